Context: an optimization exercise on an open-source flow, tuned for small area. The choices shown serve that exercise and are no tape-out recipe. Where RTL was checked, it was by simulation tests only, not by an equivalence proof against the original. Order is by start time. A run may have started before the one above it ended, and the first run may already hold edits. The series may have gaps, and a smaller design here may also do less where the tests do not look. Function not checked in runs 11 and 12: the RTL went through the layout flow alone. No driver is modelled on the clock port, so clocking that relies on it looks cheaper here than on a real chip.

File: design/flow/config.mk
export PLATFORM = sky130hd
export DESIGN_NAME = uart_top
export DESIGN_NICKNAME = uart_top
export VERILOG_FILES = /design/flow/design.v
export SDC_FILE = /design/flow/constraint.sdc
export NUM_CORES = 4
export LEC_CHECK = 0
export CAP_MARGIN = 20
export CORE_MARGIN = 2
export CORE_UTILIZATION = 40
export SLEW_MARGIN = 20
File: design/flow/constraint.sdc
create_clock -name core_clock -period 5.0 [get_ports {clk_i}]
set_input_delay 1.0000 -clock core_clock [delete_from_list [all_inputs] [get_ports {clk_i}]]
set_output_delay 1.0000 -clock core_clock [all_outputs]
set_load 0.01 [all_outputs]
File: design/flow/design.v
package uart_reg_pkg;
    typedef struct packed {
        reg        TX_EN;  
        reg        TX_CLR_OVRN;  
        reg        RX_EN;  
        reg        RX_CLR_OVRN;  
        reg [7:0]  TX_DATA;  
        reg [15:0]  BAUDDIV;  
    } config_reg_t;
    typedef struct packed {
        reg        RX_VALID;  
        reg        RX_OVRN;  
        reg [4:0]  RX_LVL;  
        reg        RX_BUSY;  
        reg        TX_OVRN;  
        reg [4:0]  TX_LVL;  
        reg        TX_BUSY;  
        reg [7:0]  RX_DATA;  
    } status_reg_t;
endpackage
module baud_gen #(
    parameter int DIV_W = 16
) (
    input wire             clk_i,
    input wire             reset_i,
    input wire             en_i,
    input wire [DIV_W-1:0] div_i,
    output reg             osr_tick_o
);
    reg [DIV_W-1:0] div_r;
    reg [DIV_W-1:0] div_cntr_r;
    reg             baud_clear_r;
    always_ff @(posedge clk_i) begin
        if (reset_i) begin
            div_r        <= 'd0;
            baud_clear_r <= 1'b0;
        end else if (div_i != div_r) begin
            div_r        <= div_i;
            baud_clear_r <= 1'b1;
        end else begin
            baud_clear_r <= 1'b0;
        end
    end
    always_ff @(posedge clk_i) begin
        if (reset_i) begin
            div_cntr_r <= 'd0;
            osr_tick_o <= 1'b0;
        end else if (baud_clear_r) begin
            div_cntr_r <= 'd0;
            osr_tick_o <= 1'b0;
        end else if (en_i) begin
             if (div_cntr_r == div_r-1) begin
                div_cntr_r <= 'd0;
                osr_tick_o <= 1'b1;
            end else begin
                div_cntr_r <= div_cntr_r + 1;
                osr_tick_o <= 1'b0;
            end
        end else begin
            div_cntr_r <= 'd0;
            osr_tick_o <= 1'b0;
        end
    end
endmodule
module baud_from_osr #(
    parameter int OSR = 16
) (
    input wire clk_i,
    input wire reset_i,
    input wire enable_i,
    input wire osr_tick_i,
    output reg baud_tick_o,
    output reg [$clog2(OSR)-1:0] osr_cntr_o
);
    always_ff @(posedge clk_i) begin : baud_cntr
        if (reset_i) begin
            baud_tick_o <= 1'b0;
            osr_cntr_o  <= 0;
        end else if (enable_i) begin
            if (osr_cntr_o == OSR-1 && osr_tick_i) begin
                baud_tick_o <= 1'b1;
                osr_cntr_o <= 0;
            end else if (osr_tick_i) begin
                baud_tick_o <= 1'b0;
                osr_cntr_o <= osr_cntr_o + 1;
            end else begin
                baud_tick_o <= 1'b0;
            end
        end else begin
            baud_tick_o <= 1'b0;
            osr_cntr_o <= 0;
        end
    end
endmodule
`timescale 1ns/1ps
module uart_fifo #(
    parameter int WIDTH = 8,
    parameter int DEPTH = 16
) (
    input  wire             clk_i,
    input  wire             reset_i,
    input  wire [WIDTH-1:0] wdata_i,
    input  wire             wen_i,
    input  wire             ren_i,
    output wire [WIDTH-1:0] rdata_o,
    input wire              clr_ovrn_i,
    output reg              ovrn_o,
    output reg [$clog2(DEPTH):0]   lvl_o,  
    output wire             valid_o,
    output wire             almost_empty_o,
    output wire             empty_o,
    output wire             almost_full_o,
    output wire             full_o
);
    localparam int ADDR_W = $clog2(DEPTH);
    reg [ADDR_W-1:0] write_ptr_r;
    reg [ADDR_W-1:0] read_ptr_r;
    reg [WIDTH-1:0] fifo_data_r [DEPTH-1:0];
    always_ff @(posedge clk_i) begin
        if (reset_i) begin
            write_ptr_r <= 0;
            read_ptr_r  <= 0;
            ovrn_o      <= 0;
            lvl_o       <= 0;
            for (int i=0; i < DEPTH; i++) begin
                fifo_data_r[i] <= 0;
            end
        end else begin
            if (wen_i && ~full_o) begin : write_logic
                fifo_data_r[write_ptr_r] <= wdata_i;
                if (write_ptr_r == DEPTH-1) write_ptr_r <= 0;
                else                        write_ptr_r <= write_ptr_r + 1;
            end
            if (ren_i && ~empty_o) begin : read_logic
                if (read_ptr_r == DEPTH-1) read_ptr_r <= 0;
                else                       read_ptr_r <= read_ptr_r + 1;
            end
            if (wen_i && full_o) ovrn_o <= 1'b1;
            else if (clr_ovrn_i) ovrn_o <= 1'b0;
            casez ({wen_i && ~full_o, ren_i && ~empty_o})
                2'b10: lvl_o <= lvl_o + 1;
                2'b01: lvl_o <= lvl_o - 1;
                default:;
            endcase
        end
    end
    assign valid_o        = ~empty_o;
    assign almost_empty_o = (lvl_o == 1);
    assign empty_o        = (lvl_o == 0);
    assign almost_full_o = (lvl_o == DEPTH-1);
    assign full_o        = (lvl_o == DEPTH);
    assign rdata_o = fifo_data_r[read_ptr_r];
endmodule
`timescale 1ns/1ps
module tx_engine #(
    parameter int OSR = 16  
) (
    input wire       clk_i,
    input wire       reset_i,
    input wire       osr_tick_i,
    input wire       tx_fifo_valid_i,
    input wire [7:0] tx_fifo_data_i,
    output reg       tx_fifo_ren_o,
    input wire       tx_en_i,
    output reg       tx_busy_o,
    output reg       transmit_bit_o
);
    typedef enum logic [3:0] {
        IDLE    = 4'b0001,
        FETCH   = 4'b0010,
        SEND    = 4'b0100,
        STOP    = 4'b1000
    } tx_state_t;
    tx_state_t tx_state_r;
    reg [7:0] transmit_byte_r;
    reg       transmit_en_r;
    reg       start_bit_sent_r;
    reg       stop_bit_sent_r;
    reg [3:0] transmit_cntr_r;
    reg       baud_tick_r;
    always_ff @(posedge clk_i) begin : tx_fsm
        if (reset_i) begin
            tx_state_r       <= IDLE;
            transmit_byte_r  <= 0;
            transmit_en_r    <= 1'b0;
            start_bit_sent_r <= 1'b0;
            stop_bit_sent_r  <= 1'b0;
            transmit_cntr_r  <= 0;
            tx_fifo_ren_o    <= 1'b0;
            tx_busy_o        <= 1'b0;
            transmit_bit_o   <= 1'b1;
        end else begin
            case (tx_state_r)
                IDLE:
                begin
                    if (tx_en_i && tx_fifo_valid_i) begin
                        tx_state_r    <= FETCH;
                        tx_busy_o     <= 1'b1;
                        tx_fifo_ren_o <= 1'b1;
                    end
                end
                FETCH:
                begin
                    tx_fifo_ren_o <= 1'b0;
                    transmit_byte_r <= tx_fifo_data_i;
                    tx_state_r      <= SEND;
                    transmit_en_r   <= 1'b1;
                end
                SEND:
                begin
                    if (baud_tick_r) begin
                        if (~start_bit_sent_r) begin
                            transmit_bit_o   <= 1'b0;
                            start_bit_sent_r <= 1'b1;
                        end else begin
                            if (transmit_cntr_r == 7) begin
                                tx_state_r       <= STOP;
                                transmit_bit_o   <= transmit_byte_r[0];
                            end else begin
                                transmit_bit_o  <= transmit_byte_r[0];
                                transmit_cntr_r <= transmit_cntr_r + 1;
                            end
                            transmit_byte_r <= transmit_byte_r >> 1;
                        end
                    end
                end
                STOP:
                begin
                    if (baud_tick_r) begin
                        if (stop_bit_sent_r) begin
                            tx_state_r       <= IDLE;
                            transmit_cntr_r  <= 0;
                            transmit_en_r    <= 1'b0;
                            stop_bit_sent_r  <= 1'b0;
                            start_bit_sent_r <= 1'b0;
                            tx_busy_o        <= 1'b0;
                        end else begin
                            stop_bit_sent_r <= 1'b1;
                            transmit_bit_o  <= 1'b1;
                        end
                    end
                end
            endcase
        end
    end
    baud_from_osr #(
        .OSR            (OSR)
    ) u_baud_from_osr (
        .clk_i          (clk_i),
        .reset_i        (reset_i),
        .enable_i       (transmit_en_r),
        .osr_tick_i     (osr_tick_i),
        .baud_tick_o    (baud_tick_r)
    );
endmodule
`timescale 1ns/1ps
module rx_engine #(
    parameter int OSR=16
) (
    input wire        clk_i,
    input wire        reset_i,
    input wire        osr_tick_i,
    output reg  [7:0] rx_fifo_data_o,
    output reg        rx_fifo_wen_o,
    input wire        recieve_bit_i,
    input wire        rx_en_i,
    output reg        rx_busy_o
);
    typedef enum logic [3:0] {
        MONITOR       = 4'b0001,
        START_VERIFY  = 4'b0010,
        RECIEVE       = 4'b0100,
        STOP          = 4'b1000
    } rx_state_t;
    rx_state_t            rx_state_r;
    reg                   recieve_en_r;
    reg [$clog2(OSR)-1:0] osr_cntr_r;
    reg [2:0]             recieve_cntr_r;
    wire                  majority;
    reg                   sample_valid;
    reg                   sample_en_r;
    reg                   sample_0;
    reg                   sample_1;
    reg                   sample_2;
    reg                   recieve_bit_s1r;
    reg                   recieve_bit_s2r;
    always_ff @(posedge clk_i) begin : recive_bit_sync
        if (reset_i) begin
            recieve_bit_s1r <= 1'b1;
            recieve_bit_s2r <= 1'b1;
        end else begin
            recieve_bit_s1r <= recieve_bit_i;
            recieve_bit_s2r <= recieve_bit_s1r;
        end
    end
    always_ff @(posedge clk_i) begin : rx_fsm
        if (reset_i) begin
            rx_state_r     <= MONITOR;
            recieve_en_r   <= 1'b0;
            recieve_cntr_r <= 0;
            rx_fifo_data_o <= 0;
            rx_fifo_wen_o  <= 1'b0;
            rx_busy_o      <= 1'b0;
        end else begin
            case (rx_state_r)
                MONITOR:
                begin
                    rx_fifo_wen_o <= 1'b0;
                    if (~recieve_bit_s2r && rx_en_i) begin
                        rx_state_r   <= START_VERIFY;
                        recieve_en_r <= 1'b1;
                        rx_busy_o    <= 1'b1;
                        sample_en_r  <= 1'b1;
                    end else begin
                        recieve_en_r <= 1'b0;
                        rx_busy_o    <= 1'b0;
                        sample_en_r  <= 1'b0;
                    end
                end
                START_VERIFY:
                begin
                    if (sample_valid) begin
                        if (~majority) rx_state_r <= RECIEVE;
                        else           rx_state_r <= MONITOR;
                    end
                end
                RECIEVE:
                begin
                    if (sample_valid) begin
                        if (recieve_cntr_r == 7) begin
                            rx_state_r     <= STOP;
                            recieve_cntr_r <= 0;
                        end else begin
                            recieve_cntr_r <= recieve_cntr_r + 1;
                        end
                        rx_fifo_data_o[recieve_cntr_r] <= majority;
                    end
                end
                STOP:
                begin
                    if (sample_valid) begin
                        rx_state_r   <= MONITOR;
                        recieve_en_r <= 1'b0;
                        rx_busy_o    <= 1'b0;
                        sample_en_r  <= 1'b0;
                        if (majority) rx_fifo_wen_o <= 1'b1;
                    end
                end
            endcase
        end
    end
    always_ff @(posedge clk_i) begin : sample_logic
        if (reset_i) begin
            sample_0     <= 1'b0;
            sample_1     <= 1'b0;
            sample_2     <= 1'b0;
            sample_valid <= 1'b0;
        end else if (osr_tick_i && sample_en_r) begin
            if (osr_cntr_r == (OSR/2 - 2)) begin
                sample_0 <= recieve_bit_s2r;
            end else if (osr_cntr_r == (OSR/2 - 1)) begin
                sample_1 <= recieve_bit_s2r;
            end else if (osr_cntr_r == (OSR/2)) begin
                sample_2     <= recieve_bit_s2r;
                sample_valid <= 1'b1;
            end
        end else begin
            sample_valid <= 1'b0;
        end
    end
    assign majority = (sample_0 && sample_1) ||
                      (sample_0 && sample_2) ||
                      (sample_1 && sample_2);
    baud_from_osr #(
        .OSR            (OSR)
    ) u_baud_from_osr (
        .clk_i          (clk_i),
        .reset_i        (reset_i),
        .enable_i       (recieve_en_r),
        .osr_tick_i     (osr_tick_i),
        .baud_tick_o    (),
        .osr_cntr_o     (osr_cntr_r)
    );
endmodule
`timescale 1ns/1ps
module uart_tx (
    input wire        clk_i,
    input wire        reset_i,
    input wire        osr_tick_i,
    input wire        tx_en_i,
    input wire        tx_clr_ovrn_i,
    input wire        tx_fifo_wen_i,
    input wire [7:0]  tx_fifo_wdata_i,
    output wire       tx_busy_o,
    output wire       tx_ovrn_o,
    output wire [4:0] tx_lvl_o,
    output wire       tx_data_o
);
    wire       tx_fifo_ren;
    wire [7:0] tx_fifo_rdata;
    wire       tx_fifo_valid;
    tx_engine u_tx_engine (
        .clk_i           (clk_i),
        .reset_i         (reset_i),
        .osr_tick_i      (osr_tick_i),
        .tx_fifo_valid_i (tx_fifo_valid),
        .tx_fifo_data_i  (tx_fifo_rdata),
        .tx_fifo_ren_o   (tx_fifo_ren),
        .tx_en_i         (tx_en_i),
        .tx_busy_o       (tx_busy_o),
        .transmit_bit_o  (tx_data_o)
    );
    uart_fifo #(
        .WIDTH  (8),
        .DEPTH  (16)
    ) u_tx_fifo (
        .clk_i           (clk_i),
        .reset_i         (reset_i),
        .wdata_i         (tx_fifo_wdata_i),
        .wen_i           (tx_fifo_wen_i),
        .ren_i           (tx_fifo_ren),
        .rdata_o         (tx_fifo_rdata),
        .clr_ovrn_i      (tx_clr_ovrn_i),
        .ovrn_o          (tx_ovrn_o),
        .lvl_o           (tx_lvl_o),
        .valid_o         (tx_fifo_valid),
        .almost_empty_o  (),
        .empty_o         (),
        .almost_full_o   (),
        .full_o          ()
    );
endmodule
`timescale 1ns/1ps
module uart_rx (
    input wire        clk_i,
    input wire        reset_i,
    input wire        osr_tick_i,
    input wire        rx_data_i,
    input wire        rx_en_i,
    input wire        rx_clr_ovrn_i,
    input wire        rx_fifo_ren_i,
    output wire       rx_busy_o,
    output wire       rx_ovrn_o,
    output wire [4:0] rx_lvl_o,
    output wire       rx_valid_o,
    output wire [7:0] rx_data_o
);
    wire [7:0] rx_fifo_wdata;
    wire       rx_fifo_wen;
    rx_engine u_rx_engine (
        .clk_i          (clk_i),
        .reset_i        (reset_i),
        .osr_tick_i     (osr_tick_i),
        .rx_fifo_data_o (rx_fifo_wdata),
        .rx_fifo_wen_o  (rx_fifo_wen),
        .recieve_bit_i  (rx_data_i),
        .rx_en_i        (rx_en_i),
        .rx_busy_o      (rx_busy_o)
    );
    uart_fifo #(
        .WIDTH  (8),
        .DEPTH  (16)
    ) u_rx_fifo (
        .clk_i           (clk_i),
        .reset_i         (reset_i),
        .wdata_i         (rx_fifo_wdata),
        .wen_i           (rx_fifo_wen),
        .ren_i           (rx_fifo_ren_i),
        .rdata_o         (rx_data_o),
        .clr_ovrn_i      (rx_clr_ovrn_i),
        .ovrn_o          (rx_ovrn_o),
        .lvl_o           (rx_lvl_o),
        .valid_o         (rx_valid_o),
        .almost_empty_o  (),
        .empty_o         (),
        .almost_full_o   (),
        .full_o          ()
    );
endmodule
`timescale 1ns / 1ps
import uart_reg_pkg::*;
module uart_regfile (
    input logic         clk_i,
    input logic         reset_i,
    output uart_reg_pkg::config_reg_t config_grp,
    input uart_reg_pkg::status_reg_t status_grp,
    input logic         reg_we_i,
    input logic [4:0]  reg_waddr_i,
    input logic [31:0]  reg_wdata_i,
    input  logic [4:0] reg_raddr_i,
    output logic [31:0] reg_rdata_o
);
    always_ff @(posedge clk_i) begin : reg_write_ff
        if (reset_i) begin
            config_grp.TX_EN        <= 1'h0;
            config_grp.TX_CLR_OVRN  <= 1'h0;
            config_grp.RX_EN        <= 1'h0;
            config_grp.RX_CLR_OVRN  <= 1'h0;
            config_grp.TX_DATA      <= 8'h00;
            config_grp.BAUDDIV      <= 16'h0029;
        end else if (reg_we_i) begin
            case (reg_waddr_i)
                5'h0:
                begin
                    config_grp.TX_EN        <= reg_wdata_i[0];
                    config_grp.TX_CLR_OVRN  <= reg_wdata_i[1];
                    config_grp.RX_EN        <= reg_wdata_i[2];
                    config_grp.RX_CLR_OVRN  <= reg_wdata_i[3];
                end
                5'h8:
                begin
                    config_grp.TX_DATA      <= reg_wdata_i[7:0];
                end
                5'h10:
                begin
                    config_grp.BAUDDIV      <= reg_wdata_i[15:0];
                end
                endcase
        end
    end
    always_comb begin : reg_read_comb
        reg_rdata_o = 32'h0;
        case (reg_raddr_i)
            5'h0:
            begin
                reg_rdata_o[0]     = config_grp.TX_EN;
                reg_rdata_o[1]     = config_grp.TX_CLR_OVRN;
                reg_rdata_o[2]     = config_grp.RX_EN;
                reg_rdata_o[3]     = config_grp.RX_CLR_OVRN;
            end
            5'h8:
            begin
                reg_rdata_o[7:0]   = config_grp.TX_DATA;
            end
            5'h10:
            begin
                reg_rdata_o[15:0]  = config_grp.BAUDDIV;
            end
            5'h4:
            begin
                reg_rdata_o[0]     = status_grp.RX_VALID;
                reg_rdata_o[1]     = status_grp.RX_OVRN;
                reg_rdata_o[6:2]   = status_grp.RX_LVL;
                reg_rdata_o[7]     = status_grp.RX_BUSY;
                reg_rdata_o[8]     = status_grp.TX_OVRN;
                reg_rdata_o[13:9]  = status_grp.TX_LVL;
                reg_rdata_o[14]    = status_grp.TX_BUSY;
            end
            5'hC:
            begin
                reg_rdata_o[7:0]   = status_grp.RX_DATA;
            end
        endcase
    end
endmodule
`timescale 1ns/1ps
import uart_reg_pkg::*;
module uart_reg_interface (
    input wire pclk_i,
    input wire reset_i,
    input wire        psel_i,
    input wire        penable_i,
    input wire        pwrite_i,
    input wire [4:0] paddr_i,
    input wire [31:0] pwdata_i,
    output wire [31:0] prdata_o,
    output wire       pready_o,
    output wire       pslverr_o,
    output wire       rx_fifo_ren_o,
    output wire       tx_fifo_wen_o,
    output wire [7:0] tx_fifo_wdata_o,
    output uart_reg_pkg::config_reg_t config_grp,
    input uart_reg_pkg::status_reg_t status_grp
);
    wire        reg_we;
    wire [31:0] reg_rdata;
    assign reg_we    = psel_i && penable_i && pwrite_i;
    assign rx_fifo_ren_o = psel_i && penable_i && !pwrite_i &&
                           (paddr_i == 5'hC);
    assign tx_fifo_wen_o   = reg_we && (paddr_i == 5'h8);
    assign tx_fifo_wdata_o = pwdata_i[7:0];
    assign pready_o  = 1'b1;
    assign pslverr_o = psel_i && (paddr_i > 5'h10);
    assign prdata_o  = reg_rdata;
    uart_regfile u_uart_regfile (
        .clk_i       (pclk_i),
        .reset_i     (reset_i),
        .config_grp  (config_grp),
        .status_grp  (status_grp),
        .reg_we_i    (reg_we),
        .reg_waddr_i (paddr_i),
        .reg_wdata_i (pwdata_i),
        .reg_raddr_i (paddr_i),
        .reg_rdata_o (reg_rdata)
    );
endmodule
`timescale 1ns/1ps
import uart_reg_pkg::*;
module uart_top (
    input wire         clk_i,
    input wire         reset_i,
    input wire         rx_data_i,
    output wire        tx_data_o,
    input wire         psel_i,
    input wire         penable_i,
    input wire         pwrite_i,
    input wire  [4:0]  paddr_i,
    input wire  [31:0] pwdata_i,
    output wire [31:0] prdata_o,
    output wire        pready_o,
    output wire        pslverr_o
);
    uart_reg_pkg::config_reg_t config_grp;
    uart_reg_pkg::status_reg_t status_grp;
    wire        rx_fifo_ren;
    wire        tx_fifo_wen;
    wire [7:0]  tx_fifo_wdata;
    wire         osr_tick;
    uart_reg_interface u_uart_reg_interface (
        .pclk_i      (clk_i),
        .reset_i     (reset_i),
        .psel_i      (psel_i),
        .penable_i   (penable_i),
        .pwrite_i    (pwrite_i),
        .paddr_i     (paddr_i),
        .pwdata_i    (pwdata_i),
        .prdata_o    (prdata_o),
        .pready_o    (pready_o),
        .pslverr_o   (pslverr_o),
        .rx_fifo_ren_o(rx_fifo_ren),
        .tx_fifo_wen_o(tx_fifo_wen),
        .tx_fifo_wdata_o(tx_fifo_wdata),
        .config_grp  (config_grp),
        .status_grp  (status_grp)
    );
    baud_gen u_baud_gen (
        .clk_i      (clk_i),
        .reset_i    (reset_i),
        .en_i       (config_grp.TX_EN || config_grp.RX_EN),
        .div_i      (config_grp.BAUDDIV),
        .osr_tick_o (osr_tick)
    );
    uart_rx u_uart_rx (
        .clk_i       (clk_i),
        .reset_i     (reset_i),
        .osr_tick_i  (osr_tick),
        .rx_data_i   (rx_data_i),
        .rx_en_i     (config_grp.RX_EN),
        .rx_clr_ovrn_i(config_grp.RX_CLR_OVRN),
        .rx_fifo_ren_i(rx_fifo_ren),
        .rx_busy_o   (status_grp.RX_BUSY),
        .rx_ovrn_o   (status_grp.RX_OVRN),
        .rx_lvl_o    (status_grp.RX_LVL),
        .rx_valid_o  (status_grp.RX_VALID),
        .rx_data_o   (status_grp.RX_DATA)
    );
    uart_tx u_uart_tx (
        .clk_i       (clk_i),
        .reset_i     (reset_i),
        .osr_tick_i  (osr_tick),
        .tx_en_i     (config_grp.TX_EN),
        .tx_clr_ovrn_i(config_grp.TX_CLR_OVRN),
        .tx_fifo_wen_i(tx_fifo_wen),
        .tx_fifo_wdata_i(tx_fifo_wdata),
        .tx_busy_o   (status_grp.TX_BUSY),
        .tx_ovrn_o   (status_grp.TX_OVRN),
        .tx_lvl_o    (status_grp.TX_LVL),
        .tx_data_o   (tx_data_o)
    );
endmodule
File: design/flow/run.sh
#!/bin/bash
# synth_recipe.tcl (not shown) runs the flow's synth.tcl, then flattens the netlist and writes it again
# the make line also repeats each setting of config.mk as NAME=value (left out here)
make -C /OpenROAD-flow-scripts/flow DESIGN_CONFIG=/design/flow/config.mk WORK_HOME=/design/flow/orfs CLKGATE_MAP_FILE= SYNTH_SCRIPT=/design/flow/synth_recipe.tcl finish
==> reports/results.tsv, run 1 <==
metric	value	unit
initial antenna violation count	0	
worst setup path class	input pin to output port	
drt pass-1 iters	5	
CP Launch Type	input pin	
overall routed net length	44400	um
total track usage	18.0	%
grt total ovfl	0	
Rows	80	
Final setup violation count	0	
reg2reg setup slack	1.68	ns
clock latency (worst-skew pair)	0.56	ns
largest net degree at the start of global routing	118	
hold slack	0.407	ns
clock-pin transition on the worst setup and hold timing paths	0.06	ns
max_slew headroom	30.5	%
post-synth top area share	39.7	%
Post-synth EDFFs	257	
Routability Congestion	0.813	
CTS tree	done	
number of nets still failing antenna checks after routing	0	
RSZ-0062 raised after global routing	no	
Avg Synthesized Cell Area	12.0	um2
clock period minus worst slack	4.70	ns
Max Fclk	213	MHz
worst r2r src	u_uart_rx.u_rx_fifo.lvl_o[0]$_SDFFE_PP0P_	
top cells by area, synth	edfxtp_1 40%, dfxtp_1 16%, mux4_2 8.9%	
DR iter-0 viols	849	
Port Buf Inserts	44	
worst hold endpoint	u_uart_rx.u_rx_engine.recieve_bit_s2r$_SDFF_PP1_	
worst reg2reg path endpoint	u_uart_rx.u_rx_fifo.lvl_o[4]$_SDFFE_PP0P_	
setup repair bufs after CTS	0	
initial core utilization	40.6	%
vias post-DR	12100	
DR vias/cell	5.28	
H-tree Lvls	2	
depth of the worst hold-timing path	1	
die area	50400	um2
Die Width	224	um
CP top delay family	buffers and inverters	
io pins	78	
crit path DAT	3.70	ns
post-synthesis sequential area ratio	55.3	%
worst clock skew	0.00972	ns
crit-path most repeated cell	clkdlybuf4s50_1	
Seq cells post-synth	409	
max-slew violation count	0	
Longest Clk Path Bufs	3	
Util after Layout	45.5	%
routed len/inst	19.4	um
Crit. End Element	output port	
status	finished clean	
ys flop type	edfxtp_1	
commonest non-fill, non-tap cells in the layout	261 x and2_1, 257 x edfxtp_1, 153 x nor2_1	
n_diodes	0	
fraction of final layout cells with drive strength greater than 1	12.7	%
area growth from synthesis to layout	12.1	%
worst path buffer plus inverter count	2	
first-pass GRT wire length	69600	um
fin crit share	94.0	%
HP Class	flop to flop	
CP max FO	7	
total of max-cap violations	0	
Worst Tran Pin Value	1.04	ns
Synth Cell Area	19400	um2
CP cell instances	clkdlybuf4s50_1, or4_1, nor2_1, a222oi_1, o21ai_0, clkdlybuf4s50_1	
Crit-path slowest cell	or4_1	
core area	47800	um2
Hold Path Origin	u_uart_rx.u_rx_engine.recieve_bit_s1r$_SDFF_PP1_	
Async S/R FF share, synth	0	%
Critical Path Stages	6	
Post-CTS Hold Buffers	0	
post-CTS sizing	0	
setup total negative slack	0	ns
final hold violation count	0	
CP max stage delay	0.75	ns
Residual DRC	0	
post-DP HPWL	29800	um
final net count	1719	
root buffer cell	clkbuf_16	
commonest non-fill, non-tap cell in the layout	and2_1	
synth warn	6	
CTS buffer count	44	
Register-to-Register Path Depth	12	
Die Ht	224	um
clk sinks	409	
CP required	4.00	ns
number of global-route vias before repair	12100	
Synth cell types	78	
synthesized instance count	1626	
Yosys top cell by area	edfxtp_1	
==> synthesized netlist by cell type (30+ instances only) <==
cell and n:
mux2i_1 33, nand2_1 111, mux4_2 77, a21oi_1 55, xnor2_1 48, clkbuf_1 61
inv_1 37, ha_1 30, nor2_1 153, edfxtp_1 257, dfxtp_1 152, and2_1 261
==> kinds of logic after synthesis <==
group / synth area share [%]
flops: 55.3
xor+xnor: 3.42
compound gates: 4.82
simple gates: 20.1
fa+ha+maj: 2.19
mux: 10.8
buf+inv: 3.29
other cells: 0.0386
==> worst max-delay path by stage <==
stage	slack, ns	endpoint	start
finish	0.30	prdata_o[4]	paddr_i[2]
global route	0.22	prdata_o[4]	paddr_i[2]
CTS	0.25	prdata_o[5]	paddr_i[2]
detailed placement	0.26	prdata_o[5]	paddr_i[2]
global placement	0.27	prdata_o[5]	paddr_i[2]
floorplan	1.43	u_uart_rx.u_rx_fifo.lvl_o[4]$_SDFFE_PP0P_	paddr_i[4]
==> state kept, by name, summed over array words and instances (netlist names), 3 cells and up, named ones only <==
name                                              cells
u_uart_rx.u_rx_fifo.fifo_data_r                     128
u_uart_tx.u_tx_fifo.fifo_data_r                     128
u_uart_reg_interface.u_uart_regfile.config_grp       28
u_baud_gen.div_cntr_r                                16
u_baud_gen.div_r                                     16
u_uart_rx.u_rx_engine.rx_fifo_data_o                  8
u_uart_tx.u_tx_engine.transmit_byte_r                 8
u_uart_rx.u_rx_fifo.lvl_o                             5
u_uart_tx.u_tx_fifo.lvl_o                             5
u_uart_rx.u_rx_engine.rx_state_r                      4
u_uart_rx.u_rx_engine.u_baud_from_osr.osr_cntr_o      4
u_uart_rx.u_rx_fifo.read_ptr_r                        4
u_uart_rx.u_rx_fifo.write_ptr_r                       4
u_uart_tx.u_tx_engine.transmit_cntr_r                 4
u_uart_tx.u_tx_engine.tx_state_r                      4
u_uart_tx.u_tx_engine.u_baud_from_osr.osr_cntr_o      4
u_uart_tx.u_tx_fifo.read_ptr_r                        4
u_uart_tx.u_tx_fifo.write_ptr_r                       4
u_uart_rx.u_rx_engine.recieve_cntr_r                  3
==> per-layer routing <==
metal / vias up / wire length [um] / part of all wire (%) / GRT usage, %
met1: 6021 / 19800 / 45 / 24.1
met3: 76 / 1740 / 3.9 / 2.87
met2: 227 / 21500 / 48 / 29.8
met5: - / 0 / 0 / 0
met4: 0 / 1380 / 3.1 / 6.07
li1: 5773 / - / - / -
==> final cells by class <==
class	count	area, um2
Clock inverter	16	174
Sequential cell	409	10800
Timing Repair Buffer	60	583
Inverter	38	143
Tap cell	615	769
Clock buffer	63	1260
Fill cell	4371	26100
Multi-Input combinational cell	1091	8100
==> through the flow <==
stage	instances	worst slack (ns)	instance area, um2
CTS	2292	0.251	21800
detailed placement	2213	0.260	20400
floorplan	1641	1.43	19500
global placement	2213	0.273	20400
finish	2292	0.299	21800
global route	2292	0.220	21800
==> worst register-to-register path: stages, from the launching register on <==
cell and delay (ns):
dfxtp_1 0.37, nor4_1 0.67, a21boi_1 0.36, inv_1 0.23
ha_1 0.25, inv_1 0.10, fa_1 0.38, nor2b_1 0.16
o21ai_0 0.12, and3_1 0.19, nor3_1 0.17, xnor2_1 0.14
nor2_1 0.05
Power of run 1 is not shown: the default activity estimate is doubtful for this run.
==> run 2, diff against run 1 <==
==> design/flow/design.v (replaced) <==
package uart_reg_pkg;
    typedef struct packed {
        reg        TX_EN;  
        reg        TX_CLR_OVRN;  
        reg        RX_EN;  
        reg        RX_CLR_OVRN;  
        reg [7:0]  TX_DATA;  
        reg [15:0]  BAUDDIV;  
    } config_reg_t;
    typedef struct packed {
        reg        RX_VALID;  
        reg        RX_OVRN;  
        reg [4:0]  RX_LVL;  
        reg        RX_BUSY;  
        reg        TX_OVRN;  
        reg [4:0]  TX_LVL;  
        reg        TX_BUSY;  
        reg [7:0]  RX_DATA;  
    } status_reg_t;
endpackage
`timescale 1ns/1ps
module uart_top (
    input wire         clk_i,
    input wire         reset_i,
    input wire         rx_data_i,
    output wire        tx_data_o,
    input wire         psel_i,
    input wire         penable_i,
    input wire         pwrite_i,
    input wire  [4:0]  paddr_i,
    input wire  [31:0] pwdata_i,
    output reg  [31:0] prdata_o,
    output wire        pready_o,
    output wire        pslverr_o
);
    wire acc    = psel_i & penable_i;
    wire wr     = acc & pwrite_i;
    wire rd     = acc & ~pwrite_i;
    wire a_cfg  = (paddr_i == 5'h00);
    wire a_txd  = (paddr_i == 5'h08);
    wire a_rxd  = (paddr_i == 5'h0C);
    wire a_baud = (paddr_i == 5'h10);
    assign pready_o  = 1'b1;
    assign pslverr_o = psel_i & paddr_i[4] & (|paddr_i[3:0]);
    reg        tx_en, tx_clr, rx_en, rx_clr;
    reg [7:0]  tx_data_r;
    reg [15:0] baud_div;
    always @(posedge clk_i) begin
        if (reset_i) begin
            tx_en     <= 1'b0;
            tx_clr    <= 1'b0;
            rx_en     <= 1'b0;
            rx_clr    <= 1'b0;
            tx_data_r <= 8'h00;
            baud_div  <= 16'h0029;
        end else begin
            if (wr & a_cfg) begin
                tx_en  <= pwdata_i[0];
                tx_clr <= pwdata_i[1];
                rx_en  <= pwdata_i[2];
                rx_clr <= pwdata_i[3];
            end
            if (wr & a_txd)  tx_data_r <= pwdata_i[7:0];
            if (wr & a_baud) baud_div  <= pwdata_i[15:0];
        end
    end
    reg [15:0] bcnt;
    reg        tick;
    reg        bpend, bclr;
    wire       ben   = tx_en | rx_en;
    wire       bfire = (bcnt == 16'd1);
    always @(posedge clk_i) begin
        bpend <= ~reset_i & wr & a_baud & (pwdata_i[15:0] != baud_div);
        bclr  <= ~reset_i & bpend;
        tick  <= ~reset_i & ben & ~bclr & bfire;
        if (reset_i | ~ben | bclr | bfire) bcnt <= baud_div;
        else                               bcnt <= bcnt - 16'd1;
    end
    reg [7:0] txf [0:15];
    reg [4:0] tx_lvl;
    reg       tx_ovrn;
    wire      tx_full  = tx_lvl[4];
    wire      tx_wr    = wr & a_txd;
    wire      tx_push  = tx_wr & ~tx_full;
    wire      tx_pop;
    wire [7:0] tx_head;
    integer i;
    always @(posedge clk_i) begin
        if (tx_push) begin
            txf[0] <= pwdata_i[7:0];
            for (i = 1; i < 16; i = i + 1) txf[i] <= txf[i-1];
        end
    end
    wire [7:0] txm [0:15];
    genvar g;
    generate
        for (g = 0; g < 16; g = g + 1) begin : g_txm
            assign txm[g] = txf[(g + 15) % 16];
        end
    endgenerate
    assign tx_head = txm[tx_lvl[3:0]];
    always @(posedge clk_i) begin
        if (reset_i) begin
            tx_lvl  <= 5'd0;
            tx_ovrn <= 1'b0;
        end else begin
            if (tx_push & ~tx_pop)      tx_lvl <= tx_lvl + 5'd1;
            else if (~tx_push & tx_pop) tx_lvl <= tx_lvl - 5'd1;
            if (tx_wr & tx_full) tx_ovrn <= 1'b1;
            else if (tx_clr)     tx_ovrn <= 1'b0;
        end
    end
    localparam [3:0] T_IDLE = 4'd0, T_FETCH = 4'd1, T_STOP = 4'd12;
    reg [3:0] tst;
    reg [7:0] tbyte;
    reg [3:0] tcnt;
    reg       tbt;
    wire      tact = (tst != T_IDLE) & (tst != T_FETCH);
    assign    tx_pop = (tst == T_FETCH);
    always @(posedge clk_i) begin
        if (reset_i) begin
            tst <= T_IDLE;
        end else begin
            case (tst)
                T_IDLE:  if (tx_en & (tx_lvl != 5'd0)) tst <= T_FETCH;
                T_FETCH: tst <= 4'd2;
                default: if (tbt) tst <= (tst == T_STOP) ? T_IDLE : tst + 4'd1;
            endcase
        end
        if (tst == T_FETCH) tbyte <= tx_head;
        if (reset_i | ~tact) tcnt <= 4'd0;
        else if (tick)       tcnt <= tcnt + 4'd1;
        tbt <= ~reset_i & tact & tick & (tcnt == 4'd15);
    end
    wire tdata_ph = (tst >= 4'd4) & (tst <= 4'd11);
    wire [2:0] tbit = {tst[3], tst[1:0]};
    assign tx_data_o = (tst == 4'd3) ? 1'b0 : (tdata_ph ? tbyte[tbit] : 1'b1);
    wire tx_busy = (tst != T_IDLE);
    localparam [3:0] R_MON = 4'd0, R_PUSH = 4'd1, R_FS = 4'd2, R_SV = 4'd3, R_STOP = 4'd12;
    reg       s1, s2;
    reg [3:0] rst_q;
    reg [7:0] rbyte;
    reg [3:0] rcnt;
    reg       sp, sq, svalid;
    wire      rbusy = (rst_q != R_MON) & (rst_q != R_PUSH);
    wire      rmon  = (rst_q == R_MON) | (rst_q == R_PUSH) | (rst_q == R_FS);
    wire      rdata_ph = (rst_q >= 4'd4) & (rst_q <= 4'd11);
    always @(posedge clk_i) begin
        if (reset_i) begin
            s1 <= 1'b1;
            s2 <= 1'b1;
        end else begin
            s1 <= rx_data_i;
            s2 <= s1;
        end
    end
    always @(posedge clk_i) begin
        if (reset_i) begin
            rst_q <= R_MON;
        end else if (rmon) begin
            rst_q <= (~s2 & rx_en) ? R_SV : R_MON;
        end else if (svalid) begin
            if (rst_q == R_SV)        rst_q <= sp ? R_FS : 4'd4;
            else if (rst_q == R_STOP) rst_q <= sp ? R_PUSH : R_MON;
            else                      rst_q <= rst_q + 4'd1;
        end
        if (svalid & rdata_ph) rbyte <= {sp, rbyte[7:1]};
        if (reset_i | ~rbusy) rcnt <= 4'd0;
        else if (tick)        rcnt <= rcnt + 4'd1;
        if (tick & rbusy) begin
            if (rcnt == 4'd6) begin
                sp <= s2;
                sq <= s2;
            end else if (rcnt == 4'd7) begin
                sp <= sp & s2;
                sq <= sq | s2;
            end else if (rcnt == 4'd8) begin
                sp <= sp | (sq & s2);
            end
        end
        svalid <= ~reset_i & tick & rbusy & (rcnt == 4'd8);
    end
    reg [7:0] rxf [0:15];
    reg [4:0] rx_lvl;
    reg       rx_ovrn;
    wire      rx_full  = rx_lvl[4];
    wire      rx_wen   = (rst_q == R_PUSH);
    wire      rx_push  = rx_wen & ~rx_full;
    wire      rx_valid = (rx_lvl != 5'd0);
    wire      rx_pop   = rd & a_rxd & rx_valid;
    always @(posedge clk_i) begin
        if (rx_push) begin
            rxf[0] <= rbyte;
            for (i = 1; i < 16; i = i + 1) rxf[i] <= rxf[i-1];
        end
    end
    wire [7:0] rxm [0:15];
    generate
        for (g = 0; g < 16; g = g + 1) begin : g_rxm
            assign rxm[g] = rxf[(g + 15) % 16];
        end
    endgenerate
    wire [7:0] rx_head = rxm[rx_lvl[3:0]];
    always @(posedge clk_i) begin
        if (reset_i) begin
            rx_lvl  <= 5'd0;
            rx_ovrn <= 1'b0;
        end else begin
            if (rx_push & ~rx_pop)      rx_lvl <= rx_lvl + 5'd1;
            else if (~rx_push & rx_pop) rx_lvl <= rx_lvl - 5'd1;
            if (rx_wen & rx_full) rx_ovrn <= 1'b1;
            else if (rx_clr)      rx_ovrn <= 1'b0;
        end
    end
    always @(*) begin
        prdata_o = 32'h0;
        case (paddr_i)
            5'h00: prdata_o[3:0]  = {rx_clr, rx_en, tx_clr, tx_en};
            5'h04: prdata_o[14:0] = {tx_busy, tx_lvl, tx_ovrn, rbusy, rx_lvl, rx_ovrn, rx_valid};
            5'h08: prdata_o[7:0]  = tx_data_r;
            5'h0C: prdata_o[7:0]  = rx_head;
            5'h10: prdata_o[15:0] = baud_div;
            default: ;
        endcase
    end
endmodule
==> reports/results.tsv, run 2 <==
metric	value	unit	change
status	finished clean		
Async S/R FF share, synth	0	%	unchanged
core area	37500	um2	-22%
Final setup violation count	0		unchanged
Critical Path Stages	9		+3
CP Launch Type	input pin		
Longest Clk Path Bufs	3		unchanged
Routability Congestion	0.805		-1.1%
worst setup path class	input pin to output port		
CP max FO	12		+5
CP required	4.00	ns	about the same
crit path DAT	3.61	ns	-0.09 ns
worst r2r src	rx_lvl[1]$_SDFFE_PP0P_		
Seq cells post-synth	353		-14%
DR iter-0 viols	887		+4.5%
CP top delay family	buffers and inverters		
fraction of final layout cells with drive strength greater than 1	11.5	%	-1.2 points
RSZ-0062 raised after global routing	no		
DR vias/cell	5.48		+3.8%
total track usage	18.2	%	+0.27 points
top cells by area, synth	edfxtp_1 54%, dfxtp_1 10%, nand2_1 2.5%		
number of global-route vias before repair	9406		-22%
final net count	1298		-24%
ys flop type	edfxtp_1		
clock latency (worst-skew pair)	0.54	ns	-0.02 ns
routed len/inst	20.3	um	+4.7%
final non-filler cell total	1768		-23%
Hold Path Origin	s1$_SDFF_PP1_		
post-synth top area share	54.2	%	+14 points
Residual DRC	0		unchanged
largest net degree at the start of global routing	79		-33%
Synth cell types	78		unchanged
placed cells	1698		-23%
fin crit share	92.3	%	-1.7 points
Die Width	199	um	-11%
Crit-path slowest cell	clkdlybuf4s50_1		
clock period minus worst slack	4.61	ns	-0.0875 ns
root buffer cell	clkbuf_16		
depth of the worst hold-timing path	1		unchanged
post-DP HPWL	23500	um	-21%
Worst Tran Pin Value	1.07	ns	+0.0327 ns
grt total ovfl	0		unchanged
fill count	3441		-21%
first-pass GRT wire length	55500	um	-20%
Rows	71		-11%
CP max stage delay	0.69	ns	-0.06 ns
reg2reg setup slack	1.52	ns	-0.16 ns
n_diodes	0		unchanged
initial antenna violation count	0		unchanged
synth warn	3		-3
post-CTS sizing	0		unchanged
synthesized instance count	1180		-27%
Largest regs	rxf (128), txf (128)		
Die Ht	199	um	-11%
worst clock skew	0.0157	ns	+0.00597 ns
Yosys top cell by area	edfxtp_1		
CP cell instances	clkdlybuf4s50_1, nor4_1, buf_4, and2_1, buf_4, a22o_1, a21oi_1, o21ai_0, clkdlybuf4s50_1		
Post-CTS Hold Buffers	0		unchanged
Crit. End Element	output port		
number of nets still failing antenna checks after routing	0		unchanged
Post-synth EDFFs	274		+6.6%
die area	39500	um2	-22%
setup repair bufs after CTS	0		unchanged
worst hold endpoint	s2$_SDFF_PP1_		
CTS tree	done		
Avg Synthesized Cell Area	12.9	um2	+7.6%
io pins	78		unchanged
area growth from synthesis to layout	14.5	%	
max_slew headroom	28.4	%	-2.1 points
Port Buf Inserts	44		unchanged
commonest non-fill, non-tap cell in the layout	edfxtp_1		
clk sinks	353		-14%
Register-to-Register Path Depth	11		-1
most common cell in the netlist	edfxtp_1		
HP Class	flop to flop		
worst path buffer plus inverter count	4		+2
initial core utilization	40.5	%	-0.13 points
overall routed net length	35800	um	-19%
clock-pin transition on the worst setup and hold timing paths	0.06	ns	about the same
Post-synth top cells	274 x edfxtp_1, 101 x nand2_1, 79 x dfxtp_1, 72 x nor2_1, 56 x o21ai_0		
Max Fclk	217	MHz	+1.9%
commonest non-fill, non-tap cells in the layout	274 x edfxtp_1, 100 x nand2_1, 78 x dfxtp_1		
worst reg2reg path endpoint	rx_lvl[4]$_SDFFE_PP0P_		
max-slew violation count	0		unchanged
final hold violation count	0		unchanged
H-tree Lvls	2		unchanged
vias post-DR	9685		-20%
setup total negative slack	0	ns	unchanged
CTS buffer count	39		-11%
drt pass-1 iters	5		unchanged
total of max-cap violations	0		unchanged
post-synthesis sequential area ratio	64.6	%	+9.3 points
Synth Cell Area	15200	um2	-22%
-- run 2: worst max-delay path by stage --
stage,startpoint,end,slack (ns)
finish,paddr_i[3],prdata_o[5],0.39
global placement,paddr_i[1],prdata_o[3],0.42
global route,rx_lvl[3]$_SDFFE_PP0P_,prdata_o[0],0.22
detailed placement,paddr_i[1],prdata_o[3],0.42
CTS,rx_lvl[3]$_SDFFE_PP0P_,prdata_o[0],0.40
floorplan,paddr_i[4],tx_lvl[4]$_SDFFE_PP0P_,-1.29
-- run 2: cell type report --
class / count / area [um2] / area share, %
repair buffers: 71 / 638 / 3.67
multi-input cells: 731 / 4950 / 28.5
clock inverters: 23 / 203 / 1.17
flip-flops and latches: 353 / 9810 / 56.4
inverters: 32 / 120 / 0.691
well taps: 511 / 639 / 3.68
clock buffers: 47 / 1030 / 5.90
-- run 2: cell families (layout without fill, tap and decap cells) --
logic type	count (synthesis)	in the layout	synth area share, %
DFF	353	353	64.6
and+or+nand+nor	318	318	10.4
AOI/OAI and AO/OA	268	268	12.2
buffers and inverters	111	173	3.51
muxes	58	58	4.46
xor gates and xnor gates	43	43	2.48
adders and majority gates	27	27	2.32
other	2	17	0.0495
-- run 2: worst register-to-register path, stage by stage (launching register included) --
cell and delay [ns]:
dfxtp_2 0.55, nor2_1 0.53, nand2_1 0.40, o211ai_1 0.30
ha_1 0.22, inv_1 0.11, fa_1 0.41, a21o_1 0.17
a21oi_1 0.19, xnor2_1 0.10, or3_1 0.30, a21oi_1 0.14
-- run 2: metal layers --
| metal | part of all wire [%] | global-route usage [%] | wire, um | vias to the layer above |
|---|---|---|---|---|
| li1 | - | - | - | 4524 |
| met3 | 5.7 | 3.09 | 2040 | 53 |
| met1 | 46 | 26.6 | 16600 | 4797 |
| met2 | 46 | 27.8 | 16400 | 311 |
| met4 | 2.4 | 5.61 | 848 | 0 |
| met5 | 0 | 0 | 0 | - |
-- run 2: through the flow --
step / util, % / setup slack [ns] / area (um2) / hold slack [ns]
floorplan: - / -1.29 / 15300 / 0.389
global placement: 43.1 / 0.421 / 16200 / 0.398
detailed placement: 43.1 / 0.422 / 16200 / 0.396
CTS: 46.4 / 0.402 / 17400 / 0.410
global route: 46.4 / 0.221 / 17400 / 0.423
finish: 46.4 / 0.387 / 17400 / 0.407
Power of run 2 is not shown: the default activity estimate is doubtful for this run.
==> run 3, diff against run 2 <==
--- a/design/flow/config.mk
+++ b/design/flow/config.mk
@@ -5,7 +5,10 @@
 export SDC_FILE = /design/flow/constraint.sdc
 export NUM_CORES = 4
 export LEC_CHECK = 0
+export ABC_AREA = 1
 export CAP_MARGIN = 20
 export CORE_MARGIN = 2
-export CORE_UTILIZATION = 40
+export CORE_UTILIZATION = 60
+export CTS_BUF_LIST = sky130_fd_sc_hd__clkbuf_4
+export CTS_CLUSTER_SIZE = 20
 export SLEW_MARGIN = 20
==> reports/results.tsv, run 3 <==
metric	value	unit	change
CTS buffer count	90		+130%
Post-Synth XOR/XNOR Area	2.10	%	-0.38 points
Setup crit end	prdata_o[3]		
depth of the worst hold-timing path	2		+1
post-synth top area share	54.8	%	+0.65 points
Worst Tran Pin Value	1.05	ns	-0.0246 ns
final net count	1624		+25%
Yosys top cell by area	edfxtp_1		
core area	24500	um2	-35%
total track usage	25.2	%	+6.9 points
synth warn	3		unchanged
crit path DAT	3.47	ns	-0.14 ns
Register-to-Register Path Depth	13		+2
Seq cells post-synth	353		unchanged
DR iter-0 viols	872		-1.7%
DR vias/cell	5.40		-1.4%
Max Fclk	224	MHz	+3.2%
HP Class	flop to flop		
fill count	1893		-45%
top cells by area, synth	edfxtp_1 55%, dfxtp_1 11%, nand2_1 9.7%		
worst clock skew	0.0503	ns	+0.0346 ns
worst r2r src	rst_q[2]$_SDFFE_PP0P_		
worst setup margin	0.529	ns	+0.142 ns
commonest non-fill, non-tap cells in the layout	386 x nand2_1, 274 x edfxtp_1, 148 x nor2_1		
Port Buf Inserts	44		unchanged
final non-filler cell total	1946		+10%
Crit-path slowest cell	nor2_2		
synthesized instance count	1443		+22%
initial antenna violation count	1		+1
Synth Area in Simple Gates	20.6	%	+10 points
first-pass GRT wire length	51900	um	-6.5%
Avg Synthesized Cell Area	10.4	um2	-19%
Routability Congestion	0.847		+5.3%
RSZ-0062 raised after global routing	no		
Rows	57		-20%
Async S/R FF share, synth	0	%	unchanged
clk sinks	353		unchanged
largest net degree at the start of global routing	129		+63%
Crit. End Element	output port		
placed cells	1786		+5.2%
routed len/inst	16.7	um	-17%
compound-gate portion of the synthesized area	5.05	%	-7.2 points
hold slack	0.395	ns	-0.0119 ns
Synth Cell Area	15000	um2	-1.2%
fin crit share	89.4	%	-2.8 points
crit-path most repeated cell	nand2_1		
post-DP HPWL	21400	um	-8.8%
CP required	4.00	ns	about the same
Final setup violation count	0		unchanged
initial core utilization	61.3	%	+21 points
CP top delay family	simple AND/OR/NAND/NOR gates		
commonest non-fill, non-tap cell in the layout	nand2_1		
Synth Area in Adders	2.35	%	+0.028 points
Residual DRC	0		unchanged
status	finished clean		
setup repair bufs after CTS	0		unchanged
clock latency (worst-skew pair)	0.71	ns	+0.17 ns
fraction of final layout cells with drive strength greater than 1	10.7	%	-0.86 points
Post-CTS Hold Buffers	0		unchanged
Critical Path Stages	10		+1
post-synthesis sequential area ratio	65.4	%	+0.77 points
clock-pin transition on the worst setup and hold timing paths	0.07	ns	about the same
overall routed net length	32600	um	-9.2%
CP Launch Type	flop		
Post-synth EDFFs	274		unchanged
CP max FO	15		+3
Hold Path Origin	bpend$_DFF_P_		
largest family of logic cells by synthesized area	simple AND/OR/NAND/NOR gates		
die area	26300	um2	-34%
vias post-DR	10500		+8.5%
area growth from synthesis to layout	12.3	%	
mux cell area share after synthesis	0	%	-4.5 points
crit path from	rx_lvl[1]$_SDFFE_PP0P_		
CP cell instances	inv_1, nor2_2, buf_4, nand3_1, nand2_1, nor2_1, nand2_1, o21ai_1, nand2_1, clkdlybuf4s50_1		
number of nets still failing antenna checks after routing	0		unchanged
max_slew headroom	30.1	%	+1.7 points
Die Width	162	um	-18%
worst path buffer plus inverter count	3		-1
Synth cell types	39		-50%
most common cell in the netlist	nand2_1		
grt total ovfl	0		unchanged
number of global-route vias before repair	10100		+7.9%
max-slew violation count	0		unchanged
ys flop type	edfxtp_1		
io pins	78		unchanged
worst setup path class	flop to output port		
total of max-cap violations	0		unchanged
dpl ws	0.634	ns	+0.212 ns
Largest regs	rxf (128), txf (128)		
final hold violation count	0		unchanged
post-CTS sizing	0		unchanged
clock period minus worst slack	4.47	ns	-0.142 ns
CTS tree	done		
H-tree Lvls	3		+1
CP max stage delay	0.68	ns	about the same
Longest Clk Path Bufs	3		unchanged
reg2reg setup slack	2.14	ns	+0.62 ns
Die Ht	162	um	-18%
Post-synth top cells	386 x nand2_1, 274 x edfxtp_1, 151 x nor2_1, 132 x nand3_1, 95 x inv_1		
root buffer cell	clkbuf_4		
worst reg2reg path endpoint	rx_lvl[3]$_SDFFE_PP0P_		
drt pass-1 iters	5		unchanged
==> run 3: changes by cell type in the layout (fill, tap and decap cells not counted), moves of 19 or more <==
cell	previous run	this run
nand2_1	100	386
clkbuf_16	39	0
nand3_1	31	132
inv_1	30	93
mux2i_1	35	0
clkbuf_4	0	133
buf_4	27	8
nor2b_1	19	0
nor2_1	70	148
a22oi_1	30	0
==> run 3: worst min-delay path by stage <==
stage | endpoint | slack, ns
floorplan | bclr$_DFF_P_ | 0.39
global placement | s2$_SDFF_PP1_ | 0.39
detailed placement | bclr$_DFF_P_ | 0.39
CTS | bclr$_DFF_P_ | 0.39
global route | txf[10][1]$_DFFE_PP_ | 0.41
finish | bclr$_DFF_P_ | 0.39
==> run 3: layout make-up <==
| class | instances | area [um2] | share of cell area, % |
|---|---|---|---|
| diodes | 1 | 2.50 | 0.0148 |
| multi-input cells | 956 | 4600 | 27.3 |
| well taps | 324 | 405 | 2.40 |
| inverters | 100 | 379 | 2.25 |
| clock inverters | 26 | 138 | 0.817 |
| clock buffers | 133 | 998 | 5.92 |
| repair buffers | 53 | 520 | 3.09 |
| flip-flops and latches | 353 | 9810 | 58.2 |
==> run 3: per-stage QoR <==
| step | util (%) | cell area [um2] | setup TNS, ns |
|---|---|---|---|
| floorplan | - | 15100 | -0.138 |
| global placement | 64.3 | 15700 | 0 |
| CTS | 68.9 | 16900 | 0 |
| finish | 68.9 | 16900 | 0 |
| global route | 68.9 | 16900 | 0 |
| detailed placement | 64.3 | 15700 | 0 |
==> run 3: kinds of logic (layout without fill, tap and decap cells) <==
logic type | Yosys count | count (layout)
xor+xnor | 36 | 36
compound gates | 144 | 144
buf+inv | 149 | 312
fa+ha+maj | 27 | 27
flops | 353 | 353
other cells | 2 | 18
simple gates | 732 | 732
==> run 3: tightest hold or removal path: stages (launching register included) <==
cell and delay [ns]:
dfxtp_1 0.30, inv_1 0.04, nor2_1 0.03
==> run 3: layer usage <==
layer / GRT usage, % / vias to the layer above / share of wire, % / wire, um
met5: 0 / - / 0 / 0
met4: 10.7 / 0 / 3.0 / 971
met3: 4.26 / 74 / 4.7 / 1520
met2: 39.8 / 309 / 47 / 15400
met1: 34.9 / 4939 / 45 / 14700
li1: - / 5186 / - / -
Power of run 3 is not shown: the default activity estimate is doubtful for this run.
==> run 4, diff against run 3 <==
--- a/design/flow/config.mk
+++ b/design/flow/config.mk
@@ -9,6 +9,6 @@
 export CAP_MARGIN = 20
 export CORE_MARGIN = 2
 export CORE_UTILIZATION = 60
-export CTS_BUF_LIST = sky130_fd_sc_hd__clkbuf_4
-export CTS_CLUSTER_SIZE = 20
+export CTS_BUF_LIST = sky130_fd_sc_hd__clkbuf_8
+export CTS_CLUSTER_SIZE = 40
 export SLEW_MARGIN = 20
==> reports/results.tsv, run 4 <==
metric	value	unit	change
Post-CTS Hold Buffers	0		unchanged
Seq cells post-synth	353		unchanged
H-tree Lvls	2		-1
status	finished clean		
Die Width	162	um	unchanged
Hold Path Origin	s1$_SDFF_PP1_		
CTS buffer count	54		-40%
Synth Area in Simple Gates	20.6	%	unchanged
clk sinks	353		unchanged
area growth from synthesis to layout	11.4	%	
number of global-route vias before repair	9791		-3.5%
Avg Synthesized Cell Area	10.4	um2	unchanged
Post-synth EDFFs	274		unchanged
most common cell in the netlist	nand2_1		
placed cells	1786		unchanged
overall routed net length	32400	um	-0.58%
n_diodes	0		-1
largest net degree at the start of global routing	129		unchanged
Final setup violation count	0		unchanged
largest family of logic cells by synthesized area	simple AND/OR/NAND/NOR gates		
CTS tree	done		
clock period minus worst slack	4.44	ns	-0.0357 ns
DR iter-0 viols	897		+2.9%
worst setup path class	flop to output port		
worst setup margin	0.565	ns	+0.0357 ns
CP required	4.00	ns	about the same
max_slew headroom	28.5	%	-1.6 points
depth of the worst hold-timing path	1		-1
final non-filler cell total	1886		-3.1%
final net count	1588		-2.2%
crit path DAT	3.44	ns	-0.03 ns
Die Ht	162	um	unchanged
Synth cell types	39		unchanged
clock-pin transition on the worst setup and hold timing paths	0.06	ns	about the same
grt total ovfl	0		unchanged
Async S/R FF share, synth	0	%	unchanged
setup repair bufs after CTS	0		unchanged
number of nets still failing antenna checks after routing	0		unchanged
Post-Synth XOR/XNOR Area	2.10	%	unchanged
commonest non-fill, non-tap cell in the layout	nand2_1		
worst r2r src	rx_lvl[0]$_SDFFE_PP0P_		
Synth Area in Adders	2.35	%	unchanged
HP Class	flop to flop		
Synth Cell Area	15000	um2	unchanged
initial antenna violation count	0		-1
synth warn	3		unchanged
top cells by area, synth	edfxtp_1 55%, dfxtp_1 11%, nand2_1 9.7%		
total track usage	24.8	%	-0.35 points
routed len/inst	17.2	um	+2.6%
io pins	78		unchanged
CP Launch Type	flop		
DP Area	15700	um2	unchanged
final hold violation count	0		unchanged
fraction of final layout cells with drive strength greater than 1	6.53	%	-4.1 points
commonest non-fill, non-tap cells in the layout	386 x nand2_1, 274 x edfxtp_1, 148 x nor2_1		
RSZ-0062 raised after global routing	no		
worst clock skew	0.0352	ns	-0.0150 ns
Rows	57		unchanged
first-pass GRT wire length	51100	um	-1.5%
post-synth top area share	54.8	%	unchanged
compound-gate portion of the synthesized area	5.05	%	unchanged
clock latency (worst-skew pair)	0.59	ns	-0.12 ns
die area	26300	um2	unchanged
mux cell area share after synthesis	0	%	unchanged
Residual DRC	0		unchanged
CP max FO	15		unchanged
max-slew violation count	0		unchanged
vias post-DR	10300		-2.3%
Crit. End Element	output port		
DR vias/cell	5.45		+0.85%
Worst Tran Pin Value	1.07	ns	+0.0233 ns
core area	24500	um2	unchanged
drt pass-1 iters	5		unchanged
Post-synth top cells	386 x nand2_1, 274 x edfxtp_1, 151 x nor2_1, 132 x nand3_1, 95 x inv_1		
fill count	1872		-1.1%
post-route cell area	16700	um2	-0.86%
post-CTS sizing	0		unchanged
worst reg2reg path endpoint	rx_lvl[3]$_SDFFE_PP0P_		
root buffer cell	clkbuf_8		
reg2reg setup slack	2.18	ns	+0.04 ns
Register-to-Register Path Depth	12		-1
total of max-cap violations	0		unchanged
fin crit share	88.7	%	-0.71 points
post-DP HPWL	21400	um	unchanged
initial core utilization	61.3	%	unchanged
Port Buf Inserts	44		unchanged
Routability Congestion	0.847		unchanged
post-synthesis sequential area ratio	65.4	%	unchanged
Max Fclk	225	MHz	+0.80%
crit path from	rx_lvl[1]$_SDFFE_PP0P_		
synthesized instance count	1443		unchanged
Longest Clk Path Bufs	3		unchanged
dpl ws	0.634	ns	unchanged
worst hold endpoint	s2$_SDFF_PP1_		
Yosys top cell by area	edfxtp_1		
ys flop type	edfxtp_1		
Largest regs	rxf (128), txf (128)		
## run 4: area by class of cell
class,count,area (um2),share of cell area (%)
well taps,324,405,2.43
multi-input cells,956,4600,27.5
repair buffers,53,520,3.11
clock buffers,60,826,4.94
flip-flops and latches,353,9810,58.7
inverters,100,379,2.27
clock inverters,40,168,1.00
## run 4: cell families after synthesis
logic type	Yosys count
buffers and inverters	149
DFF	353
AOI/OAI and AO/OA	144
other	2
adders and majority gates	27
and+or+nand+nor	732
xor gates and xnor gates	36
## run 4: how the worst max path moves through the flow
stage / end / slack (ns) / depth (start not counted)
after floorplan: tx_lvl[3]$_SDFFE_PP0P_ / -0.1 / 14
after global placement: prdata_o[3] / 0.66 / 9
after detailed placement: prdata_o[3] / 0.63 / 7
after CTS: prdata_o[3] / 0.53 / 10
after global routing: prdata_o[3] / 0.41 / 10
final: prdata_o[3] / 0.56 / 10
## run 4: worst max-delay path, cell delays in order, from the launching register on
cell	delay (ns)
dfxtp_1	0.55
inv_1	0.18
nor2_2	0.70
buf_4	0.26
nand3_1	0.08
nand2_1	0.11
nor2_1	0.05
nand2_1	0.07
o21ai_1	0.13
nand2_1	0.15
clkdlybuf4s50_1	0.56
## run 4: routing by layer
metal	part of all wire, %	track usage, %	vias up
li1	-	-	5059
met1	45	35.2	4843
met2	46	39.2	295
met3	5.1	3.52	74
met4	3.2	9.69	0
met5	0	0	-
## run 4: stage by stage
stage / hold WS, ns / utilization (%) / TNS [ns]
2_1_floorplan: 0.388 / - / -0.138
3_3_place_gp: 0.391 / 64.3 / 0
3_5_place_dp: 0.395 / 64.3 / 0
4_1_cts: 0.415 / 68.3 / 0
5_1_grt: 0.424 / 68.3 / 0
6_report: 0.411 / 68.3 / 0
Power of run 4 is not shown: the default activity estimate is doubtful for this run.
==> run 5, diff against run 4 <==
==> design/flow/flow/run.sh (new file) <==
#!/bin/bash
set -euo pipefail
export BUFFER_PORTS_ARGS="-buffer_cell sky130_fd_sc_hd__buf_1"
export CTS_ARGS="-sink_clustering_enable -repair_clock_nets -dont_use_dummy_load -buf_list sky130_fd_sc_hd__clkbuf_16 -sink_clustering_size 30 -sink_clustering_max_diameter 60"
bash standard.sh > flow_make.log 2>&1
==> design/flow/standard.sh (new file) <==
#!/bin/bash
# synth_recipe.tcl (not shown) runs the flow's synth.tcl, then flattens the netlist and writes it again
# the make line also repeats each setting of config.mk as NAME=value (left out here)
make -C /OpenROAD-flow-scripts/flow DESIGN_CONFIG=/design/flow/config.mk WORK_HOME=/design/flow/orfs CLKGATE_MAP_FILE= SYNTH_SCRIPT=/design/flow/synth_recipe.tcl "${@:-finish}"
--- a/design/flow/config.mk
+++ b/design/flow/config.mk
@@ -9,6 +9,4 @@
 export CAP_MARGIN = 20
 export CORE_MARGIN = 2
 export CORE_UTILIZATION = 60
-export CTS_BUF_LIST = sky130_fd_sc_hd__clkbuf_8
-export CTS_CLUSTER_SIZE = 40
 export SLEW_MARGIN = 20
removed: design/flow/run.sh
==> reports/results.tsv, run 5 <==
metric	value	unit	change
status	finished clean		
grt total ovfl	0		unchanged
n_diodes	0		unchanged
synthesized instance count	1443		unchanged
Largest regs	rxf (128), txf (128)		
first-pass GRT wire length	50000	um	-2.2%
Routability Congestion	0.841		-0.76%
Util after Layout	65.9	%	-2.4 points
DR iter-0 viols	831		-7.4%
Max Fclk	249	MHz	+10%
Post-synth top cells	386 x nand2_1, 274 x edfxtp_1, 151 x nor2_1, 132 x nand3_1, 95 x inv_1		
Avg Synthesized Cell Area	10.4	um2	unchanged
clk sinks	353		unchanged
synth warn	3		unchanged
Synth cell types	39		unchanged
clock-pin transition on the worst setup and hold timing paths	0.08	ns	+0.02 ns
Async S/R FF share, synth	0	%	unchanged
drt pass-1 iters	5		unchanged
number of global-route vias before repair	9402		-4.0%
clock latency (worst-skew pair)	0.56	ns	-0.03 ns
CTS buffer count	28		-48%
worst path buffer plus inverter count	3		unchanged
initial core utilization	61.3	%	unchanged
post-DP HPWL	21200	um	-1.2%
fraction of final layout cells with drive strength greater than 1	4.10	%	-2.4 points
Residual DRC	0		unchanged
max-slew violation count	0		unchanged
CP top delay family	simple AND/OR/NAND/NOR gates		
crit-path most repeated cell	nand2_1		
met2 routed WL	15000	um	-0.51%
RSZ-0062 raised after global routing	no		
Port Buf Inserts	44		unchanged
reg2reg setup slack	2.12	ns	-0.06 ns
die area	26300	um2	unchanged
io pins	78		unchanged
max layer used	met4		
Final setup violation count	0		unchanged
max_slew headroom	30.6	%	+2.1 points
Die Width	162	um	unchanged
Worst Tran Pin Value	1.04	ns	-0.0314 ns
Rows	57		unchanged
Seq cells post-synth	353		unchanged
M1 WL	14000	um	-4.3%
overall routed net length	31500	um	-2.5%
wire length on met3	1450	um	-11%
Crit. End Element	output port		
Synth Cell Area	15000	um2	unchanged
total track usage	24.1	%	-0.66 points
routed len/inst	17.4	um	+1.4%
worst clock skew	0.0270	ns	-0.00826 ns
CTS tree	done		
initial antenna violation count	0		unchanged
CP max stage delay	0.80	ns	+0.10 ns
Post-CTS Hold Buffers	0		unchanged
Post-synth EDFFs	274		unchanged
commonest non-fill, non-tap cells in the layout	386 x nand2_1, 274 x edfxtp_1, 148 x nor2_1		
DR vias/cell	5.56		+2.0%
total of max-cap violations	0		unchanged
CP cell instances	inv_1, nor2_2, buf_4, nand3_1, nand2_1, nor2_1, nand2_1, o21ai_1, nand2_1, buf_1		
core area	24500	um2	unchanged
setup repair bufs after CTS	0		unchanged
top cells by area, synth	edfxtp_1 55%, dfxtp_1 11%, nand2_1 9.7%		
ys flop type	edfxtp_1		
post-synth top area share	54.8	%	unchanged
clock period minus worst slack	4.02	ns	-0.414 ns
commonest non-fill, non-tap cell in the layout	nand2_1		
root buffer cell	clkbuf_16		
final hold violation count	0		unchanged
H-tree Lvls	1		-1
most common cell in the netlist	nand2_1		
CP required	4.00	ns	about the same
CP Launch Type	flop		
fin crit share	80.4	%	-8.3 points
area growth from synthesis to layout	7.51	%	
Longest Clk Path Bufs	3		unchanged
vias post-DR	10100		-2.0%
final net count	1560		-1.8%
Crit-path slowest cell	nor2_2		
crit path DAT	3.02	ns	-0.42 ns
Die Ht	162	um	unchanged
post-synthesis sequential area ratio	65.4	%	unchanged
number of nets still failing antenna checks after routing	0		unchanged
HP Class	flop to flop		
worst setup path class	flop to output port		
Yosys top cell by area	edfxtp_1		
CP max FO	18		+3
post-CTS sizing	0		unchanged
largest net degree at the start of global routing	129		unchanged
-- run 5: cell counts after synthesis --
No cell type changed its count.
-- run 5: through the flow --
step	hold WS, ns	TNS (ns)	worst slack (ns)	std cells	instance area (um2)
3_5_place_dp	0.397	0	1.36	1784	15400
3_3_place_gp	0.390	0	1.36	1784	15400
4_1_cts	0.409	0	0.986	1812	16100
6_report	0.406	0	0.979	1812	16100
5_1_grt	0.413	0	0.817	1812	16100
2_1_floorplan	0.388	-0.138	-0.0963	1458	15100
-- run 5: cell families (layout without fill, tap and decap cells) --
family                     count (synthesis)  after routing  share of synthesized area [%]
other                                      2             17                         0.0501
buffers and inverters                    149            179                           4.44
AOI/OAI and AO/OA                        144            144                           5.04
xor gates and xnor gates                  36             36                           2.10
DFF                                      353            353                           65.4
and+or+nand+nor                          732            732                           20.6
adders and majority gates                 27             27                           2.35
-- run 5: path summary, 6_finish.rpt --
check                           end  cells after the start              startpoint
max                     prdata_o[4]                     10  rx_lvl[1]$_SDFFE_PP0P_
min                    bclr$_DFF_P_                      2           bpend$_DFF_P_
max reg2reg  rx_lvl[3]$_SDFFE_PP0P_                     12  rx_lvl[0]$_SDFFE_PP0P_
min reg2reg            bclr$_DFF_P_                      2           bpend$_DFF_P_
-- run 5: final cells by class --
| type | count | area [um2] |
|---|---|---|
| flip-flops and latches | 353 | 9810 |
| fillers | 1975 | 8330 |
| multi-input cells | 956 | 4600 |
| clock buffers | 28 | 701 |
| well taps | 324 | 405 |
| inverters | 100 | 379 |
| repair buffers | 51 | 234 |
-- run 5: per-layer routing --
layer  vias to the layer above  track usage (%)
li1                       4951                -
met4                         0             8.29
met3                        62             2.53
met1                      4796             33.5
met2                       260             40.3
met5                         -                0
-- run 5: worst reg2reg max path, cell delays in order (launching register included) --
cell	delay, ns
dfxtp_1	0.41
nor2_2	0.14
buf_4	0.33
nand2_2	0.38
o21ai_0	0.30
ha_1	0.21
inv_1	0.10
ha_1	0.34
a21oi_1	0.15
nand2_1	0.08
xor2_1	0.14
o21ai_0	0.14
inv_1	0.05
Power of run 5 is not shown: the default activity estimate is doubtful for this run.
==> run 6, diff against run 5 <==
==> design/flow/flow/run.sh (replaced) <==
#!/bin/bash
set -euo pipefail
export BUFFER_PORTS_ARGS="-buffer_cell sky130_fd_sc_hd__buf_1"
export CTS_ARGS="-sink_clustering_enable -repair_clock_nets -dont_use_dummy_load -buf_list sky130_fd_sc_hd__clkbuf_8 -sink_clustering_size 16 -sink_clustering_max_diameter 50"
bash standard.sh > flow_make.log 2>&1
==> reports/results.tsv, run 6 <==
metric	value	unit	change
synth warn	3		unchanged
drt pass-1 iters	6		+1
clock latency (worst-skew pair)	0.56	ns	about the same
Synth Cell Area	15000	um2	unchanged
initial antenna violation count	0		unchanged
final net count	1569		+0.58%
io pins	78		unchanged
commonest non-fill, non-tap cells in the layout	386 x nand2_1, 274 x edfxtp_1, 148 x nor2_1		
CTS buffer count	37		+32%
Die Ht	162	um	unchanged
Seq cells post-synth	353		unchanged
area growth from synthesis to layout	6.24	%	
max_slew headroom	31.8	%	+1.2 points
Avg Synthesized Cell Area	10.4	um2	unchanged
Post-synth top cells	386 x nand2_1, 274 x edfxtp_1, 151 x nor2_1, 132 x nand3_1, 95 x inv_1		
Final setup violation count	0		unchanged
Yosys top cell by area	edfxtp_1		
crit-path most repeated cell	nand2_1		
final non-filler cell total	1821		+0.50%
Routability Congestion	0.841		unchanged
Async S/R FF share, synth	0	%	unchanged
clock period minus worst slack	3.98	ns	-0.0421 ns
CP Launch Type	flop		
root buffer cell	clkbuf_8		
first-pass GRT wire length	49900	um	-0.18%
CP max stage delay	0.78	ns	-0.02 ns
clk sinks	353		unchanged
clock-pin transition on the worst setup and hold timing paths	0.09	ns	about the same
grt total ovfl	0		unchanged
top cells by area, synth	edfxtp_1 55%, dfxtp_1 11%, nand2_1 9.7%		
status	finished clean		
ys flop type	edfxtp_1		
core area	24500	um2	unchanged
final hold violation count	0		unchanged
initial core utilization	61.3	%	unchanged
number of nets still failing antenna checks after routing	0		unchanged
number of global-route vias before repair	9454		+0.55%
H-tree Lvls	2		+1
CP cell instances	inv_1, nor2_2, buf_4, nand3_1, nand2_1, nor2_1, nand2_1, o21ai_1, nand2_1, buf_1		
setup repair bufs after CTS	0		unchanged
placed cells	1784		unchanged
worst setup path class	flop to output port		
most common cell in the netlist	nand2_1		
worst clock skew	0.0470	ns	+0.0200 ns
Crit. End Element	output port		
fin crit share	79.6	%	-0.84 points
CTS tree	done		
fraction of final layout cells with drive strength greater than 1	4.68	%	+0.58 points
Residual DRC	0		unchanged
total track usage	24.2	%	+0.080 points
total of max-cap violations	0		unchanged
overall routed net length	31400	um	-0.34%
Synth cell types	39		unchanged
commonest non-fill, non-tap cell in the layout	nand2_1		
vias post-DR	10100		+0.79%
CP max FO	18		unchanged
post-DP HPWL	21200	um	unchanged
Max Fclk	251	MHz	+1.1%
Post-synth EDFFs	274		unchanged
post-synthesis sequential area ratio	65.4	%	unchanged
DR vias/cell	5.57		+0.30%
Longest Clk Path Bufs	3		unchanged
RSZ-0062 raised after global routing	no		
Rows	57		unchanged
post-CTS sizing	0		unchanged
Worst Tran Pin Value	1.02	ns	-0.0183 ns
Die Width	162	um	unchanged
HP Class	flop to flop		
DR iter-0 viols	831		unchanged
crit path DAT	2.98	ns	-0.04 ns
n_diodes	0		unchanged
synthesized instance count	1443		unchanged
max-slew violation count	0		unchanged
Largest regs	rxf (128), txf (128)		
largest net degree at the start of global routing	129		unchanged
Crit-path slowest cell	nor2_2		
post-synth top area share	54.8	%	unchanged
CP required	4.00	ns	about the same
Post-CTS Hold Buffers	0		unchanged
die area	26300	um2	unchanged
Port Buf Inserts	44		unchanged
routed len/inst	17.3	um	-0.83%
==> run 6: worst paths after layout <==
path / end / from / slack (ns) / cells after the start
min reg2reg: rxf[0][0]$_DFFE_PP_ / rbyte[0]$_DFFE_PP_ / 0.39 / 0
min: rxf[0][0]$_DFFE_PP_ / rbyte[0]$_DFFE_PP_ / 0.39 / 0
max reg2reg: rx_lvl[3]$_SDFFE_PP0P_ / rx_lvl[0]$_SDFFE_PP0P_ / 2.13 / 12
max: prdata_o[4] / rx_lvl[1]$_SDFFE_PP0P_ / 1.02 / 10
==> run 6: critical path, delay by kind of cell, from the launching register on <==
kind / cells / cell delay, ns
AOI/OAI and AO/OA: 1 / 0.11
and+or+nand+nor: 6 / 1.19
buffers and inverters: 3 / 0.59
DFF: 1 / 0.54
==> run 6: metrics by stage <==
step / TNS [ns] / area, um2 / utilization (%) / hold WS (ns) / setup WS [ns]
5_1_grt: 0 / 15900 / 65.2 / 0.404 / 0.834
2_1_floorplan: -0.138 / 15100 / - / 0.388 / -0.0963
4_1_cts: 0 / 15900 / 65.1 / 0.395 / 0.995
6_report: 0 / 15900 / 65.2 / 0.395 / 1.02
3_3_place_gp: 0 / 15400 / 63.1 / 0.390 / 1.36
3_5_place_dp: 0 / 15400 / 63.1 / 0.397 / 1.36
==> run 6: cells by family (layout without fill, tap and decap cells) <==
| logic type | count (synthesis) | after routing | share of synthesized area, % |
|---|---|---|---|
| and+or+nand+nor | 732 | 732 | 20.6 |
| xor gates and xnor gates | 36 | 36 | 2.10 |
| adders and majority gates | 27 | 27 | 2.35 |
| AOI/OAI and AO/OA | 144 | 144 | 5.04 |
| DFF | 353 | 353 | 65.4 |
| other | 2 | 17 | 0.0501 |
| buffers and inverters | 149 | 188 | 4.44 |
==> run 6: cell type report <==
cell class,count,area [um2]
clock buffers,37,509
fillers,2012,8520
inverters,100,379
multi-input cells,956,4600
flip-flops and latches,353,9810
well taps,324,405
repair buffers,51,234
==> run 6: per-layer routing <==
layer | global-route usage [%] | up-vias | part of all wire, %
met3 | 3.22 | 66 | 5.4
met4 | 8.85 | 0 | 3.5
met2 | 39.9 | 281 | 48
met5 | 0 | - | 0
met1 | 33.4 | 4837 | 44
li1 | - | 4965 | -
Power of run 6 is not shown: the default activity estimate is doubtful for this run.
==> run 7, diff against run 6 <==
==> design/flow/design.v (replaced) <==
package uart_reg_pkg;
    typedef struct packed {
        reg        TX_EN;  
        reg        TX_CLR_OVRN;  
        reg        RX_EN;  
        reg        RX_CLR_OVRN;  
        reg [7:0]  TX_DATA;  
        reg [15:0]  BAUDDIV;  
    } config_reg_t;
    typedef struct packed {
        reg        RX_VALID;  
        reg        RX_OVRN;  
        reg [4:0]  RX_LVL;  
        reg        RX_BUSY;  
        reg        TX_OVRN;  
        reg [4:0]  TX_LVL;  
        reg        TX_BUSY;  
        reg [7:0]  RX_DATA;  
    } status_reg_t;
endpackage
`timescale 1ns/1ps
module uart_top (
    input wire         clk_i,
    input wire         reset_i,
    input wire         rx_data_i,
    output wire        tx_data_o,
    input wire         psel_i,
    input wire         penable_i,
    input wire         pwrite_i,
    input wire  [4:0]  paddr_i,
    input wire  [31:0] pwdata_i,
    output reg  [31:0] prdata_o,
    output wire        pready_o,
    output wire        pslverr_o
);
    wire acc    = psel_i & penable_i;
    wire wr     = acc & pwrite_i;
    wire rd     = acc & ~pwrite_i;
    wire a_cfg  = (paddr_i == 5'h00);
    wire a_txd  = (paddr_i == 5'h08);
    wire a_rxd  = (paddr_i == 5'h0C);
    wire a_baud = (paddr_i == 5'h10);
    assign pready_o  = 1'b1;
    assign pslverr_o = psel_i & paddr_i[4] & (|paddr_i[3:0]);
    reg        tx_en, tx_clr, rx_en, rx_clr;
    reg [7:0]  tx_data_r;
    reg [15:0] baud_div;
    always @(posedge clk_i) begin
        if (reset_i) begin
            tx_en     <= 1'b0;
            tx_clr    <= 1'b0;
            rx_en     <= 1'b0;
            rx_clr    <= 1'b0;
            tx_data_r <= 8'h00;
            baud_div  <= 16'h0029;
        end else begin
            if (wr & a_cfg) begin
                tx_en  <= pwdata_i[0];
                tx_clr <= pwdata_i[1];
                rx_en  <= pwdata_i[2];
                rx_clr <= pwdata_i[3];
            end
            if (wr & a_txd)  tx_data_r <= pwdata_i[7:0];
            if (wr & a_baud) baud_div  <= pwdata_i[15:0];
        end
    end
    wire       tick;
    wire       tx_busy, tx_ovrn, rx_busy, rx_ovrn;
    wire [4:0] tx_lvl, rx_lvl;
    wire [7:0] rx_head;
    wire       rx_valid = (rx_lvl != 5'd0);
    uart_baud u_baud (
        .clk_i(clk_i), .reset_i(reset_i),
        .en_i(tx_en | rx_en), .div_i(baud_div),
        .wr_i(wr & a_baud), .wdata_i(pwdata_i[15:0]),
        .tick_o(tick)
    );
    uart_txp u_tx (
        .clk_i(clk_i), .reset_i(reset_i), .tick_i(tick),
        .en_i(tx_en), .clr_i(tx_clr),
        .wr_i(wr & a_txd), .wdata_i(pwdata_i[7:0]),
        .lvl_o(tx_lvl), .ovrn_o(tx_ovrn), .busy_o(tx_busy),
        .tx_o(tx_data_o)
    );
    uart_rxp u_rx (
        .clk_i(clk_i), .reset_i(reset_i), .tick_i(tick),
        .en_i(rx_en), .clr_i(rx_clr), .rx_i(rx_data_i),
        .pop_i(rd & a_rxd & rx_valid),
        .lvl_o(rx_lvl), .ovrn_o(rx_ovrn), .busy_o(rx_busy),
        .head_o(rx_head)
    );
    always @(*) begin
        prdata_o = 32'h0;
        case (paddr_i)
            5'h00: prdata_o[3:0]  = {rx_clr, rx_en, tx_clr, tx_en};
            5'h04: prdata_o[14:0] = {tx_busy, tx_lvl, tx_ovrn, rx_busy, rx_lvl, rx_ovrn, rx_valid};
            5'h08: prdata_o[7:0]  = tx_data_r;
            5'h0C: prdata_o[7:0]  = rx_head;
            5'h10: prdata_o[15:0] = baud_div;
            default: ;
        endcase
    end
endmodule
module uart_baud (
    input  wire        clk_i,
    input  wire        reset_i,
    input  wire        en_i,
    input  wire [15:0] div_i,
    input  wire        wr_i,
    input  wire [15:0] wdata_i,
    output reg         tick_o
);
    reg [15:0] bcnt;
    reg        bpend, bclr;
    wire       bfire = (bcnt == 16'd1);
    always @(posedge clk_i) begin
        bpend  <= wr_i & (wdata_i != div_i);
        bclr   <= bpend;
        tick_o <= en_i & ~bclr & bfire;
        if (~en_i | bclr | bfire) bcnt <= div_i;
        else                      bcnt <= bcnt - 16'd1;
    end
endmodule
module uart_txp (
    input  wire       clk_i,
    input  wire       reset_i,
    input  wire       tick_i,
    input  wire       en_i,
    input  wire       clr_i,
    input  wire       wr_i,
    input  wire [7:0] wdata_i,
    output reg  [4:0] lvl_o,
    output reg        ovrn_o,
    output wire       busy_o,
    output wire       tx_o
);
    localparam [3:0] T_IDLE = 4'd0, T_FETCH = 4'd1, T_STOP = 4'd12;
    reg [7:0] fifo [0:15];
    reg [3:0] st;
    reg [7:0] tbyte;
    reg [3:0] cnt;
    reg       btick;
    wire full = lvl_o[4];
    wire push = wr_i & ~full;
    wire pop  = (st == T_FETCH);
    wire act  = (st != T_IDLE) & (st != T_FETCH);
    integer i;
    always @(posedge clk_i) begin
        if (push) begin
            fifo[0] <= wdata_i;
            for (i = 1; i < 16; i = i + 1) fifo[i] <= fifo[i-1];
        end
    end
    wire [7:0] rot [0:15];
    genvar g;
    generate
        for (g = 0; g < 16; g = g + 1) begin : g_rot
            assign rot[g] = fifo[(g + 15) % 16];
        end
    endgenerate
    wire [7:0] head = rot[lvl_o[3:0]];
    always @(posedge clk_i) begin
        if (reset_i) begin
            lvl_o  <= 5'd0;
            ovrn_o <= 1'b0;
            st     <= T_IDLE;
        end else begin
            if (push & ~pop)      lvl_o <= lvl_o + 5'd1;
            else if (~push & pop) lvl_o <= lvl_o - 5'd1;
            if (wr_i & full) ovrn_o <= 1'b1;
            else if (clr_i)  ovrn_o <= 1'b0;
            case (st)
                T_IDLE:  if (en_i & (lvl_o != 5'd0)) st <= T_FETCH;
                T_FETCH: st <= 4'd2;
                default: if (btick) st <= (st == T_STOP) ? T_IDLE : st + 4'd1;
            endcase
        end
        if (pop) tbyte <= head;
        if (~act)        cnt <= 4'd0;
        else if (tick_i) cnt <= cnt + 4'd1;
        btick <= act & tick_i & (cnt == 4'd15);
    end
    wire dph = (st >= 4'd4) & (st <= 4'd11);
    assign tx_o   = (st == 4'd3) ? 1'b0 : (dph ? tbyte[{st[3], st[1:0]}] : 1'b1);
    assign busy_o = (st != T_IDLE);
endmodule
module uart_rxp (
    input  wire       clk_i,
    input  wire       reset_i,
    input  wire       tick_i,
    input  wire       en_i,
    input  wire       clr_i,
    input  wire       rx_i,
    input  wire       pop_i,
    output reg  [4:0] lvl_o,
    output reg        ovrn_o,
    output wire       busy_o,
    output wire [7:0] head_o
);
    localparam [3:0] R_MON = 4'd0, R_PUSH = 4'd1, R_FS = 4'd2, R_SV = 4'd3, R_STOP = 4'd12;
    reg       s1, s2;
    reg [3:0] st;
    reg [7:0] rbyte;
    reg [3:0] cnt;
    reg       sp, sq, svalid;
    reg [7:0] fifo [0:15];
    wire mon  = (st == R_MON) | (st == R_PUSH) | (st == R_FS);
    wire dph  = (st >= 4'd4) & (st <= 4'd11);
    wire full = lvl_o[4];
    wire wen  = (st == R_PUSH);
    wire push = wen & ~full;
    assign busy_o = (st != R_MON) & (st != R_PUSH);
    always @(posedge clk_i) begin
        s1 <= rx_i;
        s2 <= s1;
    end
    always @(posedge clk_i) begin
        if (reset_i) begin
            st     <= R_MON;
            lvl_o  <= 5'd0;
            ovrn_o <= 1'b0;
        end else begin
            if (mon) begin
                st <= (~s2 & en_i) ? R_SV : R_MON;
            end else if (svalid) begin
                if (st == R_SV)        st <= sp ? R_FS : 4'd4;
                else if (st == R_STOP) st <= sp ? R_PUSH : R_MON;
                else                   st <= st + 4'd1;
            end
            if (push & ~pop_i)      lvl_o <= lvl_o + 5'd1;
            else if (~push & pop_i) lvl_o <= lvl_o - 5'd1;
            if (wen & full)  ovrn_o <= 1'b1;
            else if (clr_i)  ovrn_o <= 1'b0;
        end
        if (svalid & dph) rbyte <= {sp, rbyte[7:1]};
        if (~busy_o)     cnt <= 4'd0;
        else if (tick_i) cnt <= cnt + 4'd1;
        if (tick_i & busy_o) begin
            if (cnt == 4'd6) begin
                sp <= s2;
                sq <= s2;
            end else if (cnt == 4'd7) begin
                sp <= sp & s2;
                sq <= sq | s2;
            end else if (cnt == 4'd8) begin
                sp <= sp | (sq & s2);
            end
        end
        svalid <= tick_i & busy_o & (cnt == 4'd8);
    end
    integer i;
    always @(posedge clk_i) begin
        if (push) begin
            fifo[0] <= rbyte;
            for (i = 1; i < 16; i = i + 1) fifo[i] <= fifo[i-1];
        end
    end
    wire [7:0] rot [0:15];
    genvar g;
    generate
        for (g = 0; g < 16; g = g + 1) begin : g_rot
            assign rot[g] = fifo[(g + 15) % 16];
        end
    endgenerate
    assign head_o = rot[lvl_o[3:0]];
endmodule
==> reports/results.tsv, run 7 <==
metric	value	unit	change
RSZ-0062 raised after global routing	no		
Post-synth top cells	403 x nand2_1, 274 x edfxtp_1, 165 x nor2_1, 153 x nand3_1, 113 x inv_1		
max-slew violation count	0		unchanged
routed len/inst	16.9	um	-2.2%
worst clock skew	0.0560	ns	+0.00903 ns
commonest non-fill, non-tap cells in the layout	403 x nand2_1, 274 x edfxtp_1, 163 x nor2_1		
CP max stage delay	0.70	ns	-0.08 ns
Die Ht	163	um	+0.28%
Avg Synthesized Cell Area	10.2	um2	-2.3%
clk sinks	353		unchanged
status	finished clean		
total track usage	24.1	%	-0.17 points
io pins	78		unchanged
final hold violation count	0		unchanged
Seq cells post-synth	353		unchanged
first-pass GRT wire length	49800	um	-0.17%
crit path DAT	2.90	ns	-0.08 ns
area growth from synthesis to layout	6.19	%	about the same
DR vias/cell	5.46		-2.1%
reg2reg setup slack	1.91	ns	-0.22 ns
number of global-route vias before repair	9488		+0.36%
root buffer cell	clkbuf_8		
Residual DRC	0		unchanged
post-synthesis sequential area ratio	65.0	%	-0.37 points
H-tree Lvls	2		unchanged
setup total negative slack	0	ns	unchanged
post-DP HPWL	21000	um	-0.61%
clock-pin transition on the worst setup and hold timing paths	0.08	ns	about the same
CTS tree	done		
max_slew headroom	26.1	%	-5.8 points
initial core utilization	60.4	%	-0.89 points
most common cell in the netlist	nand2_1		
synthesized instance count	1485		+2.9%
CP cell instances	inv_1, nor2_4, nand3_1, nand2_1, inv_1, nand2_1, nor2_1, nand2_1, nand2_1, nand2_1, buf_1		
post-CTS sizing	0		unchanged
Port Buf Inserts	44		unchanged
core area	25000	um2	+2.1%
final non-filler cell total	1867		+2.5%
CTS buffer count	36		-2.7%
largest net degree at the start of global routing	129		unchanged
fraction of final layout cells with drive strength greater than 1	4.23	%	-0.45 points
Yosys top cell by area	edfxtp_1		
clock latency (worst-skew pair)	0.54	ns	-0.02 ns
worst setup path class	flop to output port		
ys flop type	edfxtp_1		
Rows	58		+1.8%
Longest Clk Path Bufs	3		unchanged
placed cells	1831		+2.6%
Worst Tran Pin Value	1.11	ns	+0.0878 ns
vias post-DR	10200		+0.41%
Routability Congestion	0.822		-2.3%
grt total ovfl	0		unchanged
CP required	4.00	ns	about the same
Post-synth EDFFs	274		unchanged
post-synth top area share	54.5	%	-0.31 points
n_diodes	0		unchanged
Synth cell types	33		-15%
fin crit share	78.0	%	-1.6 points
Crit. End Element	output port		
final net count	1609		+2.5%
Synth Cell Area	15100	um2	+0.57%
top cells by area, synth	edfxtp_1 55%, dfxtp_1 10%, nand2_1 10%		
HP Class	flop to flop		
initial antenna violation count	0		unchanged
crit-path most repeated cell	nand2_1		
Crit-path slowest cell	nor2_4		
Util after Layout	64.2	%	-0.98 points
number of nets still failing antenna checks after routing	0		unchanged
overall routed net length	31500	um	+0.30%
Final setup violation count	0		unchanged
setup repair bufs after CTS	0		unchanged
Die Width	163	um	+0.28%
die area	26400	um2	+0.56%
total of max-cap violations	0		unchanged
Async S/R FF share, synth	0	%	unchanged
CP Launch Type	flop		
DR iter-0 viols	885		+6.5%
Largest regs	u_rx.fifo (128), u_tx.fifo (128)		
commonest non-fill, non-tap cell in the layout	nand2_1		
CP max FO	32		+14
Max Fclk	256	MHz	+2.0%
clock period minus worst slack	3.90	ns	-0.0797 ns
synth warn	6		+3
drt pass-1 iters	6		unchanged
Post-CTS Hold Buffers	0		unchanged
run 7: cell count changes after synthesis, sizes merged, moves of 11 or more:
| cell | delta |
|---|---|
| a21oi | -11 |
| inv | +22 |
| nand2 | +14 |
| nand3 | +20 |
| nor2 | +14 |
| o22ai | -13 |
run 7: worst max-delay path, delay by kind of cell (launching register included):
| kind | cells | cell delay, ns |
|---|---|---|
| AND/OR/NAND/NOR | 8 | 1.46 |
| flip-flops | 1 | 0.49 |
| buffers and inverters | 3 | 0.41 |
run 7: per-stage QoR:
stage          hold slack (ns)  instance area (um2)  setup WS [ns]
2_1_floorplan            0.310                15200        -0.0972
6_report                 0.318                16000           1.10
3_5_place_dp             0.315                15500           1.34
5_1_grt                  0.339                16000          0.965
4_1_cts                  0.317                16000           1.10
3_3_place_gp             0.313                15500           1.36
run 7: final cells by class:
type / instances / area, um2
Timing Repair Buffer: 51 / 230
Clock buffer: 36 / 495
Sequential cell: 353 / 9810
Fill cell: 2101 / 8940
Inverter: 120 / 450
Tap cell: 330 / 413
Multi-Input combinational cell: 977 / 4620
run 7: cells by family (layout without fill, tap and decap cells):
family                   Yosys count  count (layout)  synth area share, %
buffers and inverters            170             207                 4.85
AO/OA/AOI/OAI                    127             127                 4.49
adder cells (fa/ha/maj)           27              27                 2.34
other                              2              17               0.0498
AND/OR/NAND/NOR                  775             775                 21.5
flip-flops                       353             353                 65.0
XOR/XNOR                          31              31                 1.80
run 7: path summary, 6_finish.rpt:
check,start,endpoint,depth (start not counted)
worst max-delay path,u_rx.lvl_o[0]$_SDFFE_PP0P_,prdata_o[1],11
worst min-delay path,u_baud.bpend$_DFF_P_,u_baud.bclr$_DFF_P_,0
worst max register to register,u_rx.lvl_o[0]$_SDFFE_PP0P_,u_rx.lvl_o[4]$_SDFFE_PP0P_,14
worst min register to register,u_baud.bpend$_DFF_P_,u_baud.bclr$_DFF_P_,0
run 7: metal layers:
metal	GRT usage (%)	up-vias	routed length [um]	share of wire, %
met2	39.7	240	15000	48
met4	7.84	0	894	2.8
met1	33.5	4848	14300	46
met3	3.16	53	1310	4.1
li1	-	5050	-	-
met5	0	-	0	0
Power of run 7 is not shown: the default activity estimate is doubtful for this run.
==> run 8, diff against run 7 <==
==> design/flow/flow/run.sh (replaced) <==
#!/bin/bash
set -euo pipefail
export BUFFER_PORTS_ARGS="-buffer_cell sky130_fd_sc_hd__buf_1"
export CTS_ARGS="-sink_clustering_enable -repair_clock_nets -dont_use_dummy_load -buf_list sky130_fd_sc_hd__clkbuf_8 -sink_clustering_size 20 -sink_clustering_max_diameter 50"
bash standard.sh > flow_make.log 2>&1
--- a/design/flow/config.mk
+++ b/design/flow/config.mk
@@ -8,5 +8,5 @@
 export ABC_AREA = 1
 export CAP_MARGIN = 20
 export CORE_MARGIN = 2
-export CORE_UTILIZATION = 60
+export CORE_UTILIZATION = 70
 export SLEW_MARGIN = 20
==> reports/results.tsv, run 8 <==
metric	value	unit	change
CP Launch Type	flop		
n_diodes	0		unchanged
CTS buffer count	35		-2.8%
total of max-cap violations	0		unchanged
clock latency (worst-skew pair)	0.57	ns	+0.03 ns
area growth from synthesis to layout	5.70	%	
max_slew headroom	31.1	%	+5.1 points
drt pass-1 iters	5		-1
max-slew violation count	0		unchanged
most common cell in the netlist	nand2_1		
Residual DRC	0		unchanged
core area	21100	um2	-16%
initial core utilization	71.6	%	+11 points
DR iter-0 viols	862		-2.6%
number of global-route vias before repair	9919		+4.5%
Die Ht	151	um	-7.2%
worst clock skew	0.0813	ns	+0.0253 ns
Crit. End Element	output port		
worst setup margin	1.33	ns	+0.235 ns
worst setup path class	flop to output port		
initial antenna violation count	0		unchanged
Async S/R FF share, synth	0	%	unchanged
first-pass GRT wire length	49300	um	-1.1%
Routability Congestion	0.912		+11%
Final setup violation count	0		unchanged
crit-path most repeated cell	nand2_1		
Worst Tran Pin Value	1.03	ns	-0.0762 ns
Synth Cell Area	15100	um2	unchanged
post-DP HPWL	21200	um	+0.96%
post-CTS sizing	0		unchanged
clk sinks	353		unchanged
depth of the worst hold-timing path	0		unchanged
Crit-path slowest cell	nor2_4		
Largest regs	u_rx.fifo (128), u_tx.fifo (128)		
H-tree Lvls	2		unchanged
Longest Clk Path Bufs	3		unchanged
total track usage	28.0	%	+3.9 points
fraction of final layout cells with drive strength greater than 1	4.29	%	+0.062 points
HP Class	flop to flop		
CP max FO	27		-16%
commonest non-fill, non-tap cell in the layout	nand2_1		
Rows	53		-8.6%
CP cell instances	inv_2, nor2_4, nand3_1, nand2_1, nor2_1, nand2_1, inv_1, nand2_1, nand2_1, nand2_1, buf_1		
io pins	78		unchanged
Max Fclk	273	MHz	+6.4%
die area	22700	um2	-14%
top cells by area, synth	edfxtp_1 55%, dfxtp_1 10%, nand2_1 10%		
Avg Synthesized Cell Area	10.2	um2	unchanged
dpl ws	1.46	ns	+0.121 ns
Synth cell types	33		unchanged
setup total negative slack	0	ns	unchanged
routed len/inst	17.4	um	+2.9%
status	finished clean		
root buffer cell	clkbuf_8		
crit path DAT	2.67	ns	-0.23 ns
Yosys top cell by area	edfxtp_1		
largest net degree at the start of global routing	129		unchanged
clock-pin transition on the worst setup and hold timing paths	0.07	ns	about the same
CTS tree	done		
Port Buf Inserts	44		unchanged
vias post-DR	10400		+1.7%
final hold violation count	0		unchanged
CP required	4.00	ns	about the same
fill count	1438		-32%
commonest non-fill, non-tap cells in the layout	403 x nand2_1, 274 x edfxtp_1, 163 x nor2_1		
fin crit share	73.3	%	-4.7 points
clock period minus worst slack	3.67	ns	-0.235 ns
ys flop type	edfxtp_1		
post-synthesis sequential area ratio	65.0	%	unchanged
DR vias/cell	5.72		+4.8%
synthesized instance count	1485		unchanged
Post-synth EDFFs	274		unchanged
RSZ-0062 raised after global routing	no		
Seq cells post-synth	353		unchanged
post-synth top area share	54.5	%	unchanged
grt total ovfl	0		unchanged
final net count	1610		+0.062%
Post-synth top cells	403 x nand2_1, 274 x edfxtp_1, 165 x nor2_1, 153 x nand3_1, 113 x inv_1		
Register-to-Register Path Depth	14		unchanged
overall routed net length	31500	um	about the same
Post-CTS Hold Buffers	0		unchanged
CP max stage delay	0.60	ns	-0.10 ns
Die Width	151	um	-7.2%
setup repair bufs after CTS	0		unchanged
synth warn	6		unchanged
number of nets still failing antenna checks after routing	0		unchanged
## run 8: cell counts after synthesis
Identical to the previous run, type by type.
## run 8: area by class of cell
type                    instances  area [um2]  share of cell area (%)
inverters                     120         450                    2.82
repair buffers                 53         245                    1.54
well taps                     275         344                    2.16
flip-flops and latches        353        9810                    61.5
clock buffers                  35         482                    3.02
multi-input cells             977        4620                    29.0
## run 8: metrics by stage
| step | hold slack (ns) | utilization, % | instance area [um2] | std cells |
|---|---|---|---|---|
| 3_3_place_gp | 0.312 | 73.4 | 15500 | 1778 |
| 6_report | 0.331 | 75.6 | 16000 | 1813 |
| 3_5_place_dp | 0.315 | 73.4 | 15500 | 1778 |
| 4_1_cts | 0.332 | 75.6 | 16000 | 1813 |
| 2_1_floorplan | 0.310 | - | 15200 | 1500 |
| 5_1_grt | 0.345 | 75.6 | 16000 | 1813 |
## run 8: worst paths after layout
check	from	to	slack (ns)
max reg2reg	u_rx.lvl_o[0]$_SDFFE_PP0P_	u_rx.lvl_o[4]$_SDFFE_PP0P_	1.97
min reg2reg	u_baud.bpend$_DFF_P_	u_baud.bclr$_DFF_P_	0.33
min	u_baud.bpend$_DFF_P_	u_baud.bclr$_DFF_P_	0.33
max	u_rx.lvl_o[1]$_SDFFE_PP0P_	prdata_o[7]	1.33
## run 8: kinds of logic after synthesis
family / share of synthesized area, %
flops: 65.0
xor+xnor: 1.80
compound gates: 4.49
fa+ha+maj: 2.34
buf+inv: 4.85
other cells: 0.0498
simple gates: 21.5
## run 8: critical path, delay by kind of cell (launching register included)
kind	cells	cell delay, ns
simple gates	8	1.31
flops	1	0.48
buf+inv	3	0.32
## run 8: layer usage
layer	share of wire, %	up-vias	GRT usage (%)
li1	-	5053	-
met1	42	4892	36.8
met2	48	344	46.4
met3	5.8	80	4.04
met4	4.0	0	13.3
met5	0	-	0
Power of run 8 is not shown: the default activity estimate is doubtful for this run.
==> run 9, diff against run 8 <==
==> design/flow/flow/run.sh (replaced) <==
#!/bin/bash
set -euo pipefail
export BUFFER_PORTS_ARGS="-buffer_cell sky130_fd_sc_hd__buf_1"
export CTS_ARGS="-sink_clustering_enable -repair_clock_nets -dont_use_dummy_load -buf_list sky130_fd_sc_hd__clkbuf_16 -sink_clustering_size 40 -sink_clustering_max_diameter 50"
bash standard.sh > flow_make.log 2>&1
--- a/design/flow/config.mk
+++ b/design/flow/config.mk
@@ -8,5 +8,5 @@
 export ABC_AREA = 1
 export CAP_MARGIN = 20
 export CORE_MARGIN = 2
-export CORE_UTILIZATION = 70
+export CORE_UTILIZATION = 60
 export SLEW_MARGIN = 20
==> reports/results.tsv, run 9 <==
metric	value	unit	change
Max Fclk	261	MHz	-4.2%
total of max-cap violations	0		unchanged
Worst Tran Pin Value	1.10	ns	+0.0634 ns
Final setup violation count	0		unchanged
HP Class	flop to flop		
commonest non-fill, non-tap cell in the layout	nand2_1		
io pins	78		unchanged
Async S/R FF share, synth	0	%	unchanged
Post-synth EDFFs	274		unchanged
CTS buffer count	36		+2.9%
post-synthesis sequential area ratio	65.0	%	unchanged
DR vias/cell	5.49		-4.0%
synthesized instance count	1485		unchanged
routed len/inst	17.0	um	-2.2%
largest net degree at the start of global routing	129		unchanged
Synth Cell Area	15100	um2	unchanged
most common cell in the netlist	nand2_1		
final net count	1609		-0.062%
Port Buf Inserts	44		unchanged
fin crit share	76.5	%	+3.2 points
Crit. End Element	output port		
CP Launch Type	flop		
DR iter-0 viols	863		+0.12%
commonest non-fill, non-tap cells in the layout	403 x nand2_1, 274 x edfxtp_1, 163 x nor2_1		
first-pass GRT wire length	50100	um	+1.6%
area growth from synthesis to layout	8.87	%	
Residual DRC	0		unchanged
number of nets still failing antenna checks after routing	0		unchanged
Largest regs	u_rx.fifo (128), u_tx.fifo (128)		
ys flop type	edfxtp_1		
Avg Synthesized Cell Area	10.2	um2	unchanged
Die Width	163	um	+7.8%
initial antenna violation count	0		unchanged
initial core utilization	60.4	%	-11 points
max-slew violation count	0		unchanged
status	finished clean		
worst clock skew	0.0409	ns	-0.0404 ns
worst setup path class	flop to output port		
grt total ovfl	0		unchanged
Rows	58		+9.4%
RSZ-0062 raised after global routing	no		
Routability Congestion	0.822		-9.9%
H-tree Lvls	2		unchanged
crit path DAT	2.82	ns	+0.15 ns
fraction of final layout cells with drive strength greater than 1	4.23	%	-0.062 points
clock period minus worst slack	3.82	ns	+0.159 ns
n_diodes	0		unchanged
clock latency (worst-skew pair)	0.51	ns	-0.06 ns
Yosys top cell by area	edfxtp_1		
top cells by area, synth	edfxtp_1 55%, dfxtp_1 10%, nand2_1 10%		
drt pass-1 iters	5		unchanged
number of global-route vias before repair	9552		-3.7%
synth warn	6		unchanged
clk sinks	353		unchanged
Post-synth top cells	403 x nand2_1, 274 x edfxtp_1, 165 x nor2_1, 153 x nand3_1, 113 x inv_1		
Synth cell types	33		unchanged
Longest Clk Path Bufs	3		unchanged
root buffer cell	clkbuf_16		
Post-CTS Hold Buffers	0		unchanged
CP max FO	32		+19%
core area	25000	um2	+18%
post-CTS sizing	0		unchanged
post-DP HPWL	21000	um	-0.95%
setup repair bufs after CTS	0		unchanged
clock-pin transition on the worst setup and hold timing paths	0.06	ns	about the same
die area	26400	um2	+16%
setup total negative slack	0	ns	unchanged
total track usage	24.2	%	-3.8 points
vias post-DR	10300		-1.1%
Seq cells post-synth	353		unchanged
max_slew headroom	26.9	%	-4.2 points
post-synth top area share	54.5	%	unchanged
CTS tree	done		
Die Ht	163	um	+7.8%
final hold violation count	0		unchanged
overall routed net length	31700	um	+0.73%
CP required	4.00	ns	about the same
==> run 9: cell counts after synthesis <==
No cell type changed its count.
==> run 9: worst max-delay path, stage by stage, from the launching register on <==
cell     delay, ns
dfxtp_1       0.48
inv_1         0.21
nor2_4        0.67
nand3_1       0.27
nand2_1       0.14
inv_1         0.04
nand2_1       0.05
nor2_1        0.04
nand2_1       0.07
nand2_1       0.09
nand2_1       0.09
buf_1         0.15
==> run 9: final cells by class <==
| cell class | count | area (um2) |
|---|---|---|
| timing repair buffer | 51 | 230 |
| fill | 2051 | 8540 |
| multi-input combinational | 977 | 4620 |
| sequential | 353 | 9810 |
| clock buffer | 36 | 901 |
| inverter | 120 | 450 |
| tap | 330 | 413 |
==> run 9: worst paths after layout <==
kind	from	slack, ns	endpoint	cells past startpoint
setup / recovery	u_rx.lvl_o[0]$_SDFFE_PP0P_	1.18	prdata_o[1]	11
hold / removal	u_baud.bpend$_DFF_P_	0.32	u_baud.bclr$_DFF_P_	0
setup reg to reg	u_rx.lvl_o[0]$_SDFFE_PP0P_	1.90	u_rx.lvl_o[4]$_SDFFE_PP0P_	14
hold reg to reg	u_baud.bpend$_DFF_P_	0.32	u_baud.bclr$_DFF_P_	0
==> run 9: cell families after synthesis <==
logic type / after synthesis / share of synthesized area [%]
adders and majority gates: 27 / 2.34
other: 2 / 0.0498
xor gates and xnor gates: 31 / 1.80
DFF: 353 / 65.0
buffers and inverters: 170 / 4.85
AOI/OAI and AO/OA: 127 / 4.49
and+or+nand+nor: 775 / 21.5
==> run 9: per-stage QoR <==
stage               area [um2]  worst slack [ns]  hold slack [ns]  utilization, %  std cells
global route             16400              1.00            0.338            65.8       1867
floorplan                15200           -0.0972            0.310               -       1500
detailed placement       15500              1.34            0.315            62.2       1831
CTS                      16400              1.15            0.319            65.8       1867
global placement         15500              1.36            0.313            62.2       1831
finish                   16400              1.18            0.322            65.8       1867
==> run 9: per-layer routing <==
metal	share of wire [%]	routed length, um	global-route usage, %
met3	4.4	1390	3.31
met4	3.0	945	8.13
met1	45	14300	33.7
met5	0	0	0
met2	48	15100	39.7
Power of run 9 is not shown: the default activity estimate is doubtful for this run.
==> run 10, diff against run 9 <==
==> design/flow/flow/run.sh (replaced) <==
#!/bin/bash
set -euo pipefail
export BUFFER_PORTS_ARGS="-buffer_cell sky130_fd_sc_hd__buf_1"
export CTS_ARGS='-sink_clustering_enable -repair_clock_nets -dont_use_dummy_load -buf_list {sky130_fd_sc_hd__clkbuf_4 sky130_fd_sc_hd__clkbuf_8}'
bash standard.sh > flow_make.log 2>&1
==> reports/results.tsv, run 10 <==
metric	value	unit	change
initial antenna violation count	0		unchanged
worst path buffer plus inverter count	3		unchanged
grt total ovfl	0		unchanged
Synth Area in Simple Gates	21.5	%	unchanged
worst clock skew	0.0544	ns	+0.0135 ns
post-synthesis sequential area ratio	65.0	%	unchanged
synth warn	6		unchanged
Synth Cell Area	15100	um2	unchanged
Crit. End Element	output port		
setup repair bufs after CTS	0		unchanged
Rows	58		unchanged
commonest non-fill, non-tap cells in the layout	403 x nand2_1, 274 x edfxtp_1, 163 x nor2_1		
DP Area	15500	um2	unchanged
crit-path most repeated cell	nand2_1		
post-synth top area share	54.5	%	unchanged
max_slew headroom	35.6	%	+8.7 points
overall routed net length	31700	um	about the same
Final setup violation count	0		unchanged
total track usage	24.2	%	about the same
worst setup margin	1.08	ns	-0.0926 ns
clock latency (worst-skew pair)	0.59	ns	+0.08 ns
CP Launch Type	flop		
DR vias/cell	5.43		-1.1%
fin crit share	78.3	%	+1.9 points
vias post-DR	10300		+0.020%
Seq cells post-synth	353		unchanged
worst setup path class	flop to output port		
clk sinks	353		unchanged
final hold violation count	0		unchanged
final net count	1631		+1.4%
post-route cell area	16300	um2	-0.54%
H-tree Lvls	2		unchanged
CTS tree	done		
Async S/R FF share, synth	0	%	unchanged
dpl ws	1.34	ns	unchanged
routed len/inst	16.8	um	-1.2%
area growth from synthesis to layout	8.28	%	
synthesized instance count	1485		unchanged
Routability Congestion	0.822		unchanged
most common cell in the netlist	nand2_1		
HP Class	flop to flop		
clock period minus worst slack	3.92	ns	+0.0926 ns
crit path DAT	2.92	ns	+0.10 ns
mux cell area share after synthesis	0	%	unchanged
ys flop type	edfxtp_1		
Synth cell types	33		unchanged
Max Fclk	255	MHz	-2.4%
number of nets still failing antenna checks after routing	0		unchanged
top cells by area, synth	edfxtp_1 55%, dfxtp_1 10%, nand2_1 10%		
Util after Layout	65.5	%	-0.36 points
die area	26400	um2	unchanged
Port Buf Inserts	44		unchanged
largest net degree at the start of global routing	129		unchanged
largest family of logic cells by synthesized area	simple AND/OR/NAND/NOR gates		
Synth Area in Adders	2.34	%	unchanged
Longest Clk Path Bufs	3		unchanged
Avg Synthesized Cell Area	10.2	um2	unchanged
Largest regs	u_rx.fifo (128), u_tx.fifo (128)		
Post-Synth XOR/XNOR Area	1.80	%	unchanged
Residual DRC	0		unchanged
CP cell instances	inv_1, nor2_4, nand3_1, nand2_1, inv_1, nand2_1, nor2_1, nand2_1, nand2_1, nand2_1, buf_1		
Worst Tran Pin Value	0.965	ns	-0.132 ns
n_diodes	0		unchanged
max-slew violation count	0		unchanged
commonest non-fill, non-tap cell in the layout	nand2_1		
CTS buffer count	57		+58%
number of global-route vias before repair	9612		+0.63%
Post-CTS Hold Buffers	0		unchanged
Post-synth top cells	403 x nand2_1, 274 x edfxtp_1, 165 x nor2_1, 153 x nand3_1, 113 x inv_1		
Die Width	163	um	unchanged
DR iter-0 viols	794		-8.0%
Post-synth EDFFs	274		unchanged
Yosys top cell by area	edfxtp_1		
compound-gate portion of the synthesized area	4.49	%	unchanged
CP required	4.00	ns	about the same
drt pass-1 iters	5		unchanged
status	finished clean		
root buffer cell	clkbuf_8		
CP top delay family	simple AND/OR/NAND/NOR gates		
Crit-path slowest cell	nor2_4		
core area	25000	um2	unchanged
total of max-cap violations	0		unchanged
CP max stage delay	0.70	ns	+0.03 ns
io pins	78		unchanged
initial core utilization	60.4	%	unchanged
CP max FO	32		unchanged
RSZ-0062 raised after global routing	no		
first-pass GRT wire length	50100	um	+0.12%
Die Ht	163	um	unchanged
clock-pin transition on the worst setup and hold timing paths	0.06	ns	about the same
fraction of final layout cells with drive strength greater than 1	5.58	%	+1.4 points
post-CTS sizing	0		unchanged
post-DP HPWL	21000	um	unchanged
## run 10: final timing paths
path / start / end / slack [ns] / cells after the start
setup / recovery: u_rx.lvl_o[0]$_SDFFE_PP0P_ / prdata_o[1] / 1.08 / 11
hold / removal: u_baud.bpend$_DFF_P_ / u_baud.bclr$_DFF_P_ / 0.33 / 0
setup reg to reg: u_rx.lvl_o[1]$_SDFFE_PP0P_ / u_rx.lvl_o[4]$_SDFFE_PP0P_ / 1.87 / 14
hold reg to reg: u_baud.bpend$_DFF_P_ / u_baud.bclr$_DFF_P_ / 0.33 / 0
## run 10: cell families after synthesis
group	after synthesis
DFF	353
other	2
adders and majority gates	27
AOI/OAI and AO/OA	127
buffers and inverters	170
xor gates and xnor gates	31
and+or+nand+nor	775
## run 10: metrics by stage
stage	setup TNS [ns]	instances	hold slack, ns
final	0	1889	0.330
after global routing	0	1889	0.348
after CTS	0	1888	0.330
after detailed placement	0	1831	0.315
after global placement	0	1831	0.313
after floorplan	-0.0972	1500	0.310
## run 10: metal layers
layer / up-vias / global-route usage (%) / routed length, um
met2: 260 / 39.5 / 15000
li1: 5098 / - / -
met4: 0 / 8.41 / 922
met1: 4825 / 33.6 / 14400
met3: 70 / 3.39 / 1390
met5: - / 0 / 0
## run 10: layout make-up
cell class	count	area, um2
Sequential cell	353	9810
Multi-Input combinational cell	977	4620
Timing Repair Buffer	52	258
Inverter	120	450
Tap cell	330	413
Clock buffer	57	785
Fill cell	2066	8620
Power of run 10 is not shown: the default activity estimate is doubtful for this run.
==> run 11, diff against run 10 <==
--- a/design/flow/design.v
+++ b/design/flow/design.v
@@ -135,36 +135,46 @@
     output wire       tx_o
 );
     localparam [3:0] T_IDLE = 4'd0, T_FETCH = 4'd1, T_STOP = 4'd12;
-    reg [7:0] fifo [0:15];
-    reg [3:0] st;
-    reg [7:0] tbyte;
-    reg [3:0] cnt;
-    reg       btick;
+    reg [7:0]  fifo [0:15];
+    reg [15:0] v;
+    reg        pend;
+    reg [3:0]  st;
+    reg [7:0]  tbyte;
+    reg [3:0]  cnt;
+    reg        btick;
     wire full = lvl_o[4];
     wire push = wr_i & ~full;
     wire pop  = (st == T_FETCH);
     wire act  = (st != T_IDLE) & (st != T_FETCH);
-    integer i;
-    always @(posedge clk_i) begin
-        if (push) begin
-            fifo[0] <= wdata_i;
-            for (i = 1; i < 16; i = i + 1) fifo[i] <= fifo[i-1];
-        end
-    end
-    wire [7:0] rot [0:15];
+    wire take = pend & v[15];
+    wire [16:1] ld;
+    assign ld[16] = take;
     genvar g;
     generate
-        for (g = 0; g < 16; g = g + 1) begin : g_rot
-            assign rot[g] = fifo[(g + 15) % 16];
+        for (g = 1; g < 16; g = g + 1) begin : g_ld
+            assign ld[g] = v[g-1] & (~v[g] | ld[g+1]);
         end
     endgenerate
-    wire [7:0] head = rot[lvl_o[3:0]];
+    integer i;
+    always @(posedge clk_i) begin
+        if (push) fifo[0] <= wdata_i;
+        for (i = 1; i < 16; i = i + 1)
+            if (ld[i]) fifo[i] <= fifo[i-1];
+        if (take) tbyte <= fifo[15];
+    end
     always @(posedge clk_i) begin
         if (reset_i) begin
+            v      <= 16'h0000;
+            pend   <= 1'b0;
             lvl_o  <= 5'd0;
             ovrn_o <= 1'b0;
             st     <= T_IDLE;
         end else begin
+            v[0] <= push | (v[0] & ~ld[1]);
+            for (i = 1; i < 16; i = i + 1)
+                v[i] <= ld[i] | (v[i] & ~ld[i+1]);
+            if (pop)       pend <= 1'b1;
+            else if (take) pend <= 1'b0;
             if (push & ~pop)      lvl_o <= lvl_o + 5'd1;
             else if (~push & pop) lvl_o <= lvl_o - 5'd1;
             if (wr_i & full) ovrn_o <= 1'b1;
@@ -175,7 +185,6 @@
                 default: if (btick) st <= (st == T_STOP) ? T_IDLE : st + 4'd1;
             endcase
         end
-        if (pop) tbyte <= head;
         if (~act)        cnt <= 4'd0;
         else if (tick_i) cnt <= cnt + 4'd1;
         btick <= act & tick_i & (cnt == 4'd15);
==> design/flow/flow/run.sh (replaced) <==
#!/bin/bash
set -euo pipefail
export BUFFER_PORTS_ARGS="-buffer_cell sky130_fd_sc_hd__buf_1"
export CTS_ARGS="-sink_clustering_enable -repair_clock_nets -dont_use_dummy_load -buf_list sky130_fd_sc_hd__clkbuf_16 -sink_clustering_size 22 -sink_clustering_max_diameter 80"
bash standard.sh > flow_make.log 2>&1
==> reports/results.tsv, run 11 <==
metric	value	unit	change
post-synth top area share	57.4	%	+2.9 points
RSZ-0062 raised after global routing	no		
DR iter-0 viols	676		-15%
die area	25200	um2	-4.9%
Residual DRC	0		unchanged
CTS tree	done		
core area	23500	um2	-6.0%
io pins	78		unchanged
largest net degree at the start of global routing	73		-43%
clk sinks	370		+4.8%
worst reg2reg path endpoint	u_rx.lvl_o[4]$_SDFFE_PP0P_		
Worst Tran Pin Value	1.03	ns	+0.0699 ns
Post-CTS Hold Buffers	0		unchanged
clock-pin transition on the worst setup and hold timing paths	0.09	ns	+0.03 ns
fin crit share	77.9	%	-0.46 points
initial antenna violation count	0		unchanged
CP max stage delay	0.67	ns	-0.03 ns
root buffer cell	clkbuf_16		
M1 WL	12300	um	-15%
clock period minus worst slack	3.89	ns	-0.0228 ns
commonest non-fill, non-tap cells in the layout	274 x edfxtp_1, 216 x nand2_1, 123 x inv_1		
Synth cell types	46		+39%
Async S/R FF share, synth	0	%	unchanged
initial core utilization	61.1	%	+0.64 points
CP max FO	8		-75%
Crit-path slowest cell	nor2_1		
clock latency (worst-skew pair)	0.52	ns	-0.07 ns
worst clock skew	0.0496	ns	-0.00481 ns
CP cell instances	inv_1, nor2_1, inv_1, nor2_1, nand2_1, nand4_1, nor3_1, nand3_1, nand2_1, o2111ai_1, buf_1		
final net count	1309		-20%
first-pass GRT wire length	41200	um	-18%
worst path buffer plus inverter count	3		unchanged
total track usage	21.4	%	-2.8 points
Rows	56		-3.4%
Crit. End Element	output port		
routed len/inst	17.2	um	+2.4%
max layer used	met4		
Die Width	159	um	-2.5%
grt total ovfl	0		unchanged
commonest non-fill, non-tap cell in the layout	edfxtp_1		
area growth from synthesis to layout	7.13	%	
post-CTS sizing	0		unchanged
Port Buf Inserts	44		unchanged
reg2reg setup slack	2.28	ns	+0.41 ns
worst setup path class	flop to output port		
Setup crit end	prdata_o[6]		
Avg Synthesized Cell Area	12.1	um2	+19%
number of nets still failing antenna checks after routing	0		unchanged
synthesized instance count	1182		-20%
Critical Path Stages	11		unchanged
Seq cells post-synth	370		+4.8%
CP top delay family	simple AND/OR/NAND/NOR gates		
wire length on met3	1400	um	+0.79%
CTS buffer count	21		-63%
post-DP HPWL	18500	um	-12%
worst r2r src	u_rx.lvl_o[0]$_SDFFE_PP0P_		
crit path from	u_rx.lvl_o[3]$_SDFFE_PP0P_		
number of global-route vias before repair	7679		-20%
Final setup violation count	0		unchanged
n_diodes	0		unchanged
Register-to-Register Path Depth	16		+2
Yosys top cell by area	edfxtp_1		
overall routed net length	26800	um	-16%
CP Launch Type	flop		
DR vias/cell	5.47		+0.87%
max-slew violation count	0		unchanged
met2 routed WL	12700	um	-15%
Max Fclk	257	MHz	+0.58%
final hold violation count	0		unchanged
drt pass-1 iters	4		-1
ys flop type	edfxtp_1		
setup total negative slack	0	ns	unchanged
setup repair bufs after CTS	0		unchanged
fraction of final layout cells with drive strength greater than 1	4.45	%	-1.1 points
Routability Congestion	0.810		-1.4%
Largest regs	u_rx.fifo (128), u_tx.fifo (128)		
post-synthesis sequential area ratio	70.8	%	+5.8 points
Die Ht	159	um	-2.5%
status	finished clean		
Longest Clk Path Bufs	3		unchanged
max_slew headroom	30.6	%	-5.0 points
Synth Cell Area	14300	um2	-5.0%
Post-synth top cells	274 x edfxtp_1, 216 x nand2_1, 124 x inv_1, 96 x dfxtp_1, 92 x nor2_1		
vias post-DR	8519		-17%
crit path DAT	2.89	ns	-0.03 ns
total of max-cap violations	0		unchanged
CP required	4.00	ns	about the same
top cells by area, synth	edfxtp_1 57%, dfxtp_1 13%, nand2_1 5.7%		
synth warn	6		unchanged
H-tree Lvls	1		-1
most common cell in the netlist	edfxtp_1		
Post-synth EDFFs	274		unchanged
HP Class	flop to flop		
[run 11: worst min-delay path by stage]
| stage | start | end | slack (ns) | cells after the start |
|---|---|---|---|---|
| after CTS | u_rx.s1$_DFF_P_ | u_rx.s2$_DFF_P_ | 0.34 | 0 |
| after floorplan | u_baud.bpend$_DFF_P_ | u_baud.bclr$_DFF_P_ | 0.31 | 0 |
| after global routing | u_rx.s1$_DFF_P_ | u_rx.s2$_DFF_P_ | 0.35 | 0 |
| after global placement | u_rx.s1$_DFF_P_ | u_rx.s2$_DFF_P_ | 0.31 | 0 |
| final | u_rx.s1$_DFF_P_ | u_rx.s2$_DFF_P_ | 0.34 | 0 |
| after detailed placement | u_rx.s1$_DFF_P_ | u_rx.s2$_DFF_P_ | 0.32 | 0 |
[run 11: kinds of logic (layout without fill, tap and decap cells)]
| kind of cell | after synthesis | count (layout) | synth area share, % |
|---|---|---|---|
| XOR/XNOR | 29 | 29 | 1.77 |
| buffers and inverters | 160 | 200 | 4.67 |
| AND/OR/NAND/NOR | 411 | 411 | 12.8 |
| other | 2 | 17 | 0.0524 |
| AO/OA/AOI/OAI | 183 | 183 | 7.45 |
| adder cells (fa/ha/maj) | 27 | 27 | 2.46 |
| flip-flops | 370 | 370 | 70.8 |
[run 11: area by class of cell]
| type | count | area (um2) |
|---|---|---|
| repair buffers | 52 | 226 |
| flip-flops and latches | 370 | 10100 |
| multi-input cells | 667 | 3580 |
| fillers | 1803 | 8110 |
| inverters | 127 | 477 |
| clock buffers | 21 | 526 |
| well taps | 319 | 399 |
[run 11: layer usage]
layer	global-route usage, %	vias to the layer above
met2	35.4	194
met4	4.38	0
met5	0	-
met1	30.9	4113
met3	2.75	28
li1	-	4184
[run 11: metrics by stage]
| stage | setup slack (ns) | utilization [%] | area [um2] | hold WS, ns | instances |
|---|---|---|---|---|---|
| 2_1_floorplan | 0.757 | - | 14400 | 0.310 | 1197 |
| 3_3_place_gp | 1.09 | 63.2 | 14800 | 0.310 | 1535 |
| 4_1_cts | 1.06 | 65.4 | 15400 | 0.339 | 1556 |
| 6_report | 1.11 | 65.4 | 15400 | 0.338 | 1556 |
| 5_1_grt | 0.949 | 65.4 | 15400 | 0.350 | 1556 |
| 3_5_place_dp | 1.00 | 63.2 | 14800 | 0.317 | 1535 |
Power of run 11 is not shown: the default activity estimate is doubtful for this run.
==> run 12, diff against run 11 <==
==> design/flow/flow/run.sh (replaced) <==
#!/bin/bash
set -euo pipefail
export BUFFER_PORTS_ARGS="-buffer_cell sky130_fd_sc_hd__buf_1"
export CTS_ARGS="-sink_clustering_enable -repair_clock_nets -dont_use_dummy_load -buf_list sky130_fd_sc_hd__clkbuf_16 -sink_clustering_size 30 -sink_clustering_max_diameter 100"
bash standard.sh > flow_make.log 2>&1
==> reports/results.tsv, run 12 <==
metric	value	unit	change
CP top delay family	simple AND/OR/NAND/NOR gates		
synth warn	6		unchanged
commonest non-fill, non-tap cell in the layout	edfxtp_1		
vias post-DR	8441		-0.92%
clk sinks	370		unchanged
reg2reg setup slack	2.27	ns	about the same
Die Ht	159	um	unchanged
number of global-route vias before repair	7681		+0.026%
Synth cell types	46		unchanged
CP Launch Type	flop		
Avg Synthesized Cell Area	12.1	um2	unchanged
Routability Congestion	0.810		unchanged
RSZ-0062 raised after global routing	no		
Yosys top cell by area	edfxtp_1		
Crit-path slowest cell	nor2_1		
Final setup violation count	0		unchanged
Crit. End Element	output port		
synthesized instance count	1182		unchanged
ys flop type	edfxtp_1		
largest net degree at the start of global routing	73		unchanged
worst path buffer plus inverter count	3		unchanged
first-pass GRT wire length	40900	um	-0.57%
worst setup path class	flop to output port		
Post-CTS Hold Buffers	0		unchanged
setup repair bufs after CTS	0		unchanged
Register-to-Register Path Depth	16		unchanged
worst hold endpoint	u_baud.bclr$_DFF_P_		
Rows	56		unchanged
n_diodes	0		unchanged
Worst Tran Pin Value	1.03	ns	-0.00732 ns
clock period minus worst slack	3.83	ns	-0.0596 ns
top cells by area, synth	edfxtp_1 57%, dfxtp_1 13%, nand2_1 5.7%		
CP required	4.00	ns	about the same
CTS tree	done		
Post-synth top cells	274 x edfxtp_1, 216 x nand2_1, 124 x inv_1, 96 x dfxtp_1, 92 x nor2_1		
most common cell in the netlist	edfxtp_1		
Synth Cell Area	14300	um2	unchanged
Die Width	159	um	unchanged
root buffer cell	clkbuf_16		
worst r2r src	u_rx.lvl_o[0]$_SDFFE_PP0P_		
CTS buffer count	16		-24%
Residual DRC	0		unchanged
Largest regs	u_rx.fifo (128), u_tx.fifo (128)		
Seq cells post-synth	370		unchanged
fraction of final layout cells with drive strength greater than 1	4.06	%	-0.39 points
overall routed net length	26500	um	-1.1%
die area	25200	um2	unchanged
crit path DAT	2.83	ns	-0.06 ns
fin crit share	76.7	%	-1.2 points
clock-pin transition on the worst setup and hold timing paths	0.12	ns	+0.03 ns
Async S/R FF share, synth	0	%	unchanged
commonest non-fill, non-tap cells in the layout	274 x edfxtp_1, 216 x nand2_1, 123 x inv_1		
total track usage	21.2	%	-0.15 points
post-DP HPWL	18500	um	unchanged
routed len/inst	17.1	um	-0.79%
DR iter-0 viols	640		-5.3%
DR vias/cell	5.44		-0.60%
core area	23500	um2	unchanged
Max Fclk	261	MHz	+1.6%
post-synthesis sequential area ratio	70.8	%	unchanged
worst reg2reg path endpoint	u_rx.lvl_o[4]$_SDFFE_PP0P_		
Hold Path Origin	u_baud.bpend$_DFF_P_		
total of max-cap violations	0		unchanged
status	finished clean		
final net count	1304		-0.38%
HP Class	flop to flop		
CP max FO	8		unchanged
worst clock skew	0.0535	ns	+0.00383 ns
CP max stage delay	0.65	ns	-0.02 ns
max-slew violation count	0		unchanged
H-tree Lvls	1		unchanged
Port Buf Inserts	44		unchanged
Post-synth EDFFs	274		unchanged
drt pass-1 iters	5		+1
post-synth top area share	57.4	%	unchanged
CP cell instances	inv_1, nor2_1, inv_1, nor2_1, nand2_1, nand4_1, nor3_1, nand3_1, nand2_1, o2111ai_1, buf_1		
setup total negative slack	0	ns	unchanged
post-CTS sizing	0		unchanged
Longest Clk Path Bufs	3		unchanged
grt total ovfl	0		unchanged
initial core utilization	61.1	%	unchanged
number of nets still failing antenna checks after routing	0		unchanged
max_slew headroom	31.1	%	+0.49 points
initial antenna violation count	0		unchanged
final hold violation count	0		unchanged
io pins	78		unchanged
depth of the worst hold-timing path	0		unchanged
area growth from synthesis to layout	6.26	%	
clock latency (worst-skew pair)	0.52	ns	about the same
[run 12: cell counts after synthesis]
No cell type changed its count.
[run 12: logic make-up (layout without fill, tap and decap cells)]
family,count (synthesis),after routing,share of synthesized area (%)
flops,370,370,70.8
other cells,2,17,0.0524
simple gates,411,411,12.8
buf+inv,160,195,4.67
xor+xnor,29,29,1.77
fa+ha+maj,27,27,2.46
compound gates,183,183,7.45
[run 12: through the flow]
| step | area (um2) | hold WS (ns) | util (%) | setup WS, ns | std cells |
|---|---|---|---|---|---|
| after global routing | 15200 | 0.344 | 64.9 | 0.970 | 1551 |
| final | 15200 | 0.334 | 64.9 | 1.17 | 1551 |
| after global placement | 14800 | 0.310 | 63.2 | 1.09 | 1535 |
| after floorplan | 14400 | 0.310 | - | 0.757 | 1197 |
| after detailed placement | 14800 | 0.317 | 63.2 | 1.00 | 1535 |
| after CTS | 15200 | 0.341 | 64.9 | 1.10 | 1551 |
[run 12: worst max-delay path by stage]
| stage | endpoint | cells past startpoint | startpoint |
|---|---|---|---|
| final | prdata_o[6] | 11 | u_rx.lvl_o[3]$_SDFFE_PP0P_ |
| after global routing | prdata_o[2] | 11 | u_rx.lvl_o[3]$_SDFFE_PP0P_ |
| after CTS | prdata_o[6] | 11 | u_rx.lvl_o[3]$_SDFFE_PP0P_ |
| after detailed placement | u_tx.lvl_o[4]$_SDFFE_PP0P_ | 20 | paddr_i[4] |
| after global placement | u_tx.lvl_o[4]$_SDFFE_PP0P_ | 20 | paddr_i[4] |
| after floorplan | u_rx.lvl_o[4]$_SDFFE_PP0P_ | 14 | u_rx.st[2]$_SDFFE_PP0P_ |
[run 12: area by class of cell]
type,count,area (um2)
sequential,370,10100
fill,1830,8240
multi-input combinational,667,3580
inverter,127,477
clock buffer,16,400
tap,319,399
timing repair buffer,52,226
[run 12: layer usage]
metal | vias up | global-route usage (%) | wire length (um)
li1 | 4167 | - | -
met1 | 4058 | 30.6 | 12200
met2 | 189 | 35.3 | 12700
met3 | 27 | 2.72 | 1150
met4 | 0 | 4.16 | 380
met5 | - | 0 | 0
Power of run 12 is not shown: the default activity estimate is doubtful for this run.
==> run 13, diff against run 12 <==
--- a/design/flow/design.v
+++ b/design/flow/design.v
@@ -110,6 +110,17 @@
     input  wire [15:0] wdata_i,
     output reg         tick_o
 );
+    function automatic [15:0] dec_toggle(input [15:0] c);
+        integer k;
+        reg all0;
+        begin
+            all0 = 1'b1;
+            for (k = 0; k < 16; k = k + 1) begin
+                dec_toggle[k] = all0;
+                all0 = all0 & ~c[k];
+            end
+        end
+    endfunction
     reg [15:0] bcnt;
     reg        bpend, bclr;
     wire       bfire = (bcnt == 16'd1);
@@ -118,7 +129,7 @@
         bclr   <= bpend;
         tick_o <= en_i & ~bclr & bfire;
         if (~en_i | bclr | bfire) bcnt <= div_i;
-        else                      bcnt <= bcnt - 16'd1;
+        else                      bcnt <= bcnt ^ dec_toggle(bcnt);
     end
 endmodule
 module uart_txp (
@@ -134,6 +145,19 @@
     output wire       busy_o,
     output wire       tx_o
 );
+    function automatic [4:0] updn_toggle(input [4:0] c, input up, input dn);
+        integer k;
+        reg all1, all0;
+        begin
+            all1 = 1'b1;
+            all0 = 1'b1;
+            for (k = 0; k < 5; k = k + 1) begin
+                updn_toggle[k] = (up & all1) | (dn & all0);
+                all1 = all1 & c[k];
+                all0 = all0 & ~c[k];
+            end
+        end
+    endfunction
     localparam [3:0] T_IDLE = 4'd0, T_FETCH = 4'd1, T_STOP = 4'd12;
     reg [7:0]  fifo [0:15];
     reg [15:0] v;
@@ -175,8 +199,7 @@
                 v[i] <= ld[i] | (v[i] & ~ld[i+1]);
             if (pop)       pend <= 1'b1;
             else if (take) pend <= 1'b0;
-            if (push & ~pop)      lvl_o <= lvl_o + 5'd1;
-            else if (~push & pop) lvl_o <= lvl_o - 5'd1;
+            lvl_o <= lvl_o ^ updn_toggle(lvl_o, push & ~pop, ~push & pop);
             if (wr_i & full) ovrn_o <= 1'b1;
             else if (clr_i)  ovrn_o <= 1'b0;
             case (st)
@@ -206,6 +229,19 @@
     output wire       busy_o,
     output wire [7:0] head_o
 );
+    function automatic [4:0] updn_toggle(input [4:0] c, input up, input dn);
+        integer k;
+        reg all1, all0;
+        begin
+            all1 = 1'b1;
+            all0 = 1'b1;
+            for (k = 0; k < 5; k = k + 1) begin
+                updn_toggle[k] = (up & all1) | (dn & all0);
+                all1 = all1 & c[k];
+                all0 = all0 & ~c[k];
+            end
+        end
+    endfunction
     localparam [3:0] R_MON = 4'd0, R_PUSH = 4'd1, R_FS = 4'd2, R_SV = 4'd3, R_STOP = 4'd12;
     reg       s1, s2;
     reg [3:0] st;
@@ -236,8 +272,7 @@
                 else if (st == R_STOP) st <= sp ? R_PUSH : R_MON;
                 else                   st <= st + 4'd1;
             end
-            if (push & ~pop_i)      lvl_o <= lvl_o + 5'd1;
-            else if (~push & pop_i) lvl_o <= lvl_o - 5'd1;
+            lvl_o <= lvl_o ^ updn_toggle(lvl_o, push & ~pop_i, ~push & pop_i);
             if (wen & full)  ovrn_o <= 1'b1;
             else if (clr_i)  ovrn_o <= 1'b0;
         end
==> reports/results.tsv, run 13 <==
metric	value	unit	change
status	finished clean		
Hold Path Origin	u_baud.bpend$_DFF_P_		
worst path buffer plus inverter count	4		+1
crit path DAT	3.02	ns	+0.19 ns
Routability Congestion	0.849		+4.8%
number of global-route vias before repair	7376		-4.0%
ys flop type	edfxtp_1		
synth warn	6		unchanged
largest net degree at the start of global routing	58		-21%
max_slew headroom	31.0	%	-0.13 points
H-tree Lvls	1		unchanged
fill count	1834		+0.22%
clock period minus worst slack	4.02	ns	+0.185 ns
Rows	56		unchanged
Post-CTS Hold Buffers	0		unchanged
CP max FO	6		-2
initial core utilization	60.6	%	-0.48 points
Final setup violation count	0		unchanged
first-pass GRT wire length	38900	um	-5.0%
clk sinks	370		unchanged
setup repair bufs after CTS	0		unchanged
Post-synth EDFFs	274		unchanged
Port Buf Inserts	44		unchanged
DR iter-0 viols	683		+6.7%
clock latency (worst-skew pair)	0.51	ns	about the same
total track usage	20.2	%	-1.1 points
top cells by area, synth	edfxtp_1 58%, dfxtp_1 14%, nand2_1 5.5%		
overall routed net length	24800	um	-6.5%
Synth cell types	48		+4.3%
HP Class	flop to flop		
CP required	4.00	ns	about the same
Avg Synthesized Cell Area	12.4	um2	+2.4%
Max Fclk	249	MHz	-4.6%
Longest Clk Path Bufs	3		unchanged
Die Ht	158	um	-0.67%
final hold violation count	0		unchanged
n_diodes	0		unchanged
root buffer cell	clkbuf_16		
Die Width	158	um	-0.67%
grt total ovfl	0		unchanged
Synth Cell Area	14100	um2	-1.4%
CP max stage delay	0.51	ns	-0.14 ns
Seq cells post-synth	370		unchanged
Register Area	10100	um2	unchanged
clock-pin transition on the worst setup and hold timing paths	0.11	ns	about the same
worst setup path class	flop to output port		
Async S/R FF share, synth	0	%	unchanged
Post-synth top cells	274 x edfxtp_1, 207 x nand2_1, 112 x inv_1, 96 x dfxtp_1, 93 x nor2_1		
routed len/inst	16.4	um	-3.7%
post-DP HPWL	17600	um	-4.9%
CTS buffer count	16		unchanged
die area	24800	um2	-1.3%
Yosys top cell by area	edfxtp_1		
Worst Tran Pin Value	1.03	ns	+0.00591 ns
setup total negative slack	0	ns	unchanged
total of max-cap violations	0		unchanged
DR vias/cell	5.40		-0.81%
fraction of final layout cells with drive strength greater than 1	4.21	%	+0.15 points
drt pass-1 iters	7		+2
area of the multi-input gates	3440	um2	-4.1%
CP Launch Type	flop		
max-slew violation count	0		unchanged
post-synthesis sequential area ratio	71.8	%	+0.99 points
post-CTS sizing	0		unchanged
crit path from	u_rx.lvl_o[0]$_SDFF_PP0_		
area growth from synthesis to layout	6.27	%	about the same
CP top delay family	simple AND/OR/NAND/NOR gates		
commonest non-fill, non-tap cells in the layout	274 x edfxtp_1, 207 x nand2_1, 112 x inv_1		
most common cell in the netlist	edfxtp_1		
Crit-path slowest cell	a211oi_1		
initial antenna violation count	0		unchanged
commonest non-fill, non-tap cell in the layout	edfxtp_1		
Crit. End Element	output port		
fin crit share	80.4	%	+3.7 points
synthesized instance count	1138		-3.7%
CTS tree	done		
CP cell instances	inv_1, nand2_1, inv_1, nand2_1, inv_1, a22o_1, a211oi_1, nand4_1, nand2_1, nand3_1, buf_1		
io pins	78		unchanged
worst r2r src	u_baud.bcnt[0]$_DFF_P_		
RSZ-0062 raised after global routing	no		
vias post-DR	8135		-3.6%
number of nets still failing antenna checks after routing	0		unchanged
final net count	1267		-2.8%
worst clock skew	0.0498	ns	-0.00367 ns
Residual DRC	0		unchanged
Largest regs	u_rx.fifo (128), u_tx.fifo (128)		
post-synth top area share	58.2	%	+0.80 points
core area	23300	um2	-0.60%
## run 13: worst paths after layout
kind,endpoint,slack [ns],cells past startpoint
setup reg to reg,u_baud.bcnt[15]$_DFF_P_,1.46,17
hold reg to reg,u_baud.bclr$_DFF_P_,0.28,0
hold / removal,u_baud.bclr$_DFF_P_,0.28,0
setup / recovery,prdata_o[7],0.98,11
## run 13: layout make-up
type	instances	area share (%)
multi-input cells	636	22.9
well taps	319	2.66
inverters	117	2.92
clock buffers	16	2.66
repair buffers	49	1.35
flip-flops and latches	370	67.5
## run 13: worst reg2reg max path, stage by stage (launching register included)
cell,delay [ns]
dfxtp_1,0.36
inv_1,0.05
ha_1,0.19
ha_1,0.20
ha_1,0.20
ha_1,0.20
ha_1,0.20
ha_1,0.20
ha_1,0.22
ha_1,0.20
ha_1,0.19
ha_1,0.20
ha_1,0.20
ha_1,0.20
ha_1,0.20
ha_1,0.20
xnor2_1,0.14
o21ai_0,0.10
## run 13: kinds of logic (layout without fill, tap and decap cells)
family	Yosys count	count (layout)	share of synthesized area, %
compound gates	177	177	7.48
xor+xnor	15	15	0.929
fa+ha+maj	34	34	3.01
buf+inv	147	182	4.37
flops	370	370	71.8
other cells	2	17	0.0531
simple gates	393	393	12.4
## run 13: metal layers
metal / track usage [%] / vias to the layer above / wire [um]
met5: 0 / - / 0
met4: 4.11 / 0 / 351
met3: 2.59 / 30 / 1520
met2: 32.1 / 203 / 11400
met1: 30.2 / 3871 / 11500
li1: - / 4031 / -
## run 13: per-stage QoR
step	hold slack (ns)	area [um2]	util, %	instances	setup slack (ns)
3_5_place_dp	0.321	14600	62.7	1491	1.26
3_3_place_gp	0.313	14600	62.7	1491	1.28
5_1_grt	0.262	15000	64.4	1507	0.777
4_1_cts	0.266	15000	64.4	1507	0.930
2_1_floorplan	0.310	14200	-	1153	1.40
6_report	0.279	15000	64.4	1507	0.980
Power of run 13 is not shown: the default activity estimate is doubtful for this run.
==> run 14, diff against run 13 <==
--- a/design/flow/design.v
+++ b/design/flow/design.v
@@ -249,6 +249,9 @@
     reg [3:0] cnt;
     reg       sp, sq, svalid;
     reg [7:0] fifo [0:15];
+    reg       f;        
+    reg [4:0] q;        
+    wire moving = f & (q != lvl_o);
     wire mon  = (st == R_MON) | (st == R_PUSH) | (st == R_FS);
     wire dph  = (st >= 4'd4) & (st <= 4'd11);
     wire full = lvl_o[4];
@@ -264,6 +267,7 @@
             st     <= R_MON;
             lvl_o  <= 5'd0;
             ovrn_o <= 1'b0;
+            f      <= 1'b0;
         end else begin
             if (mon) begin
                 st <= (~s2 & en_i) ? R_SV : R_MON;
@@ -273,6 +277,13 @@
                 else                   st <= st + 4'd1;
             end
             lvl_o <= lvl_o ^ updn_toggle(lvl_o, push & ~pop_i, ~push & pop_i);
+            if (push) begin
+                f <= 1'b1;
+                q <= 5'd16;
+            end else begin
+                f <= moving & ~(pop_i & (lvl_o == 5'd1));
+                if (moving) q <= q - 5'd1;
+            end
             if (wen & full)  ovrn_o <= 1'b1;
             else if (clr_i)  ovrn_o <= 1'b0;
         end
@@ -292,19 +303,18 @@
         end
         svalid <= tick_i & busy_o & (cnt == 4'd8);
     end
-    integer i;
-    always @(posedge clk_i) begin
-        if (push) begin
-            fifo[0] <= rbyte;
-            for (i = 1; i < 16; i = i + 1) fifo[i] <= fifo[i-1];
-        end
-    end
-    wire [7:0] rot [0:15];
+    wire [15:1] ld;
     genvar g;
     generate
-        for (g = 0; g < 16; g = g + 1) begin : g_rot
-            assign rot[g] = fifo[(g + 15) % 16];
+        for (g = 1; g < 16; g = g + 1) begin : g_ld
+            assign ld[g] = pop_i | (moving & (lvl_o <= 5'd16 - g));
         end
     endgenerate
-    assign head_o = rot[lvl_o[3:0]];
+    integer i;
+    always @(posedge clk_i) begin
+        if (push) fifo[0] <= rbyte;
+        for (i = 1; i < 16; i = i + 1)
+            if (ld[i]) fifo[i] <= fifo[i-1];
+    end
+    assign head_o = (moving & ~(|lvl_o[4:1])) ? rbyte : fifo[15];
 endmodule
==> reports/results.tsv, run 14 <==
metric	value	unit	change
status	finished clean		
CP Launch Type	input pin		
worst r2r src	u_baud.bcnt[0]$_DFF_P_		
Port Buf Inserts	44		unchanged
commonest non-fill, non-tap cells in the layout	279 x edfxtp_1, 122 x inv_1, 121 x nand2_1		
first-pass GRT wire length	34800	um	-11%
max_slew headroom	33.7	%	+2.7 points
routed len/inst	15.8	um	-3.6%
root buffer cell	clkbuf_16		
worst hold endpoint	u_baud.bclr$_DFF_P_		
depth of the worst hold-timing path	0		unchanged
Synth cell types	47		-2.1%
vias post-DR	7377		-9.3%
CTS buffer count	16		unchanged
H-tree Lvls	1		unchanged
fill count	1740		-5.1%
clock-pin transition on the worst setup and hold timing paths	0.11	ns	about the same
CP max FO	13		+7
Final setup violation count	0		unchanged
final hold violation count	0		unchanged
Largest regs	u_rx.fifo (128), u_tx.fifo (128)		
Die Ht	156	um	-0.70%
Yosys top cell by area	edfxtp_1		
post-synth top area share	60.1	%	+1.9 points
post-route cell area	14700	um2	-2.0%
initial core utilization	61.4	%	+0.76 points
synthesized instance count	1061		-6.8%
CP required	4.00	ns	about the same
clk sinks	376		+1.6%
commonest non-fill, non-tap cell in the layout	edfxtp_1		
post-CTS sizing	0		unchanged
fin crit share	75.4	%	-5.0 points
total track usage	18.4	%	-1.8 points
Crit. End Element	output port		
Async S/R FF share, synth	0	%	unchanged
Crit-path slowest cell	nor2_2		
setup repair bufs after CTS	0		unchanged
Register Area	10300	um2	+1.7%
n_diodes	0		unchanged
most common cell in the netlist	edfxtp_1		
CTS tree	done		
final net count	1183		-6.6%
Longest Clk Path Bufs	3		unchanged
Post-synth EDFFs	279		+1.8%
Hold Path Origin	u_baud.bpend$_DFF_P_		
drt pass-1 iters	6		-1
DR iter-0 viols	602		-12%
hold slack	0.340	ns	+0.0613 ns
die area	24500	um2	-1.4%
Avg Synthesized Cell Area	13.1	um2	+5.7%
Worst Tran Pin Value	0.990	ns	-0.0432 ns
grt total ovfl	0		unchanged
post-DP HPWL	15600	um	-11%
reg2reg setup slack	1.60	ns	+0.14 ns
Routability Congestion	0.861		+1.4%
clock period minus worst slack	3.77	ns	-0.250 ns
worst reg2reg path endpoint	u_baud.bcnt[15]$_DFF_P_		
fraction of final layout cells with drive strength greater than 1	4.81	%	+0.60 points
synth warn	6		unchanged
area growth from synthesis to layout	5.67	%	
number of global-route vias before repair	6748		-8.5%
worst clock skew	0.0364	ns	-0.0134 ns
max-slew violation count	0		unchanged
crit path DAT	2.77	ns	-0.25 ns
initial antenna violation count	0		unchanged
Rows	55		-1.8%
total of max-cap violations	0		unchanged
Seq cells post-synth	376		+1.6%
RSZ-0062 raised after global routing	no		
post-synthesis sequential area ratio	74.0	%	+2.3 points
worst path buffer plus inverter count	5		+1
Register-to-Register Path Depth	17		unchanged
core area	22700	um2	-2.7%
worst setup path class	input pin to output port		
CP top delay family	simple AND/OR/NAND/NOR gates		
HP Class	flop to flop		
clock latency (worst-skew pair)	0.52	ns	about the same
setup total negative slack	0	ns	unchanged
Max Fclk	265	MHz	+6.6%
top cells by area, synth	edfxtp_1 60%, dfxtp_1 14%, inv_1 3.3%		
number of nets still failing antenna checks after routing	0		unchanged
Residual DRC	0		unchanged
DP Area	14300	um2	-2.1%
DR vias/cell	5.31		-1.5%
Synth Cell Area	13900	um2	-1.4%
Post-CTS Hold Buffers	0		unchanged
area of the multi-input gates	2980	um2	-13%
io pins	78		unchanged
overall routed net length	22000	um	-11%
Post-synth top cells	279 x edfxtp_1, 122 x inv_1, 121 x nand2_1, 97 x dfxtp_1, 92 x nor2_1		
ys flop type	edfxtp_1		
CP cell instances	buf_1, nor2_2, inv_1, nor3_2, inv_1, nor2_2, inv_2, o22ai_1, a21oi_1, nand2_1, buf_1		
CP max stage delay	0.46	ns	-0.05 ns
Die Width	156	um	-0.70%
largest net degree at the start of global routing	43		-26%
## run 14: stage by stage
stage | utilization, % | instances | setup WS (ns)
4_1_cts | 64.9 | 1388 | 1.26
2_1_floorplan | - | 1076 | 1.88
3_5_place_dp | 63.1 | 1372 | 1.12
6_report | 64.9 | 1388 | 1.23
5_1_grt | 64.9 | 1388 | 0.971
3_3_place_gp | 63.1 | 1372 | 1.23
## run 14: routing by layer
layer	vias to the layer above	wire length (um)	GRT usage (%)
li1	3708	-	-
met1	3456	10200	26.8
met2	181	10100	29.6
met3	32	1240	2.69
met4	0	471	4.46
met5	-	0	0
## run 14: final cells by class
class                   count  area share, %
flip-flops and latches    376           70.1
inverters                 129           3.29
clock buffers              16           2.72
multi-input cells         535           20.2
repair buffers             47           1.27
well taps                 285           2.42
## run 14: worst reg2reg max path: cells and delay by family (launching register included)
kind	cells	cell delay [ns]
XOR/XNOR	1	0.14
buffers and inverters	1	0.05
flip-flops	1	0.37
AO/OA/AOI/OAI	1	0.10
adder cells (fa/ha/maj)	14	2.60
## run 14: kinds of logic (layout without fill, tap and decap cells)
kind of cell,Yosys count,in the layout,share of synthesized area [%]
buffers and inverters,165,192,4.98
AND/OR/NAND/NOR,285,285,9.36
other,2,17,0.0539
flip-flops,376,376,74.0
multiplexers,1,1,0.0718
adder cells (fa/ha/maj),35,35,3.14
XOR/XNOR,19,19,1.19
AO/OA/AOI/OAI,178,178,7.15
## run 14: worst max-delay path by stage
stage               depth (start not counted)                     start                        end
floorplan                                   8                paddr_i[1]                prdata_o[2]
global placement                           11                paddr_i[2]  u_rx.fifo[8][4]$_DFFE_PP_
detailed placement                         11                paddr_i[2]  u_rx.fifo[8][4]$_DFFE_PP_
CTS                                        11                paddr_i[1]                prdata_o[4]
global route                               12  u_rx.lvl_o[0]$_SDFF_PP0_                prdata_o[5]
finish                                     11                paddr_i[1]                prdata_o[4]
Power of run 14 is not shown: the default activity estimate is doubtful for this run.
==> run 15, diff against run 14 <==
==> design/flow/flow/run.sh (replaced) <==
#!/bin/bash
# The standard layout (standard.sh), with our own choices for:
#  - ABC's area script: synthesis is the standard flow's, with the same registers;
#    only the mapping of the logic between them differs
#  - the cell that buffers each port (buf_1)
#  - clock tree synthesis options (no dummy loads, clkbuf_16 clusters)
# Each tool's full output goes to the ORFS logs under orfs/logs/, and
# make's output to flow_make.log.
set -euo pipefail
rm -rf scripts_local
cp -r "$FLOW_HOME/scripts" scripts_local
cp flow/abc_area.script scripts_local/abc_area.script
export SCRIPTS_DIR="$PWD/scripts_local"
export BUFFER_PORTS_ARGS="-buffer_cell sky130_fd_sc_hd__buf_1"
export CTS_ARGS="-sink_clustering_enable -repair_clock_nets -dont_use_dummy_load -buf_list sky130_fd_sc_hd__clkbuf_16 -sink_clustering_size 30 -sink_clustering_max_diameter 100"
bash standard.sh > flow_make.log 2>&1
==> design/flow/flow/abc_area.script (new file) <==
strash
dc2
dch -f
amap
topo
stime -c
==> reports/results.tsv, run 15 <==
metric	value	unit	change
status	finished clean		
Die Width	154	um	-1.7%
post-synthesis sequential area ratio	76.8	%	+2.7 points
most common cell in the netlist	edfxtp_1		
CTS buffer count	16		unchanged
worst r2r src	u_rx.lvl_o[2]$_SDFF_PP0_		
Seq cells post-synth	376		unchanged
crit path DAT	3.47	ns	+0.70 ns
Hold Path Origin	u_baud.bpend$_DFF_P_		
Post-synth EDFFs	279		unchanged
io pins	78		unchanged
RSZ-0062 raised after global routing	no		
Post-CTS Hold Buffers	0		unchanged
setup total negative slack	0	ns	unchanged
post-synth top area share	62.3	%	+2.2 points
commonest non-fill, non-tap cell in the layout	edfxtp_1		
ys flop type	edfxtp_1		
fraction of final layout cells with drive strength greater than 1	3.08	%	-1.7 points
area growth from synthesis to layout	7.00	%	
largest net degree at the start of global routing	44		+2.3%
max_slew headroom	31.6	%	-2.1 points
core area	21900	um2	-3.6%
initial antenna violation count	0		unchanged
initial core utilization	61.4	%	about the same
total of max-cap violations	0		unchanged
Port Buf Inserts	44		unchanged
Synth cell types	39		-17%
clk sinks	376		unchanged
routed len/inst	18.1	um	+14%
Rows	54		-1.8%
Worst Tran Pin Value	1.02	ns	+0.0326 ns
drt pass-1 iters	5		-1
HP Class	flop to flop		
vias post-DR	7467		+1.2%
max-slew violation count	0		unchanged
Async S/R FF share, synth	0	%	unchanged
total track usage	19.8	%	+1.5 points
clock-pin transition on the worst setup and hold timing paths	0.12	ns	about the same
CP required	4.00	ns	about the same
CP Launch Type	flop		
Residual DRC	0		unchanged
n_diodes	0		unchanged
final net count	1088		-8.0%
overall routed net length	23300	um	+5.8%
Routability Congestion	0.861		about the same
Avg Synthesized Cell Area	14.3	um2	+9.0%
clock latency (worst-skew pair)	0.51	ns	about the same
post-DP HPWL	16800	um	+7.6%
Longest Clk Path Bufs	3		unchanged
first-pass GRT wire length	37000	um	+6.5%
number of nets still failing antenna checks after routing	0		unchanged
root buffer cell	clkbuf_16		
Die Ht	154	um	-1.7%
worst clock skew	0.0360	ns	-0.000481 ns
Synth Cell Area	13400	um2	-3.6%
Max Fclk	224	MHz	-16%
DR vias/cell	5.80		+9.1%
worst setup path class	flop to output port		
Post-synth top cells	279 x edfxtp_1, 110 x clkinv_1, 98 x nor2_1, 97 x dfxtp_1, 64 x a21oi_1		
fin crit share	89.3	%	+14 points
Final setup violation count	0		unchanged
die area	23600	um2	-3.5%
final hold violation count	0		unchanged
setup repair bufs after CTS	0		unchanged
Yosys top cell by area	edfxtp_1		
post-CTS sizing	0		unchanged
synth warn	6		unchanged
commonest non-fill, non-tap cells in the layout	279 x edfxtp_1, 110 x clkinv_1, 97 x nor2_1, 97 x dfxtp_1, 64 x a21oi_1		
grt total ovfl	0		unchanged
CTS tree	done		
H-tree Lvls	1		unchanged
number of global-route vias before repair	7177		+6.4%
crit path from	u_rx.lvl_o[2]$_SDFF_PP0_		
Crit. End Element	output port		
DR iter-0 viols	619		+2.8%
CP max FO	9		-4
Largest regs	u_rx.fifo (128), u_tx.fifo (128)		
fill count	1614		-7.2%
clock period minus worst slack	4.47	ns	+0.695 ns
synthesized instance count	939		-11%
top cells by area, synth	edfxtp_1 62%, dfxtp_1 14%, ha_1 3.3%		
run 15: logic make-up (layout without fill, tap and decap cells):
family	after synthesis	in the layout	share of synthesized area, %
other cells	2	17	0.0559
compound gates	215	215	9.82
fa+ha+maj	35	35	3.26
buf+inv	127	181	4.02
flops	376	376	76.8
simple gates	184	184	6.07
run 15: worst paths after layout:
path                                     to  slack, ns  cells past startpoint
setup reg to reg  u_rx.fifo[9][3]$_DFFE_PP_       1.10                      9
setup / recovery                prdata_o[3]       0.53                     11
hold / removal          u_baud.bclr$_DFF_P_       0.35                      0
hold reg to reg         u_baud.bclr$_DFF_P_       0.35                      0
run 15: through the flow:
stage / setup WS (ns) / std cells / util, % / hold slack [ns] / area (um2)
final: 0.535 / 1288 / 65.7 / 0.347 / 14400
after global routing: 0.172 / 1288 / 65.7 / 0.355 / 14400
after CTS: 0.496 / 1288 / 65.6 / 0.345 / 14400
after detailed placement: 0.463 / 1272 / 63.8 / 0.318 / 14000
after global placement: 0.758 / 1272 / 63.8 / 0.324 / 14000
after floorplan: 0.421 / 954 / - / 0.310 / 13500
run 15: worst max-delay path, cell delays in order (launching register included):
cell	delay (ns)
dfxtp_1	0.49
clkinv_1	0.30
o2111ai_1	0.27
o21ai_0	0.13
nor2_1	0.15
nand2_1	0.11
nor2_2	0.31
clkinv_1	0.33
o221a_1	0.30
a221oi_1	0.23
o221ai_1	0.18
buf_1	0.18
run 15: metal layers:
metal / GRT usage [%] / vias up / routed length (um)
li1: - / 3552 / -
met1: 29.1 / 3638 / 10600
met2: 32.4 / 246 / 10800
met3: 3.10 / 31 / 1600
met4: 3.28 / 0 / 316
met5: 0 / - / 0
run 15: final cells by class:
type	count	area [um2]	area share, %
sequential	376	10300	71.8
clock buffer	16	400	2.78
tap	280	350	2.44
timing repair buffer	55	249	1.73
inverter	110	413	2.87
multi-input combinational	451	2650	18.4
Power of run 15 is not shown: the default activity estimate is doubtful for this run.
==> run 16, diff against run 15 <==
--- a/design/flow/config.mk
+++ b/design/flow/config.mk
@@ -8,5 +8,5 @@
 export ABC_AREA = 1
 export CAP_MARGIN = 20
 export CORE_MARGIN = 2
-export CORE_UTILIZATION = 60
+export CORE_UTILIZATION = 75
 export SLEW_MARGIN = 20
==> reports/results.tsv, run 16 <==
metric	value	unit	change
status	finished clean		
Synth cell types	39		unchanged
Synth Cell Area	13400	um2	unchanged
Worst Tran Pin Value	1.09	ns	+0.0650 ns
Port Buf Inserts	44		unchanged
H-tree Lvls	1		unchanged
CP required	4.00	ns	about the same
CP max stage delay	0.48	ns	about the same
max_slew headroom	27.2	%	-4.4 points
Crit. End Element	output port		
synthesized instance count	939		unchanged
clock-pin transition on the worst setup and hold timing paths	0.11	ns	about the same
CP cell instances	clkinv_1, o2111ai_1, o21ai_0, nor2_1, nand2_1, nor2_2, clkinv_1, o221a_1, a221oi_1, o221ai_1, buf_1		
largest net degree at the start of global routing	44		unchanged
number of global-route vias before repair	7359		+2.5%
crit-path most repeated cell	clkinv_1		
Die Width	138	um	-10%
area growth from synthesis to layout	6.39	%	
top cells by area, synth	edfxtp_1 62%, dfxtp_1 14%, ha_1 3.3%		
HP Class	flop to flop		
Rows	48		-11%
CP max FO	9		unchanged
total track usage	25.7	%	+5.9 points
CTS buffer count	16		unchanged
worst path buffer plus inverter count	3		unchanged
fin crit share	92.2	%	+2.9 points
first-pass GRT wire length	36800	um	-0.58%
setup repair bufs after CTS	0		unchanged
n_diodes	0		unchanged
worst clock skew	0.0409	ns	+0.00492 ns
RSZ-0062 raised after global routing	no		
number of nets still failing antenna checks after routing	0		unchanged
Largest regs	u_rx.fifo (128), u_tx.fifo (128)		
drt pass-1 iters	5		unchanged
worst setup path class	flop to output port		
final net count	1086		-0.18%
Final setup violation count	0		unchanged
Max Fclk	217	MHz	-3.2%
final hold violation count	0		unchanged
clock period minus worst slack	4.61	ns	+0.147 ns
root buffer cell	clkbuf_16		
post-DP HPWL	16900	um	+0.43%
CTS tree	done		
vias post-DR	7666		+2.7%
overall routed net length	23900	um	+2.8%
post-CTS sizing	0		unchanged
placed cells	1215		-4.5%
grt total ovfl	0		unchanged
post-synth top area share	62.3	%	unchanged
commonest non-fill, non-tap cells in the layout	279 x edfxtp_1, 110 x clkinv_1, 97 x dfxtp_1		
CP Launch Type	flop		
Util after Layout	82.1	%	+16 points
commonest non-fill, non-tap cell in the layout	edfxtp_1		
Post-synth top cells	279 x edfxtp_1, 110 x clkinv_1, 98 x nor2_1, 97 x dfxtp_1, 64 x a21oi_1		
CP top delay family	compound AO/OA/AOI/OAI gates		
post-synthesis sequential area ratio	76.8	%	unchanged
core area	17400	um2	-20%
clk sinks	376		unchanged
die area	19000	um2	-20%
ys flop type	edfxtp_1		
final non-filler cell total	1231		-4.4%
DR iter-0 viols	731		+18%
DR vias/cell	6.23		+7.4%
total of max-cap violations	0		unchanged
Residual DRC	0		unchanged
Seq cells post-synth	376		unchanged
hold slack	0.345	ns	-0.00228 ns
most common cell in the netlist	edfxtp_1		
max-slew violation count	0		unchanged
fill count	906		-44%
initial core utilization	77.2	%	+16 points
Async S/R FF share, synth	0	%	unchanged
Die Ht	138	um	-10%
Yosys top cell by area	edfxtp_1		
Longest Clk Path Bufs	3		unchanged
Routability Congestion	0.948		+10%
setup total negative slack	0	ns	unchanged
Crit-path slowest cell	dfxtp_1		
Avg Synthesized Cell Area	14.3	um2	unchanged
crit path DAT	3.61	ns	+0.14 ns
Post-CTS Hold Buffers	0		unchanged
clock latency (worst-skew pair)	0.51	ns	about the same
initial antenna violation count	0		unchanged
routed len/inst	19.4	um	+7.6%
io pins	78		unchanged
fraction of final layout cells with drive strength greater than 1	2.98	%	-0.093 points
Post-synth EDFFs	279		unchanged
synth warn	6		unchanged
[run 16: cell counts after synthesis]
No cell type changed its count.
[run 16: path summary, 6_finish.rpt]
kind | start | end | depth (start not counted) | slack (ns)
max | u_rx.lvl_o[2]$_SDFF_PP0_ | prdata_o[3] | 11 | 0.39
min | u_baud.bpend$_DFF_P_ | u_baud.bclr$_DFF_P_ | 0 | 0.35
max reg2reg | u_rx.lvl_o[2]$_SDFF_PP0_ | u_rx.fifo[9][3]$_DFFE_PP_ | 9 | 1.10
min reg2reg | u_baud.bpend$_DFF_P_ | u_baud.bclr$_DFF_P_ | 0 | 0.35
[run 16: cell families (layout without fill, tap and decap cells)]
logic type | after synthesis | in the layout | share of synthesized area [%]
DFF | 376 | 376 | 76.8
AOI/OAI and AO/OA | 215 | 215 | 9.82
and+or+nand+nor | 184 | 184 | 6.07
buffers and inverters | 127 | 179 | 4.02
adders and majority gates | 35 | 35 | 3.26
other | 2 | 17 | 0.0559
[run 16: layout make-up]
type,count,area [um2],area share [%]
Sequential cell,376,10300,72.2
Tap cell,225,282,1.97
Multi-Input combinational cell,451,2650,18.5
Timing Repair Buffer,53,234,1.64
Inverter,110,413,2.89
Clock buffer,16,400,2.80
[run 16: layer usage]
layer,wire length [um],share of wire (%),GRT usage (%),up-vias
met5,0,0,0,-
met4,359,1.5,6.18,0
met3,2570,11,4.46,46
met2,11600,48,43.3,398
met1,9430,39,35.7,3675
li1,-,-,-,3547
[run 16: per-stage QoR]
step | area [um2] | setup WS [ns]
floorplan | 13500 | 0.421
global placement | 13900 | 0.571
detailed placement | 13900 | 0.254
CTS | 14300 | 0.423
global route | 14300 | 0.115
finish | 14300 | 0.388
Power of run 16 is not shown: the default activity estimate is doubtful for this run.
==> run 17, diff against run 16 <==
--- a/design/flow/flow/run.sh
+++ b/design/flow/flow/run.sh
@@ -12,5 +12,5 @@
 cp flow/abc_area.script scripts_local/abc_area.script
 export SCRIPTS_DIR="$PWD/scripts_local"
 export BUFFER_PORTS_ARGS="-buffer_cell sky130_fd_sc_hd__buf_1"
-export CTS_ARGS="-sink_clustering_enable -repair_clock_nets -dont_use_dummy_load -buf_list sky130_fd_sc_hd__clkbuf_16 -sink_clustering_size 30 -sink_clustering_max_diameter 100"
+export CTS_ARGS="-sink_clustering_enable -repair_clock_nets -dont_use_dummy_load -buf_list sky130_fd_sc_hd__clkbuf_16 -sink_clustering_size 32 -sink_clustering_max_diameter 90"
 bash standard.sh > flow_make.log 2>&1
--- a/design/flow/config.mk
+++ b/design/flow/config.mk
@@ -8,5 +8,5 @@
 export ABC_AREA = 1
 export CAP_MARGIN = 20
 export CORE_MARGIN = 2
-export CORE_UTILIZATION = 75
+export CORE_UTILIZATION = 60
 export SLEW_MARGIN = 20
==> reports/results.tsv, run 17 <==
metric	value	unit	change
status	finished clean		
clock period minus worst slack	4.47	ns	-0.143 ns
Yosys top cell by area	edfxtp_1		
number of global-route vias before repair	7198		-2.2%
CP max FO	9		unchanged
max-slew violation count	0		unchanged
first-pass GRT wire length	37100	um	+0.73%
area growth from synthesis to layout	6.81	%	
crit path DAT	3.47	ns	-0.14 ns
core area	21900	um2	+26%
commonest non-fill, non-tap cell in the layout	edfxtp_1		
total track usage	19.8	%	-5.9 points
CTS buffer count	15		-1
Largest regs	u_rx.fifo (128), u_tx.fifo (128)		
largest net degree at the start of global routing	44		unchanged
fin crit share	89.4	%	-2.9 points
CP Launch Type	flop		
RSZ-0062 raised after global routing	no		
CP required	4.00	ns	about the same
clock-pin transition on the worst setup and hold timing paths	0.12	ns	about the same
post-synth top area share	62.3	%	unchanged
setup repair bufs after CTS	0		unchanged
routed len/inst	18.1	um	-7.0%
Residual DRC	0		unchanged
fraction of final layout cells with drive strength greater than 1	2.98	%	about the same
Post-synth top cells	279 x edfxtp_1, 110 x clkinv_1, 98 x nor2_1, 97 x dfxtp_1, 64 x a21oi_1		
final net count	1087		+0.092%
drt pass-1 iters	5		unchanged
n_diodes	0		unchanged
Crit. End Element	output port		
io pins	78		unchanged
Post-synth EDFFs	279		unchanged
Avg Synthesized Cell Area	14.3	um2	unchanged
synthesized instance count	939		unchanged
top cells by area, synth	edfxtp_1 62%, dfxtp_1 14%, ha_1 3.3%		
HP Class	flop to flop		
initial antenna violation count	0		unchanged
Synth Cell Area	13400	um2	unchanged
most common cell in the netlist	edfxtp_1		
Die Ht	154	um	+11%
Seq cells post-synth	376		unchanged
grt total ovfl	0		unchanged
clock latency (worst-skew pair)	0.51	ns	about the same
overall routed net length	23300	um	-2.8%
CTS tree	done		
worst setup path class	flop to output port		
max_slew headroom	31.4	%	+4.2 points
DR iter-0 viols	620		-15%
root buffer cell	clkbuf_16		
Routability Congestion	0.861		-9.2%
Rows	54		+13%
Worst Tran Pin Value	1.02	ns	-0.0628 ns
Max Fclk	224	MHz	+3.2%
number of nets still failing antenna checks after routing	0		unchanged
post-synthesis sequential area ratio	76.8	%	unchanged
Synth cell types	39		unchanged
ys flop type	edfxtp_1		
synth warn	6		unchanged
final hold violation count	0		unchanged
initial core utilization	61.4	%	-16 points
Longest Clk Path Bufs	3		unchanged
Final setup violation count	0		unchanged
die area	23600	um2	+24%
clk sinks	376		unchanged
setup total negative slack	0	ns	unchanged
worst clock skew	0.0314	ns	-0.00947 ns
commonest non-fill, non-tap cells in the layout	279 x edfxtp_1, 110 x clkinv_1, 97 x nor2_1, 97 x dfxtp_1, 64 x a21oi_1		
Die Width	154	um	+11%
total of max-cap violations	0		unchanged
vias post-DR	7441		-2.9%
post-DP HPWL	16800	um	-0.43%
DR vias/cell	5.78		-7.2%
H-tree Lvls	1		unchanged
Async S/R FF share, synth	0	%	unchanged
Port Buf Inserts	44		unchanged
[run 17: cell counts after synthesis]
Identical to the previous run, type by type.
[run 17: area by class of cell]
class	instances	area, um2
clock buffer	15	375
fill	1614	7530
inverter	110	413
timing repair buffer	55	249
tap	280	350
multi-input combinational	451	2650
sequential	376	10300
[run 17: metal layers]
metal	up-vias	track usage [%]	wire length [um]
met2	273	32.7	10900
met1	3608	28.9	10400
met3	25	3.21	1710
met5	-	0	0
li1	3535	-	-
met4	0	3.19	267
[run 17: worst max-delay path: stages (launching register included)]
cell	delay (ns)
dfxtp_1	0.59
clkinv_1	0.28
o21ai_0	0.19
o21ai_0	0.13
nor2_1	0.15
nand2_1	0.11
nor2_2	0.30
clkinv_1	0.32
o221a_1	0.30
a221oi_1	0.23
o221ai_1	0.18
buf_1	0.18
[run 17: kinds of logic after synthesis]
kind of cell	synth area share (%)
AOI/OAI and AO/OA	9.82
DFF	76.8
and+or+nand+nor	6.07
adders and majority gates	3.26
buffers and inverters	4.02
other	0.0559
[run 17: per-stage QoR]
step	hold slack (ns)	setup WS (ns)	instances	util, %	area [um2]
6_report	0.346	0.531	1287	65.6	14400
3_3_place_gp	0.324	0.758	1272	63.8	14000
4_1_cts	0.347	0.485	1287	65.5	14300
2_1_floorplan	0.310	0.421	954	-	13500
5_1_grt	0.355	0.138	1287	65.6	14400
3_5_place_dp	0.318	0.463	1272	63.8	14000
[run 17: worst paths after layout]
path | startpoint | end | slack [ns] | cells past startpoint
worst max-delay path | u_rx.lvl_o[1]$_SDFF_PP0_ | prdata_o[3] | 0.53 | 11
worst max register to register | u_rx.lvl_o[2]$_SDFF_PP0_ | u_rx.fifo[9][5]$_DFFE_PP_ | 1.09 | 9
worst min-delay path | u_baud.bpend$_DFF_P_ | u_baud.bclr$_DFF_P_ | 0.35 | 0
worst min register to register | u_baud.bpend$_DFF_P_ | u_baud.bclr$_DFF_P_ | 0.35 | 0
[run 17: timing repair]
action                                  4_1_cts  5_1_grt
hold buffers                                  0        0
resized for setup                             0        1
endpoints found under the setup margin        0        1
Power of run 17 is not shown: the default activity estimate is doubtful for this run.
==> run 18, diff against run 17 <==
--- a/design/flow/flow/run.sh
+++ b/design/flow/flow/run.sh
@@ -12,5 +12,5 @@
 cp flow/abc_area.script scripts_local/abc_area.script
 export SCRIPTS_DIR="$PWD/scripts_local"
 export BUFFER_PORTS_ARGS="-buffer_cell sky130_fd_sc_hd__buf_1"
-export CTS_ARGS="-sink_clustering_enable -repair_clock_nets -dont_use_dummy_load -buf_list sky130_fd_sc_hd__clkbuf_16 -sink_clustering_size 32 -sink_clustering_max_diameter 90"
+export CTS_ARGS="-sink_clustering_enable -repair_clock_nets -dont_use_dummy_load -buf_list sky130_fd_sc_hd__clkbuf_16 -sink_clustering_size 30 -sink_clustering_max_diameter 100"
 bash standard.sh > flow_make.log 2>&1
--- a/design/flow/config.mk
+++ b/design/flow/config.mk
@@ -8,5 +8,6 @@
 export ABC_AREA = 1
 export CAP_MARGIN = 20
 export CORE_MARGIN = 2
-export CORE_UTILIZATION = 60
+export CORE_UTILIZATION = 70
+export PLACE_DENSITY = 0.75
 export SLEW_MARGIN = 20
==> reports/results.tsv, run 18 <==
metric	value	unit	change
commonest non-fill, non-tap cell in the layout	edfxtp_1		
Avg Synthesized Cell Area	14.3	um2	unchanged
CTS buffer count	16		+1
post-DP HPWL	16300	um	-3.2%
Util after Layout	76.3	%	+11 points
ys flop type	edfxtp_1		
Synth Cell Area	13400	um2	unchanged
synth warn	6		unchanged
final non-filler cell total	1241		-3.6%
Async S/R FF share, synth	0	%	unchanged
clock latency (worst-skew pair)	0.51	ns	about the same
Crit. End Element	output port		
worst reg2reg path endpoint	u_rx.fifo[9][3]$_DFFE_PP_		
synthesized instance count	939		unchanged
fraction of final layout cells with drive strength greater than 1	3.08	%	+0.099 points
routed len/inst	18.3	um	+1.2%
max_slew headroom	28.9	%	-2.5 points
number of nets still failing antenna checks after routing	0		unchanged
Register-to-Register Path Depth	9		unchanged
post-synthesis sequential area ratio	76.8	%	unchanged
H-tree Lvls	1		unchanged
DR iter-0 viols	655		+5.6%
status	finished clean		
post-route cell area	14300	um2	-0.26%
setup repair bufs after CTS	0		unchanged
Largest regs	u_rx.fifo (128), u_tx.fifo (128)		
Final setup violation count	0		unchanged
clk sinks	376		unchanged
CP Launch Type	flop		
root buffer cell	clkbuf_16		
total of max-cap violations	0		unchanged
post-synth top area share	62.3	%	unchanged
max-slew violation count	0		unchanged
Residual DRC	0		unchanged
Longest Clk Path Bufs	3		unchanged
Hold Path Origin	u_baud.bpend$_DFF_P_		
CP max FO	9		unchanged
Yosys top cell by area	edfxtp_1		
DR vias/cell	6.00		+3.7%
HP Class	flop to flop		
clock-pin transition on the worst setup and hold timing paths	0.11	ns	about the same
Port Buf Inserts	44		unchanged
setup total negative slack	0	ns	unchanged
most common cell in the netlist	edfxtp_1		
Routability Congestion	0.958		+11%
placed cells	1225		-3.7%
DP Area	13900	um2	-0.47%
worst setup path class	flop to output port		
initial core utilization	71.6	%	+10 points
CP required	4.00	ns	about the same
number of global-route vias before repair	7057		-2.0%
vias post-DR	7444		+0.040%
first-pass GRT wire length	35000	um	-5.5%
RSZ-0062 raised after global routing	no		
initial antenna violation count	0		unchanged
core area	18800	um2	-14%
overall routed net length	22700	um	-2.4%
fin crit share	92.7	%	+3.3 points
CTS tree	done		
total track usage	22.5	%	+2.6 points
Rows	50		-7.4%
reg2reg setup slack	1.22	ns	+0.13 ns
Seq cells post-synth	376		unchanged
depth of the worst hold-timing path	0		unchanged
fill count	1108		-31%
Worst Tran Pin Value	1.06	ns	+0.0378 ns
worst hold endpoint	u_baud.bclr$_DFF_P_		
Max Fclk	216	MHz	-3.6%
clock period minus worst slack	4.63	ns	+0.165 ns
top cells by area, synth	edfxtp_1 62%, dfxtp_1 14%, ha_1 3.3%		
worst r2r src	u_rx.lvl_o[2]$_SDFF_PP0_		
worst clock skew	0.0455	ns	+0.0141 ns
Die Ht	143	um	-7.2%
final net count	1087		unchanged
area growth from synthesis to layout	6.53	%	
commonest non-fill, non-tap cells in the layout	279 x edfxtp_1, 110 x clkinv_1, 97 x dfxtp_1		
Die Width	143	um	-7.2%
final hold violation count	0		unchanged
crit path DAT	3.63	ns	+0.16 ns
drt pass-1 iters	7		+2
largest net degree at the start of global routing	44		unchanged
die area	20300	um2	-14%
Post-synth top cells	279 x edfxtp_1, 110 x clkinv_1, 98 x nor2_1, 97 x dfxtp_1, 64 x a21oi_1		
Post-synth EDFFs	279		unchanged
io pins	78		unchanged
Synth cell types	39		unchanged
n_diodes	0		unchanged
grt total ovfl	0		unchanged
## run 18: cell counts after synthesis
Identical to the previous run, type by type.
## run 18: timing repair
action / CTS / global route
gates resized for setup: 0 / 1
hold buffers: 0 / 0
setup endpoints to repair: 0 / 1
## run 18: cell families (layout without fill, tap and decap cells)
| kind of cell | count (synthesis) | in the layout | share of synthesized area [%] |
|---|---|---|---|
| and+or+nand+nor | 184 | 184 | 6.07 |
| buffers and inverters | 127 | 180 | 4.02 |
| AOI/OAI and AO/OA | 215 | 215 | 9.82 |
| other | 2 | 17 | 0.0559 |
| DFF | 376 | 376 | 76.8 |
| adders and majority gates | 35 | 35 | 3.26 |
## run 18: area by class of cell
class	count	area, um2	share of cell area, %
sequential	376	10300	72.1
multi-input combinational	451	2650	18.5
inverter	110	413	2.88
clock buffer	16	400	2.80
tap	234	293	2.04
timing repair buffer	54	241	1.69
## run 18: worst max path at each step
stage                                  start                    endpoint  slack, ns  depth (start not counted)
floorplan                         paddr_i[1]   u_rx.fifo[6][0]$_DFFE_PP_       0.42                          8
global placement                  paddr_i[1]  u_rx.fifo[14][6]$_DFFE_PP_       0.63                         11
detailed placement                paddr_i[1]  u_rx.fifo[14][6]$_DFFE_PP_       0.36                         11
CTS                 u_rx.lvl_o[1]$_SDFF_PP0_                 prdata_o[3]       0.36                         11
global route        u_rx.lvl_o[2]$_SDFF_PP0_                 prdata_o[3]       0.11                         11
finish              u_rx.lvl_o[1]$_SDFF_PP0_                 prdata_o[3]       0.37                         11
## run 18: metrics by stage
stage	hold WS, ns	worst slack [ns]
finish	0.342	0.365
global route	0.346	0.114
CTS	0.344	0.358
detailed placement	0.319	0.362
global placement	0.322	0.625
floorplan	0.310	0.421
## run 18: metal layers
layer,vias to the layer above,wire length [um],GRT usage [%]
met1,3571,9650,32.0
met4,0,393,4.95
met3,29,2080,5.45
met5,-,0,0
li1,3552,-,-
met2,292,10600,36.0
## run 18: critical path, cell delays in order (launching register included)
cell and delay, ns:
dfxtp_1 0.56, clkinv_1 0.28, o21ai_0 0.20, o21ai_0 0.13
nor2_1 0.16, nand2_1 0.10, nor2_2 0.35, clkinv_1 0.38
o221a_1 0.32, a221oi_1 0.26, o221ai_1 0.21, buf_1 0.18
Power of run 18 is not shown: the default activity estimate is doubtful for this run.
==> run 19, diff against run 18 <==
--- a/design/flow/flow/run.sh
+++ b/design/flow/flow/run.sh
@@ -12,5 +12,5 @@
 cp flow/abc_area.script scripts_local/abc_area.script
 export SCRIPTS_DIR="$PWD/scripts_local"
 export BUFFER_PORTS_ARGS="-buffer_cell sky130_fd_sc_hd__buf_1"
-export CTS_ARGS="-sink_clustering_enable -repair_clock_nets -dont_use_dummy_load -buf_list sky130_fd_sc_hd__clkbuf_16 -sink_clustering_size 30 -sink_clustering_max_diameter 100"
+export CTS_ARGS='-sink_clustering_enable -repair_clock_nets -dont_use_dummy_load -buf_list {sky130_fd_sc_hd__clkbuf_8 sky130_fd_sc_hd__clkbuf_16} -sink_clustering_size 30 -sink_clustering_max_diameter 100'
 bash standard.sh > flow_make.log 2>&1
--- a/design/flow/config.mk
+++ b/design/flow/config.mk
@@ -8,6 +8,5 @@
 export ABC_AREA = 1
 export CAP_MARGIN = 20
 export CORE_MARGIN = 2
-export CORE_UTILIZATION = 70
-export PLACE_DENSITY = 0.75
+export CORE_UTILIZATION = 60
 export SLEW_MARGIN = 20
==> reports/results.tsv, run 19 <==
metric	value	unit	change
Synth Cell Area	13400	um2	unchanged
Max Fclk	224	MHz	+3.8%
DR iter-0 viols	619		-5.5%
first-pass GRT wire length	37000	um	+5.6%
worst clock skew	0.0360	ns	-0.00958 ns
post-synth top area share	62.3	%	unchanged
post-synthesis sequential area ratio	76.8	%	unchanged
number of nets still failing antenna checks after routing	0		unchanged
clock-pin transition on the worst setup and hold timing paths	0.12	ns	about the same
wire length on met3	1600	um	-23%
Die Width	154	um	+7.8%
Routability Congestion	0.861		-10%
Worst Tran Pin Value	1.02	ns	-0.0400 ns
top cells by area, synth	edfxtp_1 62%, dfxtp_1 14%, ha_1 3.3%		
commonest non-fill, non-tap cell in the layout	edfxtp_1		
status	finished clean		
fill count	1614		+46%
Longest Clk Path Bufs	3		unchanged
fraction of final layout cells with drive strength greater than 1	3.08	%	about the same
met2 routed WL	10800	um	+1.9%
Crit. End Element	output port		
number of global-route vias before repair	7177		+1.7%
Avg Synthesized Cell Area	14.3	um2	unchanged
max-slew violation count	0		unchanged
RSZ-0062 raised after global routing	no		
Post-CTS Hold Buffers	0		unchanged
CP max FO	9		unchanged
vias post-DR	7467		+0.31%
CP required	4.00	ns	about the same
drt pass-1 iters	5		-2
post-DP HPWL	16800	um	+3.3%
max_slew headroom	31.6	%	+2.7 points
DR vias/cell	5.80		-3.4%
routed len/inst	18.1	um	-1.3%
worst setup path class	flop to output port		
synthesized instance count	939		unchanged
final net count	1088		+0.092%
largest net degree at the start of global routing	44		unchanged
Die Ht	154	um	+7.8%
Post-synth top cells	279 x edfxtp_1, 110 x clkinv_1, 98 x nor2_1, 97 x dfxtp_1, 64 x a21oi_1		
die area	23600	um2	+16%
Async S/R FF share, synth	0	%	unchanged
root buffer cell	clkbuf_16		
Final setup violation count	0		unchanged
Synth cell types	39		unchanged
Rows	54		+8.0%
io pins	78		unchanged
setup total negative slack	0	ns	unchanged
Post-synth EDFFs	279		unchanged
crit path DAT	3.47	ns	-0.16 ns
n_diodes	0		unchanged
worst setup margin	0.535	ns	+0.169 ns
CTS tree	done		
Port Buf Inserts	44		unchanged
commonest non-fill, non-tap cells in the layout	279 x edfxtp_1, 110 x clkinv_1, 97 x nor2_1, 97 x dfxtp_1, 64 x a21oi_1		
initial antenna violation count	0		unchanged
max layer used	met4		
HP Class	flop to flop		
most common cell in the netlist	edfxtp_1		
Residual DRC	0		unchanged
CP Launch Type	flop		
H-tree Lvls	1		unchanged
Yosys top cell by area	edfxtp_1		
CTS buffer count	16		unchanged
clk sinks	376		unchanged
clock period minus worst slack	4.47	ns	-0.169 ns
fin crit share	89.3	%	-3.4 points
area growth from synthesis to layout	7.00	%	
synth warn	6		unchanged
final hold violation count	0		unchanged
overall routed net length	23300	um	+2.5%
Seq cells post-synth	376		unchanged
total of max-cap violations	0		unchanged
clock latency (worst-skew pair)	0.51	ns	about the same
total track usage	19.8	%	-2.7 points
M1 WL	10600	um	+9.5%
ys flop type	edfxtp_1		
Largest regs	u_rx.fifo (128), u_tx.fifo (128)		
post-CTS sizing	0		unchanged
dpl ws	0.463	ns	+0.101 ns
initial core utilization	61.4	%	-10 points
setup repair bufs after CTS	0		unchanged
core area	21900	um2	+17%
grt total ovfl	0		unchanged
==> run 19: cell counts after synthesis <==
No cell type changed its count.
==> run 19: path summary, 6_finish.rpt <==
kind	endpoint	cells past startpoint	startpoint	slack (ns)
hold / removal	u_baud.bclr$_DFF_P_	0	u_baud.bpend$_DFF_P_	0.35
setup / recovery	prdata_o[3]	11	u_rx.lvl_o[2]$_SDFF_PP0_	0.53
setup reg to reg	u_rx.fifo[9][3]$_DFFE_PP_	9	u_rx.lvl_o[2]$_SDFF_PP0_	1.10
hold reg to reg	u_baud.bclr$_DFF_P_	0	u_baud.bpend$_DFF_P_	0.35
==> run 19: cell families (layout without fill, tap and decap cells) <==
group           Yosys count  count (layout)  synth area share (%)
flops                   376             376                  76.8
fa+ha+maj                35              35                  3.26
compound gates          215             215                  9.82
buf+inv                 127             181                  4.02
other cells               2              17                0.0559
simple gates            184             184                  6.07
==> run 19: layer usage <==
| layer | global-route usage [%] | vias to the layer above |
|---|---|---|
| met2 | 32.4 | 246 |
| met4 | 3.28 | 0 |
| met5 | 0 | - |
| met1 | 29.1 | 3638 |
| li1 | - | 3552 |
| met3 | 3.10 | 31 |
==> run 19: final cells by class <==
cell class              instances  area, um2  area share (%)
flip-flops and latches        376      10300            71.8
multi-input cells             451       2650            18.4
inverters                     110        413            2.87
clock buffers                  16        400            2.78
well taps                     280        350            2.44
repair buffers                 55        249            1.73
==> run 19: metrics by stage <==
| stage | utilization, % | hold WS, ns | instances | cell area [um2] |
|---|---|---|---|---|
| after CTS | 65.6 | 0.345 | 1288 | 14400 |
| after global placement | 63.8 | 0.324 | 1272 | 14000 |
| after global routing | 65.7 | 0.355 | 1288 | 14400 |
| final | 65.7 | 0.347 | 1288 | 14400 |
| after detailed placement | 63.8 | 0.318 | 1272 | 14000 |
| after floorplan | - | 0.310 | 954 | 13500 |
==> run 19: worst max-delay path, cell delays in order (launching register included) <==
cell and delay (ns):
dfxtp_1 0.49, clkinv_1 0.30, o2111ai_1 0.27, o21ai_0 0.13, nor2_1 0.15, nand2_1 0.11, nor2_2 0.31, clkinv_1 0.33
o221a_1 0.30, a221oi_1 0.23, o221ai_1 0.18, buf_1 0.18
Power of run 19 is not shown: the default activity estimate is doubtful for this run.
==> run 20, diff against run 19 <==
--- a/design/flow/flow/run.sh
+++ b/design/flow/flow/run.sh
@@ -12,5 +12,5 @@
 cp flow/abc_area.script scripts_local/abc_area.script
 export SCRIPTS_DIR="$PWD/scripts_local"
 export BUFFER_PORTS_ARGS="-buffer_cell sky130_fd_sc_hd__buf_1"
-export CTS_ARGS='-sink_clustering_enable -repair_clock_nets -dont_use_dummy_load -buf_list {sky130_fd_sc_hd__clkbuf_8 sky130_fd_sc_hd__clkbuf_16} -sink_clustering_size 30 -sink_clustering_max_diameter 100'
+export CTS_ARGS='-sink_clustering_enable -repair_clock_nets -dont_use_dummy_load -buf_list sky130_fd_sc_hd__clkbuf_16 -sink_clustering_size 30 -sink_clustering_max_diameter 100 -sink_clustering_buffer sky130_fd_sc_hd__clkbuf_16 -root_buf sky130_fd_sc_hd__clkbuf_8'
 bash standard.sh > flow_make.log 2>&1
==> reports/results.tsv, run 20 <==
metric	value	unit	change
status	finished clean		
Final setup violation count	0		unchanged
most common cell in the netlist	edfxtp_1		
CP max stage delay	0.49	ns	about the same
setup total negative slack	0	ns	unchanged
core area	21900	um2	unchanged
Die Width	154	um	unchanged
post-route cell area	14300	um2	-0.23%
n_diodes	0		unchanged
initial antenna violation count	0		unchanged
Yosys top cell by area	edfxtp_1		
Max Fclk	222	MHz	-0.74%
clock-pin transition on the worst setup and hold timing paths	0.12	ns	about the same
CP max FO	9		unchanged
Rows	54		unchanged
mux cell area share after synthesis	0	%	unchanged
CP required	4.00	ns	about the same
Synth Area in Simple Gates	6.07	%	unchanged
DP Area	14000	um2	unchanged
clock period minus worst slack	4.50	ns	+0.0332 ns
first-pass GRT wire length	37000	um	-0.13%
total of max-cap violations	0		unchanged
Post-synth EDFFs	279		unchanged
CP Launch Type	flop		
largest net degree at the start of global routing	44		unchanged
final net count	1088		unchanged
worst clock skew	0.0359	ns	-0.0000116 ns
HP Class	flop to flop		
Post-Synth XOR/XNOR Area	0	%	unchanged
Util after Layout	65.5	%	-0.15 points
synth warn	6		unchanged
reg2reg setup slack	1.08	ns	-0.02 ns
Synth Cell Area	13400	um2	unchanged
crit-path most repeated cell	clkinv_1		
setup repair bufs after CTS	0		unchanged
Avg Synthesized Cell Area	14.3	um2	unchanged
Synth Area in Adders	3.26	%	unchanged
Port Buf Inserts	44		unchanged
commonest non-fill, non-tap cells in the layout	279 x edfxtp_1, 110 x clkinv_1, 97 x nor2_1, 97 x dfxtp_1, 64 x a21oi_1		
number of global-route vias before repair	7176		-0.014%
die area	23600	um2	unchanged
Crit-path slowest cell	dfxtp_1		
ys flop type	edfxtp_1		
top cells by area, synth	edfxtp_1 62%, dfxtp_1 14%, ha_1 3.3%		
Synth cell types	39		unchanged
Async S/R FF share, synth	0	%	unchanged
number of nets still failing antenna checks after routing	0		unchanged
Residual DRC	0		unchanged
root buffer cell	clkbuf_8		
clk sinks	376		unchanged
max_slew headroom	30.1	%	-1.5 points
overall routed net length	23400	um	+0.36%
fin crit share	90.0	%	+0.66 points
Crit. End Element	output port		
final hold violation count	0		unchanged
crit path DAT	3.50	ns	+0.03 ns
CP top delay family	compound AO/OA/AOI/OAI gates		
initial core utilization	61.4	%	unchanged
CTS tree	done		
DR vias/cell	5.83		+0.48%
worst path buffer plus inverter count	3		unchanged
total track usage	19.8	%	about the same
fraction of final layout cells with drive strength greater than 1	3.08	%	unchanged
compound-gate portion of the synthesized area	9.82	%	unchanged
largest family of logic cells by synthesized area	compound AO/OA/AOI/OAI gates		
area growth from synthesis to layout	6.75	%	
post-synthesis sequential area ratio	76.8	%	unchanged
routed len/inst	18.1	um	+0.36%
Longest Clk Path Bufs	3		unchanged
Routability Congestion	0.861		unchanged
Seq cells post-synth	376		unchanged
DR iter-0 viols	630		+1.8%
io pins	78		unchanged
Worst Tran Pin Value	1.04	ns	+0.0220 ns
drt pass-1 iters	5		unchanged
grt total ovfl	0		unchanged
commonest non-fill, non-tap cell in the layout	edfxtp_1		
max-slew violation count	0		unchanged
Post-synth top cells	279 x edfxtp_1, 110 x clkinv_1, 98 x nor2_1, 97 x dfxtp_1, 64 x a21oi_1		
Die Ht	154	um	unchanged
worst setup path class	flop to output port		
clock latency (worst-skew pair)	0.56	ns	+0.05 ns
Post-CTS Hold Buffers	0		unchanged
Largest regs	u_rx.fifo (128), u_tx.fifo (128)		
synthesized instance count	939		unchanged
RSZ-0062 raised after global routing	no		
CP cell instances	clkinv_1, o2111ai_1, o21ai_0, nor2_1, nand2_1, nor2_2, clkinv_1, o221a_1, a221oi_1, o221ai_1, buf_1		
post-DP HPWL	16800	um	unchanged
fill count	1615		+0.062%
H-tree Lvls	1		unchanged
post-synth top area share	62.3	%	unchanged
vias post-DR	7503		+0.48%
CTS buffer count	16		unchanged
post-CTS sizing	0		unchanged
==> run 20: area by class of cell <==
type	count	area (um2)	share of cell area [%]
Tap cell	280	350	2.44
Multi-Input combinational cell	451	2650	18.5
Sequential cell	376	10300	71.9
Clock buffer	16	367	2.55
Timing Repair Buffer	55	249	1.74
Inverter	110	413	2.88
==> run 20: path summary, 6_finish.rpt <==
kind | start | end | cells after the start
max | u_rx.lvl_o[2]$_SDFF_PP0_ | prdata_o[3] | 11
min | u_baud.bpend$_DFF_P_ | u_baud.bclr$_DFF_P_ | 0
max reg2reg | u_rx.lvl_o[2]$_SDFF_PP0_ | u_rx.fifo[9][3]$_DFFE_PP_ | 9
min reg2reg | u_baud.bpend$_DFF_P_ | u_baud.bclr$_DFF_P_ | 0
==> run 20: cells by family (layout without fill, tap and decap cells) <==
logic type,after synthesis,after routing
other cells,2,17
compound gates,215,215
fa+ha+maj,35,35
flops,376,376
simple gates,184,184
buf+inv,127,181
==> run 20: per-stage QoR <==
| step | hold WS (ns) | cells | setup slack (ns) |
|---|---|---|---|
| after CTS | 0.346 | 1288 | 0.434 |
| after detailed placement | 0.318 | 1272 | 0.463 |
| after floorplan | 0.310 | 954 | 0.421 |
| after global routing | 0.355 | 1288 | 0.115 |
| after global placement | 0.324 | 1272 | 0.758 |
| final | 0.346 | 1288 | 0.502 |
==> run 20: per-layer routing <==
layer  up-vias  track usage, %  part of all wire (%)
met4         0            3.45                   1.2
met3        28            3.21                   7.0
met2       271            32.4                    47
met1      3656            29.0                    45
met5         -               0                     0
li1       3548               -                     -
Power of run 20 is not shown: the default activity estimate is doubtful for this run.
==> run 21, diff against run 20 <==
--- a/design/flow/flow/run.sh
+++ b/design/flow/flow/run.sh
@@ -3,7 +3,8 @@
 #  - ABC's area script: synthesis is the standard flow's, with the same registers;
 #    only the mapping of the logic between them differs
 #  - the cell that buffers each port (buf_1)
-#  - clock tree synthesis options (no dummy loads, clkbuf_16 clusters)
+#  - clock tree synthesis options (no dummy loads, clkbuf_16 clusters,
+#    clkbuf_8 root)
 # Each tool's full output goes to the ORFS logs under orfs/logs/, and
 # make's output to flow_make.log.
 set -euo pipefail
==> reports/results.tsv, run 21 <==
metric	value	unit	change
CP cell instances	clkinv_1, o2111ai_1, o21ai_0, nor2_1, nand2_1, nor2_2, clkinv_1, o221a_1, a221oi_1, o221ai_1, buf_1		
clock-pin transition on the worst setup and hold timing paths	0.12	ns	about the same
synth warn	6		unchanged
Seq cells post-synth	376		unchanged
grt total ovfl	0		unchanged
worst clock skew	0.0359	ns	unchanged
crit-path most repeated cell	clkinv_1		
RSZ-0062 raised after global routing	no		
Crit-path slowest cell	dfxtp_1		
Register Area	10300	um2	unchanged
total track usage	19.8	%	unchanged
fraction of final layout cells with drive strength greater than 1	3.08	%	unchanged
CTS tree	done		
area growth from synthesis to layout	6.75	%	unchanged
M1 GR Usage	29.0	%	unchanged
Die Ht	154	um	unchanged
Async S/R FF share, synth	0	%	unchanged
grt met2 use	32.4	%	unchanged
Crit. End Element	output port		
max_slew headroom	30.1	%	unchanged
setup total negative slack	0	ns	unchanged
Largest regs	u_rx.fifo (128), u_tx.fifo (128)		
worst setup path class	flop to output port		
Die Width	154	um	unchanged
H-tree Lvls	1		unchanged
drt pass-1 iters	5		unchanged
most common cell in the netlist	edfxtp_1		
crit path DAT	3.50	ns	about the same
initial core utilization	61.4	%	unchanged
Avg Synthesized Cell Area	14.3	um2	unchanged
ys flop type	edfxtp_1		
die area	23600	um2	unchanged
clk sinks	376		unchanged
Max Fclk	222	MHz	unchanged
placed cells	1272		unchanged
CTS buffer count	16		unchanged
GR peak layer	met2		
Worst Tran Pin Value	1.04	ns	unchanged
post-synth top area share	62.3	%	unchanged
DP Area	14000	um2	unchanged
commonest non-fill, non-tap cells in the layout	279 x edfxtp_1, 110 x clkinv_1, 97 x nor2_1, 97 x dfxtp_1, 64 x a21oi_1		
Rows	54		unchanged
Residual DRC	0		unchanged
top cells by area, synth	edfxtp_1 62%, dfxtp_1 14%, ha_1 3.3%		
worst setup margin	0.502	ns	unchanged
CP required	4.00	ns	about the same
Post-synth top cells	279 x edfxtp_1, 110 x clkinv_1, 98 x nor2_1, 97 x dfxtp_1, 64 x a21oi_1		
fill count	1615		unchanged
io pins	78		unchanged
initial antenna violation count	0		unchanged
first-pass GRT wire length	37000	um	unchanged
post-route cell area	14300	um2	unchanged
Post-synth EDFFs	279		unchanged
number of global-route vias before repair	7176		unchanged
final hold violation count	0		unchanged
CP max FO	9		unchanged
final net count	1088		unchanged
post-synthesis sequential area ratio	76.8	%	unchanged
commonest non-fill, non-tap cell in the layout	edfxtp_1		
Longest Clk Path Bufs	3		unchanged
Synth Cell Area	13400	um2	unchanged
largest net degree at the start of global routing	44		unchanged
fin crit share	90.0	%	unchanged
Synth cell types	39		unchanged
root buffer cell	clkbuf_8		
HP Class	flop to flop		
clock latency (worst-skew pair)	0.56	ns	about the same
CP Launch Type	flop		
dpl ws	0.463	ns	unchanged
Routability Congestion	0.861		unchanged
met3 Resource Use GR	3.21	%	unchanged
routed len/inst	18.1	um	unchanged
synthesized instance count	939		unchanged
total of max-cap violations	0		unchanged
Port Buf Inserts	44		unchanged
post-DP HPWL	16800	um	unchanged
Final setup violation count	0		unchanged
n_diodes	0		unchanged
number of nets still failing antenna checks after routing	0		unchanged
Yosys top cell by area	edfxtp_1		
core area	21900	um2	unchanged
DR iter-0 viols	630		unchanged
max-slew violation count	0		unchanged
clock period minus worst slack	4.50	ns	unchanged
status	finished clean		
CP max stage delay	0.49	ns	about the same
CP top delay family	compound AO/OA/AOI/OAI gates		
worst path buffer plus inverter count	3		unchanged
vias post-DR	7503		unchanged
final non-filler cell total	1288		unchanged
overall routed net length	23400	um	unchanged
area of the multi-input gates	2650	um2	unchanged
DR vias/cell	5.83		unchanged
run 21: cell counts in the layout (fill, tap and decap cells not counted):
Identical to the previous run, type by type.
run 21: path summary, 6_finish.rpt:
| kind | from | to | slack [ns] | cells past startpoint |
|---|---|---|---|---|
| worst max-delay path | u_rx.lvl_o[2]$_SDFF_PP0_ | prdata_o[3] | 0.50 | 11 |
| worst min register to register | u_baud.bpend$_DFF_P_ | u_baud.bclr$_DFF_P_ | 0.35 | 0 |
| worst max register to register | u_rx.lvl_o[2]$_SDFF_PP0_ | u_rx.fifo[9][3]$_DFFE_PP_ | 1.08 | 9 |
| worst min-delay path | u_baud.bpend$_DFF_P_ | u_baud.bclr$_DFF_P_ | 0.35 | 0 |
run 21: cell families (layout without fill, tap and decap cells):
logic type / Yosys count / count (layout) / synth area share [%]
other: 2 / 17 / 0.0559
DFF: 376 / 376 / 76.8
buffers and inverters: 127 / 181 / 4.02
and+or+nand+nor: 184 / 184 / 6.07
adders and majority gates: 35 / 35 / 3.26
AOI/OAI and AO/OA: 215 / 215 / 9.82
run 21: layout make-up:
cell class                 instances  share of cell area, %
sequential                       376                   71.9
multi-input combinational        451                   18.5
inverter                         110                   2.88
clock buffer                      16                   2.55
tap                              280                   2.44
timing repair buffer              55                   1.74
run 21: stage by stage:
stage	utilization [%]	hold WS [ns]
after floorplan	-	0.310
after global routing	65.5	0.355
after detailed placement	63.8	0.318
after CTS	65.5	0.346
after global placement	63.8	0.324
final	65.5	0.346
run 21: repair_timing:
action | in CTS | in global routing
setup endpoints to repair | 0 | 1
resized for setup | 0 | 1
hold buffers | 0 | 0
setup buffers | 0 | 0
run 21: per-layer routing:
layer  part of all wire, %  routed length, um
met2                    47              10900
met5                     0                  0
met3                   7.0               1640
met1                    45              10600
met4                   1.2                282
Power of run 21 is not shown: the default activity estimate is doubtful for this run.
==> run 22, diff against run 21 <==
--- a/design/flow/design.v
+++ b/design/flow/design.v
@@ -248,10 +248,10 @@
     reg [7:0] rbyte;
     reg [3:0] cnt;
     reg       sp, sq, svalid;
-    reg [7:0] fifo [0:15];
+    reg [7:0] ring [0:15];
+    reg [3:0] hpos;     
     reg       f;        
-    reg [4:0] q;        
-    wire moving = f & (q != lvl_o);
+    wire ins = f & (hpos + 4'd2 == lvl_o[3:0]);
     wire mon  = (st == R_MON) | (st == R_PUSH) | (st == R_FS);
     wire dph  = (st >= 4'd4) & (st <= 4'd11);
     wire full = lvl_o[4];
@@ -277,13 +277,8 @@
                 else                   st <= st + 4'd1;
             end
             lvl_o <= lvl_o ^ updn_toggle(lvl_o, push & ~pop_i, ~push & pop_i);
-            if (push) begin
-                f <= 1'b1;
-                q <= 5'd16;
-            end else begin
-                f <= moving & ~(pop_i & (lvl_o == 5'd1));
-                if (moving) q <= q - 5'd1;
-            end
+            if (push)                                f <= 1'b1;
+            else if (ins | (pop_i & (lvl_o == 5'd1))) f <= 1'b0;
             if (wen & full)  ovrn_o <= 1'b1;
             else if (clr_i)  ovrn_o <= 1'b0;
         end
@@ -303,18 +298,11 @@
         end
         svalid <= tick_i & busy_o & (cnt == 4'd8);
     end
-    wire [15:1] ld;
-    genvar g;
-    generate
-        for (g = 1; g < 16; g = g + 1) begin : g_ld
-            assign ld[g] = pop_i | (moving & (lvl_o <= 5'd16 - g));
-        end
-    endgenerate
     integer i;
     always @(posedge clk_i) begin
-        if (push) fifo[0] <= rbyte;
-        for (i = 1; i < 16; i = i + 1)
-            if (ld[i]) fifo[i] <= fifo[i-1];
+        ring[0] <= ins ? rbyte : ring[15];
+        for (i = 1; i < 16; i = i + 1) ring[i] <= ring[i-1];
+        hpos <= pop_i ? hpos : hpos + 4'd1;
     end
-    assign head_o = (moving & ~(|lvl_o[4:1])) ? rbyte : fifo[15];
+    assign head_o = (f & (lvl_o == 5'd1)) ? rbyte : ring[hpos];
 endmodule
==> reports/results.tsv, run 22 <==
metric	value	unit	change
Max Fclk	213	MHz	-4.3%
max_slew headroom	28.5	%	-1.6 points
mux cell area share after synthesis	0	%	unchanged
total of max-cap violations	0		unchanged
CTS buffer count	16		unchanged
synthesized instance count	1032		+9.9%
status	finished clean		
hold slack	0.334	ns	-0.0118 ns
largest family of logic cells by synthesized area	compound AO/OA/AOI/OAI gates		
Post-synth top cells	225 x dfxtp_1, 150 x edfxtp_1, 115 x clkinv_1, 106 x nor2_1, 57 x a21oi_1		
initial antenna violation count	0		unchanged
Die Ht	150	um	-2.2%
fill count	1633		+1.1%
Residual DRC	0		unchanged
root buffer cell	clkbuf_8		
Longest Clk Path Bufs	3		unchanged
worst setup path class	flop to output port		
DR vias/cell	5.72		-1.7%
RSZ-0062 raised after global routing	no		
Post-CTS Hold Buffers	0		unchanged
clock latency (worst-skew pair)	0.57	ns	about the same
Avg Synthesized Cell Area	12.4	um2	-13%
Hold Path Origin	u_rx.ring[8][4]$_DFF_P_		
post-DP HPWL	17500	um	+3.8%
DR iter-0 viols	538		-15%
number of nets still failing antenna checks after routing	0		unchanged
total track usage	21.9	%	+2.1 points
number of global-route vias before repair	7261		+1.2%
worst r2r src	u_baud.bcnt[0]$_DFF_P_		
die area	22600	um2	-4.3%
commonest non-fill, non-tap cells in the layout	225 x dfxtp_1, 150 x edfxtp_1, 115 x clkinv_1		
overall routed net length	24500	um	+5.1%
Synth cell types	46		+18%
top cells by area, synth	dfxtp_1 35%, edfxtp_1 35%, ha_1 3.8%		
crit path DAT	3.70	ns	+0.20 ns
routed len/inst	17.7	um	-2.3%
drt pass-1 iters	6		+1
CP max FO	8		-1
fin crit share	94.0	%	+4.0 points
setup total negative slack	0	ns	unchanged
post-synth top area share	35.1	%	-27 points
Rows	53		-1.9%
compound-gate portion of the synthesized area	13.9	%	+4.1 points
Register-to-Register Path Depth	18		+9
H-tree Lvls	1		unchanged
depth of the worst hold-timing path	0		unchanged
Largest regs	u_rx.ring (128), u_tx.fifo (128)		
HP Class	flop to flop		
Crit-path slowest cell	edfxtp_1		
Port Buf Inserts	44		unchanged
Die Width	150	um	-2.2%
largest net degree at the start of global routing	44		unchanged
Post-Synth XOR/XNOR Area	0	%	unchanged
Final setup violation count	0		unchanged
Worst Tran Pin Value	1.07	ns	+0.0244 ns
clock-pin transition on the worst setup and hold timing paths	0.11	ns	about the same
most common cell in the netlist	dfxtp_1		
worst clock skew	0.0514	ns	+0.0155 ns
CP required	4.00	ns	about the same
grt total ovfl	0		unchanged
Async S/R FF share, synth	0	%	unchanged
area growth from synthesis to layout	7.63	%	
clk sinks	375		-0.27%
Seq cells post-synth	375		-0.27%
post-synthesis sequential area ratio	70.1	%	-6.6 points
initial core utilization	61.1	%	-0.30 points
Synth Cell Area	12800	um2	-4.4%
vias post-DR	7928		+5.7%
Routability Congestion	0.870		+1.0%
final hold violation count	0		unchanged
final net count	1193		+9.7%
fraction of final layout cells with drive strength greater than 1	3.61	%	+0.53 points
reg2reg setup slack	1.40	ns	+0.32 ns
worst reg2reg path endpoint	u_baud.bcnt[15]$_DFF_P_		
CP max stage delay	0.45	ns	-0.04 ns
first-pass GRT wire length	38100	um	+3.2%
Post-synth EDFFs	150		-46%
Crit. End Element	output port		
max-slew violation count	0		unchanged
io pins	78		unchanged
ys flop type	dfxtp_1		
worst hold endpoint	u_rx.ring[9][4]$_DFF_P_		
Yosys top cell by area	dfxtp_1		
CP cell instances	clkinv_1, ha_1, clkinv_1, nor2_1, a22o_1, a221oi_1, nand2_1, a221oi_1, nand3_1, o221a_1, a2111oi_0, o21ai_0, buf_1		
Synth Area in Adders	3.80	%	+0.54 points
clock period minus worst slack	4.70	ns	+0.201 ns
synth warn	6		unchanged
Synth Area in Simple Gates	7.73	%	+1.7 points
commonest non-fill, non-tap cell in the layout	dfxtp_1		
CP Launch Type	flop		
setup repair bufs after CTS	0		unchanged
core area	21000	um2	-4.0%
CTS tree	done		
==> run 22: cell types whose count changed in the layout (fill, tap and decap cells not counted), moves of 8 or more <==
cell / previous run / this run
edfxtp_1: 279 / 150
a222oi_1: 0 / 23
buf_4: 11 / 19
a22o_1: 0 / 11
nand2_1: 31 / 46
dfxtp_1: 97 / 225
nor2_1: 97 / 105
==> run 22: critical path, delay by kind of cell, from the launching register on <==
| kind | cells | cell delay [ns] |
|---|---|---|
| simple gates | 3 | 0.41 |
| fa+ha+maj | 1 | 0.26 |
| flops | 1 | 0.45 |
| compound gates | 6 | 1.50 |
| buf+inv | 3 | 0.48 |
==> run 22: final cells by class <==
cell class / count / area, um2 / share of cell area, %
repair buffers: 63 / 309 / 2.24
multi-input cells: 540 / 3360 / 24.3
diodes: 1 / 2.50 / 0.0181
well taps: 275 / 344 / 2.49
flip-flops and latches: 375 / 9010 / 65.2
inverters: 115 / 432 / 3.12
clock buffers: 16 / 367 / 2.65
==> run 22: layer usage <==
metal | track usage, % | vias up | part of all wire, %
met5 | 0 | - | 0
met3 | 3.82 | 24 | 7.7
met2 | 33.2 | 247 | 44
met1 | 33.5 | 3742 | 47
li1 | - | 3915 | -
met4 | 4.25 | 0 | 1.1
==> run 22: what timing repair did <==
| item | in CTS | in global routing |
|---|---|---|
| setup endpoints to repair | 0 | 3 |
| hold endpoints to repair | 0 | 0 |
| gates resized for setup | 0 | 3 |
==> run 22: how the worst max path moves through the flow <==
stage,from,endpoint,slack (ns),depth (start not counted)
after CTS,u_rx.hpos[1]$_DFFE_PN_,prdata_o[7],0.17,13
after detailed placement,u_rx.hpos[1]$_DFFE_PN_,prdata_o[7],0.81,13
after global routing,u_rx.hpos[1]$_DFFE_PN_,prdata_o[7],0.04,13
final,u_rx.hpos[0]$_DFFE_PN_,prdata_o[3],0.30,13
after floorplan,paddr_i[1],u_tx.lvl_o[4]$_SDFF_PP0_,0.73,12
after global placement,u_rx.hpos[1]$_DFFE_PN_,prdata_o[7],0.77,13
==> run 22: cell families after synthesis <==
| group | count (synthesis) |
|---|---|
| AO/OA/AOI/OAI | 261 |
| AND/OR/NAND/NOR | 223 |
| other | 2 |
| adder cells (fa/ha/maj) | 39 |
| buffers and inverters | 132 |
| flip-flops | 375 |
==> run 22: stage by stage <==
| step | setup slack (ns) | cells | instance area (um2) | util (%) |
|---|---|---|---|---|
| after detailed placement | 0.808 | 1368 | 13400 | 63.9 |
| after floorplan | 0.728 | 1047 | 12900 | - |
| final | 0.300 | 1385 | 13800 | 65.8 |
| after global placement | 0.768 | 1368 | 13400 | 63.9 |
| after CTS | 0.170 | 1384 | 13800 | 65.7 |
| after global routing | 0.0364 | 1384 | 13800 | 65.8 |
Power of run 22 is not shown: the default activity estimate is doubtful for this run.
==> run 23, diff against run 22 <==
--- a/design/flow/design.v
+++ b/design/flow/design.v
@@ -78,7 +78,7 @@
     uart_txp u_tx (
         .clk_i(clk_i), .reset_i(reset_i), .tick_i(tick),
         .en_i(tx_en), .clr_i(tx_clr),
-        .wr_i(wr & a_txd), .wdata_i(pwdata_i[7:0]),
+        .wr_i(wr & a_txd), .stage_i(tx_data_r),
         .lvl_o(tx_lvl), .ovrn_o(tx_ovrn), .busy_o(tx_busy),
         .tx_o(tx_data_o)
     );
@@ -139,7 +139,7 @@
     input  wire       en_i,
     input  wire       clr_i,
     input  wire       wr_i,
-    input  wire [7:0] wdata_i,
+    input  wire [7:0] stage_i,
     output reg  [4:0] lvl_o,
     output reg        ovrn_o,
     output wire       busy_o,
@@ -158,10 +158,14 @@
             end
         end
     endfunction
+    function automatic [4:0] inc17(input [4:0] c);
+        inc17 = (c == 5'd16) ? 5'd0 : c + 5'd1;
+    endfunction
     localparam [3:0] T_IDLE = 4'd0, T_FETCH = 4'd1, T_STOP = 4'd12;
-    reg [7:0]  fifo [0:15];
-    reg [15:0] v;
-    reg        pend;
+    reg [7:0]  ring [0:16];
+    reg [4:0]  hp, tp;
+    reg        w;           
+    reg        pend;        
     reg [3:0]  st;
     reg [7:0]  tbyte;
     reg [3:0]  cnt;
@@ -170,33 +174,31 @@
     wire push = wr_i & ~full;
     wire pop  = (st == T_FETCH);
     wire act  = (st != T_IDLE) & (st != T_FETCH);
-    wire take = pend & v[15];
-    wire [16:1] ld;
-    assign ld[16] = take;
-    genvar g;
-    generate
-        for (g = 1; g < 16; g = g + 1) begin : g_ld
-            assign ld[g] = v[g-1] & (~v[g] | ld[g+1]);
-        end
-    endgenerate
+    wire take = pend & (hp == 5'd16);
+    wire ins  = w & (tp[0] | tp[4]);
     integer i;
     always @(posedge clk_i) begin
-        if (push) fifo[0] <= wdata_i;
-        for (i = 1; i < 16; i = i + 1)
-            if (ld[i]) fifo[i] <= fifo[i-1];
-        if (take) tbyte <= fifo[15];
+        for (i = 0; i < 17; i = i + 1) begin
+            if (i % 2 == 0 && ins && inc17(tp) == i)
+                ring[i] <= stage_i;
+            else
+                ring[i] <= ring[(i + 16) % 17];
+        end
+        if (take) tbyte <= ring[16];
     end
     always @(posedge clk_i) begin
         if (reset_i) begin
-            v      <= 16'h0000;
+            hp     <= 5'd0;
+            tp     <= 5'd0;
+            w      <= 1'b0;
             pend   <= 1'b0;
             lvl_o  <= 5'd0;
             ovrn_o <= 1'b0;
             st     <= T_IDLE;
         end else begin
-            v[0] <= push | (v[0] & ~ld[1]);
-            for (i = 1; i < 16; i = i + 1)
-                v[i] <= ld[i] | (v[i] & ~ld[i+1]);
+            if (~take) hp <= inc17(hp);
+            if (~ins)  tp <= inc17(tp);
+            w <= push | (w & ~ins);
             if (pop)       pend <= 1'b1;
             else if (take) pend <= 1'b0;
             lvl_o <= lvl_o ^ updn_toggle(lvl_o, push & ~pop, ~push & pop);
@@ -302,7 +304,8 @@
     always @(posedge clk_i) begin
         ring[0] <= ins ? rbyte : ring[15];
         for (i = 1; i < 16; i = i + 1) ring[i] <= ring[i-1];
-        hpos <= pop_i ? hpos : hpos + 4'd1;
+        if (reset_i)    hpos <= 4'd0;
+        else if (~pop_i) hpos <= hpos + 4'd1;
     end
     assign head_o = (f & (lvl_o == 5'd1)) ? rbyte : ring[hpos];
 endmodule
==> design/flow/flow/abc_area.script (replaced) <==
strash
dc2
dch -f
amap
topo
stime -c
buffer -c
upsize -c
dnsize -c
==> reports/results.tsv, run 23 <==
metric	value	unit	change
max-slew violation count	0		unchanged
CP top delay family	compound AO/OA/AOI/OAI gates		
Port Buf Inserts	44		unchanged
Die Width	149	um	-0.99%
grt total ovfl	0		unchanged
ys flop type	dfxtp_1		
total of max-cap violations	0		unchanged
post-synth top area share	57.3	%	+22 points
HP Class	flop to flop		
setup total negative slack	0	ns	unchanged
CP max stage delay	0.75	ns	+0.30 ns
Largest regs	u_tx.ring (136), u_rx.ring (128)		
dpl ws	1.10	ns	+0.294 ns
post-CTS sizing	0		unchanged
DR vias/cell	5.60		-2.1%
area growth from synthesis to layout	5.54	%	
status	finished clean		
Rows	52		-1.9%
fraction of final layout cells with drive strength greater than 1	4.20	%	+0.59 points
worst setup path class	flop to output port		
final net count	1351		+13%
Avg Synthesized Cell Area	10.2	um2	-18%
root buffer cell	clkbuf_8		
Worst Tran Pin Value	1.07	ns	-0.000162 ns
Register-to-Register Path Depth	17		-1
worst path buffer plus inverter count	3		unchanged
synthesized instance count	1234		+20%
Crit-path slowest cell	a2111oi_0		
CP cell instances	ha_1, inv_1, nor2_2, nor4_1, nand3_1, inv_2, a2111oi_0, o221ai_1, buf_1		
fill count	1711		+4.8%
die area	22200	um2	-2.0%
Post-CTS Hold Buffers	0		unchanged
fin crit share	91.0	%	-3.0 points
worst hold endpoint	u_tx.ring[7][1]$_DFF_P_		
Die Ht	149	um	-0.99%
core area	20400	um2	-2.8%
reg2reg setup slack	1.40	ns	about the same
final hold violation count	0		unchanged
Crit. End Element	output port		
clock latency (worst-skew pair)	0.55	ns	-0.02 ns
worst clock skew	0.0281	ns	-0.0234 ns
max_slew headroom	28.5	%	about the same
n_diodes	0		-1
first-pass GRT wire length	41000	um	+7.6%
clock-pin transition on the worst setup and hold timing paths	0.11	ns	about the same
Synth Cell Area	12600	um2	-2.0%
most common cell in the netlist	dfxtp_1		
worst reg2reg path endpoint	u_baud.bcnt[15]$_DFF_P_		
Post-synth EDFFs	18		-88%
commonest non-fill, non-tap cell in the layout	dfxtp_1		
initial core utilization	61.6	%	+0.50 points
Biggest register	u_tx.ring		
routed len/inst	16.8	um	-4.9%
commonest non-fill, non-tap cells in the layout	360 x dfxtp_1, 161 x nor2_1, 135 x a21oi_1		
largest net degree at the start of global routing	39		-11%
Longest Clk Path Bufs	3		unchanged
initial antenna violation count	0		unchanged
DR iter-0 viols	556		+3.3%
Yosys top cell by area	dfxtp_1		
synth warn	6		unchanged
Synth cell types	58		+26%
RSZ-0062 raised after global routing	no		
top cells by area, synth	dfxtp_1 57%, a21oi_1 5.4%, nor2_1 4.8%		
io pins	78		unchanged
max reg flops	136		
drt pass-1 iters	5		-1
Residual DRC	0		unchanged
number of nets still failing antenna checks after routing	0		unchanged
post-DP HPWL	18300	um	+4.6%
number of global-route vias before repair	7862		+8.3%
CTS buffer count	16		unchanged
Post-synth top cells	360 x dfxtp_1, 161 x nor2_1, 135 x a21oi_1, 116 x inv_1, 45 x o21ai_0		
CP max FO	9		+1
Async S/R FF share, synth	0	%	unchanged
depth of the worst hold-timing path	0		unchanged
Max Fclk	220	MHz	+3.3%
clk sinks	378		+0.80%
clock period minus worst slack	4.55	ns	-0.152 ns
CTS tree	done		
CP required	4.00	ns	about the same
Routability Congestion	0.815		-6.3%
H-tree Lvls	1		unchanged
worst r2r src	u_baud.bcnt[0]$_DFF_P_		
worst setup margin	0.452	ns	+0.152 ns
vias post-DR	8583		+8.3%
Seq cells post-synth	378		+0.80%
post-synthesis sequential area ratio	61.6	%	-8.6 points
CP Launch Type	flop		
overall routed net length	25800	um	+5.2%
setup repair bufs after CTS	0		unchanged
crit path DAT	3.55	ns	-0.15 ns
Hold Path Origin	u_tx.ring[6][1]$_DFF_P_		
total track usage	23.2	%	+1.3 points
Final setup violation count	0		unchanged
## run 23: changes by cell type after synthesis, moves of 6 or more
cell / before / now
nor4_1: 13 / 6
clkbuf_1: 0 / 26
nor2b_1: 12 / 4
nor2_2: 0 / 12
nor2_1: 106 / 161
a21oi_1: 57 / 135
clkinv_1: 115 / 1
nand2_1: 46 / 40
a211oi_1: 16 / 25
buf_2: 0 / 7
inv_1: 0 / 116
a22o_1: 11 / 0
edfxtp_1: 150 / 18
dfxtp_1: 225 / 360
## run 23: layout make-up
cell class	count	area, um2	area share, %
flip-flops and latches	378	7750	58.3
multi-input cells	698	4170	31.4
inverters	121	454	3.42
clock buffers	16	367	2.76
well taps	270	338	2.54
repair buffers	49	204	1.54
## run 23: through the flow
| stage | hold slack [ns] | area [um2] | util [%] | std cells |
|---|---|---|---|---|
| 3_3_place_gp | 0.310 | 12900 | 63.2 | 1515 |
| 5_1_grt | 0.327 | 13300 | 65.0 | 1532 |
| 6_report | 0.318 | 13300 | 65.0 | 1532 |
| 2_1_floorplan | 0.310 | 12600 | - | 1249 |
| 4_1_cts | 0.322 | 13300 | 65.0 | 1531 |
| 3_5_place_dp | 0.312 | 12900 | 63.2 | 1515 |
## run 23: kinds of logic after synthesis
family	after synthesis	share of synthesized area (%)
other	2	0.0597
flip-flops	378	61.6
AO/OA/AOI/OAI	349	17.8
buffers and inverters	173	5.74
adder cells (fa/ha/maj)	44	4.37
AND/OR/NAND/NOR	288	10.5
## run 23: worst max-delay path by stage
stage	startpoint	to	slack (ns)	depth (start not counted)
finish	u_rx.hpos[1]$_SDFFE_PP0N_	prdata_o[1]	0.45	9
global route	u_rx.hpos[0]$_SDFFE_PP0N_	prdata_o[1]	0.25	10
CTS	u_rx.hpos[0]$_SDFFE_PP0N_	prdata_o[1]	0.49	10
detailed placement	u_rx.hpos[0]$_SDFFE_PP0N_	prdata_o[1]	1.10	10
global placement	u_rx.hpos[0]$_SDFFE_PP0N_	prdata_o[1]	1.13	10
floorplan	paddr_i[1]	prdata_o[7]	1.52	7
## run 23: layer usage
metal / GRT usage (%) / up-vias / part of all wire (%)
met5: 0 / - / 0
met3: 2.54 / 30 / 5.1
met4: 5.48 / 0 / 1.8
met2: 37.0 / 184 / 45
met1: 34.4 / 4042 / 48
li1: - / 4327 / -
## run 23: worst register-to-register path: stages, from the launching register on
cell	delay, ns
dfxtp_1	0.39
inv_1	0.06
ha_1	0.20
ha_1	0.20
ha_1	0.20
ha_1	0.22
ha_1	0.20
ha_1	0.19
ha_1	0.20
ha_1	0.20
ha_1	0.20
ha_1	0.20
ha_1	0.20
ha_1	0.20
ha_1	0.20
ha_1	0.20
a21oi_1	0.14
o22ai_1	0.08
Power of run 23 is not shown: the default activity estimate is doubtful for this run.
==> run 24, diff against run 23 <==
==> design/flow/flow/abc_area.script (replaced) <==
strash
dc2
dch -f
amap
topo
stime -c
--- a/design/flow/config.mk
+++ b/design/flow/config.mk
@@ -9,4 +9,5 @@
 export CAP_MARGIN = 20
 export CORE_MARGIN = 2
 export CORE_UTILIZATION = 60
+export SETUP_SLACK_MARGIN = 0.2
 export SLEW_MARGIN = 20
==> reports/results.tsv, run 24 <==
metric	value	unit	change
clock period minus worst slack	4.63	ns	+0.0790 ns
Async S/R FF share, synth	0	%	unchanged
total of max-cap violations	0		unchanged
worst clock skew	0.0394	ns	+0.0113 ns
Die Ht	147	um	-0.91%
Post-synth top cells	360 x dfxtp_1, 177 x nor2_1, 135 x a21oi_1, 121 x clkinv_1, 46 x o21ai_0		
DR iter-0 viols	598		+7.6%
vias post-DR	8741		+1.8%
worst r2r src	u_baud.bcnt[0]$_DFF_P_		
n_diodes	0		unchanged
max_slew headroom	28.3	%	-0.20 points
fill count	1709		-0.12%
total track usage	24.7	%	+1.4 points
Post-synth EDFFs	18		unchanged
Longest Clk Path Bufs	3		unchanged
clock latency (worst-skew pair)	0.57	ns	+0.02 ns
Final setup violation count	0		unchanged
fin crit share	92.5	%	+1.6 points
Routability Congestion	0.867		+6.4%
fraction of final layout cells with drive strength greater than 1	3.07	%	-1.1 points
root buffer cell	clkbuf_8		
die area	21800	um2	-1.8%
drt pass-1 iters	5		unchanged
Setup crit end	prdata_o[6]		
crit-path most repeated cell	clkinv_1		
number of global-route vias before repair	8153		+3.7%
CTS tree	done		
grt total ovfl	0		unchanged
Die Width	147	um	-0.91%
dpl ws	0.764	ns	-0.338 ns
initial core utilization	61.0	%	-0.56 points
area of the multi-input gates	4120	um2	-1.2%
max-slew violation count	0		unchanged
CP cell instances	clkinv_1, ha_1, clkinv_1, nor2_2, a2111oi_0, nand3_1, clkinv_1, or3_1, o211ai_1, a21boi_0, o221ai_1, buf_1		
io pins	78		unchanged
largest net degree at the start of global routing	38		-2.6%
setup repair bufs after CTS	0		unchanged
routed len/inst	17.3	um	+2.4%
Seq cells post-synth	378		unchanged
Critical Path Stages	12		+3
Largest regs	u_tx.ring (136), u_rx.ring (128)		
depth of the worst hold-timing path	0		unchanged
Crit-path slowest cell	nor2_2		
post-DP HPWL	18200	um	-0.17%
ys flop type	dfxtp_1		
CP max stage delay	0.52	ns	-0.23 ns
worst setup path class	flop to output port		
H-tree Lvls	1		unchanged
first-pass GRT wire length	42800	um	+4.4%
CP required	4.00	ns	about the same
Register Area	7750	um2	unchanged
Biggest register	u_tx.ring		
Max Fclk	216	MHz	-1.7%
synth warn	6		unchanged
area growth from synthesis to layout	7.57	%	
Port Buf Inserts	44		unchanged
overall routed net length	26600	um	+2.9%
Yosys top cell by area	dfxtp_1		
most common cell in the netlist	dfxtp_1		
CP max FO	9		unchanged
final net count	1358		+0.52%
initial antenna violation count	1		+1
synthesized instance count	1199		-2.8%
core area	20200	um2	-0.96%
clock-pin transition on the worst setup and hold timing paths	0.11	ns	about the same
RSZ-0062 raised after global routing	yes		
Rows	52		unchanged
setup total negative slack	0	ns	unchanged
CP top delay family	simple AND/OR/NAND/NOR gates		
worst reg2reg path endpoint	u_baud.bcnt[15]$_DFF_P_		
worst setup margin	0.373	ns	-0.0790 ns
CTS buffer count	16		unchanged
reg2reg setup slack	1.35	ns	-0.05 ns
commonest non-fill, non-tap cell in the layout	dfxtp_1		
number of nets still failing antenna checks after routing	0		unchanged
hold slack	0.317	ns	-0.00146 ns
Register-to-Register Path Depth	18		+1
CP Launch Type	flop		
commonest non-fill, non-tap cells in the layout	360 x dfxtp_1, 167 x nor2_1, 135 x a21oi_1		
DR vias/cell	5.68		+1.4%
Crit. End Element	output port		
status	finished clean		
final hold violation count	0		unchanged
max reg flops	136		unchanged
Residual DRC	0		unchanged
post-synthesis sequential area ratio	62.7	%	+1.2 points
Worst Tran Pin Value	1.08	ns	+0.00700 ns
Post-CTS Hold Buffers	0		unchanged
clk sinks	378		unchanged
crit path from	u_rx.hpos[0]$_SDFFE_PP0N_		
worst path buffer plus inverter count	4		+1
Synth Cell Area	12400	um2	-1.9%
Avg Synthesized Cell Area	10.3	um2	+1.0%
post-synth top area share	58.3	%	+1.1 points
HP Class	flop to flop		
crit path DAT	3.63	ns	+0.08 ns
top cells by area, synth	dfxtp_1 58%, a21oi_1 5.5%, nor2_1 5.4%		
Synth cell types	45		-22%
-- run 24: timing repair --
| item | CTS | global route |
|---|---|---|
| pin swaps | 0 | 0 |
| endpoints found under the setup margin | 1 | 6 |
| resized for setup | 3 | 8 |
-- run 24: worst reg2reg max path, cell delays in order, from the launching register on --
cell and delay, ns:
dfxtp_1 0.38, clkinv_1 0.08, ha_1 0.20, ha_1 0.20, ha_1 0.21, ha_1 0.20, ha_1 0.20, ha_1 0.20
ha_1 0.20, ha_1 0.20, ha_1 0.20, ha_1 0.20, ha_1 0.20, ha_1 0.20, ha_1 0.20, ha_1 0.21
nor2_1 0.11, a21oi_1 0.05, o22ai_1 0.13
-- run 24: per-stage QoR --
stage / util, % / cell area, um2 / std cells
floorplan: - / 12400 / 1214
global placement: 63.6 / 12900 / 1523
detailed placement: 63.6 / 12900 / 1523
CTS: 65.5 / 13200 / 1539
global route: 65.7 / 13300 / 1539
finish: 65.7 / 13300 / 1539
-- run 24: per-layer routing --
layer	up-vias	global-route usage [%]	routed length, um
met3	45	3.46	1480
met5	-	0	13
met1	4076	35.9	12500
met2	249	38.9	11900
met4	2	6.97	675
li1	4369	-	-
-- run 24: area by class of cell --
cell class	instances	share of cell area, %
clock buffer	16	2.76
inverter	121	3.42
timing repair buffer	56	1.93
tap	270	2.54
sequential	378	58.3
multi-input combinational	698	31.0
-- run 24: how the worst min path moves through the flow --
stage                             startpoint  slack (ns)                        to
floorplan               u_baud.bpend$_DFF_P_        0.31       u_baud.bclr$_DFF_P_
global placement    u_tx.ring[14][5]$_DFF_P_        0.31  u_tx.ring[15][5]$_DFF_P_
detailed placement   u_tx.ring[4][7]$_DFF_P_        0.31   u_tx.ring[5][7]$_DFF_P_
CTS                  u_tx.ring[6][6]$_DFF_P_        0.32   u_tx.ring[7][6]$_DFF_P_
global route         u_tx.ring[6][6]$_DFF_P_        0.33   u_tx.ring[7][6]$_DFF_P_
finish               u_tx.ring[6][6]$_DFF_P_        0.32   u_tx.ring[7][6]$_DFF_P_
-- run 24: cell families (layout without fill, tap and decap cells) --
logic type,Yosys count,count (layout),share of synthesized area (%)
other cells,2,17,0.0608
compound gates,349,349,18.1
simple gates,288,288,9.96
buf+inv,138,193,4.71
flops,378,378,62.7
fa+ha+maj,44,44,4.46
Power of run 24 is not shown: the default activity estimate is doubtful for this run.
==> run 25, diff against run 24 <==
--- a/design/flow/flow/run.sh
+++ b/design/flow/flow/run.sh
@@ -1,6 +1,7 @@
 #!/bin/bash
 # The standard layout (standard.sh), with our own choices for:
-#  - ABC's area script: synthesis is the standard flow's, with the same registers;
+#  - ABC's area script (area mapping, then ABC's own timing repair):
+#    synthesis is the standard flow's, with the same registers;
 #    only the mapping of the logic between them differs
 #  - the cell that buffers each port (buf_1)
 #  - clock tree synthesis options (no dummy loads, clkbuf_16 clusters,
==> design/flow/flow/abc_area.script (replaced) <==
strash
dc2
dch -f
amap
topo
stime -c
buffer -c
upsize -c
dnsize -c
--- a/design/flow/config.mk
+++ b/design/flow/config.mk
@@ -9,5 +9,4 @@
 export CAP_MARGIN = 20
 export CORE_MARGIN = 2
 export CORE_UTILIZATION = 60
-export SETUP_SLACK_MARGIN = 0.2
 export SLEW_MARGIN = 20
==> reports/results.tsv, run 25 <==
metric	value	unit	change
routed len/inst	16.8	um	-2.4%
Final setup violation count	0		unchanged
clock period minus worst slack	4.55	ns	-0.0790 ns
depth of the worst hold-timing path	0		unchanged
H-tree Lvls	1		unchanged
n_diodes	0		unchanged
Synth Cell Area	12600	um2	+1.9%
max-slew violation count	0		unchanged
fraction of final layout cells with drive strength greater than 1	4.20	%	+1.1 points
Post-synth top cells	360 x dfxtp_1, 161 x nor2_1, 135 x a21oi_1, 116 x inv_1, 45 x o21ai_0		
Hold Path Origin	u_tx.ring[6][1]$_DFF_P_		
total track usage	23.2	%	-1.4 points
Async S/R FF share, synth	0	%	unchanged
final hold violation count	0		unchanged
initial antenna violation count	0		-1
Worst Tran Pin Value	1.07	ns	-0.00700 ns
clock-pin transition on the worst setup and hold timing paths	0.11	ns	about the same
area of the multi-input gates	4170	um2	+1.2%
post-CTS sizing	0		-3
top cells by area, synth	dfxtp_1 57%, a21oi_1 5.4%, nor2_1 4.8%		
area growth from synthesis to layout	5.54	%	
total of max-cap violations	0		unchanged
Max Fclk	220	MHz	+1.7%
clk sinks	378		unchanged
crit path DAT	3.55	ns	-0.08 ns
Synth cell types	58		+29%
core area	20400	um2	+0.96%
Post-CTS Hold Buffers	0		unchanged
number of global-route vias before repair	7862		-3.6%
Register Area	7750	um2	unchanged
HP Class	flop to flop		
initial core utilization	61.6	%	+0.56 points
root buffer cell	clkbuf_8		
CTS tree	done		
DR vias/cell	5.60		-1.4%
DR iter-0 viols	556		-7.0%
Rows	52		unchanged
Largest regs	u_tx.ring (136), u_rx.ring (128)		
Crit. End Element	output port		
Longest Clk Path Bufs	3		unchanged
Yosys top cell by area	dfxtp_1		
die area	22200	um2	+1.8%
io pins	78		unchanged
final non-filler cell total	1532		-0.45%
Seq cells post-synth	378		unchanged
commonest non-fill, non-tap cells in the layout	360 x dfxtp_1, 161 x nor2_1, 135 x a21oi_1		
Biggest register	u_tx.ring		
worst reg2reg path endpoint	u_baud.bcnt[15]$_DFF_P_		
status	finished clean		
vias post-DR	8583		-1.8%
max reg flops	136		unchanged
most common cell in the netlist	dfxtp_1		
number of nets still failing antenna checks after routing	0		unchanged
dpl ws	1.10	ns	+0.338 ns
overall routed net length	25800	um	-2.8%
CP required	4.00	ns	about the same
largest net degree at the start of global routing	39		+2.6%
setup repair bufs after CTS	0		unchanged
worst setup margin	0.452	ns	+0.0790 ns
clock latency (worst-skew pair)	0.55	ns	-0.02 ns
post-DP HPWL	18300	um	+0.17%
setup total negative slack	0	ns	unchanged
synthesized instance count	1234		+2.9%
fin crit share	91.0	%	-1.6 points
worst clock skew	0.0281	ns	-0.0113 ns
post-synthesis sequential area ratio	61.6	%	-1.2 points
ys flop type	dfxtp_1		
final net count	1351		-0.52%
worst hold endpoint	u_tx.ring[7][1]$_DFF_P_		
Die Ht	149	um	+0.92%
worst setup path class	flop to output port		
Register-to-Register Path Depth	17		-1
synth warn	6		unchanged
post-synth top area share	57.3	%	-1.1 points
RSZ-0062 raised after global routing	no		
CTS buffer count	16		unchanged
CP max FO	9		unchanged
first-pass GRT wire length	41000	um	-4.2%
max_slew headroom	28.5	%	+0.20 points
Post-synth EDFFs	18		unchanged
Die Width	149	um	+0.92%
drt pass-1 iters	5		unchanged
Avg Synthesized Cell Area	10.2	um2	-1.0%
Residual DRC	0		unchanged
CP Launch Type	flop		
Routability Congestion	0.815		-6.0%
grt total ovfl	0		unchanged
commonest non-fill, non-tap cell in the layout	dfxtp_1		
reg2reg setup slack	1.40	ns	+0.05 ns
fill count	1711		+0.12%
placed cells	1515		-0.53%
Port Buf Inserts	44		unchanged
worst r2r src	u_baud.bcnt[0]$_DFF_P_		
run 25: how the worst max path moves through the flow:
| stage | cells after the start | to | startpoint | slack [ns] |
|---|---|---|---|---|
| final | 9 | prdata_o[1] | u_rx.hpos[1]$_SDFFE_PP0N_ | 0.45 |
| after global routing | 10 | prdata_o[1] | u_rx.hpos[0]$_SDFFE_PP0N_ | 0.25 |
| after CTS | 10 | prdata_o[1] | u_rx.hpos[0]$_SDFFE_PP0N_ | 0.49 |
| after detailed placement | 10 | prdata_o[1] | u_rx.hpos[0]$_SDFFE_PP0N_ | 1.10 |
| after global placement | 10 | prdata_o[1] | u_rx.hpos[0]$_SDFFE_PP0N_ | 1.13 |
| after floorplan | 7 | prdata_o[7] | paddr_i[1] | 1.52 |
run 25: stage by stage:
stage	area (um2)	utilization, %	hold WS, ns
floorplan	12600	-	0.310
global placement	12900	63.2	0.310
detailed placement	12900	63.2	0.312
CTS	13300	65.0	0.322
global route	13300	65.0	0.327
finish	13300	65.0	0.318
run 25: cell families after synthesis:
logic type	share of synthesized area, %
DFF	61.6
AOI/OAI and AO/OA	17.8
buffers and inverters	5.74
adders and majority gates	4.37
and+or+nand+nor	10.5
other	0.0597
run 25: layer usage:
| metal | up-vias | wire (um) | global-route usage [%] |
|---|---|---|---|
| met5 | - | 0 | 0 |
| met4 | 0 | 453 | 5.48 |
| met3 | 30 | 1310 | 2.54 |
| met2 | 184 | 11500 | 37.0 |
| met1 | 4042 | 12500 | 34.4 |
| li1 | 4327 | - | - |
run 25: cell type report:
class,instances,share of cell area (%)
inverters,121,3.42
well taps,270,2.54
clock buffers,16,2.76
repair buffers,49,1.54
multi-input cells,698,31.4
flip-flops and latches,378,58.3
run 25: worst max-delay path: stages, from the launching register on:
cell	delay (ns)
dfxtp_1	0.46
ha_1	0.30
inv_1	0.11
nor2_2	0.48
nor4_1	0.12
nand3_1	0.18
inv_2	0.12
a2111oi_0	0.75
o221ai_1	0.28
buf_1	0.19
Power of run 25 is not shown: the default activity estimate is doubtful for this run.
==> run 26, diff against run 25 <==
--- a/design/flow/design.v
+++ b/design/flow/design.v
@@ -165,16 +165,16 @@
     reg [7:0]  ring [0:16];
     reg [4:0]  hp, tp;
     reg        w;           
-    reg        pend;        
     reg [3:0]  st;
-    reg [7:0]  tbyte;
+    reg        nb, ob;      
     reg [3:0]  cnt;
     reg        btick;
     wire full = lvl_o[4];
     wire push = wr_i & ~full;
     wire pop  = (st == T_FETCH);
     wire act  = (st != T_IDLE) & (st != T_FETCH);
-    wire take = pend & (hp == 5'd16);
+    wire rel  = btick & (st == T_STOP);
+    wire cap  = (hp == 5'd16) & (st >= 4'd3) & (st <= 4'd10);
     wire ins  = w & (tp[0] | tp[4]);
     integer i;
     always @(posedge clk_i) begin
@@ -184,23 +184,21 @@
             else
                 ring[i] <= ring[(i + 16) % 17];
         end
-        if (take) tbyte <= ring[16];
+        if (cap) nb <= ring[16][st[2:0] - 3'd3];
+        if (btick) ob <= nb;
     end
     always @(posedge clk_i) begin
         if (reset_i) begin
             hp     <= 5'd0;
             tp     <= 5'd0;
             w      <= 1'b0;
-            pend   <= 1'b0;
             lvl_o  <= 5'd0;
             ovrn_o <= 1'b0;
             st     <= T_IDLE;
         end else begin
-            if (~take) hp <= inc17(hp);
+            if (~rel)  hp <= inc17(hp);
             if (~ins)  tp <= inc17(tp);
             w <= push | (w & ~ins);
-            if (pop)       pend <= 1'b1;
-            else if (take) pend <= 1'b0;
             lvl_o <= lvl_o ^ updn_toggle(lvl_o, push & ~pop, ~push & pop);
             if (wr_i & full) ovrn_o <= 1'b1;
             else if (clr_i)  ovrn_o <= 1'b0;
@@ -215,7 +213,7 @@
         btick <= act & tick_i & (cnt == 4'd15);
     end
     wire dph = (st >= 4'd4) & (st <= 4'd11);
-    assign tx_o   = (st == 4'd3) ? 1'b0 : (dph ? tbyte[{st[3], st[1:0]}] : 1'b1);
+    assign tx_o   = (st == 4'd3) ? 1'b0 : (dph ? ob : 1'b1);
     assign busy_o = (st != T_IDLE);
 endmodule
 module uart_rxp (
==> reports/results.tsv, run 26 <==
metric	value	unit	change
Routability Congestion	0.837		+2.7%
HP Class	flop to flop		
Hold Path Origin	u_tx.ring[12][1]$_DFF_P_		
GR peak layer	met2		
total track usage	24.9	%	+1.7 points
CP cell instances	inv_1, ha_1, inv_1, nor2_1, a22o_1, a221o_1, a2111oi_0, a31oi_1, nor2_1, o221ai_1, buf_1		
fraction of final layout cells with drive strength greater than 1	4.06	%	-0.14 points
Die Ht	148	um	-0.35%
crit path from	u_rx.hpos[0]$_SDFFE_PP0N_		
Rows	52		unchanged
Post-synth top cells	359 x dfxtp_1, 139 x nor2_1, 137 x inv_1, 114 x a21oi_1, 49 x o21ai_0		
total of max-cap violations	0		unchanged
clock latency (worst-skew pair)	0.56	ns	about the same
routed len/inst	17.8	um	+5.8%
CTS buffer count	16		unchanged
initial antenna violation count	2		+2
commonest non-fill, non-tap cells in the layout	359 x dfxtp_1, 138 x nor2_1, 137 x inv_1		
Final setup violation count	0		unchanged
commonest non-fill, non-tap cell in the layout	dfxtp_1		
Max Fclk	217	MHz	-1.3%
Avg Synthesized Cell Area	10.1	um2	-0.48%
synthesized instance count	1231		-0.24%
Port Buf Inserts	44		unchanged
worst clock skew	0.0657	ns	+0.0377 ns
CP required	4.00	ns	about the same
crit path DAT	3.61	ns	+0.06 ns
Post-synth EDFFs	12		-6
post-DP HPWL	18900	um	+3.8%
status	finished clean		
n_diodes	0		unchanged
CP Launch Type	flop		
Residual DRC	0		unchanged
clk sinks	371		-1.9%
Die Width	148	um	-0.35%
die area	22000	um2	-0.70%
worst r2r src	u_baud.bcnt[0]$_DFF_P_		
Async S/R FF share, synth	0	%	unchanged
final net count	1347		-0.30%
root buffer cell	clkbuf_8		
final hold violation count	0		unchanged
grt total ovfl	0		unchanged
setup total negative slack	0	ns	unchanged
Synth cell types	58		unchanged
io pins	78		unchanged
fin crit share	92.1	%	+1.2 points
most common cell in the netlist	dfxtp_1		
DR iter-0 viols	612		+10%
Crit-path slowest cell	a2111oi_0		
max-slew violation count	0		unchanged
area of the multi-input gates	4180	um2	about the same
drt pass-1 iters	6		+1
number of nets still failing antenna checks after routing	0		unchanged
vias post-DR	8656		+0.85%
Largest regs	u_tx.ring (136), u_rx.ring (128)		
CP max stage delay	0.63	ns	-0.12 ns
H-tree Lvls	1		unchanged
first-pass GRT wire length	43400	um	+5.8%
M1 GR Usage	37.2	%	+2.8 points
initial core utilization	61.4	%	-0.25 points
CP max FO	8		-1
post-synthesis sequential area ratio	60.4	%	-1.2 points
met3 Resource Use GR	4.69	%	+2.2 points
clock-pin transition on the worst setup and hold timing paths	0.11	ns	about the same
largest net degree at the start of global routing	37		-5.1%
Crit. End Element	output port		
Seq cells post-synth	371		-1.9%
area growth from synthesis to layout	5.34	%	
worst setup path class	flop to output port		
clock period minus worst slack	4.61	ns	+0.0582 ns
Util after Layout	64.6	%	-0.39 points
Biggest register	u_tx.ring		
ys flop type	dfxtp_1		
max_slew headroom	27.2	%	-1.2 points
setup repair bufs after CTS	0		unchanged
Register Area	7550	um2	-2.6%
Synth Cell Area	12500	um2	-0.73%
post-CTS sizing	0		unchanged
post-synth top area share	57.5	%	+0.26 points
Worst Tran Pin Value	1.09	ns	+0.0187 ns
grt met2 use	37.9	%	+0.97 points
overall routed net length	27200	um	+5.5%
top cells by area, synth	dfxtp_1 58%, a21oi_1 4.6%, ha_1 4.5%		
Post-CTS Hold Buffers	0		unchanged
synth warn	6		unchanged
RSZ-0062 raised after global routing	no		
Longest Clk Path Bufs	3		unchanged
max reg flops	136		unchanged
Yosys top cell by area	dfxtp_1		
DR vias/cell	5.67		+1.2%
core area	20400	um2	-0.32%
number of global-route vias before repair	8176		+4.0%
fill count	1713		+0.12%
CTS tree	done		
run 26: worst max-delay path, delay by kind of cell, from the launching register on:
kind	cells	cell delay [ns]
AOI/OAI and AO/OA	5	1.57
buffers and inverters	3	0.43
DFF	1	0.42
and+or+nand+nor	2	0.41
adders and majority gates	1	0.21
run 26: through the flow:
step | std cells | hold slack [ns] | setup slack, ns | instance area, um2
after global routing | 1527 | 0.329 | 0.143 | 13200
after detailed placement | 1511 | 0.312 | 1.04 | 12800
after global placement | 1511 | 0.310 | 1.10 | 12800
after floorplan | 1246 | 0.310 | 1.66 | 12600
final | 1527 | 0.324 | 0.393 | 13200
after CTS | 1527 | 0.333 | 0.475 | 13200
run 26: worst paths after layout:
path	slack, ns	to	depth (start not counted)
max reg2reg	1.63	u_baud.bcnt[15]$_DFF_P_	17
min	0.32	u_tx.ring[13][1]$_DFF_P_	0
min reg2reg	0.32	u_tx.ring[13][1]$_DFF_P_	0
max	0.39	prdata_o[1]	11
run 26: kinds of logic after synthesis:
kind of cell,after synthesis,synth area share [%]
DFF,371,60.4
other,2,0.0601
adders and majority gates,45,4.51
and+or+nand+nor,274,10.2
AOI/OAI and AO/OA,345,18.2
buffers and inverters,194,6.64
run 26: final cells by class:
| cell class | instances | area share [%] |
|---|---|---|
| sequential | 371 | 57.3 |
| timing repair buffer | 50 | 1.61 |
| inverter | 139 | 3.96 |
| tap | 270 | 2.57 |
| multi-input combinational | 681 | 31.7 |
| clock buffer | 16 | 2.79 |
run 26: layer usage:
metal | part of all wire, % | wire length [um]
met3 | 7.1 | 1930
met2 | 43 | 11800
met1 | 48 | 13100
met5 | 0.048 | 13
met4 | 1.6 | 436
Power of run 26 is not shown: the default activity estimate is doubtful for this run.
==> run 27, diff against run 26 <==
--- a/design/flow/config.mk
+++ b/design/flow/config.mk
@@ -8,5 +8,5 @@
 export ABC_AREA = 1
 export CAP_MARGIN = 20
 export CORE_MARGIN = 2
-export CORE_UTILIZATION = 60
+export CORE_UTILIZATION = 72
 export SLEW_MARGIN = 20
==> reports/results.tsv, run 27 <==
metric	value	unit	change
status	finished clean		
CP max stage delay	0.54	ns	-0.09 ns
Max Fclk	221	MHz	+1.6%
initial antenna violation count	0		-2
clock-pin transition on the worst setup and hold timing paths	0.11	ns	about the same
Post-CTS Hold Buffers	0		unchanged
Avg Synthesized Cell Area	10.1	um2	unchanged
Port Buf Inserts	44		unchanged
HP Class	flop to flop		
final net count	1348		+0.074%
total of max-cap violations	0		unchanged
area growth from synthesis to layout	4.93	%	
hold slack	0.283	ns	-0.0407 ns
Residual DRC	0		unchanged
Seq cells post-synth	371		unchanged
Die Ht	136	um	-8.5%
clock latency (worst-skew pair)	0.56	ns	about the same
worst clock skew	0.0471	ns	-0.0187 ns
final hold violation count	0		unchanged
synthesized instance count	1231		unchanged
commonest non-fill, non-tap cell in the layout	dfxtp_1		
n_diodes	0		unchanged
Post-synth top cells	359 x dfxtp_1, 139 x nor2_1, 137 x inv_1, 114 x a21oi_1, 49 x o21ai_0		
number of nets still failing antenna checks after routing	0		unchanged
setup total negative slack	0	ns	unchanged
most common cell in the netlist	dfxtp_1		
post-DP HPWL	18800	um	-0.94%
Biggest register	u_tx.ring		
fill count	1219		-29%
Routability Congestion	0.877		+4.8%
initial core utilization	73.0	%	+12 points
fraction of final layout cells with drive strength greater than 1	4.05	%	about the same
synth warn	6		unchanged
setup repair bufs after CTS	0		unchanged
Post-synth EDFFs	12		unchanged
max-slew violation count	0		unchanged
max reg flops	136		unchanged
CP max FO	8		unchanged
drt pass-1 iters	6		unchanged
CTS tree	done		
post-CTS sizing	0		unchanged
worst path buffer plus inverter count	3		unchanged
grt total ovfl	0		unchanged
clk sinks	371		unchanged
DR iter-0 viols	712		+16%
crit path DAT	3.53	ns	-0.08 ns
DP Area	12700	um2	-0.44%
CP top delay family	compound AO/OA/AOI/OAI gates		
total track usage	29.2	%	+4.3 points
root buffer cell	clkbuf_8		
routed len/inst	18.2	um	+1.9%
number of global-route vias before repair	8210		+0.42%
fin crit share	90.7	%	-1.4 points
placed cells	1466		-3.0%
CP cell instances	inv_1, ha_1, inv_1, nor2_1, a22o_1, a221o_1, a2111oi_0, a31oi_1, nor2_1, o221ai_1, buf_1		
first-pass GRT wire length	42100	um	-2.9%
Worst Tran Pin Value	1.01	ns	-0.0755 ns
Final setup violation count	0		unchanged
Crit-path slowest cell	a2111oi_0		
DR vias/cell	5.96		+5.2%
post-synth top area share	57.5	%	unchanged
H-tree Lvls	1		unchanged
Largest regs	u_tx.ring (136), u_rx.ring (128)		
Synth Cell Area	12500	um2	unchanged
CTS buffer count	16		unchanged
worst setup path class	flop to output port		
ys flop type	dfxtp_1		
Async S/R FF share, synth	0	%	unchanged
top cells by area, synth	dfxtp_1 58%, a21oi_1 4.6%, ha_1 4.5%		
Synth cell types	58		unchanged
io pins	78		unchanged
Longest Clk Path Bufs	3		unchanged
CP Launch Type	flop		
overall routed net length	26900	um	-1.1%
CP required	4.00	ns	about the same
post-route cell area	13100	um2	-0.39%
post-synthesis sequential area ratio	60.4	%	unchanged
die area	18400	um2	-16%
Rows	48		-7.7%
commonest non-fill, non-tap cells in the layout	359 x dfxtp_1, 139 x nor2_1, 137 x inv_1		
Crit. End Element	output port		
Yosys top cell by area	dfxtp_1		
Die Width	136	um	-8.5%
core area	17100	um2	-16%
clock period minus worst slack	4.53	ns	-0.0722 ns
largest net degree at the start of global routing	37		unchanged
max_slew headroom	32.3	%	+5.1 points
RSZ-0062 raised after global routing	no		
vias post-DR	8841		+2.1%
final non-filler cell total	1483		-2.9%
[run 27: final cells by class]
type,count,area (um2),share of cell area (%)
flip-flops and latches,371,7550,57.6
inverters,139,522,3.98
repair buffers,51,219,1.67
multi-input cells,681,4170,31.8
clock buffers,16,367,2.80
well taps,225,282,2.15
[run 27: routing by layer]
layer	part of all wire, %	global-route usage [%]
met2	45	46.0
met3	6.7	5.54
met1	46	41.7
met4	2.5	7.70
met5	0	0
[run 27: kinds of logic (layout without fill, tap and decap cells)]
| group | after synthesis | in the layout | synth area share, % |
|---|---|---|---|
| other | 2 | 17 | 0.0601 |
| AND/OR/NAND/NOR | 274 | 274 | 10.2 |
| flip-flops | 371 | 371 | 60.4 |
| buffers and inverters | 194 | 206 | 6.64 |
| adder cells (fa/ha/maj) | 45 | 45 | 4.51 |
| AO/OA/AOI/OAI | 345 | 345 | 18.2 |
[run 27: worst paths after layout]
check	depth (start not counted)	start	slack, ns	to
hold reg to reg	0	u_rx.s1$_DFF_P_	0.28	u_rx.s2$_DFF_P_
setup reg to reg	17	u_baud.bcnt[0]$_DFF_P_	1.60	u_baud.bcnt[15]$_DFF_P_
hold / removal	0	u_rx.s1$_DFF_P_	0.28	u_rx.s2$_DFF_P_
setup / recovery	11	u_rx.hpos[0]$_SDFFE_PP0N_	0.47	prdata_o[1]
[run 27: stage by stage]
stage	worst slack [ns]	utilization, %
after floorplan	1.66	-
after global placement	1.11	74.4
after detailed placement	1.07	74.4
after CTS	0.540	76.5
after global routing	0.317	76.6
final	0.466	76.6
Power of run 27 is not shown: the default activity estimate is doubtful for this run.
==> run 28, diff against run 27 <==
==> design/flow/flow/abc_area.script (replaced) <==
strash
dc2
dch -f
amap
topo
stime -c
upsize -c
dnsize -c
--- a/design/flow/config.mk
+++ b/design/flow/config.mk
@@ -8,5 +8,5 @@
 export ABC_AREA = 1
 export CAP_MARGIN = 20
 export CORE_MARGIN = 2
-export CORE_UTILIZATION = 72
+export CORE_UTILIZATION = 60
 export SLEW_MARGIN = 20
==> reports/results.tsv, run 28 <==
metric	value	unit	change
DR vias/cell	5.70		-4.3%
fill count	1663		+36%
synthesized instance count	1193		-3.1%
largest net degree at the start of global routing	36		-2.7%
die area	21800	um2	+18%
first-pass GRT wire length	42700	um	+1.3%
Worst Tran Pin Value	1.04	ns	+0.0317 ns
commonest non-fill, non-tap cells in the layout	359 x dfxtp_1, 136 x nor2_1, 131 x clkinv_1		
total of max-cap violations	0		unchanged
post-synthesis sequential area ratio	61.0	%	+0.59 points
final hold violation count	0		unchanged
Avg Synthesized Cell Area	10.4	um2	+2.2%
Residual DRC	0		unchanged
Routability Congestion	0.906		+3.3%
number of global-route vias before repair	8095		-1.4%
largest family of logic cells by synthesized area	compound AO/OA/AOI/OAI gates		
CP required	4.00	ns	about the same
post-synth top area share	58.1	%	+0.56 points
CTS buffer count	16		unchanged
initial antenna violation count	0		unchanged
fin crit share	90.2	%	-0.53 points
final non-filler cell total	1528		+3.0%
root buffer cell	clkbuf_8		
Hold Path Origin	u_tx.ring[0][3]$_DFF_P_		
worst hold endpoint	u_tx.ring[1][3]$_DFF_P_		
Final setup violation count	0		unchanged
Longest Clk Path Bufs	3		unchanged
Crit. End Element	output port		
clock period minus worst slack	4.51	ns	-0.0266 ns
io pins	78		unchanged
fraction of final layout cells with drive strength greater than 1	4.77	%	+0.72 points
grt total ovfl	0		unchanged
Rows	52		+8.3%
Synth cell types	61		+5.2%
clock-pin transition on the worst setup and hold timing paths	0.12	ns	about the same
Synth Area in Simple Gates	10.7	%	+0.50 points
CP Launch Type	flop		
most common cell in the netlist	dfxtp_1		
crit path DAT	3.51	ns	-0.02 ns
Post-synth top cells	359 x dfxtp_1, 136 x nor2_1, 131 x clkinv_1, 114 x a21oi_1, 46 x o21ai_0		
clk sinks	371		unchanged
Max Fclk	222	MHz	+0.59%
RSZ-0062 raised after global routing	no		
clock latency (worst-skew pair)	0.59	ns	+0.03 ns
Post-Synth XOR/XNOR Area	0	%	unchanged
worst setup path class	flop to output port		
Post-synth EDFFs	12		unchanged
area of the multi-input gates	4230	um2	+1.4%
worst clock skew	0.0579	ns	+0.0109 ns
max-slew violation count	0		unchanged
Async S/R FF share, synth	0	%	unchanged
commonest non-fill, non-tap cell in the layout	dfxtp_1		
post-CTS sizing	0		unchanged
core area	20200	um2	+18%
drt pass-1 iters	5		-1
Register-to-Register Path Depth	17		unchanged
H-tree Lvls	1		unchanged
total track usage	24.5	%	-4.6 points
Port Buf Inserts	44		unchanged
placed cells	1512		+3.1%
Biggest register	u_tx.ring		
depth of the worst hold-timing path	0		unchanged
status	finished clean		
post-DP HPWL	18300	um	-2.5%
n_diodes	0		unchanged
max_slew headroom	30.2	%	-2.1 points
initial core utilization	61.2	%	-12 points
CP max FO	9		+1
HP Class	flop to flop		
setup repair bufs after CTS	0		unchanged
area growth from synthesis to layout	6.89	%	
ys flop type	dfxtp_1		
worst reg2reg path endpoint	u_baud.bcnt[15]$_DFF_P_		
routed len/inst	17.5	um	-3.5%
compound-gate portion of the synthesized area	18.5	%	+0.26 points
worst r2r src	u_baud.bcnt[0]$_DFF_P_		
vias post-DR	8717		-1.4%
Seq cells post-synth	371		unchanged
Register Area	7550	um2	unchanged
CTS tree	done		
synth warn	6		unchanged
Synth Cell Area	12400	um2	-0.96%
Die Ht	148	um	+8.8%
max reg flops	136		unchanged
DR iter-0 viols	675		-5.2%
overall routed net length	26800	um	-0.53%
final net count	1348		unchanged
mux cell area share after synthesis	0	%	unchanged
Die Width	148	um	+8.8%
Synth Area in Adders	4.55	%	+0.044 points
Yosys top cell by area	dfxtp_1		
number of nets still failing antenna checks after routing	0		unchanged
setup total negative slack	0	ns	unchanged
Post-CTS Hold Buffers	0		unchanged
reg2reg setup slack	1.59	ns	about the same
top cells by area, synth	dfxtp_1 58%, a21oi_1 4.6%, ha_1 4.6%		
Largest regs	u_tx.ring (136), u_rx.ring (128)		
-- run 28: cell types whose count changed after synthesis, moves of 4 or more --
| cell | change |
|---|---|
| clkbuf_1 | -25 |
| or2_2 | -4 |
| nor2_4 | +4 |
| inv_2 | +5 |
| inv_1 | -136 |
| buf_2 | -9 |
| or2_0 | +5 |
| clkinv_1 | +131 |
-- run 28: per-stage QoR --
step                      hold slack, ns  setup slack (ns)  cell area (um2)  utilization (%)
after floorplan                    0.310              1.78            12400                -
after global placement             0.310              1.12            12900             63.6
after detailed placement           0.312              1.07            12900             63.6
after CTS                          0.301             0.405            13200             65.4
after global routing               0.303             0.207            13200             65.4
final                              0.290             0.492            13200             65.4
-- run 28: layout make-up --
type,instances,share of cell area [%]
tap,270,2.55
clock buffer,16,2.77
timing repair buffer,51,1.66
sequential,371,57.1
multi-input combinational,681,32.0
inverter,139,3.94
-- run 28: per-layer routing --
metal | vias to the layer above | routed length (um) | GRT usage [%]
met5 | - | 0 | 0
met4 | 0 | 504 | 5.05
met3 | 39 | 1420 | 2.72
met2 | 226 | 12000 | 38.7
met1 | 4103 | 12900 | 36.8
li1 | 4349 | - | -
-- run 28: worst max-delay path by stage --
stage | startpoint | end | cells past startpoint
after floorplan | paddr_i[1] | prdata_o[2] | 7
after global placement | u_rx.hpos[1]$_SDFFE_PP0N_ | prdata_o[4] | 9
after detailed placement | u_rx.hpos[1]$_SDFFE_PP0N_ | prdata_o[4] | 9
after CTS | u_rx.hpos[1]$_SDFFE_PP0N_ | prdata_o[4] | 9
after global routing | u_rx.hpos[1]$_SDFFE_PP0N_ | prdata_o[4] | 9
final | u_rx.hpos[1]$_SDFFE_PP0N_ | prdata_o[4] | 9
-- run 28: logic make-up after synthesis --
logic type | count (synthesis)
buffers and inverters | 156
flip-flops | 371
AND/OR/NAND/NOR | 274
other | 2
adder cells (fa/ha/maj) | 45
AO/OA/AOI/OAI | 345
-- run 28: worst max-delay path: stages (launching register included) --
cell and delay, ns:
dfxtp_1 0.45, ha_1 0.19, clkinv_1 0.14, nor2_1 0.75, nor4_1 0.18, nand3_2 0.26, o21ai_0 0.15, a211oi_1 0.33
o221ai_1 0.28, buf_1 0.19
Power of run 28 is not shown: the default activity estimate is doubtful for this run.
==> run 29, diff against run 28 <==
==> design/flow/flow/abc_area.script (replaced) <==
strash
dc2
dch -f
amap
topo
stime -c
--- a/design/flow/config.mk
+++ b/design/flow/config.mk
@@ -9,4 +9,5 @@
 export CAP_MARGIN = 20
 export CORE_MARGIN = 2
 export CORE_UTILIZATION = 60
+export SETUP_SLACK_MARGIN = 0.15
 export SLEW_MARGIN = 20
==> reports/results.tsv, run 29 <==
metric	value	unit	change
Post-synth top cells	359 x dfxtp_1, 152 x nor2_1, 139 x clkinv_1, 114 x a21oi_1, 51 x o21ai_0		
Post-synth EDFFs	12		unchanged
Max Fclk	221	MHz	-0.53%
io pins	78		unchanged
largest net degree at the start of global routing	36		unchanged
CP cell instances	clkinv_1, ha_1, clkinv_1, nor2_1, a22o_1, a221o_1, a2111oi_0, a31oi_1, nor2_1, o221ai_1, buf_1		
ys flop type	dfxtp_1		
die area	21500	um2	-1.2%
max_slew headroom	30.3	%	+0.12 points
area growth from synthesis to layout	7.71	%	
CP Launch Type	flop		
synthesized instance count	1193		unchanged
reg2reg setup slack	1.58	ns	about the same
commonest non-fill, non-tap cells in the layout	359 x dfxtp_1, 149 x nor2_1, 139 x clkinv_1		
Avg Synthesized Cell Area	10.2	um2	-1.2%
Synth Cell Area	12200	um2	-1.2%
Residual DRC	0		unchanged
core area	20100	um2	-0.64%
crit path DAT	3.53	ns	+0.02 ns
overall routed net length	26500	um	-1.1%
Longest Clk Path Bufs	3		unchanged
total track usage	24.2	%	-0.33 points
initial antenna violation count	0		unchanged
setup total negative slack	0	ns	unchanged
root buffer cell	clkbuf_8		
clk sinks	371		unchanged
Seq cells post-synth	371		unchanged
post-synth top area share	58.8	%	+0.71 points
CP max FO	8		-1
drt pass-1 iters	6		+1
synth warn	6		unchanged
Async S/R FF share, synth	0	%	unchanged
post-synthesis sequential area ratio	61.7	%	+0.75 points
Crit. End Element	output port		
max reg flops	136		unchanged
Yosys top cell by area	dfxtp_1		
routed len/inst	17.2	um	-1.8%
fin crit share	90.6	%	+0.48 points
worst hold endpoint	u_rx.ring[10][2]$_DFF_P_		
DR vias/cell	5.68		-0.43%
Synth cell types	44		-28%
Die Ht	147	um	-0.59%
RSZ-0062 raised after global routing	no		
Final setup violation count	0		unchanged
Largest regs	u_tx.ring (136), u_rx.ring (128)		
clock latency (worst-skew pair)	0.56	ns	-0.03 ns
depth of the worst hold-timing path	0		unchanged
worst setup path class	flop to output port		
worst r2r src	u_baud.bcnt[0]$_DFF_P_		
clock-pin transition on the worst setup and hold timing paths	0.11	ns	about the same
worst clock skew	0.0466	ns	-0.0113 ns
first-pass GRT wire length	42000	um	-1.7%
Rows	52		unchanged
CTS tree	done		
grt total ovfl	0		unchanged
clock period minus worst slack	4.53	ns	+0.0238 ns
Port Buf Inserts	44		unchanged
Biggest register	u_tx.ring		
top cells by area, synth	dfxtp_1 59%, a21oi_1 4.7%, nor2_1 4.7%		
CP max stage delay	0.42	ns	-0.33 ns
number of nets still failing antenna checks after routing	0		unchanged
most common cell in the netlist	dfxtp_1		
vias post-DR	8742		+0.29%
final net count	1359		+0.82%
final hold violation count	0		unchanged
Crit-path slowest cell	dfxtp_1		
max-slew violation count	0		unchanged
worst reg2reg path endpoint	u_baud.bcnt[15]$_DFF_P_		
Hold Path Origin	u_rx.ring[9][2]$_DFF_P_		
HP Class	flop to flop		
number of global-route vias before repair	8004		-1.1%
total of max-cap violations	0		unchanged
CTS buffer count	16		unchanged
fraction of final layout cells with drive strength greater than 1	2.99	%	-1.8 points
DR iter-0 viols	579		-14%
Routability Congestion	0.912		+0.62%
Worst Tran Pin Value	1.04	ns	-0.00179 ns
Die Width	147	um	-0.59%
CP required	4.00	ns	about the same
initial core utilization	60.8	%	-0.35 points
post-DP HPWL	18300	um	-0.22%
status	finished clean		
commonest non-fill, non-tap cell in the layout	dfxtp_1		
Register-to-Register Path Depth	17		unchanged
H-tree Lvls	1		unchanged
Post-CTS Hold Buffers	0		unchanged
n_diodes	0		unchanged
## run 29: what timing repair did
action,CTS,global route
gates resized for setup,0,2
setup buffers,0,0
endpoints found under the hold margin,0,0
setup endpoints to repair,0,5
## run 29: kinds of logic after synthesis
logic type	share of synthesized area (%)
flip-flops	61.7
other	0.0614
adder cells (fa/ha/maj)	4.61
buffers and inverters	5.31
AO/OA/AOI/OAI	18.5
AND/OR/NAND/NOR	9.79
## run 29: how the worst max path moves through the flow
stage / from / to / slack, ns / cells past startpoint
floorplan: paddr_i[1] / u_tx.lvl_o[4]$_SDFF_PP0_ / 1.44 / 13
global placement: u_rx.hpos[2]$_SDFFE_PP0N_ / prdata_o[0] / 0.85 / 9
detailed placement: u_rx.hpos[2]$_SDFFE_PP0N_ / prdata_o[0] / 0.82 / 9
CTS: u_rx.hpos[2]$_SDFFE_PP0N_ / prdata_o[0] / 0.20 / 9
global route: u_rx.hpos[2]$_SDFFE_PP0N_ / prdata_o[0] / 0.16 / 9
finish: u_rx.hpos[0]$_SDFFE_PP0N_ / prdata_o[1] / 0.47 / 11
## run 29: routing by layer
layer	vias up	global-route usage (%)	part of all wire, %
met4	0	6.80	2.5
met5	-	0	0
li1	4369	-	-
met3	35	2.39	4.1
met1	4146	35.1	48
met2	192	39.0	45
## run 29: critical path, delay by kind of cell, from the launching register on
kind | cells | cell delay, ns
simple gates | 2 | 0.41
flops | 1 | 0.42
fa+ha+maj | 1 | 0.24
buf+inv | 3 | 0.49
compound gates | 5 | 1.41
## run 29: through the flow
stage               utilization [%]  hold WS (ns)  instance area [um2]  std cells  setup WS [ns]
finish                         65.5         0.297                13200       1539          0.468
global route                   65.5         0.294                13200       1539          0.160
CTS                            65.4         0.303                13200       1538          0.205
detailed placement             63.6         0.312                12800       1522          0.819
global placement               63.6         0.310                12800       1522          0.851
floorplan                         -         0.310                12300       1208           1.44
## run 29: final cells by class
class,count,area [um2]
clock buffer,16,367
fill,1634,6940
inverter,139,522
multi-input combinational,681,4090
sequential,371,7550
tap,270,338
timing repair buffer,62,302
Power of run 29 is not shown: the default activity estimate is doubtful for this run.

## separate check: timing with driven ports
In the flow no input, the clock included, has a driving cell. The finished layouts below were timed again as built, in two steps.
Step 1: set_driving_cell puts a clkbuf_16 on clk_i and a buf_2 on each other input, an assumption about the parent block.
Step 2 times the ports against the registers' clock, not the clock port: input delays grow and output delays shrink by t, the midpoint of the rising clock arrivals with the driver on.
Three values: ideal ports, drivers, drivers and shift; two values: the first two.
run | t (ns) | setup slack, ns | hold slack, ns | worst slew at a driven data input, ns | pins driven straight from the clock port
run 1 | 0.611 | 0.299 / 0.268 / 0.268 | 0.407 / 0.407 / 0.407 | 0.06 | 1
run 2 | 0.583 | 0.387 / 0.346 / 0.361 | 0.407 / 0.407 / 0.407 | 0.05 | 1
run 3 | 0.725 | 0.529 / 0.484 / 0.606 | 0.395 / 0.395 / 0.395 | 0.04 | 1
run 4 | 0.617 | 0.565 / 0.522 / 0.583 | 0.411 / 0.411 / 0.411 | 0.03 | 1
run 5 | 0.589 | 0.979 / 0.930 / 1.294 | 0.406 / 0.406 / 0.406 | 0.03 | 1
run 6 | 0.579 | 1.021 / 0.974 / 1.328 | 0.395 / 0.395 / 0.395 | 0.03 | 1
run 7 | 0.567 | 1.100 / 1.054 / 1.253 | 0.318 / 0.318 / 0.318 | 0.03 | 1
run 8 | 0.578 | 1.335 / 1.288 / 1.412 | 0.331 / 0.331 / 0.331 | 0.04 | 1
run 9 | 0.543 | 1.175 / 1.124 / 1.252 | 0.322 / 0.322 / 0.322 | 0.03 | 1
run 10 | 0.607 | 1.083 / 1.035 / 1.271 | 0.330 / 0.330 / 0.330 | 0.03 | 1
run 11 | 0.543 | 1.106 / 1.056 / 0.984 | 0.338 / 0.338 / 0.338 | 0.04 | 1
run 12 | 0.542 | 1.165 / 1.119 / 0.967 | 0.334 / 0.334 / 0.334 | 0.04 | 1
run 13 | 0.532 | 0.980 / 0.933 / 1.245 | 0.279 / 0.279 / 0.279 | 0.03 | 1
run 14 | 0.554 | 1.230 / 1.211 / 1.072 | 0.340 / 0.340 / 0.340 | 0.03 | 1
run 15 | 0.539 | 0.535 / 0.488 / 0.371 | 0.347 / 0.347 / 0.347 | 0.04 | 1
run 16 | 0.530 | 0.388 / 0.345 / 0.182 | 0.345 / 0.345 / 0.345 | 0.04 | 1
run 17 | 0.539 | 0.531 / 0.483 / 0.368 | 0.346 / 0.346 / 0.346 | 0.04 | 1
run 18 | 0.529 | 0.365 / 0.322 / 0.294 | 0.342 / 0.342 / 0.342 | 0.04 | 1
run 19 | 0.539 | 0.535 / 0.488 / 0.371 | 0.347 / 0.347 / 0.347 | 0.04 | 1
run 20 | 0.593 | 0.502 / 0.457 / 0.334 | 0.346 / 0.346 / 0.346 | 0.04 | 1
run 21 | 0.593 | 0.502 / 0.457 / 0.334 | 0.346 / 0.346 / 0.346 | 0.04 | 1
run 22 | 0.582 | 0.300 / 0.260 / 0.709 | 0.334 / 0.334 / 0.334 | 0.07 | 1
run 23 | 0.581 | 0.452 / 0.407 / 0.989 | 0.318 / 0.318 / 0.318 | 0.03 | 1
run 24 | 0.593 | 0.373 / 0.328 / 0.837 | 0.317 / 0.317 / 0.317 | 0.04 | 1
run 25 | 0.581 | 0.452 / 0.407 / 0.989 | 0.318 / 0.318 / 0.318 | 0.03 | 1
run 26 | 0.570 | 0.393 / 0.351 / 0.921 | 0.324 / 0.324 / 0.324 | 0.06 | 1
run 27 | 0.579 | 0.466 / 0.422 / 0.964 | 0.283 / 0.283 / 0.283 | 0.04 | 1
run 28 | 0.605 | 0.492 / 0.448 / 1.054 | 0.290 / 0.290 / 0.290 | 0.07 | 1
run 29 | 0.586 | 0.468 / 0.424 / 1.010 | 0.297 / 0.297 / 0.297 | 0.05 | 1
After both steps setup and hold are still met in every run listed. For run 16, which loses most, drivers alone change the setup slack by -0.043 ns; drivers and shift together by -0.206 ns.
